From an optimization exercise on the open Yosys and OpenROAD flow, aimed at small area; shortcuts taken in it are not production practice.
Where RTL was checked, it was by simulation tests only, not by an equivalence proof against the original.
Order is by start time. A run may have started before the one above it ended, and the first run may already hold edits.
Some runs may be left out. An edit can pass the tests and still lose a function that they never use.
Function not checked in run 4: the RTL went through the layout flow alone.

$ cat flow/run.sh
#!/bin/bash
# synth_recipe.tcl (not shown) runs the flow's synth.tcl, then flattens the netlist and writes it again
# the make line also repeats each setting of config.mk as NAME=value (left out here)
make -C /OpenROAD-flow-scripts/flow DESIGN_CONFIG=/design/flow/config.mk WORK_HOME=/design/flow/orfs CLKGATE_MAP_FILE= SYNTH_SCRIPT=/design/flow/synth_recipe.tcl finish
$ cat flow/config.mk
export PLATFORM = sky130hd
export DESIGN_NAME = top_module
export DESIGN_NICKNAME = top_module
export VERILOG_FILES = /design/flow/design.v
export SDC_FILE = /design/flow/constraint.sdc
export NUM_CORES = 4
export LEC_CHECK = 0
export CAP_MARGIN = 20
export CORE_MARGIN = 2
export CORE_UTILIZATION = 40
export SLEW_MARGIN = 20
$ cat flow/constraint.sdc
create_clock -name core_clock -period 10.0 [get_ports {clk}]
set_input_delay 2.0000 -clock core_clock [delete_from_list [all_inputs] [get_ports {clk}]]
set_output_delay 2.0000 -clock core_clock [all_outputs]
set_load 0.01 [all_outputs]
$ cat flow/design.v
`timescale 1ns / 1ps
module clk_divider(
	input clk_in,
	input rst,
	output reg divided_clk,
	output tick
    );
parameter toggle_value = 1000000;
reg [24:0] cnt;
assign tick = (cnt==toggle_value) & ~divided_clk;
always@(posedge clk_in)
begin
	if (rst==0) begin
		cnt <= 0;
		divided_clk <= 0;
	end
	else begin
		if (cnt==toggle_value) begin
			cnt <= 0;
			divided_clk <= ~divided_clk;
		end
		else begin
			cnt <= cnt +1;
			divided_clk <= divided_clk;		
		end
	end
end
endmodule
`timescale 1ns / 1ps
module debouncer(
	input 		clk,
	input 		tick,  
	input 		rst,
	input 		noisy_in,  
	output reg 	clean_out  
    );
reg noisy_in_reg;
reg clean_out_tmp1;  
reg clean_out_tmp2;  
always@(posedge clk)
begin
	if (rst==1'b0) begin
		noisy_in_reg <= 0;
		clean_out_tmp1 <= 0;
		clean_out_tmp2 <= 0;
		clean_out <= 0;
	end
	else if (tick) begin
		noisy_in_reg <= noisy_in; 
		clean_out_tmp1 <= noisy_in_reg;
		clean_out_tmp2 <= clean_out_tmp1;
		clean_out <= ~clean_out_tmp2 & clean_out_tmp1;  
	end
end
endmodule
`timescale 1ns / 1ps
module ssd(clk,reset,a,b,c,d,e,f,g,p,
		a_out,b_out,c_out,d_out,e_out,f_out,g_out,p_out,
		an
          );
input clk, reset; 
input [7:0] a,b,c,d,e,f,g,p;
output reg a_out,b_out,c_out,d_out,e_out,f_out,g_out,p_out;
output reg [7:0] an;
reg [3:0] state; 
reg [19:0] counter; 
parameter scan_limit = 20'h186A0;
always @ (posedge clk) begin  
	if(reset==0) begin	 
		state <= 0;  
		counter <= 0;
	end 
	else begin  
		if(counter == scan_limit) begin	  
			if (state == 4'b1000) 
				state <= 1;
			else
				state <= state + 1;
			counter <= 0;
		end
		else
			counter <= counter + 1;  
	end
end
always@(posedge clk)
begin
	if(reset==0) 
	begin
		an[7:0] <= 8'b11111111;
		a_out <= 1;
		b_out  <= 1;
		c_out  <= 1;
		d_out  <= 1;
		e_out  <= 1;
		f_out  <= 1;
		g_out  <= 1;
		p_out  <= 1;
	end
	else if(state == 4'b0001) 
	begin
		an[7:0] <= 8'b11111110;
		a_out  <= a[0];
		b_out  <= b[0];
		c_out  <= c[0];
		d_out  <= d[0];
		e_out  <= e[0];
		f_out  <= f[0];
		g_out  <= g[0];
		p_out  <= p[0];
	end
	else if(state == 4'b0010) 
	begin
		an[7:0] <= 8'b11111101;
		a_out  <= a[1];
		b_out  <= b[1];
		c_out  <= c[1];
		d_out  <= d[1];
		e_out  <= e[1];
		f_out  <= f[1];
		g_out  <= g[1];
		p_out  <= p[1];
	end
	else if(state == 4'b0011) 
	begin
		an[7:0] <= 8'b11111011;
		a_out  <= a[2];
		b_out  <= b[2];
		c_out  <= c[2];
		d_out  <= d[2];
		e_out  <= e[2];
		f_out  <= f[2];
		g_out  <= g[2];
		p_out  <= p[2];
	end
	else if(state == 4'b0100)	
	begin
		an[7:0] <= 8'b11110111;
		a_out  <= a[3];
		b_out  <= b[3];
		c_out  <= c[3];
		d_out  <= d[3];
		e_out  <= e[3];
		f_out  <= f[3];
		g_out  <= g[3];
		p_out  <= p[3];
	end
	else if(state == 4'b0101)	
	begin
		an[7:0] <= 8'b11101111;
		a_out  <= a[4];
		b_out  <= b[4];
		c_out  <= c[4];
		d_out  <= d[4];
		e_out  <= e[4];
		f_out  <= f[4];
		g_out  <= g[4];
		p_out  <= p[4];
	end
	else if(state == 4'b0110)	
	begin
		an[7:0] <= 8'b11011111;
		a_out  <= a[5];
		b_out  <= b[5];
		c_out  <= c[5];
		d_out  <= d[5];
		e_out  <= e[5];
		f_out  <= f[5];
		g_out  <= g[5];
		p_out  <= p[5];
	end
	else if(state == 4'b0111)	
	begin
		an[7:0] <= 8'b10111111;
		a_out  <= a[6];
		b_out  <= b[6];
		c_out  <= c[6];
		d_out  <= d[6];
		e_out  <= e[6];
		f_out  <= f[6];
		g_out  <= g[6];
		p_out  <= p[6];
	end
	else if(state == 4'b1000)	
	begin
		an[7:0] <= 8'b01111111;
		a_out  <= a[7];
		b_out  <= b[7];
		c_out  <= c[7];
		d_out  <= d[7];
		e_out  <= e[7];
		f_out  <= f[7];
		g_out  <= g[7];
		p_out  <= p[7];
	end
	else  
	begin
		an[7:0] <= 8'b11111111;
		a_out  <= 1;
		b_out  <= 1;
		c_out  <= 1;
		d_out  <= 1;
		e_out  <= 1;
		f_out  <= 1;
		g_out  <= 1;
		p_out  <= 1;
	end
end
endmodule
`timescale 1ns / 1ps
module elevator(
input clk, tick, rst,
floor_0_p,
floor_1_p,
floor_2_p,
floor_3_p,
floor_4_p,
direction_1,
direction_2,
direction_3,
floor_0_d,
floor_1_d,
floor_2_d,
floor_3_d,
floor_4_d,
output reg led_inside_0,
led_inside_1,
led_inside_2,
led_inside_3,
led_inside_4,
led_outside_0,
led_outside_1,
led_outside_2,
led_outside_3,
led_outside_4,
led_busy,
output reg [7:0] a,b,c,d,e,f,g,p
);
parameter IDLE = 2'b00;
parameter UP = 2'b01;
parameter DOWN = 2'b10;
parameter limit = 8'b11111010;  
reg [7:0] timer;
reg [2:0] current_floor_info;
reg [1:0] STATE;
reg [1:0] NEXT_STATE;
reg [4:0] queue;
reg [2:0] wanted_floor_info;  
reg [7:0] timer_n;
reg [2:0] current_floor_info_n;
reg [1:0] NEXT_STATE_n;
reg [4:0] queue_n;
reg [2:0] wanted_floor_info_n;
reg led_busy_n;
reg led_inside_0_n, led_inside_1_n, led_inside_2_n, led_inside_3_n, led_inside_4_n;
reg led_outside_0_n, led_outside_1_n, led_outside_2_n, led_outside_3_n, led_outside_4_n;
always @(posedge clk)
begin
    if(rst==0) begin
        STATE<=IDLE;
    end
    else if(tick) begin
        STATE<=NEXT_STATE;
    end
end
always @(posedge clk)
begin
    if(rst==0) begin
        timer <= 0;
        current_floor_info <= 0;
        NEXT_STATE <= IDLE;
        queue <= 5'b00000;
        wanted_floor_info <= 3'b111;
        led_busy <= 0;
        {led_inside_0, led_inside_1, led_inside_2, led_inside_3, led_inside_4} <= 5'b0;
        {led_outside_0, led_outside_1, led_outside_2, led_outside_3, led_outside_4} <= 5'b0;
    end
    else if(tick) begin
        timer <= timer_n;
        current_floor_info <= current_floor_info_n;
        NEXT_STATE <= NEXT_STATE_n;
        queue <= queue_n;
        wanted_floor_info <= wanted_floor_info_n;
        led_busy <= led_busy_n;
        {led_inside_0, led_inside_1, led_inside_2, led_inside_3, led_inside_4} <=
            {led_inside_0_n, led_inside_1_n, led_inside_2_n, led_inside_3_n, led_inside_4_n};
        {led_outside_0, led_outside_1, led_outside_2, led_outside_3, led_outside_4} <=
            {led_outside_0_n, led_outside_1_n, led_outside_2_n, led_outside_3_n, led_outside_4_n};
    end
end
always @*
begin
    timer_n = timer;
    current_floor_info_n = current_floor_info;
    NEXT_STATE_n = NEXT_STATE;
    queue_n = queue;
    wanted_floor_info_n = wanted_floor_info;
    led_busy_n = led_busy;
    led_inside_0_n = led_inside_0; led_inside_1_n = led_inside_1; led_inside_2_n = led_inside_2;
    led_inside_3_n = led_inside_3; led_inside_4_n = led_inside_4;
    led_outside_0_n = led_outside_0; led_outside_1_n = led_outside_1; led_outside_2_n = led_outside_2;
    led_outside_3_n = led_outside_3; led_outside_4_n = led_outside_4;
    if(rst==0) begin
        timer_n=0;
        current_floor_info_n = 0;
    end
    else begin
        if(timer_n == limit) begin
            timer_n = 0;
            case(STATE)
                IDLE:
                begin
                end
                UP:
                begin
                    if(led_busy_n)
                    begin
                        if(current_floor_info_n == wanted_floor_info_n)
                        begin
                            NEXT_STATE_n = IDLE;
                            led_busy_n = 0;    
                            wanted_floor_info_n = 7;
                        end
                        else
                        begin
                            led_busy_n = 0;
                            queue_n[current_floor_info_n] = 0;
                        end
                    end
                    else 
                    begin
                        current_floor_info_n = current_floor_info_n + 1;
                        if(wanted_floor_info_n == current_floor_info_n)
                        begin
                            led_busy_n = 1;
                            if(current_floor_info_n == 1) begin
                                 led_outside_1_n = 0;
                                 led_inside_1_n = 0;
                            end
                            else if(current_floor_info_n == 2) begin
                                led_outside_2_n = 0;
                                led_inside_2_n = 0;
                            end
                            else if(current_floor_info_n == 3) begin
                                   led_outside_3_n = 0;
                                   led_inside_3_n = 0;
                            end
                            else if(current_floor_info_n == 0) begin
                                   led_outside_0_n = 0;
                                   led_inside_0_n = 0;
                            end    
                            else if(current_floor_info_n == 4) begin
                                   led_outside_4_n = 0;
                                   led_inside_4_n = 0;
                            end                                                  
                            else begin
                            end 
                        end
                        else
                        begin
                            if(queue_n[current_floor_info_n] == 1)
                            begin
                                led_busy_n = 1;
                                if(current_floor_info_n == 1) begin
                                     led_outside_1_n = 0;
                                     led_inside_1_n = 0;
                                end
                                else if(current_floor_info_n == 2) begin
                                    led_outside_2_n = 0;
                                    led_inside_2_n = 0;
                                end
                                else if(current_floor_info_n == 3) begin
                                       led_outside_3_n = 0;
                                       led_inside_3_n = 0;
                                end
                                else begin
                                end 
                            end
                            else
                            begin
                            end
                        end
                    end
                end
                DOWN:
                begin
                    if(led_busy_n)
                    begin
                        if(current_floor_info_n == wanted_floor_info_n)
                        begin
                            NEXT_STATE_n = IDLE;
                            led_busy_n = 0;    
                            wanted_floor_info_n = 7;                   
                        end
                        else
                        begin
                            led_busy_n = 0;
                            queue_n[current_floor_info_n] = 0;
                        end
                    end
                    else 
                    begin
                        current_floor_info_n = current_floor_info_n - 1;
                        if(wanted_floor_info_n == current_floor_info_n)
                        begin
                            led_busy_n = 1;
                            if(current_floor_info_n == 1) begin
                                 led_outside_1_n = 0;
                                 led_inside_1_n = 0;
                            end
                            else if(current_floor_info_n == 2) begin
                                led_outside_2_n = 0;
                                led_inside_2_n = 0;
                            end
                            else if(current_floor_info_n == 3) begin
                                   led_outside_3_n = 0;
                                   led_inside_3_n = 0;
                            end
                            else if(current_floor_info_n == 0) begin
                                   led_outside_0_n = 0;
                                   led_inside_0_n = 0;
                            end    
                            else if(current_floor_info_n == 4) begin
                                   led_outside_4_n = 0;
                                   led_inside_4_n = 0;
                            end                                                  
                            else begin
                            end 
                        end
                        else
                        begin
                            if(queue_n[current_floor_info_n] == 1)
                            begin
                                led_busy_n = 1;
                                if(current_floor_info_n == 1) begin
                                     led_outside_1_n = 0;
                                     led_inside_1_n = 0;
                                end
                                else if(current_floor_info_n == 2) begin
                                    led_outside_2_n = 0;
                                    led_inside_2_n = 0;
                                end
                                else if(current_floor_info_n == 3) begin
                                       led_outside_3_n = 0;
                                       led_inside_3_n = 0;
                                end
                                else begin
                                end 
                            end
                            else
                            begin
                            end
                        end
                    end
                end
                default:
                begin
                end
            endcase
        end
        else begin
             timer_n = timer_n + 1;
        end
    end
if (floor_0_p == 1) begin
    if(current_floor_info_n!=0)
    begin
        if(wanted_floor_info_n ==7)
        begin
            timer_n = 0;
            wanted_floor_info_n = 0;
            NEXT_STATE_n = DOWN;
            led_outside_0_n = 1;
        end
        else
        begin
        end
    end
    else
    begin
    end
end
else begin
end
if (floor_1_p == 1) begin
    if(wanted_floor_info_n == 7)
    begin
        if(current_floor_info_n!=1)
        begin
            timer_n = 0;
            wanted_floor_info_n = 1;
            led_outside_1_n = 1;
            if(current_floor_info_n>1)
            begin
                NEXT_STATE_n = DOWN;            
            end
            else
            begin
                NEXT_STATE_n = UP;
            end
        end
        else
        begin
        end
    end
    else 
    begin
        if(direction_1 == 1)
        begin
            if(wanted_floor_info_n>1 & current_floor_info_n<1)
            begin
                queue_n[1] = 1;
                led_outside_1_n = 1;
            end
            else
            begin
            end
       end
       else
       begin
            if(wanted_floor_info_n<1 & current_floor_info_n>1)
               begin
                   queue_n[1] = 1;
                   led_outside_1_n = 1;
               end
               else
               begin
               end           
       end
    end
end
else begin
end
    if (floor_2_p == 1) begin
        if(wanted_floor_info_n == 7)
        begin
            if(current_floor_info_n!=2)
                begin
                    timer_n = 0;
                    wanted_floor_info_n = 2;
                    led_outside_2_n = 1;
                    if(current_floor_info_n>2)
                    begin
                        NEXT_STATE_n = DOWN;            
                    end
                    else
                    begin
                        NEXT_STATE_n = UP;
                    end
                end
                else
                begin
                end           
        end
        else 
        begin
            if(direction_2 == 1)
            begin
                if(wanted_floor_info_n>2 & current_floor_info_n<2)
                begin
                    queue_n[2] = 1;
                    led_outside_2_n = 1;
                end
                else
                begin
                end
           end
           else
           begin
                if(wanted_floor_info_n<2 & current_floor_info_n>2)
                   begin
                       queue_n[2] = 1;
                       led_outside_2_n = 1;
                   end
                   else
                   begin
                   end           
           end
        end
    end
    else begin
    end
if (floor_3_p == 1) begin
    if(wanted_floor_info_n == 7)
    begin
        if(current_floor_info_n!=3)
            begin
                timer_n = 0;
                wanted_floor_info_n = 3;
                led_outside_3_n = 1;
                if(current_floor_info_n>3)
                begin
                    NEXT_STATE_n = DOWN;            
                end
                else
                begin
                    NEXT_STATE_n = UP;
                end
            end
            else
            begin
            end          
    end
    else 
    begin
        if(direction_3 == 1)
        begin
            if(wanted_floor_info_n>3 & current_floor_info_n<3)
            begin
                queue_n[3] = 1;
                led_outside_3_n = 1;
            end
            else
            begin
            end
       end
       else
       begin
            if(wanted_floor_info_n<3 & current_floor_info_n>3)
               begin
                   queue_n[3] = 1;
                   led_outside_3_n = 1;
               end
               else
               begin
               end           
       end
    end
end
else begin
end   
if (floor_4_p == 1) begin
    if(current_floor_info_n!=4)
    begin
        if(wanted_floor_info_n ==7)
        begin
            timer_n = 0;
            wanted_floor_info_n = 4;
            NEXT_STATE_n = UP;
            led_outside_4_n = 1;
        end
        else
        begin
        end
    end
    else
    begin
    end
end
else begin
end
if(floor_0_d == 1) 
begin
    if(current_floor_info_n!=0)
    begin
        if(wanted_floor_info_n == 7)  
        begin
            timer_n = 0;
            wanted_floor_info_n = 0;
            led_inside_0_n = 1;
            NEXT_STATE_n = DOWN;
        end
        else
        begin
        end
    end 
    else
    begin
    end
end
else
begin
end 
if(floor_1_d == 1)
begin
    if(wanted_floor_info_n == 7)
    begin
        if(current_floor_info_n!=1)
        begin
            timer_n = 0;
            led_inside_1_n = 1;
            wanted_floor_info_n = 1;
            if(current_floor_info_n<1)
            begin
                NEXT_STATE_n = UP;
            end
            else
            begin
                NEXT_STATE_n = DOWN;
            end
        end
        else
        begin
        end
    end
    else
    begin
        if(wanted_floor_info_n>current_floor_info_n)
        begin
            if(wanted_floor_info_n>1 & current_floor_info_n<1)
            begin
                queue_n[1] = 1;
                led_inside_1_n = 1;
            end
            else
            begin
            end
       end
       else
       begin
            if(wanted_floor_info_n<1 & current_floor_info_n>1)
            begin
               queue_n[1] = 1;
               led_inside_1_n = 1;
           end
           else
           begin
           end           
       end
    end     
end
else
begin
end
if(floor_2_d == 1)
begin
    if(wanted_floor_info_n == 7)
    begin
        if(current_floor_info_n!=2)
        begin
            timer_n = 0;
            wanted_floor_info_n = 2;
            led_inside_2_n = 1;
            if(current_floor_info_n<2)
            begin
                NEXT_STATE_n = UP;
            end
            else
            begin
                NEXT_STATE_n = DOWN;
            end
        end
        else
        begin
        end
    end
    else
    begin
        if(wanted_floor_info_n>current_floor_info_n)
        begin
            if(wanted_floor_info_n>2 & current_floor_info_n<2)
            begin
                queue_n[2] = 1;
                led_inside_2_n = 1;
            end
            else
            begin
            end
       end
       else
       begin
            if(wanted_floor_info_n<2 & current_floor_info_n>2)
            begin
               queue_n[2] = 1;
               led_inside_2_n = 1;
           end
           else
           begin
           end           
       end
    end     
end
else
begin
end 
if(floor_3_d == 1)
begin
    if(wanted_floor_info_n == 7)
    begin
        if(current_floor_info_n!=3)
        begin
            timer_n = 0;
            wanted_floor_info_n = 3;
            led_inside_3_n = 1;
            if(current_floor_info_n<3)
            begin
                NEXT_STATE_n = UP;
            end
            else
            begin
                NEXT_STATE_n = DOWN;
            end
        end
        else
        begin
        end
    end
    else
    begin
        if(wanted_floor_info_n>current_floor_info_n)
        begin
            if(wanted_floor_info_n>3 & current_floor_info_n<3)
            begin
                queue_n[3] = 1;
                led_inside_3_n = 1;
            end
            else
            begin
            end
       end
       else
       begin
            if(wanted_floor_info_n<3 & current_floor_info_n>3)
            begin
               queue_n[3] = 1;
               led_inside_3_n = 1;
           end
           else
           begin
           end           
       end
    end     
end
else
begin
end     
if(floor_4_d == 1) 
begin
   if(current_floor_info_n!=4)
   begin 
        if(wanted_floor_info_n == 7)  
        begin
            timer_n = 0;
            wanted_floor_info_n = 4;
            led_inside_4_n = 1;
            NEXT_STATE_n = UP;
        end
        else
        begin
        end
    end
    else
    begin
    end
end 
else
begin
end 
end
always @(posedge clk)
    if(rst==0) begin
        a <= 8'd1; b <= 8'd1; c <= 8'd1; d <= 8'd1;
        e <= 8'd1; f <= 8'd1; g <= 8'd1; p <= 8'd1;
    end
    else if(tick)
    case(STATE)
        IDLE:
            if(current_floor_info == 0) begin
                 a <= 8'b11110110;
                 b <= 8'b11001110;
                 c <= 8'b11001110;
                 d <= 8'b11101010;
                 e <= 8'b11100010;
                 f <= 8'b11110010;
                 g <= 8'b11100111;
                 p <= 8'b11111111;
            end
            else if(current_floor_info == 1) begin
                 a <= 8'b11110111;
                 b <= 8'b11001110;
                 c <= 8'b11001110;
                 d <= 8'b11101011;
                 e <= 8'b11100011;
                 f <= 8'b11110011;
                 g <= 8'b11100111;
                 p <= 8'b11111111;
            end 
            else if(current_floor_info == 2) begin
                 a <= 8'b11110110;
                 b <= 8'b11001110;
                 c <= 8'b11001111;
                 d <= 8'b11101010;
                 e <= 8'b11100010;
                 f <= 8'b11110011;
                 g <= 8'b11100110;
                 p <= 8'b11111111;
            end       
            else if(current_floor_info == 3) begin
                 a <= 8'b11110110;
                 b <= 8'b11001110;
                 c <= 8'b11001110;
                 d <= 8'b11101010;
                 e <= 8'b11100011;
                 f <= 8'b11110011;
                 g <= 8'b11100110;
                 p <= 8'b11111111;
            end  
            else if(current_floor_info == 4) begin
                 a <= 8'b11110111;
                 b <= 8'b11001110;
                 c <= 8'b11001110;
                 d <= 8'b11101011;
                 e <= 8'b11100011;
                 f <= 8'b11110010;
                 g <= 8'b11100110;
                 p <= 8'b11111111;
            end     
            else begin
                ;
            end
        UP:
            if(current_floor_info == 0) begin
                 a <= 8'b11100110;
                 b <= 8'b11001110;
                 c <= 8'b11011110;
                 d <= 8'b11011010;
                 e <= 8'b11010010;
                 f <= 8'b11000010;
                 g <= 8'b11100111;
                 p <= 8'b11111111;
            end
            else if(current_floor_info == 1) begin
                 a <= 8'b11100111;
                 b <= 8'b11001110;
                 c <= 8'b11011110;
                 d <= 8'b11011011;
                 e <= 8'b11010011;
                 f <= 8'b11000011;
                 g <= 8'b11100111;
                 p <= 8'b11111111;
            end 
            else if(current_floor_info == 2) begin
                 a <= 8'b11100110;
                 b <= 8'b11001110;
                 c <= 8'b11011111;
                 d <= 8'b11011010;
                 e <= 8'b11010010;
                 f <= 8'b11000011;
                 g <= 8'b11100110;
                 p <= 8'b11111111;
            end       
            else if(current_floor_info == 3) begin
                 a <= 8'b11100110;
                 b <= 8'b11001110;
                 c <= 8'b11011110;
                 d <= 8'b11011010;
                 e <= 8'b11010011;
                 f <= 8'b11000011;
                 g <= 8'b11100110;
                 p <= 8'b11111111;
            end  
            else if(current_floor_info == 4) begin
                 a <= 8'b11100111;
                 b <= 8'b11001110;
                 c <= 8'b11011110;
                 d <= 8'b11011011;
                 e <= 8'b11010011;
                 f <= 8'b11000010;
                 g <= 8'b11100110;
                 p <= 8'b11111111;
            end     
            else begin
                ;
            end            
        DOWN:
            if(current_floor_info == 0) begin
                 a <= 8'b11110110;
                 b <= 8'b11011110;
                 c <= 8'b11001110;
                 d <= 8'b11001010;
                 e <= 8'b11000010;
                 f <= 8'b11110010;
                 g <= 8'b11000111;
                 p <= 8'b11111111;
            end
            else if(current_floor_info == 1) begin
                 a <= 8'b11110111;
                 b <= 8'b11011110;
                 c <= 8'b11001110;
                 d <= 8'b11001011;
                 e <= 8'b11000011;
                 f <= 8'b11110011;
                 g <= 8'b11000111;
                 p <= 8'b11111111;
            end 
            else if(current_floor_info == 2) begin
                 a <= 8'b11110110;
                 b <= 8'b11011110;
                 c <= 8'b11001111;
                 d <= 8'b11001010;
                 e <= 8'b11000010;
                 f <= 8'b11110011;
                 g <= 8'b11000110;
                 p <= 8'b11111111;
            end       
            else if(current_floor_info == 3) begin
                 a <= 8'b11110110;
                 b <= 8'b11011110;
                 c <= 8'b11001110;
                 d <= 8'b11001010;
                 e <= 8'b11000011;
                 f <= 8'b11110011;
                 g <= 8'b11000110;
                 p <= 8'b11111111;
            end  
            else if(current_floor_info == 4) begin
                 a <= 8'b11110111;
                 b <= 8'b11011110;
                 c <= 8'b11001110;
                 d <= 8'b11001011;
                 e <= 8'b11000011;
                 f <= 8'b11110010;
                 g <= 8'b11000110;
                 p <= 8'b11111111;
            end     
            else begin
                ;
            end
        default:
            ;
    endcase 
endmodule
`timescale 1ns / 1ps
module top_module(
    input clk,
    rst,
    floor_0_p,
    floor_1_p,
    floor_2_p,
    floor_3_p,
    floor_4_p,
    direction_1,
    direction_2,
    direction_3,
    floor_0_d,
    floor_1_d,
    floor_2_d,
    floor_3_d,
    floor_4_d,
    output led_inside_0,
    led_inside_1,
    led_inside_2,
    led_inside_3,
    led_inside_4,
    led_outside_0,
    led_outside_1,
    led_outside_2,
    led_outside_3,
    led_outside_4,
    led_busy,
    a_out,b_out,c_out,d_out,e_out,f_out,g_out,p_out,
    output [7:0] an
);
    wire [7:0] a,b,c,d,e,f,g,p;
    wire clk50hz, tick;
    wire floor_0_p_clean, floor_1_p_clean, floor_2_p_clean, floor_3_p_clean, floor_4_p_clean;
    clk_divider #(.toggle_value(1)) divider(.clk_in(clk), .rst(rst), .divided_clk(clk50hz), .tick(tick));
    debouncer pb0(.clk(clk), .tick(tick), .rst(rst), .noisy_in(floor_0_p), .clean_out(floor_0_p_clean));
    debouncer pb1(.clk(clk), .tick(tick), .rst(rst), .noisy_in(floor_1_p), .clean_out(floor_1_p_clean));
    debouncer pb2(.clk(clk), .tick(tick), .rst(rst), .noisy_in(floor_2_p), .clean_out(floor_2_p_clean));
    debouncer pb3(.clk(clk), .tick(tick), .rst(rst), .noisy_in(floor_3_p), .clean_out(floor_3_p_clean));
    debouncer pb4(.clk(clk), .tick(tick), .rst(rst), .noisy_in(floor_4_p), .clean_out(floor_4_p_clean));
    ssd #(.scan_limit(20'd24)) seven_segment_display(clk,rst,a,b,c,d,e,f,g,p,
		a_out,b_out,c_out,d_out,e_out,f_out,g_out,p_out,
		an);
	elevator elev(
	clk,tick,rst,
	floor_0_p_clean,floor_1_p_clean,floor_2_p_clean,floor_3_p_clean,floor_4_p_clean,
	direction_1,direction_2,direction_3,
	floor_0_d,floor_1_d,floor_2_d,floor_3_d,floor_4_d,
	led_inside_0,led_inside_1,led_inside_2,led_inside_3,led_inside_4,
	led_outside_0,led_outside_1,led_outside_2,led_outside_3,led_outside_4, led_busy,
	a,b,c,d,e,f,g,p);
endmodule
==> run summary, run 1 <==
- CTS Buf Count: 17
- Primary FF master, synth: dfxtp_1
- Clk buf depth: 2
- Fillcell total: between 1,500 and 2,000
- Core area: between 15,000 and 20,000 sq um
- Hold Buf Count CTS: 0
- Status: complete, no violations
- Vias in the first global route: approximately 6,500
- Initial Utilization: 0.406
- Synthesis warning total: 4
- Worst slew margin: 0.240
- Layout Cells excl Fill: between 1,000 and 1,500
- Resized cells post-CTS: 0
- IO Port Bufs: between 40 and 50
- Final setup fails: 0
- WL/cell: between 15 and 20 um
- Drt drc: 0
- Required @ worst endpoint: 10.36 ns
- Boundary pin count: 42
- Final worst path period need: 7.29 ns
- Mapped cell area: a little under 8000 sq um
- Slew Viols, Final: 0
- N_diodes: 0
- Clock Tree Root: clkbuf_16
- Maxcap violations: 0
- Fmax achieved: about 0.14 GHz
- TritonCTS Sinks: around 140
- Crit path capture type: register
- Antenna violation net count after detailed routing: 0
- Total negative slack: 0 ns
- Clock Latency Late Sink: ~0.43 ns
- Largest net degree at the start of global routing: 53
- CTS tree: done
- Mapped Nets: around 1,000
- Critical Path AT: 7.64 ns
- Sequential fraction of the synthesis area: 0.349
- Syn_area_per_cell: between 7 and 8 sq um
- Post-DP HPWL: ~15,000 um
- Async SR Flop Fraction: 0
- Final hold vios: 0
- Post-layout nets: about 1,100
- Biggest regs: divider.cnt x25, seven_segment_display.counter x20
- Die X-Extent: ~140 um
- Site Rows: 51
- Number of post-CTS setup repair buffers: 0
- Routability cong.: between 0.9 and 1
- Full die area: approximately 21,000 sq um
- Netlist cell types: 89
- CTS clk-pin slew, worst paths: 0.06 ns
- Share of cells above drive strength 1: 0.0745
- Routed vias/inst: about 5.6
- Post-synth EDFFs: 0
- CTS H-tree depth: 4
- Tcrit/Tclk final: 0.729
- Congestion Overflow GR: 0
- Syn Inst Count: 1,000
- Largest fanout on the critical path: 52
- Setup crit start kind: input port
- Post-synthesis register bit count: around 140
- Setup Skew: 0.0135 ns
- Worst min path class: register to register
- Iter 0 DRT Violations: about 690
- Largest Register: divider.cnt
- Via count: about 7,300
- Gr usage total: 0.199
- Initial antenna violation count: 0
- Global-route wire length before repair: roughly 33,000 um
- RSZ-0062 raised after global routing: false
- Largest register FFs: 25
- Tightest Pin Transition: ~1.1 ns
- Die Height: approximately 140 um
- Dpl cells: roughly 1,300
- Area grow syn2layout: 14.6%
- First-pass DRT Iterations: 8
- WL final: roughly 20,000 um
- CP Class: input port to register
path summary, 6_finish.rpt:
| kind | from | slack, ns | cells past startpoint | to |
|---|---|---|---|---|
| hold reg to reg | pb2.clean_out_tmp2 | 0.45 | 2 | pb2.clean_out_tmp2 |
| setup reg to reg | elev.current_floor_info[0] | 3.36 | 21 | elev.led_inside_2 |
| hold / removal | pb2.clean_out_tmp2 | 0.45 | 2 | pb2.clean_out_tmp2 |
| setup / recovery | rst | 2.71 | 20 | elev.led_inside_2 |
cells in the mapped netlist (4+ instances only):
| library cell | n | area, sq um |
|---|---|---|
| or3_1 | 16 | 100 |
| xor2_1 | 28 | 245 |
| dfxtp_1 | 137 | 2740 |
| o21a_1 | 4 | 30.0 |
| buf_2 | 7 | 35.0 |
| o22ai_1 | 7 | 43.8 |
| nor4_1 | 12 | 75.1 |
| o32ai_1 | 4 | 35.0 |
| nand2_1 | 137 | 514 |
| a22oi_1 | 7 | 52.6 |
| o31ai_1 | 8 | 60.1 |
| nor3_1 | 17 | 85.1 |
| mux2i_1 | 7 | 70.1 |
| o21ai_0 | 56 | 280 |
| nand4_1 | 20 | 125 |
| or2_2 | 6 | 37.5 |
| nor2_1 | 122 | 458 |
| clkbuf_1 | 28 | 105 |
| nand3b_1 | 7 | 52.6 |
| buf_4 | 6 | 45.0 |
| a2111oi_0 | 4 | 35.0 |
| xnor2_1 | 14 | 123 |
| o2111ai_1 | 5 | 43.8 |
| buf_6 | 5 | 56.3 |
| a21oi_1 | 79 | 395 |
| and3_1 | 11 | 68.8 |
| nor2b_1 | 6 | 37.5 |
| a211oi_1 | 5 | 37.5 |
| ha_1 | 33 | 413 |
| and2_1 | 11 | 68.8 |
| nand3_1 | 42 | 210 |
| inv_1 | 36 | 135 |
| a31oi_1 | 8 | 50.1 |
| o211ai_1 | 9 | 67.6 |
| nor3b_1 | 5 | 37.5 |
stage by stage:
| stage | setup WS (ns) | hold WS (ns) | util | area, sq um |
|---|---|---|---|---|
| 2_1_floorplan | 4.22 | 0.418 | - | 7850 |
| 3_3_place_gp | 2.40 | 0.438 | 0.435 | 8410 |
| 3_5_place_dp | 2.35 | 0.443 | 0.435 | 8410 |
| 4_1_cts | 2.78 | 0.452 | 0.465 | 8990 |
| 5_1_grt | 2.37 | 0.470 | 0.465 | 8990 |
| 6_report | 2.71 | 0.450 | 0.465 | 8990 |
critical path, cell delays in order:
cell	delay, ns
clkdlybuf4s50_1	0.39
buf_4	0.28
inv_2	0.17
buf_4	0.48
a211oi_1	0.10
buf_4	0.22
inv_1	0.41
nand2_1	0.20
a311oi_1	0.78
nor3_4	0.15
and4_4	0.25
o41ai_4	0.49
inv_2	0.11
ha_1	0.31
a21oi_1	0.13
a31oi_1	0.07
or3b_2	0.45
o311ai_1	0.41
a211oi_1	0.09
nor2_1	0.11
layout make-up:
type,instances,area [sq um],share of cell area
multi-input combinational,775,4710,0.524
inverter,39,146,0.0163
clock inverter,15,160,0.0178
tap,265,332,0.0369
sequential,137,2740,0.305
clock buffer,17,425,0.0473
timing repair buffer,50,478,0.0532
layer usage:
layer,up-vias,wire (um),share of wire,global-route usage
met5,-,0,0,0
met3,42,1330,0.065,0.0460
met4,0,414,0.020,0.0645
met1,3386,9680,0.47,0.273
met2,234,9140,0.44,0.310
li1,3639,-,-,-
kinds of logic after synthesis:
kind of cell    synth area share
fa+ha+maj                 0.0539
simple gates               0.266
xor+xnor                  0.0469
mux                       0.0161
buf+inv                   0.0513
compound gates             0.217
flops                      0.349
cell usage in the layout, fill, tap and decap left out, types with 5 or more instances in the layout:
master           netlist  layout
nand4_1               20      20
xor2_1                28      28
a22oi_1                7       7
or2_2                  6       6
nor4_1                12      12
nand2_1              137     137
nand3_1               42      42
nor3_1                17      16
and3_1                11      11
clkbuf_16              0      17
o22ai_1                7       7
nand3b_1               7       7
and2_1                11      11
o31ai_1                8       8
ha_1                  33      33
nor3b_1                5       5
nor2_1               122     122
clkdlybuf4s50_1        0      41
o211ai_1               9       9
inv_1                 36      35
buf_4                  6       9
o21ai_0               56      55
mux2i_1                7       7
o2111ai_1              5       5
a211oi_1               5       5
a21oi_1               79      79
dfxtp_1              137     137
xnor2_1               14      14
or3_1                 16      16
a31oi_1                8       8
nor2b_1                6       6
Power of run 1 is not shown: the default activity estimate is doubtful for this run.
==> run 2, diff against run 1 <==
==> flow/design.v (replaced) <==
`timescale 1ns / 1ps
module clk_divider(
	input clk_in,
	input rst,
	output tick
    );
reg q0, q1;
assign tick = q0 & ~q1;
always @(posedge clk_in)
begin
	if (rst == 1'b0) begin
		q0 <= 1'b0;
		q1 <= 1'b0;
	end
	else begin
		q0 <= ~q1;
		q1 <= q0;
	end
end
endmodule
`timescale 1ns / 1ps
module debouncer(
	input 		clk,
	input 		tick,
	input 		rst,
	input 		noisy_in,
	output reg 	clean_out
    );
reg s0, s1, s2;
always @(posedge clk)
begin
	if (rst == 1'b0) begin
		s0 <= 0;
		s1 <= 0;
		s2 <= 0;
		clean_out <= 0;
	end
	else if (tick) begin
		s0 <= noisy_in;
		s1 <= s0;
		s2 <= s1;
		clean_out <= ~s2 & s1;
	end
end
endmodule
`timescale 1ns / 1ps
module ssd(
	input clk, reset,
	input [1:0] sd,    
	input [2:0] fd,    
	output a_out, b_out, c_out, d_out, e_out, f_out, g_out, p_out,
	output [7:0] an
);
reg [4:0] counter;
reg blank;
reg [2:0] idx;
reg [1:0] xs;    
reg [2:0] xf;
always @(posedge clk) begin
	if (reset == 1'b0) begin
		counter <= 5'd31;
		blank <= 1'b1;
		idx <= 3'd7;
	end
	else if (counter == 5'd24) begin
		counter <= 5'd0;
		blank <= 1'b0;
		idx <= idx + 3'd1;
	end
	else
		counter <= counter + 5'd1;
end
always @(posedge clk) begin
	xs <= sd;
	xf <= fd;
end
assign an = blank ? 8'hFF : ~(8'd1 << idx);
reg [6:0] seg;  
wire up = xs[0], dn = xs[1];
always @* begin
	seg = 7'b1111111;
	if (!blank)
		case (idx)
			3'd0: case (xf)
				3'd0: seg = 7'b0000001;
				3'd1: seg = 7'b1001111;
				3'd2: seg = 7'b0010010;
				3'd3: seg = 7'b0000110;
				default: seg = 7'b1001100;
			endcase
			3'd2: seg = 7'b1110001;
			3'd3: seg = 7'b0111000;
			3'd4: seg = {~up, dn, up, up, up, ~up, 1'b0};
			3'd5: seg = {1'b1, 1'b0, 1'b0, ~up & ~dn, ~up & ~dn, ~up, ~dn};
			default: seg = 7'b1111111;
		endcase
end
assign {a_out, b_out, c_out, d_out, e_out, f_out, g_out} = seg;
assign p_out = 1'b1;
endmodule
`timescale 1ns / 1ps
module elevator(
	input clk, tick, rst,
	input floor_0_p, floor_1_p, floor_2_p, floor_3_p, floor_4_p,
	input direction_1, direction_2, direction_3,
	input floor_0_d, floor_1_d, floor_2_d, floor_3_d, floor_4_d,
	output reg [4:0] led_inside,
	output reg [4:0] led_outside,
	output reg led_busy,
	output reg [1:0] sd,
	output reg [2:0] fd
);
reg [7:0] timer;
reg [2:0] F;
reg [2:0] W;
reg dir;
reg [1:0] S;
reg [3:1] Q;
reg [7:0] Tn;
reg [2:0] Fn, Wn;
reg dirn, Bn;
reg [3:1] Qn;
reg [4:0] LIn, LOn;
reg stop;
wire [4:0] fp = {floor_4_p, floor_3_p, floor_2_p, floor_1_p, floor_0_p};
wire [4:0] fdn = {floor_4_d, floor_3_d, floor_2_d, floor_1_d, floor_0_d};
wire [3:1] dirs = {direction_3, direction_2, direction_1};
integer k;
always @* begin
	Tn = timer; Fn = F; Wn = W; dirn = dir; Bn = led_busy; Qn = Q;
	LIn = led_inside; LOn = led_outside;
	stop = 1'b0;
	if (timer == 8'd250) begin
		Tn = 8'd0;
		if (W != 3'd7) begin
			if (led_busy) begin
				Bn = 1'b0;
				if (F == W)
					Wn = 3'd7;
				else
					Qn[F] = 1'b0;
			end
			else begin
				Fn = dir ? F + 3'd1 : F - 3'd1;
				if (W == Fn)
					stop = 1'b1;
				else if (Fn >= 3'd1 && Fn <= 3'd3 && Q[Fn])
					stop = 1'b1;
				if (stop) begin
					Bn = 1'b1;
					LOn[Fn] = 1'b0;
					LIn[Fn] = 1'b0;
				end
			end
		end
	end
	else
		Tn = timer + 8'd1;
	for (k = 0; k < 5; k = k + 1)
		if (fp[k]) begin
			if (Wn == 3'd7) begin
				if (Fn != k) begin
					Tn = 8'd0; Wn = k; LOn[k] = 1'b1;
					dirn = (Fn < k);
				end
			end
			else if (k >= 1 && k <= 3) begin
				if (dirs[k] ? (Wn > k && Fn < k) : (Wn < k && Fn > k)) begin
					Qn[k] = 1'b1; LOn[k] = 1'b1;
				end
			end
		end
	for (k = 0; k < 5; k = k + 1)
		if (fdn[k]) begin
			if (Wn == 3'd7) begin
				if (Fn != k) begin
					Tn = 8'd0; Wn = k; LIn[k] = 1'b1;
					dirn = (Fn < k);
				end
			end
			else if (k >= 1 && k <= 3) begin
				if ((Wn > Fn) ? (Wn > k && Fn < k) : (Wn < k && Fn > k)) begin
					Qn[k] = 1'b1; LIn[k] = 1'b1;
				end
			end
		end
end
always @(posedge clk) begin
	if (rst == 1'b0) begin
		timer <= 8'd0;
		F <= 3'd0;
		W <= 3'd7;
		dir <= 1'b0;
		S <= 2'b00;
		Q <= 3'b000;
		led_busy <= 1'b0;
		led_inside <= 5'b0;
		led_outside <= 5'b0;
	end
	else if (tick) begin
		timer <= Tn;
		F <= Fn;
		W <= Wn;
		dir <= dirn;
		S <= (W == 3'd7) ? 2'b00 : (dir ? 2'b01 : 2'b10);
		Q <= Qn;
		led_busy <= Bn;
		led_inside <= LIn;
		led_outside <= LOn;
	end
end
always @(posedge clk)
	if (tick) begin
		sd <= S;
		fd <= F;
	end
endmodule
`timescale 1ns / 1ps
module top_module(
    input clk,
    rst,
    floor_0_p,
    floor_1_p,
    floor_2_p,
    floor_3_p,
    floor_4_p,
    direction_1,
    direction_2,
    direction_3,
    floor_0_d,
    floor_1_d,
    floor_2_d,
    floor_3_d,
    floor_4_d,
    output led_inside_0,
    led_inside_1,
    led_inside_2,
    led_inside_3,
    led_inside_4,
    led_outside_0,
    led_outside_1,
    led_outside_2,
    led_outside_3,
    led_outside_4,
    led_busy,
    a_out,b_out,c_out,d_out,e_out,f_out,g_out,p_out,
    output [7:0] an
);
    wire tick;
    wire p0, p1, p2, p3, p4;
    wire [4:0] li, lo;
    wire [1:0] sd;
    wire [2:0] fd;
    clk_divider divider(.clk_in(clk), .rst(rst), .tick(tick));
    debouncer pb0(.clk(clk), .tick(tick), .rst(rst), .noisy_in(floor_0_p), .clean_out(p0));
    debouncer pb1(.clk(clk), .tick(tick), .rst(rst), .noisy_in(floor_1_p), .clean_out(p1));
    debouncer pb2(.clk(clk), .tick(tick), .rst(rst), .noisy_in(floor_2_p), .clean_out(p2));
    debouncer pb3(.clk(clk), .tick(tick), .rst(rst), .noisy_in(floor_3_p), .clean_out(p3));
    debouncer pb4(.clk(clk), .tick(tick), .rst(rst), .noisy_in(floor_4_p), .clean_out(p4));
    elevator elev(
        .clk(clk), .tick(tick), .rst(rst),
        .floor_0_p(p0), .floor_1_p(p1), .floor_2_p(p2), .floor_3_p(p3), .floor_4_p(p4),
        .direction_1(direction_1), .direction_2(direction_2), .direction_3(direction_3),
        .floor_0_d(floor_0_d), .floor_1_d(floor_1_d), .floor_2_d(floor_2_d),
        .floor_3_d(floor_3_d), .floor_4_d(floor_4_d),
        .led_inside(li), .led_outside(lo), .led_busy(led_busy),
        .sd(sd), .fd(fd));
    assign {led_inside_4, led_inside_3, led_inside_2, led_inside_1, led_inside_0} = li;
    assign {led_outside_4, led_outside_3, led_outside_2, led_outside_1, led_outside_0} = lo;
    ssd seven_segment_display(.clk(clk), .reset(rst), .sd(sd), .fd(fd),
        .a_out(a_out), .b_out(b_out), .c_out(c_out), .d_out(d_out), .e_out(e_out),
        .f_out(f_out), .g_out(g_out), .p_out(p_out), .an(an));
endmodule
==> run summary, run 2 <==
- Status: complete, no violations
- Worst min path class: register to register
- Final setup fails: 0 (unchanged)
- Fmax achieved: 0.188 GHz (+37%)
- Gr usage total: 0.223 (+0.0235)
- Boundary pin count: 42 (unchanged)
- CP Class: register to register
- Area grow syn2layout: 15.1%
- Largest fanout on the critical path: 20 (-62%)
- Core area: 12,500 sq um (-35%)
- Routability cong.: 0.993 (+6.1%)
- Worst slew margin: 0.362 (+0.122)
- Required @ worst endpoint: 10.26 ns (-0.10 ns)
- Hold EP: seven_segment_display.xf[1]
- Mapped cell area: 5080 sq um (-35%)
- Post-layout nets: 704 (-34%)
- Netlist cell types: 83 (-6.7%)
- Maxcap violations: 0 (unchanged)
- Post-synth EDFFs: 5 (+5)
- Vias in the first global route: 4,368 (-32%)
- Number of post-CTS setup repair buffers: 0 (unchanged)
- Hold Crit Depth: 0 (-2)
- Final worst path period need: 5.33 ns (-1.96 ns)
- WL/cell: 17.7 um (+12%)
- Cell with the most instances after synthesis: nand2_1
- Hold slack: 0.344 ns (-0.106 ns)
- Global-route wire length before repair: 23,400 um (-29%)
- RR Endpoint: elev.led_inside[3]
- Slew Viols, Final: 0 (unchanged)
- CTS Buf Count: 9 (-8)
- WL final: 14,700 um (-28%)
- Routed vias/inst: 5.75 (+2.3%)
- Largest net degree at the start of global routing: 59 (+11%)
- Fillcell total: 1,282 (-34%)
- Drt drc: 0 (unchanged)
- Resized cells post-CTS: 0 (unchanged)
- CTS tree: done
- RSZ-0062 raised after global routing: false
- Synth top area share: 0.264 (-0.0853)
- Mapped Nets: 682 (-35%)
- Critical Path AT: 5.59 ns (-2.05 ns)
- Antenna violation net count after detailed routing: 0 (unchanged)
- N_diodes: 0 (unchanged)
- Post-synthesis register bit count: 72 (-47%)
- Synth top area cells: dfxtp_1 26%, ha_1 8.4%, nand2_1 7.4%
- Final hold vios: 0 (unchanged)
- Primary FF master, synth: dfxtp_1
- Clk buf depth: 2 (unchanged)
- Initial Utilization: 0.406 (about the same)
- Tightest Pin Transition: 0.943 ns (-0.192 ns)
- Async SR Flop Fraction: 0 (unchanged)
- Most instantiated cells after synthesis: 100 x nand2_1, 67 x dfxtp_1, 34 x ha_1
- Die X-Extent: 117 um (-19%)
- Clock Latency Late Sink: 0.33 ns (-0.10 ns)
- Initial antenna violation count: 0 (unchanged)
- Site Rows: 41 (-20%)
- Setup crit start kind: register
- Congestion Overflow GR: 0 (unchanged)
- Share of cells above drive strength 1: 0.0653 (-0.00929)
- Total negative slack: 0 ns (unchanged)
- Synthesis warning total: 4 (unchanged)
- Most frequent cells in the layout: 100 x nand2_1, 67 x dfxtp_1, 39 x clkdlybuf4s50_1, 34 x ha_1, 33 x inv_1
- Syn Inst Count: 632 (-37%)
- Full die area: 13,600 sq um (-34%)
- Hold Buf Count CTS: 0 (unchanged)
- Post-DP HPWL: 11,000 um (-25%)
- Die Height: 117 um (-19%)
- Iter 0 DRT Violations: 352 (-49%)
- Largest Register: elev.timer
- CTS clk-pin slew, worst paths: 0.06 ns (about the same)
- Worst r2r src: elev.F[0]
- Sequential fraction of the synthesis area: 0.294 (-0.0557)
- Via count: 4,780 (-35%)
- Area leader, netlist: dfxtp_1
- Setup Skew: 0.00699 ns (-0.00653 ns)
- Hold_sp: elev.fd[1]
- R2R setup slack: 4.67 ns (+1.31 ns)
- IO Port Bufs: 40 (-2.4%)
- Commonest non-fill, non-tap cell in the layout: nand2_1
- Reg2reg path depth: 14 (-33%)
- CTS H-tree depth: 3 (-1)
- First-pass DRT Iterations: 6 (-2)
- Crit path capture type: register
- Syn_area_per_cell: 8.03 sq um (+2.3%)
- Clock Tree Root: clkbuf_16
- Largest register FFs: 8 (-68%)
- Tcrit/Tclk final: 0.533 (-0.196)
- TritonCTS Sinks: 72 (-47%)
## run 2: cell count changes in the layout (fill, tap and decap cells not counted), sizes merged, moves of 15 or more
| cell | previous run | this run |
|---|---|---|
| nand2 | 137 | 100 |
| a21boi | 1 | 27 |
| xor2 | 28 | 4 |
| nand3 | 42 | 26 |
| o21ai | 59 | 34 |
| dfxtp | 137 | 67 |
| a21oi | 80 | 18 |
| nor2 | 123 | 28 |
| nand4 | 20 | 5 |
## run 2: cells by family (layout without fill, tap and decap cells)
group,count (synthesis),after routing,share of synthesized area
AND/OR/NAND/NOR,258,258,0.266
AO/OA/AOI/OAI,174,174,0.250
flip-flops,72,72,0.294
buffers and inverters,69,96,0.0572
adder cells (fa/ha/maj),35,35,0.0878
XOR/XNOR,15,15,0.0286
multiplexers,8,8,0.0163
other,1,1,0.000739
## run 2: worst max path at each step
| stage | startpoint | end | slack [ns] | depth (start not counted) |
|---|---|---|---|---|
| CTS | elev.F[0] | elev.led_inside[2] | 4.73 | 15 |
| global route | elev.F[0] | elev.led_inside[2] | 4.32 | 15 |
| global placement | floor_0_d | elev.led_inside[3] | 4.70 | 13 |
| finish | elev.F[0] | elev.led_inside[3] | 4.67 | 14 |
| floorplan | floor_0_d | elev.led_inside[3] | 5.56 | 12 |
| detailed placement | floor_0_d | elev.led_inside[2] | 4.63 | 13 |
## run 2: cell type report
type | count | area [sq um] | share of cell area
multi-input cells | 491 | 3290 | 0.564
flip-flops and latches | 72 | 1490 | 0.255
repair buffers | 46 | 440 | 0.0754
clock buffers | 10 | 229 | 0.0392
well taps | 172 | 215 | 0.0368
inverters | 34 | 128 | 0.0218
clock inverters | 6 | 43.8 | 0.00750
## run 2: worst max-delay path, stage by stage (launching register included)
cell	delay (ns)
dfxtp_1	0.76
fa_1	0.67
or3_1	0.42
mux2i_1	0.50
o32a_1	0.36
nand3_1	0.29
or4_4	0.63
nand2_1	0.14
ha_1	0.24
a31oi_1	0.30
and2_1	0.18
nand4_1	0.13
o41ai_1	0.36
o21ai_0	0.12
a21oi_1	0.14
## run 2: metrics by stage
step / setup WS, ns / utilization / std cells / area, sq um
4_1_cts: 4.73 / 0.467 / 831 / 5840
5_1_grt: 4.32 / 0.467 / 831 / 5840
3_5_place_dp: 4.63 / 0.445 / 815 / 5570
3_3_place_gp: 4.70 / 0.445 / 815 / 5570
2_1_floorplan: 5.56 / - / 632 / 5080
6_report: 4.67 / 0.467 / 831 / 5840
## run 2: metal layers
| metal | vias up | GRT usage | share of wire |
|---|---|---|---|
| met5 | - | 0 | 0 |
| met4 | 0 | 0.0839 | 0.032 |
| li1 | 2340 | - | - |
| met1 | 2212 | 0.299 | 0.44 |
| met3 | 37 | 0.0394 | 0.073 |
| met2 | 191 | 0.358 | 0.45 |
Power of run 2 is not shown: the default activity estimate is doubtful for this run.
==> run 3, diff against run 2 <==
--- a/flow/design.v
+++ b/flow/design.v
@@ -51,6 +51,7 @@
 	output a_out, b_out, c_out, d_out, e_out, f_out, g_out, p_out,
 	output [7:0] an
 );
+parameter SCAN = 5'd24;
 reg [4:0] counter;
 reg blank;
 reg [2:0] idx;
@@ -62,7 +63,7 @@
 		blank <= 1'b1;
 		idx <= 3'd7;
 	end
-	else if (counter == 5'd24) begin
+	else if (counter == SCAN) begin
 		counter <= 5'd0;
 		blank <= 1'b0;
 		idx <= idx + 3'd1;
@@ -110,81 +111,49 @@
 	output reg [1:0] sd,
 	output reg [2:0] fd
 );
+parameter LIMIT = 8'd250;
 reg [7:0] timer;
 reg [2:0] F;
 reg [2:0] W;
 reg dir;
 reg [1:0] S;
 reg [3:1] Q;
-reg [7:0] Tn;
-reg [2:0] Fn, Wn;
-reg dirn, Bn;
-reg [3:1] Qn;
-reg [4:0] LIn, LOn;
-reg stop;
 wire [4:0] fp = {floor_4_p, floor_3_p, floor_2_p, floor_1_p, floor_0_p};
-wire [4:0] fdn = {floor_4_d, floor_3_d, floor_2_d, floor_1_d, floor_0_d};
+wire [4:0] fc = {floor_4_d, floor_3_d, floor_2_d, floor_1_d, floor_0_d};
 wire [3:1] dirs = {direction_3, direction_2, direction_1};
+wire expire = (timer == LIMIT);
+wire moving = (W != 3'd7);
+wire arrive_done = expire & moving & led_busy & (F == W);    
+wire leave_stop  = expire & moving & led_busy & (F != W);    
+wire step        = expire & moving & ~led_busy;              
+wire [2:0] F1 = step ? (dir ? F + 3'd1 : F - 3'd1) : F;
+wire [2:0] W1 = arrive_done ? 3'd7 : W;
+wire [4:0] F1hot = 5'b1 << F1;
+wire stop = step & ((F1 == W) | (|(F1hot[3:1] & Q)));
+wire idle = (W1 == 3'd7);
+wire [4:0] pv = fp & ~F1hot;
+wire [4:0] cv = fc & ~F1hot;
+wire anyp = |pv;
+wire anyc = |cv;
+wire [4:0] pfirst = pv & ~{pv[3:0], 1'b0} & ~{pv[2:0], 2'b0} & ~{pv[1:0], 3'b0} & ~{pv[0], 4'b0};
+wire [4:0] cfirst = cv & ~{cv[3:0], 1'b0} & ~{cv[2:0], 2'b0} & ~{cv[1:0], 3'b0} & ~{cv[0], 4'b0};
+wire [4:0] thot = anyp ? pfirst : cfirst;
+wire [2:0] tgt = thot[1] ? 3'd1 : thot[2] ? 3'd2 : thot[3] ? 3'd3 : thot[4] ? 3'd4 : 3'd0;
+wire newt = idle & (anyp | anyc);
+wire [2:0] W2 = newt ? tgt : W1;
+reg [3:1] qp, qc;
 integer k;
 always @* begin
-	Tn = timer; Fn = F; Wn = W; dirn = dir; Bn = led_busy; Qn = Q;
-	LIn = led_inside; LOn = led_outside;
-	stop = 1'b0;
-	if (timer == 8'd250) begin
-		Tn = 8'd0;
-		if (W != 3'd7) begin
-			if (led_busy) begin
-				Bn = 1'b0;
-				if (F == W)
-					Wn = 3'd7;
-				else
-					Qn[F] = 1'b0;
-			end
-			else begin
-				Fn = dir ? F + 3'd1 : F - 3'd1;
-				if (W == Fn)
-					stop = 1'b1;
-				else if (Fn >= 3'd1 && Fn <= 3'd3 && Q[Fn])
-					stop = 1'b1;
-				if (stop) begin
-					Bn = 1'b1;
-					LOn[Fn] = 1'b0;
-					LIn[Fn] = 1'b0;
-				end
-			end
-		end
-	end
-	else
-		Tn = timer + 8'd1;
-	for (k = 0; k < 5; k = k + 1)
-		if (fp[k]) begin
-			if (Wn == 3'd7) begin
-				if (Fn != k) begin
-					Tn = 8'd0; Wn = k; LOn[k] = 1'b1;
-					dirn = (Fn < k);
-				end
-			end
-			else if (k >= 1 && k <= 3) begin
-				if (dirs[k] ? (Wn > k && Fn < k) : (Wn < k && Fn > k)) begin
-					Qn[k] = 1'b1; LOn[k] = 1'b1;
-				end
-			end
-		end
-	for (k = 0; k < 5; k = k + 1)
-		if (fdn[k]) begin
-			if (Wn == 3'd7) begin
-				if (Fn != k) begin
-					Tn = 8'd0; Wn = k; LIn[k] = 1'b1;
-					dirn = (Fn < k);
-				end
-			end
-			else if (k >= 1 && k <= 3) begin
-				if ((Wn > Fn) ? (Wn > k && Fn < k) : (Wn < k && Fn > k)) begin
-					Qn[k] = 1'b1; LIn[k] = 1'b1;
-				end
-			end
-		end
-end
+	for (k = 1; k <= 3; k = k + 1) begin
+		qc[k] = (W2 != 3'd7) & ((F1 < k && W2 > k) || (F1 > k && W2 < k));
+		qp[k] = (W2 != 3'd7) & (dirs[k] ? (F1 < k && W2 > k) : (F1 > k && W2 < k));
+	end
+end
+wire [3:1] setqp = fp[3:1] & qp;
+wire [3:1] setqc = fc[3:1] & qc;
+wire [4:0] clr = stop ? F1hot : 5'b0;
+wire [4:0] setlo = (newt & anyp ? pfirst : 5'b0) | {1'b0, setqp, 1'b0};
+wire [4:0] setli = (newt & ~anyp ? cfirst : 5'b0) | {1'b0, setqc, 1'b0};
 always @(posedge clk) begin
 	if (rst == 1'b0) begin
 		timer <= 8'd0;
@@ -198,15 +167,15 @@
 		led_outside <= 5'b0;
 	end
 	else if (tick) begin
-		timer <= Tn;
-		F <= Fn;
-		W <= Wn;
-		dir <= dirn;
-		S <= (W == 3'd7) ? 2'b00 : (dir ? 2'b01 : 2'b10);
-		Q <= Qn;
-		led_busy <= Bn;
-		led_inside <= LIn;
-		led_outside <= LOn;
+		timer <= (expire | newt) ? 8'd0 : timer + 8'd1;
+		F <= F1;
+		W <= W2;
+		if (newt) dir <= (F1 < tgt);
+		S <= moving ? (dir ? 2'b01 : 2'b10) : 2'b00;
+		Q <= (Q & ~(leave_stop ? F1hot[3:1] : 3'b0)) | setqp | setqc;
+		led_busy <= stop | (led_busy & ~(expire & moving));
+		led_inside <= (led_inside & ~clr) | setli;
+		led_outside <= (led_outside & ~clr) | setlo;
 	end
 end
 always @(posedge clk)
==> run summary, run 3 <==
- Iter 0 DRT Violations: 295 (-16%)
- Post-DP HPWL: 7770 um (-29%)
- Crit path capture type: output port
- Netlist cell types: 81 (-2.4%)
- Initial Utilization: 0.411 (+0.00556)
- RSZ-0062 raised after global routing: false
- Routability cong.: 0.931 (-6.3%)
- Most instantiated cells after synthesis: 77 x nand2_1, 67 x dfxtp_1, 46 x a21oi_1
- Commonest non-fill, non-tap cell in the layout: nand2_1
- R2R setup slack: 5.46 ns (+0.79 ns)
- Number of post-CTS setup repair buffers: 0 (unchanged)
- Clock Tree Root: clkbuf_8
- Hold_sp: elev.fd[2]
- Vias in the first global route: 3,567 (-18%)
- Area grow syn2layout: 14.9%
- WL final: 11,100 um (-25%)
- Core area: 10,300 sq um (-18%)
- Maxcap violations: 0 (unchanged)
- Worst path slowest cell: clkdlybuf4s50_1
- Antenna violation net count after detailed routing: 0 (unchanged)
- Cell with the most instances after synthesis: nand2_1
- Required @ worst endpoint: 8.00 ns (-2.26 ns)
- Die Height: 107 um (-8.3%)
- Site Rows: 37 (-9.8%)
- CP Class: register to output port
- Most frequent cells in the layout: 77 x nand2_1, 67 x dfxtp_1, 46 x a21oi_1, 44 x nor2_1, 40 x clkdlybuf4s50_1
- Status: complete, no violations
- Clock Latency Late Sink: 0.36 ns (+0.03 ns)
- Share of cells above drive strength 1: 0.0768 (+0.0115)
- Post-layout util: 0.472 (+0.00572)
- Boundary pin count: 42 (unchanged)
- Worst slew margin: 0.385 (+0.0223)
- Synth top area cells: dfxtp_1 32%, nand2_1 6.8%, a21oi_1 5.4%
- Setup Skew: 0.0108 ns (+0.00383 ns)
- Syn_area_per_cell: 8.18 sq um (+1.8%)
- TritonCTS Sinks: 72 (unchanged)
- Tcrit/Tclk final: 0.466 (-0.0673)
- Adder-cell share of the synthesized area: 0.0371 (-0.0506)
- CTS clk-pin slew, worst paths: 0.08 ns (+0.02 ns)
- Sequential fraction of the synthesis area: 0.351 (+0.0576)
- Gr usage total: 0.198 (-0.0241)
- Routed vias/inst: 5.61 (-2.5%)
- IO Port Bufs: 40 (unchanged)
- Final hold vios: 0 (unchanged)
- Slew Viols, Final: 0 (unchanged)
- Congestion Overflow GR: 0 (unchanged)
- Mapped Nets: 546 (-20%)
- Die X-Extent: 107 um (-8.3%)
- Initial antenna violation count: 0 (unchanged)
- Layout Cells excl Fill: 683 (-18%)
- Post-layout nets: 569 (-19%)
- Crit path largest cell delay: 0.55 ns (-0.21 ns)
- First-pass DRT Iterations: 7 (+1)
- XOR/XNOR Fraction of Synth Area: 0.0481 (+0.0195)
- Total negative slack: 0 ns (unchanged)
- Mapped cell area: 4240 sq um (-16%)
- Worst min path class: register to register
- Critical Path AT: 2.66 ns (-2.93 ns)
- Critical Path Source: seven_segment_display.idx[2]
- Post-synth EDFFs: 5 (unchanged)
- Fmax achieved: 0.215 GHz (+14%)
- Tightest Pin Transition: 0.919 ns (-0.0244 ns)
- N_diodes: 0 (unchanged)
- Synth Area in Simple Gates: 0.246 (-0.0198)
- Synth top area share: 0.316 (+0.0518)
- Final setup fails: 0 (unchanged)
- Drt drc: 0 (unchanged)
- Largest net degree at the start of global routing: 45 (-24%)
- Setup crit start kind: register
- Synthesis warning total: 4 (unchanged)
- Worst r2r src: elev.F[0]
- Full die area: 11,500 sq um (-16%)
- Post-synthesis register bit count: 72 (unchanged)
- Fillcell total: 1,044 (-19%)
- Dpl cells: 667 (-18%)
- Hold Buf Count CTS: 0 (unchanged)
- Area leader, netlist: dfxtp_1
- Async SR Flop Fraction: 0 (unchanged)
- Hold slack: 0.344 ns (-0.000181 ns)
- Syn Inst Count: 519 (-18%)
- CTS Buf Count: 9 (unchanged)
- WL/cell: 16.2 um (-8.5%)
- Combinational family with the most area after synthesis: simple AND/OR/NAND/NOR gates
- Largest register FFs: 8 (unchanged)
- CP cell instances: inv_1 > ha_1 > nor4b_1 > nor2_1 > o21ai_0 > o21bai_1 > clkdlybuf4s50_1
- Via count: 3,829 (-20%)
- Global-route wire length before repair: 18,000 um (-23%)
- Clk buf depth: 2 (unchanged)
- Complex-gate fraction of the synthesized area: 0.240 (-0.00942)
- Final worst path period need: 4.66 ns (-0.673 ns)
- CTS tree: done
- Resized cells post-CTS: 0 (unchanged)
- Largest Register: elev.timer
- Largest fanout on the critical path: 12 (-40%)
- Mux cell area share after synthesis: 0.0224 (+0.00614)
- CTS H-tree depth: 3 (unchanged)
- Primary FF master, synth: dfxtp_1
[run 3: stage by stage]
step                      setup WS (ns)  area (sq um)
after floorplan                    6.08          4240
after CTS                          5.34          4880
after detailed placement           5.40          4690
final                              5.34          4880
after global placement             5.41          4690
after global routing               5.13          4880
[run 3: per-layer routing]
| layer | vias to the layer above | track usage | share of wire |
|---|---|---|---|
| li1 | 1905 | - | - |
| met1 | 1787 | 0.260 | 0.46 |
| met2 | 120 | 0.331 | 0.47 |
| met3 | 17 | 0.0298 | 0.050 |
| met4 | 0 | 0.0733 | 0.019 |
| met5 | - | 0 | 0 |
[run 3: worst max-delay path: cells and delay by family, from the launching register on]
kind	cells	cell delay, ns
AND/OR/NAND/NOR	2	0.53
flip-flops	1	0.54
AO/OA/AOI/OAI	2	0.26
buffers and inverters	2	0.70
adder cells (fa/ha/maj)	1	0.27
[run 3: cell type report]
type                            count  area [sq um]  area share
Tap cell                          136           170      0.0349
Timing Repair Buffer               43           423      0.0867
Clock buffer                       11           153      0.0313
Clock inverter                      5          36.3     0.00744
Inverter                           21          78.8      0.0162
Multi-Input combinational cell    395          2520       0.518
Sequential cell                    72          1490       0.306
[run 3: worst paths after layout]
path,endpoint,cells after the start
worst min register to register,seven_segment_display.xf[2],0
worst max-delay path,e_out,7
worst max register to register,elev.led_inside[1],13
worst min-delay path,seven_segment_display.xf[2],0
[run 3: kinds of logic after synthesis]
kind of cell / Yosys count
adder cells (fa/ha/maj): 12
flip-flops: 72
XOR/XNOR: 20
multiplexers: 7
other: 1
AND/OR/NAND/NOR: 205
AO/OA/AOI/OAI: 150
buffers and inverters: 52
Power of run 3 is not shown: the default activity estimate is doubtful for this run.
==> run 4, diff against run 3 <==
==> flow/design.v (replaced) <==
`timescale 1ns / 1ps
module clk_divider(
	input clk_in,
	input rst,
	output tick
    );
reg q0, q1;
assign tick = q0 & ~q1;
always @(posedge clk_in)
begin
	if (rst == 1'b0) begin
		q0 <= 1'b0;
		q1 <= 1'b0;
	end
	else begin
		q0 <= ~q1;
		q1 <= q0;
	end
end
endmodule
`timescale 1ns / 1ps
module debouncer(
	input 		clk,
	input 		load,
	input 		hold,
	input 		noisy_in,
	output reg 	clean_out
    );
reg s0, s1, s2;
always @(posedge clk)
begin
	s0 <= (load & noisy_in) | (hold & s0);
	s1 <= (load & s0) | (hold & s1);
	s2 <= (load & s1) | (hold & s2);
	clean_out <= (load & s1 & ~s2) | (hold & clean_out);
end
endmodule
`timescale 1ns / 1ps
module ssd(
	input clk, reset,
	input [1:0] sd,    
	input [2:0] fd,    
	output a_out, b_out, c_out, d_out, e_out, f_out, g_out, p_out,
	output [7:0] an
);
reg [4:0] counter;
parameter SCAN = 24;    
reg [4:0] bcount;       
wire wrap = (SCAN == 24) ? (~counter[4] & counter[3] & ~counter[2] & counter[0]) : (bcount == SCAN);
reg blank;
reg [2:0] idx;
reg [1:0] xs;    
reg [2:0] xf;
always @(posedge clk) begin
	if (reset == 1'b0) begin
		counter <= 5'b11001;
		bcount <= 5'd31;
		blank <= 1'b1;
		idx <= 3'd7;
	end
	else begin
		counter <= {counter[3:0], counter[4] ^ counter[2] ^ wrap};
		bcount <= wrap ? 5'd0 : bcount + 5'd1;
		if (wrap) begin
			blank <= 1'b0;
			idx <= idx + 3'd1;
		end
	end
end
always @(posedge clk) begin
	xs <= sd;
	xf <= fd;
end
wire [7:0] dsel;    
assign dsel[0] = ~idx[2] & ~idx[1] & ~idx[0];
assign dsel[1] = ~idx[2] & ~idx[1] &  idx[0];
assign dsel[2] = ~idx[2] &  idx[1] & ~idx[0];
assign dsel[3] = ~idx[2] &  idx[1] &  idx[0];
assign dsel[4] =  idx[2] & ~idx[1] & ~idx[0];
assign dsel[5] =  idx[2] & ~idx[1] &  idx[0];
assign dsel[6] =  idx[2] &  idx[1] & ~idx[0];
assign dsel[7] =  idx[2] &  idx[1] &  idx[0];
assign an = ~(dsel & {8{~blank}});
reg [6:0] seg;  
wire up = xs[0], dn = xs[1];
always @* begin
	seg = 7'b1111111;
	if (!blank)
		case (idx)
			3'd0: case (xf)
				3'd0: seg = 7'b0000001;
				3'd1: seg = 7'b1001111;
				3'd2: seg = 7'b0010010;
				3'd3: seg = 7'b0000110;
				default: seg = 7'b1001100;
			endcase
			3'd2: seg = 7'b1110001;
			3'd3: seg = 7'b0111000;
			3'd4: seg = {~up, dn, up, up, up, ~up, 1'b0};
			3'd5: seg = {1'b1, 1'b0, 1'b0, ~up & ~dn, ~up & ~dn, ~up, ~dn};
			default: seg = 7'b1111111;
		endcase
end
assign {a_out, b_out, c_out, d_out, e_out, f_out, g_out} = seg;
assign p_out = 1'b1;
endmodule
`timescale 1ns / 1ps
module elevator(
	input clk, tick, rst, load, hold,
	input floor_0_p, floor_1_p, floor_2_p, floor_3_p, floor_4_p,
	input direction_1, direction_2, direction_3,
	input floor_0_d, floor_1_d, floor_2_d, floor_3_d, floor_4_d,
	output [4:0] led_inside,
	output [4:0] led_outside,
	output reg led_busy,
	output reg [1:0] sd,
	output reg [2:0] fd
);
reg [7:0] timer;
wire [7:0] timer_step = {timer[6:0], ~(timer[7] ^ timer[6] ^ timer[5] ^ timer[0])};
reg [2:0] F;
reg [2:0] W;
reg dir;
reg pt;              
reg [1:0] S;
reg [3:1] LI, LO;    
wire [4:0] fp = {floor_4_p, floor_3_p, floor_2_p, floor_1_p, floor_0_p};
wire [4:0] fc = {floor_4_d, floor_3_d, floor_2_d, floor_1_d, floor_0_d};
wire [3:1] dirs = {direction_3, direction_2, direction_1};
parameter LIMIT = 250;    
function [7:0] lfsr_after;
	input integer n;
	integer i;
	begin
		lfsr_after = 8'd0;
		for (i = 0; i < n; i = i + 1)
			lfsr_after = {lfsr_after[6:0], ~(lfsr_after[7] ^ lfsr_after[6] ^ lfsr_after[5] ^ lfsr_after[0])};
	end
endfunction
localparam [7:0] TEXP = lfsr_after(LIMIT);
wire expire = (LIMIT == 250) ? (~timer[7] & timer[6] & ~timer[5] & ~timer[4] & ~timer[2] & ~timer[1] & ~timer[0])
                             : (timer == TEXP);
wire moving = (W != 3'd7);
wire at_target = (F == W);
wire arrive_done = expire & moving & led_busy & at_target;    
wire step        = expire & moving & ~led_busy;               
wire [2:0] F1 = step ? (dir ? F + 3'd1 : F - 3'd1) : F;
wire [2:0] W1 = arrive_done ? 3'd7 : W;
wire [4:0] F1hot = 5'b1 << F1;
wire [4:0] lit = {1'b0, LO | LI, 1'b0};
wire stop = step & ((F1 == W) | (|(F1hot & lit)));
wire idle = (W == 3'd7) | arrive_done;
wire [4:0] Fhot = 5'b1 << F;
wire [4:0] pv = fp & ~Fhot;
wire [4:0] cv = fc & ~Fhot;
wire anyp = |pv;
wire anyc = |cv;
wire [4:0] pfirst = pv & ~{pv[3:0], 1'b0} & ~{pv[2:0], 2'b0} & ~{pv[1:0], 3'b0} & ~{pv[0], 4'b0};
wire [4:0] cfirst = cv & ~{cv[3:0], 1'b0} & ~{cv[2:0], 2'b0} & ~{cv[1:0], 3'b0} & ~{cv[0], 4'b0};
wire [4:0] thot = anyp ? pfirst : cfirst;
wire [2:0] tgt = {thot[4], thot[3] | thot[2], thot[3] | thot[1]};
wire newt = idle & (anyp | anyc);
wire [2:0] W2 = newt ? tgt : W1;
wire up = newt ? (tgt > F) : dir;
wire [2:0] Fq = newt ? F : F1;
reg [3:1] qp, qc;
integer k;
always @* begin
	for (k = 1; k <= 3; k = k + 1) begin
		qc[k] = ~idle | newt ? (up ? (Fq < k && W2 > k) : (Fq > k && W2 < k)) : 1'b0;
		qp[k] = ~idle | newt ? (up == dirs[k]) & (up ? (Fq < k && W2 > k) : (Fq > k && W2 < k)) : 1'b0;
	end
end
wire [3:1] clr = stop ? F1hot[3:1] : 3'b0;
wire [3:1] setlo = (newt & anyp ? pfirst[3:1] : 3'b0) | (fp[3:1] & qp);
wire [3:1] setli = (newt & ~anyp ? cfirst[3:1] : 3'b0) | (fc[3:1] & qc);
wire [7:0] timer_n = (expire | newt) ? 8'd0 : timer_step;
wire [1:0] S_n = moving ? (dir ? 2'b01 : 2'b10) : 2'b00;
wire B_n = stop | (led_busy & ~(expire & moving));
always @(posedge clk) begin
	timer <= ({8{load}} & timer_n) | ({8{hold}} & timer);
	F <= ({3{load}} & F1) | ({3{hold}} & F);
	W <= {3{~rst}} | ({3{load}} & W2) | ({3{hold}} & W);
	dir <= (load & (newt ? up : dir)) | (hold & dir);
	pt <= (load & (newt ? anyp : pt)) | (hold & pt);
	S <= ({2{load}} & S_n) | ({2{hold}} & S);
	led_busy <= (load & B_n) | (hold & led_busy);
	LI <= ({3{load}} & ((LI & ~clr) | setli)) | ({3{hold}} & LI);
	LO <= ({3{load}} & ((LO & ~clr) | setlo)) | ({3{hold}} & LO);
end
wire t0 = (W == 3'd0) & (F != 3'd0);
wire t4 = (W == 3'd4) & (F != 3'd4);
assign led_outside = {t4 & pt, LO, t0 & pt};
assign led_inside = {t4 & ~pt, LI, t0 & ~pt};
always @(posedge clk)
	if (tick) begin
		sd <= S;
		fd <= F;
	end
endmodule
`timescale 1ns / 1ps
module top_module(
    input clk,
    rst,
    floor_0_p,
    floor_1_p,
    floor_2_p,
    floor_3_p,
    floor_4_p,
    direction_1,
    direction_2,
    direction_3,
    floor_0_d,
    floor_1_d,
    floor_2_d,
    floor_3_d,
    floor_4_d,
    output led_inside_0,
    led_inside_1,
    led_inside_2,
    led_inside_3,
    led_inside_4,
    led_outside_0,
    led_outside_1,
    led_outside_2,
    led_outside_3,
    led_outside_4,
    led_busy,
    a_out,b_out,c_out,d_out,e_out,f_out,g_out,p_out,
    output [7:0] an
);
    wire tick;
    wire load = rst & tick;
    wire hold = rst & ~tick;
    wire p0, p1, p2, p3, p4;
    wire [4:0] li, lo;
    wire [1:0] sd;
    wire [2:0] fd;
    clk_divider divider(.clk_in(clk), .rst(rst), .tick(tick));
    debouncer pb0(.clk(clk), .load(load), .hold(hold), .noisy_in(floor_0_p), .clean_out(p0));
    debouncer pb1(.clk(clk), .load(load), .hold(hold), .noisy_in(floor_1_p), .clean_out(p1));
    debouncer pb2(.clk(clk), .load(load), .hold(hold), .noisy_in(floor_2_p), .clean_out(p2));
    debouncer pb3(.clk(clk), .load(load), .hold(hold), .noisy_in(floor_3_p), .clean_out(p3));
    debouncer pb4(.clk(clk), .load(load), .hold(hold), .noisy_in(floor_4_p), .clean_out(p4));
    elevator elev(
        .clk(clk), .tick(tick), .rst(rst), .load(load), .hold(hold),
        .floor_0_p(p0), .floor_1_p(p1), .floor_2_p(p2), .floor_3_p(p3), .floor_4_p(p4),
        .direction_1(direction_1), .direction_2(direction_2), .direction_3(direction_3),
        .floor_0_d(floor_0_d), .floor_1_d(floor_1_d), .floor_2_d(floor_2_d),
        .floor_3_d(floor_3_d), .floor_4_d(floor_4_d),
        .led_inside(li), .led_outside(lo), .led_busy(led_busy),
        .sd(sd), .fd(fd));
    assign {led_inside_4, led_inside_3, led_inside_2, led_inside_1, led_inside_0} = li;
    assign {led_outside_4, led_outside_3, led_outside_2, led_outside_1, led_outside_0} = lo;
    ssd seven_segment_display(.clk(clk), .reset(rst), .sd(sd), .fd(fd),
        .a_out(a_out), .b_out(b_out), .c_out(c_out), .d_out(d_out), .e_out(e_out),
        .f_out(f_out), .g_out(g_out), .p_out(p_out), .an(an));
endmodule
==> flow/flow/run.sh (new file) <==
#!/bin/bash
# Standard layout, with the port buffers made from the smallest buffer cell.
set -euo pipefail
export BUFFER_PORTS_ARGS="-buffer_cell sky130_fd_sc_hd__buf_1"
export RECOVER_POWER=100
bash standard.sh > standard.log 2>&1
==> flow/standard.sh (new file) <==
#!/bin/bash
# synth_recipe.tcl (not shown) runs the flow's synth.tcl, then flattens the netlist and writes it again
# the make line also repeats each setting of config.mk as NAME=value (left out here)
make -C /OpenROAD-flow-scripts/flow DESIGN_CONFIG=/design/flow/config.mk WORK_HOME=/design/flow/orfs CLKGATE_MAP_FILE= SYNTH_SCRIPT=/design/flow/synth_recipe.tcl "${@:-finish}"
--- a/flow/config.mk
+++ b/flow/config.mk
@@ -5,7 +5,9 @@
 export SDC_FILE = /design/flow/constraint.sdc
 export NUM_CORES = 4
 export LEC_CHECK = 0
+export ABC_AREA = 1
 export CAP_MARGIN = 20
 export CORE_MARGIN = 2
-export CORE_UTILIZATION = 40
+export CORE_UTILIZATION = 60
+export CTS_BUF_LIST = sky130_fd_sc_hd__clkbuf_4
 export SLEW_MARGIN = 20
removed: flow/run.sh
==> run summary, run 4 <==
- Complex-gate fraction of the synthesized area: 0.113 (-0.127)
- Syn_area_per_cell: 7.22 sq um (-12%)
- Largest fanout on the critical path: 22 (+10)
- Gr usage total: 0.284 (+0.0852)
- First-pass DRT Iterations: 5 (-2)
- XOR/XNOR Fraction of Synth Area: 0.0202 (-0.0279)
- Commonest non-fill, non-tap cell in the layout: nand2_1
- Post-synth EDFFs: 5 (unchanged)
- Area grow syn2layout: 10.7%
- Crit path largest cell delay: 0.84 ns (+0.29 ns)
- Worst slew margin: 0.239 (-0.146)
- CP top delay family: buffers and inverters
- TritonCTS Sinks: 66 (-8.3%)
- Setup crit start kind: input port
- Antenna violation net count after detailed routing: 0 (unchanged)
- Levels on crit path: 6 (-1)
- Number of post-CTS setup repair buffers: 0 (unchanged)
- Area leader, netlist: dfxtp_1
- Fmax achieved: 0.225 GHz (+4.9%)
- Resized cells post-CTS: 0 (unchanged)
- Netlist cell types: 38 (-53%)
- Post-layout nets: 555 (-2.5%)
- CTS tree: done
- Syn Inst Count: 481 (-7.3%)
- Die X-Extent: 80.1 um (-25%)
- Full die area: 6410 sq um (-44%)
- Synth Area in Simple Gates: 0.343 (+0.0968)
- Worst min path class: register to register
- Synth top area cells: dfxtp_1 35%, nand2_1 15%, nand3_1 5.8%
- Routed vias/inst: 5.42 (-3.3%)
- Critical Path AT: 4.73 ns (+2.07 ns)
- Largest register FFs: 8 (unchanged)
- Core area: 5540 sq um (-46%)
- Mux cell area share after synthesis: 0 (-0.0224)
- Share of cells above drive strength 1: 0.0830 (+0.00624)
- Clock Tree Root: clkbuf_4
- Total negative slack: 0 ns (unchanged)
- Slew Viols, Final: 0 (unchanged)
- Cell with the most instances after synthesis: nand2_1
- Required @ worst endpoint: 10.29 ns (+2.29 ns)
- Status: complete, no violations
- Post-layout util: 0.694 (+0.221)
- Mapped Nets: 511 (-6.4%)
- Site Rows: 27 (-27%)
- Final worst path period need: 4.44 ns (-0.219 ns)
- Reg2reg path depth: 19 (+6)
- Boundary pin count: 42 (unchanged)
- Final hold vios: 0 (unchanged)
- CTS H-tree depth: 3 (unchanged)
- Die Height: 80.1 um (-25%)
- Routability cong.: 0.919 (-1.3%)
- Clock Latency Late Sink: 0.41 ns (+0.05 ns)
- Congestion Overflow GR: 0 (unchanged)
- WL/cell: 13.6 um (-16%)
- Hold Buf Count CTS: 0 (unchanged)
- Largest Register: elev.timer
- Biggest regs: elev.timer x8, seven_segment_display.counter x5
- Pre-CTS setup slack: 5.81 ns (+0.408 ns)
- Setup ws final: 5.56 ns (+0.219 ns)
- Largest net degree at the start of global routing: 25 (-44%)
- Most instantiated cells after synthesis: 141 x nand2_1, 61 x dfxtp_1, 50 x inv_1
- Most frequent cells in the layout: 143 x nand2_1, 61 x dfxtp_1, 51 x inv_1, 41 x nand3_1, 41 x nor2_1
- Synth top area share: 0.352 (+0.0355)
- IO Port Bufs: 40 (unchanged)
- Global-route wire length before repair: 14,000 um (-22%)
- CP Class: input port to register
- Async SR Flop Fraction: 0 (unchanged)
- Crit path capture type: register
- Initial antenna violation count: 0 (unchanged)
- Drt drc: 0 (unchanged)
- Adder-cell share of the synthesized area: 0.0562 (+0.0190)
- Clk buf depth: 2 (unchanged)
- Hold Crit Depth: 0 (unchanged)
- CTS Buf Count: 9 (unchanged)
- Post-synthesis register bit count: 66 (-8.3%)
- CP dominant cell by count: clkbuf_1
- Number of buffer and inverter stages on the critical path: 4 (+2)
- CTS clk-pin slew, worst paths: 0.12 ns (+0.04 ns)
- Tcrit/Tclk final: 0.444 (-0.0219)
- Maxcap violations: 0 (unchanged)
- Final setup fails: 0 (unchanged)
- Combinational family with the most area after synthesis: simple AND/OR/NAND/NOR gates
- Initial Utilization: 0.627 (+0.216)
- Tightest Pin Transition: 1.14 ns (+0.223 ns)
- Synthesis warning total: 4 (unchanged)
- Setup Skew: 0.0208 ns (+0.00998 ns)
- Vias in the first global route: 3,091 (-13%)
- N_diodes: 0 (unchanged)
- Sequential fraction of the synthesis area: 0.395 (+0.0434)
- Primary FF master, synth: dfxtp_1
- Worst path slowest cell: clkbuf_1
- Post-DP HPWL: 6020 um (-23%)
- RSZ-0062 raised after global routing: false
- CP cell instances: clkbuf_1 > inv_1 > nor2_1 > clkbuf_1 > clkinv_1 > o32ai_1
- Mapped cell area: 3470 sq um (-18%)
- WL final: 8210 um (-26%)
- Iter 0 DRT Violations: 207 (-30%)
- Via count: 3,263 (-15%)
run 4: cell count changes in the layout (fill, tap and decap cells not counted), sizes merged, moves of 6 or more:
cell and delta:
a21oi -32, nand2 +75, and2 -6, nor4 -7
clkdlybuf4s50 -40, inv +32, nand2b -10, dfxtp -6
xor2 -7, buf +37, a31oi -10, or3 -6
o211ai -7, nand3 +31
run 4: metrics by stage:
step	instance area (sq um)	hold slack [ns]	cells
after floorplan	3470	0.323	481
after detailed placement	3690	0.333	586
after global placement	3690	0.327	586
after CTS	3880	0.344	602
after global routing	3840	0.355	602
final	3840	0.357	602
run 4: final cells by class:
class                   instances  area, sq um
clock buffers                  10         75.1
clock inverters                 6          113
fillers                       486         1700
inverters                      56          210
multi-input cells             350         1820
flip-flops and latches         66         1370
well taps                      72         90.1
repair buffers                 42          161
run 4: metal layers:
metal  part of all wire  vias up  track usage  wire length (um)
li1                   -     1665            -                 -
met1               0.47     1459        0.387              3870
met2               0.44      118        0.440              3650
met3              0.063       21       0.0506               516
met4              0.021        0        0.125               171
met5                  0        -            0                 0
run 4: worst reg2reg max path, stage by stage, from the launching register on:
cell and delay, ns:
dfxtp_1 0.44, nor2_1 0.22, nand2_1 0.17, nand2_1 0.13
nand2_1 0.09, nor2_1 0.14, nand2_1 0.07, a21oi_1 0.30
ha_1 0.34, a21oi_1 0.16, o21ai_0 0.09, nand2_1 0.07
nand3_1 0.12, nand2_1 0.29, nand3_1 0.12, o21ai_0 0.22
nand3_1 0.10, nand2_1 0.07, nand2_1 0.04, nand2_1 0.08
run 4: worst paths after layout:
| path | startpoint | end | slack [ns] |
|---|---|---|---|
| worst max-delay path | rst | elev.timer[6] | 5.56 |
| worst min-delay path | elev.sd[0] | seven_segment_display.xs[0] | 0.36 |
| worst max register to register | elev.F[0] | elev.LI[1] | 6.68 |
| worst min register to register | elev.sd[0] | seven_segment_display.xs[0] | 0.36 |
run 4: kinds of logic (layout without fill, tap and decap cells):
logic type	Yosys count	count (layout)
adders and majority gates	15	15
other	1	1
and+or+nand+nor	263	263
DFF	66	66
buffers and inverters	65	114
xor gates and xnor gates	8	8
AOI/OAI and AO/OA	63	63
Power of run 4 is not shown: the default activity estimate is doubtful for this run.
==> run 5, diff against run 4 <==
--- a/flow/design.v
+++ b/flow/design.v
@@ -81,26 +81,15 @@
 assign dsel[6] =  idx[2] &  idx[1] & ~idx[0];
 assign dsel[7] =  idx[2] &  idx[1] &  idx[0];
 assign an = ~(dsel & {8{~blank}});
-reg [6:0] seg;  
 wire up = xs[0], dn = xs[1];
-always @* begin
-	seg = 7'b1111111;
-	if (!blank)
-		case (idx)
-			3'd0: case (xf)
-				3'd0: seg = 7'b0000001;
-				3'd1: seg = 7'b1001111;
-				3'd2: seg = 7'b0010010;
-				3'd3: seg = 7'b0000110;
-				default: seg = 7'b1001100;
-			endcase
-			3'd2: seg = 7'b1110001;
-			3'd3: seg = 7'b0111000;
-			3'd4: seg = {~up, dn, up, up, up, ~up, 1'b0};
-			3'd5: seg = {1'b1, 1'b0, 1'b0, ~up & ~dn, ~up & ~dn, ~up, ~dn};
-			default: seg = 7'b1111111;
-		endcase
-end
+wire [6:0] seg_f = (xf == 3'd0) ? 7'b0000001 :
+                   (xf == 3'd1) ? 7'b1001111 :
+                   (xf == 3'd2) ? 7'b0010010 :
+                   (xf == 3'd3) ? 7'b0000110 : 7'b1001100;
+wire [6:0] seg_4 = {~up, dn, up, up, up, ~up, 1'b0};
+wire [6:0] seg_5 = {1'b1, 1'b0, 1'b0, ~up & ~dn, ~up & ~dn, ~up, ~dn};
+wire [6:0] seg = ~(({7{dsel[0]}} & ~seg_f) | ({7{dsel[2]}} & 7'b0001110) | ({7{dsel[3]}} & 7'b1000111) |
+                   ({7{dsel[4]}} & ~seg_4) | ({7{dsel[5]}} & ~seg_5)) | {7{blank}};
 assign {a_out, b_out, c_out, d_out, e_out, f_out, g_out} = seg;
 assign p_out = 1'b1;
 endmodule
==> flow/flow/run.sh (replaced) <==
#!/bin/bash
# The standard layout (bash standard.sh), with two changes that only save
# cell area: the port buffers are the smallest buffer cell, and the clock
# tree gets no dummy load cells at its leaves.
set -euo pipefail
export BUFFER_PORTS_ARGS="-buffer_cell sky130_fd_sc_hd__buf_1"
export CTS_ARGS="-sink_clustering_enable -repair_clock_nets -dont_use_dummy_load -buf_list sky130_fd_sc_hd__clkbuf_4"
bash standard.sh > standard.log 2>&1
==> run summary, run 5 <==
- Setup crit start kind: register
- CP top delay family: compound AO/OA/AOI/OAI gates
- Pre-CTS setup slack: 5.80 ns (-0.00937 ns)
- Largest register FFs: 8 (unchanged)
- Die Height: 79.6 um (-0.66%)
- Worst slew margin: 0.496 (+0.257)
- Post-layout nets: 548 (-1.3%)
- CP cell instances: inv_1 > nand2_1 > a211oi_1 > a21oi_1 > o21a_1 > buf_1
- Netlist cell types: 41 (+7.9%)
- Setup ws final: 6.05 ns (+0.483 ns)
- Full die area: 6330 sq um (-1.3%)
- Biggest regs: elev.timer x8, seven_segment_display.counter x5
- TritonCTS Sinks: 66 (unchanged)
- Post-layout util: 0.671 (-0.0228)
- Largest Register: elev.timer
- Largest net degree at the start of global routing: 24 (-4.0%)
- Required @ worst endpoint: 8.00 ns (-2.29 ns)
- Hold Buf Count CTS: 0 (unchanged)
- Core area: 5510 sq um (-0.61%)
- Boundary pin count: 42 (unchanged)
- CP Class: register to output port
- Final setup fails: 0 (unchanged)
- Die X-Extent: 79.6 um (-0.66%)
- Area grow syn2layout: 7.85%
- Worst path slowest cell: dfxtp_1
- WL/cell: 13.5 um (-1.2%)
- IO Port Bufs: 40 (unchanged)
- Status: complete, no violations
- RSZ-0062 raised after global routing: false
- Mapped cell area: 3430 sq um (-1.4%)
- Sequential fraction of the synthesis area: 0.400 (+0.00548)
- First-pass DRT Iterations: 5 (unchanged)
- Syn Inst Count: 485 (+0.83%)
- Synthesis warning total: 4 (unchanged)
- Crit path largest cell delay: 0.38 ns (-0.46 ns)
- Number of post-CTS setup repair buffers: 0 (unchanged)
- CTS tree: done
- N_diodes: 0 (unchanged)
- Congestion Overflow GR: 0 (unchanged)
- Share of cells above drive strength 1: 0.0838 (+0.000791)
- Routability cong.: 0.922 (+0.28%)
- Worst min path class: register to register
- Async SR Flop Fraction: 0 (unchanged)
- Most instantiated cells after synthesis: 132 x nand2_1, 63 x inv_1, 61 x dfxtp_1
- Clk buf depth: 2 (unchanged)
- Tightest Pin Transition: 0.756 ns (-0.386 ns)
- Gr usage total: 0.269 (-0.0143)
- Most frequent cells in the layout: 132 x nand2_1, 63 x inv_1, 61 x dfxtp_1, 43 x nor2_1, 40 x buf_1
- CTS H-tree depth: 3 (unchanged)
- CTS clk-pin slew, worst paths: 0.11 ns (about the same)
- Commonest non-fill, non-tap cell in the layout: nand2_1
- Post-synthesis register bit count: 66 (unchanged)
- Area leader, netlist: dfxtp_1
- Iter 0 DRT Violations: 271 (+31%)
- Post-DP HPWL: 5940 um (-1.3%)
- Cell with the most instances after synthesis: nand2_1
- Post-synth EDFFs: 5 (unchanged)
- Site Rows: 27 (unchanged)
- Resized cells post-CTS: 0 (unchanged)
- Fmax achieved: 0.253 GHz (+12%)
- Routed vias/inst: 5.38 (-0.68%)
- Largest fanout on the critical path: 8 (-64%)
- Total negative slack: 0 ns (unchanged)
- Synth top area share: 0.356 (+0.00488)
- Mapped Nets: 506 (-0.98%)
- Global-route wire length before repair: 13,200 um (-5.4%)
- Maxcap violations: 0 (unchanged)
- Final worst path period need: 3.95 ns (-0.483 ns)
- CTS Buf Count: 9 (unchanged)
- Tcrit/Tclk final: 0.395 (-0.0483)
- Slew Viols, Final: 0 (unchanged)
- Critical Path AT: 1.95 ns (-2.78 ns)
- Number of buffer and inverter stages on the critical path: 2 (-2)
- Syn_area_per_cell: 7.06 sq um (-2.2%)
- Synth top area cells: dfxtp_1 36%, nand2_1 14%, inv_1 6.9%
- Clock Tree Root: clkbuf_4
- Vias in the first global route: 2,960 (-4.2%)
- Initial Utilization: 0.622 (-0.00479)
- Setup Skew: 0.0296 ns (+0.00880 ns)
- Initial antenna violation count: 0 (unchanged)
- Drt drc: 0 (unchanged)
- WL final: 8040 um (-2.0%)
- Clock Latency Late Sink: 0.40 ns (about the same)
- Antenna violation net count after detailed routing: 0 (unchanged)
- Primary FF master, synth: dfxtp_1
- Crit path capture type: output port
- Final hold vios: 0 (unchanged)
- Via count: 3,214 (-1.5%)
==> run 5: cell types whose count changed after synthesis, moves of 6 or more <==
cell | before | now
inv_1 | 50 | 63
nand2_1 | 141 | 132
nand3_1 | 40 | 34
ha_1 | 14 | 5
==> run 5: path summary, 6_finish.rpt <==
path | start | endpoint | slack (ns) | depth (start not counted)
worst max-delay path | seven_segment_display.idx[0] | a_out | 6.05 | 6
worst min-delay path | elev.fd[1] | seven_segment_display.xf[1] | 0.35 | 0
worst max register to register | elev.F[1] | elev.LO[1] | 6.93 | 21
worst min register to register | elev.fd[1] | seven_segment_display.xf[1] | 0.35 | 0
==> run 5: cells by family (layout without fill, tap and decap cells) <==
logic type / Yosys count / after routing / synth area share
AOI/OAI and AO/OA: 69 / 69 / 0.123
xor gates and xnor gates: 8 / 8 / 0.0205
adders and majority gates: 6 / 6 / 0.0241
buffers and inverters: 80 / 120 / 0.0913
DFF: 66 / 66 / 0.400
other: 1 / 1 / 0.00109
and+or+nand+nor: 255 / 255 / 0.339
==> run 5: worst reg2reg max path, delay by kind of cell, from the launching register on <==
kind | cells | cell delay (ns)
AND/OR/NAND/NOR | 15 | 1.65
flip-flops | 1 | 0.42
AO/OA/AOI/OAI | 3 | 0.39
adder cells (fa/ha/maj) | 1 | 0.32
buffers and inverters | 2 | 0.24
==> run 5: per-layer routing <==
layer / wire length [um] / part of all wire / up-vias / GRT usage
met5: 0 / 0 / - / 0
met2: 3560 / 0.44 / 114 / 0.424
li1: - / - / 1653 / -
met3: 516 / 0.064 / 12 / 0.0611
met4: 118 / 0.015 / 0 / 0.0931
met1: 3840 / 0.48 / 1435 / 0.364
==> run 5: final cells by class <==
cell class / instances / area (sq um)
clock buffers: 9 / 67.6
fillers: 508 / 1810
inverters: 69 / 259
multi-input cells: 339 / 1740
flip-flops and latches: 66 / 1370
well taps: 72 / 90.1
repair buffers: 42 / 165
==> run 5: through the flow <==
step           std cells  hold WS [ns]  cell area, sq um
2_1_floorplan        485         0.323              3430
3_3_place_gp         588         0.326              3630
3_5_place_dp         588         0.327              3630
4_1_cts              597         0.347              3690
5_1_grt              597         0.360              3690
6_report             597         0.347              3690
Power of run 5 is not shown: the default activity estimate is doubtful for this run.
==> run 6, diff against run 5 <==
==> flow/flow/run.sh (replaced) <==
#!/bin/bash
# The standard layout (bash standard.sh) with three changes that only save
# cell area:
#  - synthesis is the standard flow's own (synth_recipe.tcl, unchanged), except that
#    ABC maps the logic with an area-oriented script (flow/area.abc)
#    instead of ORFS's, which buffers and upsizes for a 10 ps clock;
#  - the port buffers are the smallest buffer cell;
#  - the clock tree gets no dummy load cells at its leaves.
set -euo pipefail
here=$(pwd)
export AREA_ABC_SCRIPT="$here/flow/area.abc"
# synth_recipe.tcl with an abc wrapper after its first line (the synth wrapper)
{
  head -n 1 synth_recipe.tcl
  cat <<'TCL'
proc abc {args} {
  set i [lsearch -exact $args -script]
  if {$i >= 0 && [regexp {abc_(area|speed)\.script$} [lindex $args [expr {$i + 1}]]]} {
    set args [lreplace $args $i [expr {$i + 1}] -script $::env(AREA_ABC_SCRIPT)]
    puts "area ABC script: $::env(AREA_ABC_SCRIPT)"
  }
  yosys abc {*}$args
}
TCL
  tail -n +2 synth_recipe.tcl
} > area_synth.tcl
export BUFFER_PORTS_ARGS="-buffer_cell sky130_fd_sc_hd__buf_1"
export CTS_ARGS="-sink_clustering_enable -repair_clock_nets -dont_use_dummy_load -buf_list sky130_fd_sc_hd__clkbuf_4"
bash standard.sh SYNTH_SCRIPT="$here/area_synth.tcl" finish > standard.log 2>&1
==> flow/flow/area.abc (new file) <==
strash
dch
map -a
topo
dnsize
==> run summary, run 6 <==
- Most frequent cells in the layout: 75 x clkinv_1, 69 x nand2_1, 61 x dfxtp_1, 40 x buf_1, 39 x nor2_1
- WL final: 7090 um (-12%)
- CTS tree: done
- Synth top area cells: dfxtp_1 40%, clkinv_1 9.3%, nand2_1 8.5%
- Critical Path AT: 5.28 ns (+3.33 ns)
- Clock Tree Root: clkbuf_4
- FF/Latch Area: 1370 sq um (unchanged)
- Global-route wire length before repair: 11,500 um (-13%)
- Final worst path period need: 5.06 ns (+1.11 ns)
- Syn_area_per_cell: 7.56 sq um (+7.1%)
- Via count: 2,944 (-8.4%)
- Required @ worst endpoint: 10.21 ns (+2.21 ns)
- Largest fanout on the critical path: 10 (+2)
- Resized cells post-CTS: 0 (unchanged)
- Post-synth EDFFs: 5 (unchanged)
- Multi-input gate area: 1370 sq um (-21%)
- CTS clk-pin slew, worst paths: 0.10 ns (about the same)
- Tcrit/Tclk final: 0.506 (+0.111)
- Vias in the first global route: 2,544 (-14%)
- Mapped Nets: 422 (-17%)
- Async SR Flop Fraction: 0 (unchanged)
- Worst r2r src: elev.F[0]
- Area grow syn2layout: 9.94%
- Hold_sp: elev.fd[0]
- Initial Utilization: 0.634 (+0.0116)
- Slew Viols, Final: 0 (unchanged)
- Synth top area share: 0.403 (+0.0462)
- Gr usage total: 0.272 (+0.00290)
- Status: complete, no violations
- Routed vias/inst: 5.69 (+5.8%)
- Critical Path Source: elev.F[0]
- Full die area: 5640 sq um (-11%)
- Antenna violation net count after detailed routing: 0 (unchanged)
- Crit path capture type: register
- CTS H-tree depth: 3 (unchanged)
- RSZ-0062 raised after global routing: false
- Clk buf depth: 2 (unchanged)
- Post-layout nets: 473 (-14%)
- Post-layout util: 0.697 (+0.0257)
- CP Class: register to register
- Worst min path class: register to register
- Commonest non-fill, non-tap cell in the layout: clkinv_1
- Biggest regs: elev.timer x8, seven_segment_display.counter x5
- Fmax achieved: 0.198 GHz (-22%)
- Routability cong.: 0.917 (-0.52%)
- Number of post-CTS setup repair buffers: 0 (unchanged)
- Tightest Pin Transition: 1.08 ns (+0.324 ns)
- Die Height: 75.1 um (-5.6%)
- Initial antenna violation count: 0 (unchanged)
- Maxcap violations: 0 (unchanged)
- Largest Register: elev.timer
- Primary FF master, synth: dfxtp_1
- Largest register FFs: 8 (unchanged)
- Worst slew margin: 0.273 (-0.223)
- Final setup fails: 0 (unchanged)
- Die X-Extent: 75.1 um (-5.6%)
- CTS Buf Count: 9 (unchanged)
- Cell with the most instances after synthesis: clkinv_1
- TritonCTS Sinks: 66 (unchanged)
- Site Rows: 25 (-7.4%)
- Mapped cell area: 3030 sq um (-11%)
- IO Port Bufs: 40 (unchanged)
- Share of cells above drive strength 1: 0.0244 (-0.0594)
- First-pass DRT Iterations: 5 (unchanged)
- Iter 0 DRT Violations: 249 (-8.1%)
- WL/cell: 13.7 um (+1.8%)
- Netlist cell types: 30 (-27%)
- N_diodes: 0 (unchanged)
- Post-DP HPWL: 5340 um (-10%)
- Most instantiated cells after synthesis: 75 x clkinv_1, 69 x nand2_1, 61 x dfxtp_1
- Setup Skew: 0.0256 ns (-0.00403 ns)
- Area leader, netlist: dfxtp_1
- Congestion Overflow GR: 0 (unchanged)
- Fillcell total: 437 (-14%)
- Largest net degree at the start of global routing: 30 (+25%)
- Post-synthesis register bit count: 66 (unchanged)
- Core area: 4790 sq um (-13%)
- Hold Buf Count CTS: 0 (unchanged)
- Setup crit start kind: register
- Sequential fraction of the synthesis area: 0.452 (+0.0519)
- Drt drc: 0 (unchanged)
- Total negative slack: 0 ns (unchanged)
- Synthesis warning total: 4 (unchanged)
- Clock Latency Late Sink: 0.39 ns (about the same)
- Syn Inst Count: 401 (-17%)
- Final hold vios: 0 (unchanged)
- Boundary pin count: 42 (unchanged)
[run 6: cell count changes in the layout (fill, tap and decap cells not counted), sizes merged, moves of 5 or more]
cell and delta:
nor3 +10, o21ai +8, or2 -5, o22ai +11, clkinv +74, nand3 -26
nor2 -9, nand2 -77, inv -68
[run 6: cells by family (layout without fill, tap and decap cells)]
family                     count (synthesis)  count (layout)  share of synthesized area
DFF                                       66              66                      0.452
and+or+nand+nor                          144             144                      0.198
AOI/OAI and AO/OA                        100             100                      0.203
xor gates and xnor gates                   8               8                     0.0231
adders and majority gates                  6               6                     0.0272
other                                      1               1                    0.00124
buffers and inverters                     76             125                     0.0953
[run 6: worst paths after layout]
| check | end | slack [ns] | depth (start not counted) |
|---|---|---|---|
| max | elev.LO[1] | 4.94 | 17 |
| min | seven_segment_display.xf[0] | 0.33 | 0 |
| max reg2reg | elev.LO[1] | 4.94 | 17 |
| min reg2reg | seven_segment_display.xf[0] | 0.33 | 0 |
[run 6: metrics by stage]
step	instance area [sq um]	hold slack, ns	std cells	setup slack (ns)
global route	3330	0.318	517	4.57
detailed placement	3270	0.329	508	4.69
floorplan	3030	0.323	401	5.38
CTS	3330	0.317	517	5.06
finish	3330	0.333	517	4.94
global placement	3270	0.325	508	4.91
[run 6: layout make-up]
type,instances,area share
multi-input combinational,259,0.412
sequential,66,0.411
inverter,75,0.0844
timing repair buffer,41,0.0473
tap,67,0.0251
clock buffer,9,0.0203
[run 6: worst max-delay path, stage by stage (launching register included)]
cell and delay, ns:
dfxtp_1 0.57, clkinv_1 0.29, nor3_1 0.37, nor2_1 0.09
a21oi_1 0.25, nand2_1 0.14, a21oi_1 0.19, clkinv_1 0.20
o311ai_0 0.61, ha_1 0.36, nand3b_1 0.10, a32oi_1 0.06
o21ai_0 0.84, clkinv_1 0.27, a21oi_1 0.18, a21oi_1 0.07
a41oi_1 0.17, o22ai_1 0.09
[run 6: per-layer routing]
| layer | track usage | vias to the layer above | routed length [um] | part of all wire |
|---|---|---|---|---|
| met5 | 0 | - | 0 | 0 |
| met4 | 0.121 | 0 | 161 | 0.023 |
| met3 | 0.0643 | 17 | 466 | 0.066 |
| met2 | 0.429 | 99 | 3240 | 0.46 |
| met1 | 0.357 | 1358 | 3220 | 0.45 |
| li1 | - | 1470 | - | - |
Power of run 6 is not shown: the default activity estimate is doubtful for this run.
==> run 7, diff against run 6 <==
--- a/flow/design.v
+++ b/flow/design.v
@@ -2,10 +2,12 @@
 module clk_divider(
 	input clk_in,
 	input rst,
-	output tick
+	output tick,
+	output after_tick    
     );
 reg q0, q1;
 assign tick = q0 & ~q1;
+assign after_tick = q0 & q1;
 always @(posedge clk_in)
 begin
 	if (rst == 1'b0) begin
@@ -39,7 +41,7 @@
 module ssd(
 	input clk, reset,
 	input [1:0] sd,    
-	input [2:0] fd,    
+	input [2:0] xf,    
 	output a_out, b_out, c_out, d_out, e_out, f_out, g_out, p_out,
 	output [7:0] an
 );
@@ -50,7 +52,6 @@
 reg blank;
 reg [2:0] idx;
 reg [1:0] xs;    
-reg [2:0] xf;
 always @(posedge clk) begin
 	if (reset == 1'b0) begin
 		counter <= 5'b11001;
@@ -69,7 +70,6 @@
 end
 always @(posedge clk) begin
 	xs <= sd;
-	xf <= fd;
 end
 wire [7:0] dsel;    
 assign dsel[0] = ~idx[2] & ~idx[1] & ~idx[0];
@@ -95,7 +95,7 @@
 endmodule
 `timescale 1ns / 1ps
 module elevator(
-	input clk, tick, rst, load, hold,
+	input clk, tick, after_tick, rst, load, hold,
 	input floor_0_p, floor_1_p, floor_2_p, floor_3_p, floor_4_p,
 	input direction_1, direction_2, direction_3,
 	input floor_0_d, floor_1_d, floor_2_d, floor_3_d, floor_4_d,
@@ -103,14 +103,15 @@
 	output [4:0] led_outside,
 	output reg led_busy,
 	output reg [1:0] sd,
-	output reg [2:0] fd
+	output [2:0] dfloor
 );
 reg [7:0] timer;
 wire [7:0] timer_step = {timer[6:0], ~(timer[7] ^ timer[6] ^ timer[5] ^ timer[0])};
 reg [2:0] F;
 reg [2:0] W;
 reg dir;
-reg pt;              
+reg pt;
+reg stepped;              
 reg [1:0] S;
 reg [3:1] LI, LO;    
 wire [4:0] fp = {floor_4_p, floor_3_p, floor_2_p, floor_1_p, floor_0_p};
@@ -150,16 +151,17 @@
 wire [2:0] tgt = {thot[4], thot[3] | thot[2], thot[3] | thot[1]};
 wire newt = idle & (anyp | anyc);
 wire [2:0] W2 = newt ? tgt : W1;
-wire up = newt ? (tgt > F) : dir;
-wire [2:0] Fq = newt ? F : F1;
-reg [3:1] qp, qc;
+wire up = tgt > F;
+reg [3:1] bup, bdn;
 integer k;
 always @* begin
 	for (k = 1; k <= 3; k = k + 1) begin
-		qc[k] = ~idle | newt ? (up ? (Fq < k && W2 > k) : (Fq > k && W2 < k)) : 1'b0;
-		qp[k] = ~idle | newt ? (up == dirs[k]) & (up ? (Fq < k && W2 > k) : (Fq > k && W2 < k)) : 1'b0;
-	end
-end
+		bup[k] = (W2 != 3'd7) && F1 < k && W2 > k;
+		bdn[k] = F1 > k && W2 < k;
+	end
+end
+wire [3:1] qc = bup | bdn;
+wire [3:1] qp = (dirs & bup) | (~dirs & bdn);
 wire [3:1] clr = stop ? F1hot[3:1] : 3'b0;
 wire [3:1] setlo = (newt & anyp ? pfirst[3:1] : 3'b0) | (fp[3:1] & qp);
 wire [3:1] setli = (newt & ~anyp ? cfirst[3:1] : 3'b0) | (fc[3:1] & qc);
@@ -172,6 +174,7 @@
 	W <= {3{~rst}} | ({3{load}} & W2) | ({3{hold}} & W);
 	dir <= (load & (newt ? up : dir)) | (hold & dir);
 	pt <= (load & (newt ? anyp : pt)) | (hold & pt);
+	stepped <= (load & ((expire | newt) ? step : stepped)) | (hold & stepped);
 	S <= ({2{load}} & S_n) | ({2{hold}} & S);
 	led_busy <= (load & B_n) | (hold & led_busy);
 	LI <= ({3{load}} & ((LI & ~clr) | setli)) | ({3{hold}} & LI);
@@ -182,10 +185,10 @@
 assign led_outside = {t4 & pt, LO, t0 & pt};
 assign led_inside = {t4 & ~pt, LI, t0 & ~pt};
 always @(posedge clk)
-	if (tick) begin
+	if (tick)
 		sd <= S;
-		fd <= F;
-	end
+wire moved = stepped & ~|timer[7:1] & (~timer[0] | after_tick);    
+assign dfloor = moved ? (dir ? F - 3'd1 : F + 3'd1) : F;
 endmodule
 `timescale 1ns / 1ps
 module top_module(
@@ -224,24 +227,25 @@
     wire p0, p1, p2, p3, p4;
     wire [4:0] li, lo;
     wire [1:0] sd;
-    wire [2:0] fd;
-    clk_divider divider(.clk_in(clk), .rst(rst), .tick(tick));
+    wire [2:0] dfloor;
+    wire after_tick;
+    clk_divider divider(.clk_in(clk), .rst(rst), .tick(tick), .after_tick(after_tick));
     debouncer pb0(.clk(clk), .load(load), .hold(hold), .noisy_in(floor_0_p), .clean_out(p0));
     debouncer pb1(.clk(clk), .load(load), .hold(hold), .noisy_in(floor_1_p), .clean_out(p1));
     debouncer pb2(.clk(clk), .load(load), .hold(hold), .noisy_in(floor_2_p), .clean_out(p2));
     debouncer pb3(.clk(clk), .load(load), .hold(hold), .noisy_in(floor_3_p), .clean_out(p3));
     debouncer pb4(.clk(clk), .load(load), .hold(hold), .noisy_in(floor_4_p), .clean_out(p4));
     elevator elev(
-        .clk(clk), .tick(tick), .rst(rst), .load(load), .hold(hold),
+        .clk(clk), .tick(tick), .after_tick(after_tick), .rst(rst), .load(load), .hold(hold),
         .floor_0_p(p0), .floor_1_p(p1), .floor_2_p(p2), .floor_3_p(p3), .floor_4_p(p4),
         .direction_1(direction_1), .direction_2(direction_2), .direction_3(direction_3),
         .floor_0_d(floor_0_d), .floor_1_d(floor_1_d), .floor_2_d(floor_2_d),
         .floor_3_d(floor_3_d), .floor_4_d(floor_4_d),
         .led_inside(li), .led_outside(lo), .led_busy(led_busy),
-        .sd(sd), .fd(fd));
+        .sd(sd), .dfloor(dfloor));
     assign {led_inside_4, led_inside_3, led_inside_2, led_inside_1, led_inside_0} = li;
     assign {led_outside_4, led_outside_3, led_outside_2, led_outside_1, led_outside_0} = lo;
-    ssd seven_segment_display(.clk(clk), .reset(rst), .sd(sd), .fd(fd),
+    ssd seven_segment_display(.clk(clk), .reset(rst), .sd(sd), .xf(dfloor),
         .a_out(a_out), .b_out(b_out), .c_out(c_out), .d_out(d_out), .e_out(e_out),
         .f_out(f_out), .g_out(g_out), .p_out(p_out), .an(an));
 endmodule
==> flow/flow/area.abc (replaced) <==
strash
&get -n
&st
&dch -f
&nf -a -R 1000
&put
strash
&get -n
&st
&dch -f
&nf -a -R 1000
&put
strash
&get -n
&st
&dch -f
&nf -a -R 1000
&put
strash
&get -n
&st
&dch -f
&nf -a -R 1000
&put
topo
dnsize
==> run summary, run 7 <==
- Gr usage total: 0.264 (-0.00863)
- Most instantiated cells after synthesis: 72 x nand2_1, 59 x dfxtp_1, 30 x o21ai_0
- Maxcap violations: 0 (unchanged)
- Fmax achieved: 0.213 GHz (+8.0%)
- Synth top area share: 0.406 (+0.00321)
- Most frequent cells in the layout: 72 x nand2_1, 59 x dfxtp_1, 40 x buf_1, 30 x o21ai_0, 28 x nor2_1
- Largest net degree at the start of global routing: 31 (+3.3%)
- TritonCTS Sinks: 61 (-7.6%)
- Total negative slack: 0 ns (unchanged)
- Cell with the most instances after synthesis: nand2_1
- Post-synth EDFFs: 2 (-3)
- Die X-Extent: 73.6 um (-1.9%)
- Synthesis warning total: 4 (unchanged)
- Hold Buf Count CTS: 0 (unchanged)
- Status: complete, no violations
- Post-synthesis register bit count: 61 (-7.6%)
- Clk buf depth: 2 (unchanged)
- Area leader, netlist: dfxtp_1
- Initial Utilization: 0.620 (-0.0135)
- Number of buffer and inverter stages on the critical path: 3 (unchanged)
- CP top delay family: compound AO/OA/AOI/OAI gates
- CP cell instances: clkinv_1 > ha_1 > xor2_1 > nor2_1 > a21oi_1 > clkinv_1 > a211oi_1 > a211oi_1 > buf_1
- First-pass DRT Iterations: 4 (-1)
- Biggest regs: elev.timer x8, seven_segment_display.counter x5
- Required @ worst endpoint: 8.00 ns (-2.21 ns)
- Drt drc: 0 (unchanged)
- Initial antenna violation count: 0 (unchanged)
- Resized cells post-CTS: 0 (unchanged)
- Slew Viols, Final: 0 (unchanged)
- Critical Path AT: 2.69 ns (-2.59 ns)
- CTS H-tree depth: 3 (unchanged)
- Post-DP HPWL: 5000 um (-6.4%)
- Iter 0 DRT Violations: 215 (-14%)
- Vias in the first global route: 2,263 (-11%)
- Worst slew margin: 0.466 (+0.193)
- Final setup fails: 0 (unchanged)
- Mapped cell area: 2910 sq um (-4.0%)
- Synth top area cells: dfxtp_1 41%, nand2_1 9.3%, o21ai_0 5.2%
- Primary FF master, synth: dfxtp_1
- Sequential fraction of the synthesis area: 0.426 (-0.0257)
- Commonest non-fill, non-tap cell in the layout: nand2_1
- CTS clk-pin slew, worst paths: 0.09 ns (about the same)
- Largest fanout on the critical path: 7 (-3)
- WL/cell: 14.5 um (+5.6%)
- Clock Tree Root: clkbuf_4
- Setup Skew: 0.0211 ns (-0.00449 ns)
- Worst min path class: register to register
- Post-layout nets: 432 (-8.7%)
- WL final: 6630 um (-6.4%)
- Core area: 4690 sq um (-2.0%)
- Largest register FFs: 8 (unchanged)
- Share of cells above drive strength 1: 0.0272 (+0.00278)
- Crit path capture type: output port
- CTS Buf Count: 9 (unchanged)
- Boundary pin count: 42 (unchanged)
- Syn_area_per_cell: 8.20 sq um (+8.4%)
- Final worst path period need: 4.69 ns (-0.377 ns)
- Routability cong.: 0.973 (+6.2%)
- Global-route wire length before repair: 10,800 um (-5.9%)
- Mapped Nets: 381 (-9.7%)
- Clock Latency Late Sink: 0.40 ns (about the same)
- Site Rows: 25 (unchanged)
- Netlist cell types: 42 (+40%)
- Via count: 2,691 (-8.6%)
- IO Port Bufs: 40 (unchanged)
- Final hold vios: 0 (unchanged)
- Number of post-CTS setup repair buffers: 0 (unchanged)
- RSZ-0062 raised after global routing: false
- Largest Register: elev.timer
- Async SR Flop Fraction: 0 (unchanged)
- Area grow syn2layout: 9.93% (about the same)
- CP Class: register to output port
- Full die area: 5420 sq um (-3.8%)
- Crit path largest cell delay: 0.54 ns (-0.30 ns)
- Antenna violation net count after detailed routing: 0 (unchanged)
- N_diodes: 0 (unchanged)
- Setup crit start kind: register
- CTS tree: done
- Congestion Overflow GR: 0 (unchanged)
- Tightest Pin Transition: 0.799 ns (-0.280 ns)
- Worst path slowest cell: dfxtp_1
- Die Height: 73.6 um (-1.9%)
- Routed vias/inst: 5.88 (+3.2%)
- Syn Inst Count: 355 (-11%)
- Tcrit/Tclk final: 0.469 (-0.0377)
==> run 7: changes by cell type in the layout (fill, tap and decap cells not counted), moves of 6 or more <==
cell,delta
nor2_1,-11
o32ai_1,-7
nor2b_1,+7
xnor2_1,+7
nand2b_1,+6
a22o_1,+17
ha_1,+6
o22ai_1,-16
clkinv_1,-62
==> run 7: cell type report <==
| cell class | instances | area [sq um] |
|---|---|---|
| sequential | 61 | 1240 |
| multi-input combinational | 280 | 1620 |
| clock buffer | 9 | 67.6 |
| fill | 408 | 1490 |
| tap | 54 | 67.6 |
| timing repair buffer | 41 | 158 |
| inverter | 13 | 48.8 |
==> run 7: routing by layer <==
metal	track usage	part of all wire
met3	0.0521	0.058
met2	0.369	0.43
met5	0	0
met4	0.129	0.023
met1	0.385	0.49
==> run 7: final timing paths <==
check	to	from	depth (start not counted)	slack [ns]
max	d_out	elev.F[0]	9	5.31
min reg2reg	seven_segment_display.xs[0]	elev.sd[0]	0	0.35
max reg2reg	elev.LI[1]	elev.timer[5]	13	6.09
min	seven_segment_display.xs[0]	elev.sd[0]	0	0.35
==> run 7: logic make-up (layout without fill, tap and decap cells) <==
logic type                 after synthesis  in the layout  synth area share
AOI/OAI and AO/OA                      100            100             0.229
muxes                                    1              1           0.00344
adders and majority gates               11             11            0.0473
and+or+nand+nor                        156            156             0.240
buffers and inverters                   14             63            0.0193
xor gates and xnor gates                11             11            0.0331
other                                    1              1           0.00129
DFF                                     61             61             0.426
==> run 7: through the flow <==
step	setup WS, ns	instances	instance area (sq um)	hold slack (ns)	utilization
after floorplan	6.12	355	2910	0.323	-
after global placement	5.75	449	3130	0.325	0.667
after detailed placement	5.72	449	3130	0.334	0.667
after CTS	5.28	458	3200	0.355	0.682
after global routing	4.98	458	3200	0.369	0.682
final	5.31	458	3200	0.351	0.682
Power of run 7 is not shown: the default activity estimate is doubtful for this run.
==> run 8, diff against run 7 <==
--- a/flow/flow/run.sh
+++ b/flow/flow/run.sh
@@ -26,4 +26,4 @@
 } > area_synth.tcl
 export BUFFER_PORTS_ARGS="-buffer_cell sky130_fd_sc_hd__buf_1"
 export CTS_ARGS="-sink_clustering_enable -repair_clock_nets -dont_use_dummy_load -buf_list sky130_fd_sc_hd__clkbuf_4"
-bash standard.sh SYNTH_SCRIPT="$here/area_synth.tcl" finish > standard.log 2>&1
+bash standard.sh SYNTH_SCRIPT="$here/area_synth.tcl" ADDER_MAP_FILE= finish > standard.log 2>&1
==> run summary, run 8 <==
- IO Port Bufs: 40 (unchanged)
- Multi-input gate area: 1510 sq um (-6.7%)
- Pre-CTS setup slack: 5.55 ns (-0.172 ns)
- Boundary pin count: 42 (unchanged)
- Post-synth EDFFs: 2 (unchanged)
- Largest net degree at the start of global routing: 30 (-3.2%)
- Async SR Flop Fraction: 0 (unchanged)
- Critical Path AT: 2.75 ns (+0.06 ns)
- Adder-cell share of the synthesized area: 0.00357 (-0.0437)
- Synth top area share: 0.421 (+0.0152)
- N_diodes: 0 (unchanged)
- Synth Area in Simple Gates: 0.252 (+0.0112)
- Final setup fails: 0 (unchanged)
- Status: complete, no violations
- Post-DP HPWL: 4930 um (-1.2%)
- Die X-Extent: 72.4 um (-1.7%)
- Total negative slack: 0 ns (unchanged)
- Area grow syn2layout: 10.3%
- Levels on crit path: 10 (+1)
- Maxcap violations: 0 (unchanged)
- Mux cell area share after synthesis: 0.00401 (+0.000575)
- Congestion Overflow GR: 0 (unchanged)
- WL final: 6790 um (+2.4%)
- Core area: 4410 sq um (-5.9%)
- Synth top area cells: dfxtp_1 42%, nand2_1 11%, a22o_1 5.6%
- Slew Viols, Final: 0 (unchanged)
- Post-synthesis register bit count: 61 (unchanged)
- Die Height: 72.4 um (-1.7%)
- TritonCTS Sinks: 61 (unchanged)
- Gr usage total: 0.279 (+0.0152)
- Clock Latency Late Sink: 0.40 ns (about the same)
- Commonest non-fill, non-tap cell in the layout: nand2_1
- RR Endpoint: elev.LI[2]
- Cell with the most instances after synthesis: nand2_1
- Final worst path period need: 4.75 ns (+0.0661 ns)
- Dpl cells: 446 (-0.67%)
- CP cell instances: nand2b_1 > or2_0 > nand2_1 > nor2_1 > a211oi_1 > a21oi_1 > o21ai_0 > a221oi_1 > or2_0 > buf_1
- Routed vias/inst: 5.96 (+1.4%)
- Critical Path Source: elev.F[2]
- Hold slack: 0.351 ns (+0.000630 ns)
- Number of buffer and inverter stages on the critical path: 1 (-2)
- Setup ws final: 5.25 ns (-0.0661 ns)
- CP top delay family: simple AND/OR/NAND/NOR gates
- Setup Skew: 0.0280 ns (+0.00692 ns)
- Most frequent cells in the layout: 83 x nand2_1, 59 x dfxtp_1, 40 x buf_1, 31 x nor2_1, 31 x o21ai_0
- Setup crit start kind: register
- WL/cell: 14.9 um (+3.0%)
- Largest register FFs: 8 (unchanged)
- Crit path capture type: output port
- Fillcell total: 383 (-6.1%)
- Tcrit/Tclk final: 0.475 (+0.00661)
- CTS Buf Count: 9 (unchanged)
- Worst min path class: register to register
- CP dominant cell by count: or2_0
- End of the critical path: f_out
- RSZ-0062 raised after global routing: false
- Final hold vios: 0 (unchanged)
- Resized cells post-CTS: 0 (unchanged)
- Biggest regs: elev.timer x8, seven_segment_display.counter x5
- Mapped cell area: 2810 sq um (-3.6%)
- Initial antenna violation count: 0 (unchanged)
- Most instantiated cells after synthesis: 83 x nand2_1, 59 x dfxtp_1, 31 x nor2_1, 31 x o21ai_0, 18 x a22o_1
- Antenna violation net count after detailed routing: 0 (unchanged)
- CTS tree: done
- Synthesis warning total: 4 (unchanged)
- Hold Buf Count CTS: 0 (unchanged)
- Reg2reg path depth: 14 (+1)
- Clk buf depth: 2 (unchanged)
- Required @ worst endpoint: 8.00 ns (about the same)
- Netlist cell types: 39 (-7.1%)
- Via count: 2,710 (+0.71%)
- Clock Tree Root: clkbuf_4
- Syn_area_per_cell: 7.95 sq um (-3.1%)
- First-pass DRT Iterations: 7 (+3)
- Site Rows: 24 (-4.0%)
- Combinational family with the most area after synthesis: simple AND/OR/NAND/NOR gates
- Vias in the first global route: 2,304 (+1.8%)
- Largest fanout on the critical path: 11 (+4)
- Worst r2r src: elev.timer[4]
- XOR/XNOR Fraction of Synth Area: 0.0468 (+0.0137)
- Initial Utilization: 0.635 (+0.0152)
- Syn Inst Count: 353 (-0.56%)
- Area leader, netlist: dfxtp_1
- Complex-gate fraction of the synthesized area: 0.230 (+0.00143)
- Routability cong.: 0.932 (-4.3%)
- Post-layout nets: 420 (-2.8%)
- R2R setup slack: 5.70 ns (-0.39 ns)
- Worst path slowest cell: dfxtp_1
- FF/Latch Area: 1240 sq um (unchanged)
- Drt drc: 0 (unchanged)
- Share of cells above drive strength 1: 0.0273 (+0.0000676)
- Largest Register: elev.timer
- Layout Cells excl Fill: 455 (-0.66%)
- Full die area: 5240 sq um (-3.4%)
- CTS clk-pin slew, worst paths: 0.10 ns (about the same)
- Global-route wire length before repair: 11,300 um (+4.9%)
- CP Class: register to output port
- Crit path largest cell delay: 0.51 ns (-0.03 ns)
- Primary FF master, synth: dfxtp_1
- Worst slew margin: 0.421 (-0.0443)
- Tightest Pin Transition: 0.868 ns (+0.0685 ns)
- Number of post-CTS setup repair buffers: 0 (unchanged)
- Iter 0 DRT Violations: 369 (+72%)
- CTS H-tree depth: 3 (unchanged)
- Fmax achieved: 0.210 GHz (-1.4%)
- Mapped Nets: 368 (-3.4%)
- Sequential fraction of the synthesis area: 0.442 (+0.0160)
-- run 8: cell count changes after synthesis, sizes merged, moves of 4 or more --
cell	before	now
a211oi	6	1
nand3	15	10
a31oi	2	6
ha	11	0
nand2	72	83
-- run 8: stage by stage --
step                 util  instance area (sq um)
floorplan               -                   2810
global placement    0.686                   3030
detailed placement  0.686                   3030
CTS                 0.701                   3100
global route        0.701                   3100
finish              0.701                   3100
-- run 8: layer usage --
metal	global-route usage	wire length [um]
met1	0.410	3160
met4	0.0823	84
met5	0	0
met3	0.0556	599
met2	0.416	2940
-- run 8: how the worst min path moves through the flow --
stage,start,endpoint,cells past startpoint
2_1_floorplan,elev.sd[0],seven_segment_display.xs[0],0
3_3_place_gp,elev.sd[1],seven_segment_display.xs[1],0
3_5_place_dp,elev.sd[1],seven_segment_display.xs[1],0
4_1_cts,elev.sd[1],seven_segment_display.xs[1],0
5_1_grt,elev.sd[1],seven_segment_display.xs[1],0
6_report,elev.sd[1],seven_segment_display.xs[1],0
-- run 8: area by class of cell --
type,count,share of cell area
clock buffers,9,0.0218
inverters,13,0.0158
multi-input cells,278,0.487
flip-flops and latches,61,0.401
well taps,52,0.0210
repair buffers,42,0.0534
-- run 8: kinds of logic (layout without fill, tap and decap cells) --
group,after synthesis,in the layout
simple gates,162,162
fa+ha+maj,1,1
compound gates,98,98
mux,1,1
buf+inv,14,64
xor+xnor,15,15
other cells,1,1
flops,61,61
Power of run 8 is not shown: the default activity estimate is doubtful for this run.
==> run 9, diff against run 8 <==
--- a/flow/flow/run.sh
+++ b/flow/flow/run.sh
@@ -1,9 +1,11 @@
 #!/bin/bash
-# The standard layout (bash standard.sh) with three changes that only save
-# cell area:
-#  - synthesis is the standard flow's own (synth_recipe.tcl, unchanged), except that
-#    ABC maps the logic with an area-oriented script (flow/area.abc)
-#    instead of ORFS's, which buffers and upsizes for a 10 ps clock;
+# The standard layout (bash standard.sh) with changes that only save cell
+# area:
+#  - synthesis is the standard flow's own (synth_recipe.tcl, unchanged), except that ABC
+#    maps the logic with an area-oriented script (flow/area.abc) instead of
+#    ORFS's, which buffers and upsizes for a 10 ps clock, and that no half
+#    or full adder cells are extracted before ABC (ADDER_MAP_FILE empty), so
+#    ABC maps that logic too;
 #  - the port buffers are the smallest buffer cell;
 #  - the clock tree gets no dummy load cells at its leaves.
 set -euo pipefail
==> run summary, run 9 <==
- Gr usage total: 0.279 (unchanged)
- Sequential fraction of the synthesis area: 0.442 (unchanged)
- Site Rows: 24 (unchanged)
- Largest Register: elev.timer
- Final worst path period need: 4.75 ns (unchanged)
- Vias in the first global route: 2,304 (unchanged)
- Synthesis warning total: 4 (unchanged)
- Status: complete, no violations
- Full die area: 5240 sq um (unchanged)
- TritonCTS Sinks: 61 (unchanged)
- Area leader, netlist: dfxtp_1
- Maxcap violations: 0 (unchanged)
- Critical Path AT: 2.75 ns (about the same)
- Largest fanout on the critical path: 11 (unchanged)
- Antenna violation net count after detailed routing: 0 (unchanged)
- Crit path largest cell delay: 0.51 ns (about the same)
- Most frequent cells in the layout: 83 x nand2_1, 59 x dfxtp_1, 40 x buf_1, 31 x nor2_1, 31 x o21ai_0
- Number of post-CTS setup repair buffers: 0 (unchanged)
- Most instantiated cells after synthesis: 83 x nand2_1, 59 x dfxtp_1, 31 x nor2_1, 31 x o21ai_0, 18 x a22o_1
- Setup Skew: 0.0280 ns (unchanged)
- CP dominant cell by count: or2_0
- Iter 0 DRT Violations: 369 (unchanged)
- Initial Utilization: 0.635 (unchanged)
- Post-layout nets: 420 (unchanged)
- Syn Inst Count: 353 (unchanged)
- Drt drc: 0 (unchanged)
- Final hold vios: 0 (unchanged)
- Multi-input gate area: 1510 sq um (unchanged)
- Tightest Pin Transition: 0.868 ns (unchanged)
- Post-DP HPWL: 4930 um (unchanged)
- Share of cells above drive strength 1: 0.0273 (unchanged)
- Clock Tree Root: clkbuf_4
- Synth top area share: 0.421 (unchanged)
- Initial antenna violation count: 0 (unchanged)
- CTS Buf Count: 9 (unchanged)
- CP cell instances: nand2b_1 > or2_0 > nand2_1 > nor2_1 > a211oi_1 > a21oi_1 > o21ai_0 > a221oi_1 > or2_0 > buf_1
- Required @ worst endpoint: 8.00 ns (about the same)
- Die X-Extent: 72.4 um (unchanged)
- Congestion Overflow GR: 0 (unchanged)
- CP Class: register to output port
- CTS clk-pin slew, worst paths: 0.10 ns (about the same)
- Tcrit/Tclk final: 0.475 (unchanged)
- Commonest non-fill, non-tap cell in the layout: nand2_1
- Final setup fails: 0 (unchanged)
- Crit path capture type: output port
- Biggest regs: elev.timer x8, seven_segment_display.counter x5
- Boundary pin count: 42 (unchanged)
- CTS tree: done
- First-pass DRT Iterations: 7 (unchanged)
- RSZ-0062 raised after global routing: false
- Total negative slack: 0 ns (unchanged)
- Die Height: 72.4 um (unchanged)
- Resized cells post-CTS: 0 (unchanged)
- N_diodes: 0 (unchanged)
- Syn_area_per_cell: 7.95 sq um (unchanged)
- Core area: 4410 sq um (unchanged)
- Largest net degree at the start of global routing: 30 (unchanged)
- Async SR Flop Fraction: 0 (unchanged)
- Via count: 2,710 (unchanged)
- Fmax achieved: 0.210 GHz (unchanged)
- Routability cong.: 0.932 (unchanged)
- Clock Latency Late Sink: 0.40 ns (about the same)
- Worst path slowest cell: dfxtp_1
- FF/Latch Area: 1240 sq um (unchanged)
- Slew Viols, Final: 0 (unchanged)
- WL final: 6790 um (unchanged)
- CTS H-tree depth: 3 (unchanged)
- Post-synth EDFFs: 2 (unchanged)
- Primary FF master, synth: dfxtp_1
- Worst slew margin: 0.421 (unchanged)
- Clk buf depth: 2 (unchanged)
- WL/cell: 14.9 um (unchanged)
- Synth top area cells: dfxtp_1 42%, nand2_1 11%, a22o_1 5.6%
- Netlist cell types: 39 (unchanged)
- Cell with the most instances after synthesis: nand2_1
- Area grow syn2layout: 10.3% (unchanged)
- Hold Buf Count CTS: 0 (unchanged)
- Worst min path class: register to register
- Mapped Nets: 368 (unchanged)
- Setup crit start kind: register
- Fillcell total: 383 (unchanged)
- Routed vias/inst: 5.96 (unchanged)
- IO Port Bufs: 40 (unchanged)
- Global-route wire length before repair: 11,300 um (unchanged)
- Mapped cell area: 2810 sq um (unchanged)
- Largest register FFs: 8 (unchanged)
- Post-synthesis register bit count: 61 (unchanged)
## run 9: layer usage
metal / up-vias / track usage / part of all wire
li1: 1367 / - / -
met1: 1211 / 0.410 / 0.47
met2: 123 / 0.416 / 0.43
met3: 9 / 0.0556 / 0.088
met4: 0 / 0.0823 / 0.012
met5: - / 0 / 0
## run 9: per-stage QoR
step / hold slack (ns) / cells / area (sq um) / utilization / setup WS [ns]
finish: 0.351 / 455 / 3100 / 0.701 / 5.25
global route: 0.370 / 455 / 3100 / 0.701 / 4.90
CTS: 0.354 / 455 / 3100 / 0.701 / 5.28
detailed placement: 0.329 / 446 / 3030 / 0.686 / 5.55
global placement: 0.325 / 446 / 3030 / 0.686 / 5.61
floorplan: 0.323 / 353 / 2810 / - / 5.63
## run 9: layout make-up
class / count / area share
Multi-Input combinational cell: 278 / 0.487
Timing Repair Buffer: 42 / 0.0534
Sequential cell: 61 / 0.401
Clock buffer: 9 / 0.0218
Inverter: 13 / 0.0158
Tap cell: 52 / 0.0210
## run 9: cells by family (layout without fill, tap and decap cells)
group | Yosys count | in the layout | synth area share
adders and majority gates | 1 | 1 | 0.00357
and+or+nand+nor | 162 | 162 | 0.252
AOI/OAI and AO/OA | 98 | 98 | 0.230
muxes | 1 | 1 | 0.00401
DFF | 61 | 61 | 0.442
xor gates and xnor gates | 15 | 15 | 0.0468
buffers and inverters | 14 | 64 | 0.0201
other | 1 | 1 | 0.00134
## run 9: path summary, 6_finish.rpt
check | from | end | slack, ns | depth (start not counted)
setup / recovery | elev.F[2] | f_out | 5.25 | 10
hold / removal | elev.sd[1] | seven_segment_display.xs[1] | 0.35 | 0
hold reg to reg | elev.sd[1] | seven_segment_display.xs[1] | 0.35 | 0
setup reg to reg | elev.timer[4] | elev.LI[2] | 5.70 | 14
## run 9: worst max-delay path, delay by kind of cell, from the launching register on
family / cells / cell delay, ns
flops: 1 / 0.51
compound gates: 4 / 0.85
simple gates: 5 / 0.87
buf+inv: 1 / 0.15
Power of run 9 is not shown: the default activity estimate is doubtful for this run.
==> run 10, diff against run 9 <==
--- a/flow/flow/run.sh
+++ b/flow/flow/run.sh
@@ -27,5 +27,5 @@
   tail -n +2 synth_recipe.tcl
 } > area_synth.tcl
 export BUFFER_PORTS_ARGS="-buffer_cell sky130_fd_sc_hd__buf_1"
-export CTS_ARGS="-sink_clustering_enable -repair_clock_nets -dont_use_dummy_load -buf_list sky130_fd_sc_hd__clkbuf_4"
+export CTS_ARGS="-sink_clustering_enable -repair_clock_nets -dont_use_dummy_load -sink_clustering_size 20 -sink_clustering_max_diameter 200 -buf_list sky130_fd_sc_hd__clkbuf_8"
 bash standard.sh SYNTH_SCRIPT="$here/area_synth.tcl" ADDER_MAP_FILE= finish > standard.log 2>&1
==> run summary, run 10 <==
- Status: complete, no violations
- Resized cells post-CTS: 0 (unchanged)
- Routed vias/inst: 5.97 (+0.26%)
- CP top delay family: simple AND/OR/NAND/NOR gates
- Critical Path AT: 2.71 ns (-0.04 ns)
- Setup Skew: 0.0197 ns (-0.00830 ns)
- Sequential fraction of the synthesis area: 0.442 (unchanged)
- Setup crit start kind: register
- Complex-gate fraction of the synthesized area: 0.230 (unchanged)
- Post-layout nets: 420 (unchanged)
- Most frequent cells in the layout: 83 x nand2_1, 59 x dfxtp_1, 40 x buf_1, 31 x nor2_1, 31 x o21ai_0
- Post-synth EDFFs: 2 (unchanged)
- Maxcap violations: 0 (unchanged)
- Synth top area cells: dfxtp_1 42%, nand2_1 11%, a22o_1 5.6%
- Largest Register: elev.timer
- Adder-cell share of the synthesized area: 0.00357 (unchanged)
- CTS clk-pin slew, worst paths: 0.06 ns (-0.04 ns)
- Syn_area_per_cell: 7.95 sq um (unchanged)
- Mux cell area share after synthesis: 0.00401 (unchanged)
- Synth Area in Simple Gates: 0.252 (unchanged)
- Clock Tree Root: clkbuf_8
- Mapped cell area: 2810 sq um (unchanged)
- CTS tree: done
- XOR/XNOR Fraction of Synth Area: 0.0468 (unchanged)
- Met1 Use GR: 0.411 (+0.000880)
- Share of cells above drive strength 1: 0.0273 (unchanged)
- Cell with the most instances after synthesis: nand2_1
- Mapped Nets: 368 (unchanged)
- Netlist cell types: 39 (unchanged)
- CP cell instances: nand2b_1 > or2_0 > nand2_1 > nor2_1 > a211oi_1 > a21oi_1 > o21ai_0 > a221oi_1 > or2_0 > buf_1
- Final worst path period need: 4.71 ns (-0.0390 ns)
- Post-DP HPWL: 4930 um (unchanged)
- Routability cong.: 0.932 (unchanged)
- Slew Viols, Final: 0 (unchanged)
- Post-synthesis register bit count: 61 (unchanged)
- Clk buf depth: 2 (unchanged)
- Area grow syn2layout: 12.4%
- Commonest non-fill, non-tap cell in the layout: nand2_1
- Iter 0 DRT Violations: 341 (-7.6%)
- WL/cell: 15.0 um (+0.55%)
- Via count: 2,717 (+0.26%)
- Crit path capture type: output port
- Core area: 4410 sq um (unchanged)
- CP Class: register to output port
- Syn Inst Count: 353 (unchanged)
- Tcrit/Tclk final: 0.471 (-0.00390)
- CP dominant cell by count: or2_0
- WL final: 6820 um (+0.55%)
- Number of post-CTS setup repair buffers: 0 (unchanged)
- Biggest regs: elev.timer x8, seven_segment_display.counter x5
- Worst path slowest cell: dfxtp_1
- Die X-Extent: 72.4 um (unchanged)
- CTS Buf Count: 9 (unchanged)
- CTS H-tree depth: 3 (unchanged)
- Crit path largest cell delay: 0.50 ns (about the same)
- Total negative slack: 0 ns (unchanged)
- Worst slew margin: 0.427 (+0.00579)
- Met3 Use GR: 0.0722 (+0.0167)
- Initial antenna violation count: 0 (unchanged)
- Clock Latency Late Sink: 0.34 ns (-0.06 ns)
- Die Height: 72.4 um (unchanged)
- Area leader, netlist: dfxtp_1
- IO Port Bufs: 40 (unchanged)
- Congestion Overflow GR: 0 (unchanged)
- Global-route wire length before repair: 11,500 um (+1.5%)
- Largest fanout on the critical path: 11 (unchanged)
- Site Rows: 24 (unchanged)
- N_diodes: 0 (unchanged)
- Tightest Pin Transition: 0.859 ns (-0.00869 ns)
- Async SR Flop Fraction: 0 (unchanged)
- Synth top area share: 0.421 (unchanged)
- Final setup fails: 0 (unchanged)
- Initial Utilization: 0.635 (unchanged)
- Drt drc: 0 (unchanged)
- Antenna violation net count after detailed routing: 0 (unchanged)
- Boundary pin count: 42 (unchanged)
- Met2 usage: 0.428 (+0.0122)
- Number of buffer and inverter stages on the critical path: 1 (unchanged)
- Worst min path class: register to register
- Full die area: 5240 sq um (unchanged)
- Required @ worst endpoint: 8.00 ns (about the same)
- Largest net degree at the start of global routing: 30 (unchanged)
- TritonCTS Sinks: 61 (unchanged)
- Hold Buf Count CTS: 0 (unchanged)
- Fmax achieved: 0.212 GHz (+0.83%)
- Fillcell total: 378 (-1.3%)
- Primary FF master, synth: dfxtp_1
- Largest register FFs: 8 (unchanged)
- Final hold vios: 0 (unchanged)
- First-pass DRT Iterations: 7 (unchanged)
- Gr usage total: 0.285 (+0.00584)
- RSZ-0062 raised after global routing: false
- Vias in the first global route: 2,319 (+0.65%)
- Combinational family with the most area after synthesis: simple AND/OR/NAND/NOR gates
- Most instantiated cells after synthesis: 83 x nand2_1, 59 x dfxtp_1, 31 x nor2_1, 31 x o21ai_0, 18 x a22o_1
- Synthesis warning total: 4 (unchanged)
- Busiest grt layer: met2
## run 10: metrics by stage
stage	utilization	std cells	setup slack, ns	instance area (sq um)	hold slack, ns
floorplan	-	353	5.63	2810	0.323
global placement	0.686	446	5.61	3030	0.325
detailed placement	0.686	446	5.55	3030	0.329
CTS	0.714	455	5.31	3150	0.345
global route	0.714	455	4.93	3150	0.360
finish	0.714	455	5.29	3150	0.352
## run 10: cell families (layout without fill, tap and decap cells)
family,Yosys count,count (layout)
other,1,1
XOR/XNOR,15,15
AO/OA/AOI/OAI,98,98
adder cells (fa/ha/maj),1,1
flip-flops,61,61
buffers and inverters,14,64
multiplexers,1,1
AND/OR/NAND/NOR,162,162
## run 10: routing by layer
layer  share of wire  vias to the layer above
li1                -                     1362
met1            0.45                     1221
met2            0.45                      130
met3           0.091                        4
met4          0.0069                        0
met5               0                        -
## run 10: layout make-up
type	instances	area, sq um	share of cell area
multi-input combinational	278	1510	0.478
sequential	61	1240	0.394
timing repair buffer	42	165	0.0524
clock buffer	9	124	0.0393
tap	52	65.1	0.0206
inverter	13	48.8	0.0155
## run 10: worst paths after layout
kind                                               endpoint  slack, ns           from  cells past startpoint
worst max-delay path                                  f_out       5.29      elev.F[2]                     10
worst max register to register                   elev.LI[2]       5.70  elev.timer[4]                     14
worst min-delay path            seven_segment_display.xs[1]       0.35     elev.sd[1]                      0
worst min register to register  seven_segment_display.xs[1]       0.35     elev.sd[1]                      0
Power of run 10 is not shown: the default activity estimate is doubtful for this run.
==> run 11, diff against run 10 <==
--- a/flow/flow/run.sh
+++ b/flow/flow/run.sh
@@ -27,5 +27,5 @@
   tail -n +2 synth_recipe.tcl
 } > area_synth.tcl
 export BUFFER_PORTS_ARGS="-buffer_cell sky130_fd_sc_hd__buf_1"
-export CTS_ARGS="-sink_clustering_enable -repair_clock_nets -dont_use_dummy_load -sink_clustering_size 20 -sink_clustering_max_diameter 200 -buf_list sky130_fd_sc_hd__clkbuf_8"
+export CTS_ARGS="-sink_clustering_enable -repair_clock_nets -dont_use_dummy_load -sink_clustering_size 12 -sink_clustering_max_diameter 60 -buf_list sky130_fd_sc_hd__clkbuf_4"
 bash standard.sh SYNTH_SCRIPT="$here/area_synth.tcl" ADDER_MAP_FILE= finish > standard.log 2>&1
==> run summary, run 11 <==
- Status: complete, no violations
- Setup Skew: 0.0280 ns (+0.00830 ns)
- Most instantiated cells after synthesis: 83 x nand2_1, 59 x dfxtp_1, 31 x nor2_1, 31 x o21ai_0, 18 x a22o_1
- Final setup fails: 0 (unchanged)
- Worst slew margin: 0.421 (-0.00579)
- CP Class: register to output port
- Final hold vios: 0 (unchanged)
- Final worst path period need: 4.75 ns (+0.0390 ns)
- TritonCTS Sinks: 61 (unchanged)
- Area grow syn2layout: 10.3%
- Clock Tree Root: clkbuf_4
- Post-synthesis register bit count: 61 (unchanged)
- Vias in the first global route: 2,304 (-0.65%)
- Mapped cell area: 2810 sq um (unchanged)
- Crit path capture type: output port
- Full die area: 5240 sq um (unchanged)
- Finished Cell Area: 3100 sq um (-1.8%)
- Biggest regs: elev.timer x8, seven_segment_display.counter x5
- Clock Latency Late Sink: 0.40 ns (+0.06 ns)
- Routed vias/inst: 5.96 (-0.26%)
- Async SR Flop Fraction: 0 (unchanged)
- Gr usage total: 0.279 (-0.00584)
- Iter 0 DRT Violations: 369 (+8.2%)
- Largest fanout on the critical path: 11 (unchanged)
- Required @ worst endpoint: 8.00 ns (about the same)
- Congestion Overflow GR: 0 (unchanged)
- CTS tree: done
- Critical Path AT: 2.75 ns (+0.04 ns)
- Initial antenna violation count: 0 (unchanged)
- Primary FF master, synth: dfxtp_1
- Worst path slowest cell: dfxtp_1
- Sequential fraction of the synthesis area: 0.442 (unchanged)
- Crit path largest cell delay: 0.51 ns (about the same)
- Clk buf depth: 2 (unchanged)
- Syn Inst Count: 353 (unchanged)
- Tightest Pin Transition: 0.868 ns (+0.00869 ns)
- Post-DP HPWL: 4930 um (unchanged)
- Die Height: 72.4 um (unchanged)
- Tcrit/Tclk final: 0.475 (+0.00390)
- CTS Buf Count: 9 (unchanged)
- Setup crit start kind: register
- CTS clk-pin slew, worst paths: 0.10 ns (+0.04 ns)
- Worst min path class: register to register
- Largest register FFs: 8 (unchanged)
- Antenna violation net count after detailed routing: 0 (unchanged)
- Number of post-CTS setup repair buffers: 0 (unchanged)
- Post-layout nets: 420 (unchanged)
- Die X-Extent: 72.4 um (unchanged)
- Cell with the most instances after synthesis: nand2_1
- Via count: 2,710 (-0.26%)
- N_diodes: 0 (unchanged)
- Site Rows: 24 (unchanged)
- Maxcap violations: 0 (unchanged)
- Share of cells above drive strength 1: 0.0273 (unchanged)
- Setup ws final: 5.25 ns (-0.0390 ns)
- Post-synth EDFFs: 2 (unchanged)
- Drt drc: 0 (unchanged)
- Fmax achieved: 0.210 GHz (-0.82%)
- Global-route wire length before repair: 11,300 um (-1.4%)
- Pre-CTS setup slack: 5.55 ns (unchanged)
- Routability cong.: 0.932 (unchanged)
- CP cell instances: nand2b_1 > or2_0 > nand2_1 > nor2_1 > a211oi_1 > a21oi_1 > o21ai_0 > a221oi_1 > or2_0 > buf_1
- WL/cell: 14.9 um (-0.54%)
- WL final: 6790 um (-0.54%)
- CTS H-tree depth: 3 (unchanged)
- Core area: 4410 sq um (unchanged)
- Syn_area_per_cell: 7.95 sq um (unchanged)
- Synth top area cells: dfxtp_1 42%, nand2_1 11%, a22o_1 5.6%
- Netlist cell types: 39 (unchanged)
- Largest net degree at the start of global routing: 30 (unchanged)
- Initial Utilization: 0.635 (unchanged)
- Largest Register: elev.timer
- Slew Viols, Final: 0 (unchanged)
- Commonest non-fill, non-tap cell in the layout: nand2_1
- Synth top area share: 0.421 (unchanged)
- Hold Buf Count CTS: 0 (unchanged)
- Boundary pin count: 42 (unchanged)
- Mapped Nets: 368 (unchanged)
- Total negative slack: 0 ns (unchanged)
- CP dominant cell by count: or2_0
- IO Port Bufs: 40 (unchanged)
- Post-layout util: 0.701 (-0.0128)
- Area post-placement: 3030 sq um (unchanged)
- Area leader, netlist: dfxtp_1
- RSZ-0062 raised after global routing: false
- Synthesis warning total: 4 (unchanged)
- Resized cells post-CTS: 0 (unchanged)
- Most frequent cells in the layout: 83 x nand2_1, 59 x dfxtp_1, 40 x buf_1, 31 x nor2_1, 31 x o21ai_0
- First-pass DRT Iterations: 7 (unchanged)
==> run 11: layout make-up <==
class	instances	area (sq um)
clock buffer	9	67.6
tap	52	65.1
multi-input combinational	278	1510
timing repair buffer	42	165
sequential	61	1240
fill	383	1320
inverter	13	48.8
==> run 11: worst paths after layout <==
check / slack (ns) / endpoint / from / cells after the start
max: 5.25 / f_out / elev.F[2] / 10
min: 0.35 / seven_segment_display.xs[1] / elev.sd[1] / 0
max reg2reg: 5.70 / elev.LI[2] / elev.timer[4] / 14
min reg2reg: 0.35 / seven_segment_display.xs[1] / elev.sd[1] / 0
==> run 11: per-layer routing <==
metal | track usage | wire length, um | part of all wire
met5 | 0 | 0 | 0
met4 | 0.0823 | 84 | 0.012
met3 | 0.0556 | 599 | 0.088
met2 | 0.416 | 2940 | 0.43
met1 | 0.410 | 3160 | 0.47
==> run 11: per-stage QoR <==
stage | hold WS (ns) | instances
after floorplan | 0.323 | 353
after global placement | 0.325 | 446
after detailed placement | 0.329 | 446
after CTS | 0.354 | 455
after global routing | 0.370 | 455
final | 0.351 | 455
==> run 11: cell families (layout without fill, tap and decap cells) <==
| logic type | Yosys count | count (layout) | synth area share |
|---|---|---|---|
| flops | 61 | 61 | 0.442 |
| other cells | 1 | 1 | 0.00134 |
| mux | 1 | 1 | 0.00401 |
| fa+ha+maj | 1 | 1 | 0.00357 |
| compound gates | 98 | 98 | 0.230 |
| simple gates | 162 | 162 | 0.252 |
| buf+inv | 14 | 64 | 0.0201 |
| xor+xnor | 15 | 15 | 0.0468 |
==> run 11: worst max-delay path: cells and delay by family, from the launching register on <==
family                 cells  cell delay [ns]
AO/OA/AOI/OAI              4             0.85
AND/OR/NAND/NOR            5             0.87
flip-flops                 1             0.51
buffers and inverters      1             0.15
Power of run 11 is not shown: the default activity estimate is doubtful for this run.
==> run 12, diff against run 11 <==
--- a/flow/flow/run.sh
+++ b/flow/flow/run.sh
@@ -27,5 +27,5 @@
   tail -n +2 synth_recipe.tcl
 } > area_synth.tcl
 export BUFFER_PORTS_ARGS="-buffer_cell sky130_fd_sc_hd__buf_1"
-export CTS_ARGS="-sink_clustering_enable -repair_clock_nets -dont_use_dummy_load -sink_clustering_size 12 -sink_clustering_max_diameter 60 -buf_list sky130_fd_sc_hd__clkbuf_4"
+export CTS_ARGS="-sink_clustering_enable -repair_clock_nets -dont_use_dummy_load -buf_list {sky130_fd_sc_hd__clkbuf_2 sky130_fd_sc_hd__clkbuf_4}"
 bash standard.sh SYNTH_SCRIPT="$here/area_synth.tcl" ADDER_MAP_FILE= finish > standard.log 2>&1
==> run summary, run 12 <==
- IO Port Bufs: 40 (unchanged)
- Biggest regs: elev.timer x8, seven_segment_display.counter x5
- Async SR Flop Fraction: 0 (unchanged)
- Required @ worst endpoint: 8.00 ns (about the same)
- Most instantiated cells after synthesis: 83 x nand2_1, 59 x dfxtp_1, 31 x nor2_1, 31 x o21ai_0, 18 x a22o_1
- Cell with the most instances after synthesis: nand2_1
- Crit path capture type: output port
- Synthesis warning total: 4 (unchanged)
- Maxcap violations: 0 (unchanged)
- CP cell instances: nand2b_1 > or2_0 > nand2_1 > nor2_1 > a211oi_1 > a21oi_1 > o21ai_0 > a221oi_1 > or2_0 > buf_1
- Hold Crit Depth: 0 (unchanged)
- Clk buf depth: 2 (unchanged)
- Syn_area_per_cell: 7.95 sq um (unchanged)
- Vias in the first global route: 2,304 (unchanged)
- RSZ-0062 raised after global routing: false
- Largest fanout on the critical path: 11 (unchanged)
- Routability cong.: 0.932 (unchanged)
- Share of cells above drive strength 1: 0.0273 (unchanged)
- Mapped Nets: 368 (unchanged)
- CP dominant cell by count: or2_0
- Slew Viols, Final: 0 (unchanged)
- Setup crit start kind: register
- Post-synth EDFFs: 2 (unchanged)
- Total negative slack: 0 ns (unchanged)
- Setup Skew: 0.0280 ns (unchanged)
- First-pass DRT Iterations: 7 (unchanged)
- Tightest Pin Transition: 0.868 ns (unchanged)
- Via count: 2,710 (unchanged)
- Final setup fails: 0 (unchanged)
- Largest Register: elev.timer
- Post-layout nets: 420 (unchanged)
- Tcrit/Tclk final: 0.475 (unchanged)
- Worst slew margin: 0.421 (unchanged)
- CTS H-tree depth: 3 (unchanged)
- Global-route wire length before repair: 11,300 um (unchanged)
- Mapped cell area: 2810 sq um (unchanged)
- Largest net degree at the start of global routing: 30 (unchanged)
- Critical Path AT: 2.75 ns (about the same)
- Routed vias/inst: 5.96 (unchanged)
- Synth top area cells: dfxtp_1 42%, nand2_1 11%, a22o_1 5.6%
- TritonCTS Sinks: 61 (unchanged)
- Final worst path period need: 4.75 ns (unchanged)
- CTS clk-pin slew, worst paths: 0.10 ns (about the same)
- Status: complete, no violations
- Clock Latency Late Sink: 0.40 ns (about the same)
- Worst path slowest cell: dfxtp_1
- N_diodes: 0 (unchanged)
- Post-DP HPWL: 4930 um (unchanged)
- Post-synthesis register bit count: 61 (unchanged)
- Die Height: 72.4 um (unchanged)
- Fillcell total: 383 (unchanged)
- Full die area: 5240 sq um (unchanged)
- Sequential fraction of the synthesis area: 0.442 (unchanged)
- CTS tree: done
- WL/cell: 14.9 um (unchanged)
- Largest register FFs: 8 (unchanged)
- Core area: 4410 sq um (unchanged)
- Fmax achieved: 0.210 GHz (unchanged)
- Die X-Extent: 72.4 um (unchanged)
- Syn Inst Count: 353 (unchanged)
- CTS Buf Count: 9 (unchanged)
- Resized cells post-CTS: 0 (unchanged)
- Congestion Overflow GR: 0 (unchanged)
- Reg2reg path depth: 14 (unchanged)
- Antenna violation net count after detailed routing: 0 (unchanged)
- Hold Buf Count CTS: 0 (unchanged)
- Synth top area share: 0.421 (unchanged)
- Number of post-CTS setup repair buffers: 0 (unchanged)
- Gr usage total: 0.279 (unchanged)
- Site Rows: 24 (unchanged)
- Initial Utilization: 0.635 (unchanged)
- Commonest non-fill, non-tap cell in the layout: nand2_1
- Most frequent cells in the layout: 83 x nand2_1, 59 x dfxtp_1, 40 x buf_1, 31 x nor2_1, 31 x o21ai_0
- Iter 0 DRT Violations: 369 (unchanged)
- Area grow syn2layout: 10.3% (unchanged)
- Final hold vios: 0 (unchanged)
- WL final: 6790 um (unchanged)
- Drt drc: 0 (unchanged)
- Boundary pin count: 42 (unchanged)
- Crit path largest cell delay: 0.51 ns (about the same)
- Primary FF master, synth: dfxtp_1
- Initial antenna violation count: 0 (unchanged)
- Clock Tree Root: clkbuf_4
- Worst min path class: register to register
- CP Class: register to output port
- Netlist cell types: 39 (unchanged)
- Area leader, netlist: dfxtp_1
run 12: kinds of logic (layout without fill, tap and decap cells):
kind of cell / Yosys count / after routing / share of synthesized area
buffers and inverters: 14 / 64 / 0.0201
AOI/OAI and AO/OA: 98 / 98 / 0.230
DFF: 61 / 61 / 0.442
adders and majority gates: 1 / 1 / 0.00357
other: 1 / 1 / 0.00134
xor gates and xnor gates: 15 / 15 / 0.0468
and+or+nand+nor: 162 / 162 / 0.252
muxes: 1 / 1 / 0.00401
run 12: final timing paths:
kind	from	to	slack, ns
worst max-delay path	elev.F[2]	f_out	5.25
worst min-delay path	elev.sd[1]	seven_segment_display.xs[1]	0.35
worst max register to register	elev.timer[4]	elev.LI[2]	5.70
worst min register to register	elev.sd[1]	seven_segment_display.xs[1]	0.35
run 12: worst max-delay path, delay by kind of cell (launching register included):
| family | cells | cell delay (ns) |
|---|---|---|
| AO/OA/AOI/OAI | 4 | 0.85 |
| buffers and inverters | 1 | 0.15 |
| flip-flops | 1 | 0.51 |
| AND/OR/NAND/NOR | 5 | 0.87 |
run 12: final cells by class:
type	count	area, sq um	share of cell area
repair buffers	42	165	0.0534
well taps	52	65.1	0.0210
flip-flops and latches	61	1240	0.401
clock buffers	9	67.6	0.0218
inverters	13	48.8	0.0158
multi-input cells	278	1510	0.487
run 12: metal layers:
layer  global-route usage  wire [um]  up-vias
li1                     -          -     1367
met1                0.410       3160     1211
met2                0.416       2940      123
met3               0.0556        599        9
met4               0.0823         84        0
met5                    0          0        -
run 12: through the flow:
step | std cells | setup WS, ns | cell area (sq um) | utilization | hold WS (ns)
3_5_place_dp | 446 | 5.55 | 3030 | 0.686 | 0.329
2_1_floorplan | 353 | 5.63 | 2810 | - | 0.323
3_3_place_gp | 446 | 5.61 | 3030 | 0.686 | 0.325
5_1_grt | 455 | 4.90 | 3100 | 0.701 | 0.370
6_report | 455 | 5.25 | 3100 | 0.701 | 0.351
4_1_cts | 455 | 5.28 | 3100 | 0.701 | 0.354
Power of run 12 is not shown: the default activity estimate is doubtful for this run.
==> run 13, diff against run 12 <==
--- a/flow/flow/run.sh
+++ b/flow/flow/run.sh
@@ -2,7 +2,8 @@
 # The standard layout (bash standard.sh) with changes that only save cell
 # area:
 #  - synthesis is the standard flow's own (synth_recipe.tcl, unchanged), except that ABC
-#    maps the logic with an area-oriented script (flow/area.abc) instead of
+#    maps the logic with an area-oriented script (flow/area.abc: AIG
+#    resynthesis with &deepsyn, then area mapping with &nf) instead of
 #    ORFS's, which buffers and upsizes for a 10 ps clock, and that no half
 #    or full adder cells are extracted before ABC (ADDER_MAP_FILE empty), so
 #    ABC maps that logic too;
@@ -27,5 +28,5 @@
   tail -n +2 synth_recipe.tcl
 } > area_synth.tcl
 export BUFFER_PORTS_ARGS="-buffer_cell sky130_fd_sc_hd__buf_1"
-export CTS_ARGS="-sink_clustering_enable -repair_clock_nets -dont_use_dummy_load -buf_list {sky130_fd_sc_hd__clkbuf_2 sky130_fd_sc_hd__clkbuf_4}"
+export CTS_ARGS="-sink_clustering_enable -repair_clock_nets -dont_use_dummy_load -buf_list sky130_fd_sc_hd__clkbuf_4"
 bash standard.sh SYNTH_SCRIPT="$here/area_synth.tcl" ADDER_MAP_FILE= finish > standard.log 2>&1
==> flow/flow/area.abc (replaced) <==
strash
&get -n
&deepsyn -J 200 -T 900
&put
strash
&get -n
&st
&dch -f
&nf -a -R 1000
&put
topo
dnsize
==> run summary, run 13 <==
- Status: complete, no violations
- Largest net degree at the start of global routing: 30 (unchanged)
- Crit path capture type: output port
- Tcrit/Tclk final: 0.492 (+0.0165)
- Global-route wire length before repair: 10,600 um (-6.5%)
- CTS H-tree depth: 3 (unchanged)
- Post-synthesis register bit count: 61 (unchanged)
- Post-DP HPWL: 4650 um (-5.8%)
- Mapped cell area: 2780 sq um (-1.1%)
- First-pass DRT Iterations: 4 (-3)
- Largest register FFs: 8 (unchanged)
- Critical Path AT: 2.92 ns (+0.17 ns)
- Clock Latency Late Sink: 0.40 ns (about the same)
- R2R setup slack: 6.03 ns (+0.33 ns)
- CP Class: register to output port
- Cell with the most instances after synthesis: nand2_1
- Worst slew margin: 0.468 (+0.0470)
- Final setup fails: 0 (unchanged)
- IO Port Bufs: 40 (unchanged)
- Tightest Pin Transition: 0.793 ns (-0.0752 ns)
- Die Height: 72.0 um (-0.50%)
- Iter 0 DRT Violations: 255 (-31%)
- Worst min path class: register to register
- Sequential fraction of the synthesis area: 0.447 (+0.00479)
- Post-synth EDFFs: 2 (unchanged)
- Routability cong.: 0.884 (-5.1%)
- WL final: 6480 um (-4.6%)
- Post-layout nets: 404 (-3.8%)
- Congestion Overflow GR: 0 (unchanged)
- Most instantiated cells after synthesis: 67 x nand2_1, 59 x dfxtp_1, 31 x nor2_1
- Syn_area_per_cell: 8.26 sq um (+3.9%)
- WL/cell: 14.7 um (-1.1%)
- Antenna violation net count after detailed routing: 0 (unchanged)
- Core area: 4410 sq um (unchanged)
- Initial Utilization: 0.629 (-0.00680)
- Async SR Flop Fraction: 0 (unchanged)
- Largest fanout on the critical path: 6 (-5)
- TritonCTS Sinks: 61 (unchanged)
- Synth top area cells: dfxtp_1 43%, nand2_1 9.1%, a22o_1 5.7%
- Primary FF master, synth: dfxtp_1
- Clk buf depth: 2 (unchanged)
- Number of post-CTS setup repair buffers: 0 (unchanged)
- CTS clk-pin slew, worst paths: 0.10 ns (about the same)
- Vias in the first global route: 2,277 (-1.2%)
- Slew Viols, Final: 0 (unchanged)
- Fmax achieved: 0.203 GHz (-3.4%)
- Mapped Nets: 351 (-4.6%)
- Largest Register: elev.timer
- CTS Buf Count: 9 (unchanged)
- Site Rows: 24 (unchanged)
- Setup crit start kind: register
- Synth top area share: 0.426 (+0.00456)
- CTS tree: done
- Clock Tree Root: clkbuf_4
- Commonest non-fill, non-tap cell in the layout: nand2_1
- Boundary pin count: 42 (unchanged)
- Netlist cell types: 44 (+13%)
- Hold Buf Count CTS: 0 (unchanged)
- Biggest regs: elev.timer x8, seven_segment_display.counter x5
- Area leader, netlist: dfxtp_1
- Initial antenna violation count: 0 (unchanged)
- Full die area: 5190 sq um (-1.0%)
- Share of cells above drive strength 1: 0.0336 (+0.00630)
- Gr usage total: 0.266 (-0.0132)
- Maxcap violations: 0 (unchanged)
- RSZ-0062 raised after global routing: false
- Area grow syn2layout: 10.8%
- Drt drc: 0 (unchanged)
- Die X-Extent: 72.0 um (-0.50%)
- N_diodes: 0 (unchanged)
- Most frequent cells in the layout: 67 x nand2_1, 59 x dfxtp_1, 40 x buf_1, 30 x nor2_1, 20 x o21ai_0
- Setup Skew: 0.0224 ns (-0.00565 ns)
- Total negative slack: 0 ns (unchanged)
- Resized cells post-CTS: 0 (unchanged)
- Final hold vios: 0 (unchanged)
- Syn Inst Count: 336 (-4.8%)
- Via count: 2,587 (-4.5%)
- Final worst path period need: 4.92 ns (+0.165 ns)
- Routed vias/inst: 5.89 (-1.1%)
- Fillcell total: 376 (-1.8%)
- Required @ worst endpoint: 8.00 ns (about the same)
- Synthesis warning total: 4 (unchanged)
## run 13: cell types whose count changed in the layout (fill, tap and decap cells not counted), sizes merged, moves of 3 or more
cell     delta
or2         -3
a22oi       +3
o21ai      -11
nand2      -16
a222oi      -4
nand3       +6
a21oi       -4
o2111ai     +4
clkinv      -3
## run 13: cell families after synthesis
family / Yosys count / synth area share
xor+xnor: 15 / 0.0473
mux: 1 / 0.00406
other cells: 1 / 0.00135
simple gates: 156 / 0.253
flops: 61 / 0.447
buf+inv: 11 / 0.0162
compound gates: 91 / 0.231
## run 13: cell type report
cell class,count,area [sq um],share of cell area
multi-input cells,264,1490,0.485
flip-flops and latches,61,1240,0.404
well taps,52,65.1,0.0212
repair buffers,43,173,0.0561
inverters,10,37.5,0.0122
clock buffers,9,67.6,0.0220
## run 13: metrics by stage
step / worst slack [ns] / hold slack [ns] / cells / cell area, sq um / util
2_1_floorplan: 5.91 / 0.323 / 336 / 2780 / -
3_3_place_gp: 5.68 / 0.324 / 430 / 3010 / 0.681
3_5_place_dp: 5.49 / 0.327 / 430 / 3010 / 0.681
4_1_cts: 5.05 / 0.349 / 439 / 3080 / 0.697
5_1_grt: 4.79 / 0.353 / 439 / 3080 / 0.697
6_report: 5.08 / 0.348 / 439 / 3080 / 0.697
## run 13: path summary, 6_finish.rpt
| path | cells after the start | to | start |
|---|---|---|---|
| max | 10 | e_out | elev.timer[4] |
| min | 0 | seven_segment_display.xs[0] | elev.sd[0] |
| max reg2reg | 15 | elev.LO[3] | elev.F[0] |
| min reg2reg | 0 | seven_segment_display.xs[0] | elev.sd[0] |
## run 13: per-layer routing
| metal | vias up | track usage | part of all wire |
|---|---|---|---|
| li1 | 1320 | - | - |
| met3 | 12 | 0.0694 | 0.075 |
| met4 | 0 | 0.130 | 0.015 |
| met1 | 1164 | 0.366 | 0.48 |
| met2 | 91 | 0.388 | 0.43 |
| met5 | - | 0 | 0 |
## run 13: critical path, cell delays in order, from the launching register on
cell	delay (ns)
dfxtp_1	0.34
nor3_1	0.23
nand2_1	0.10
a211oi_1	0.64
nor2b_1	0.25
nor3_1	0.06
a21oi_1	0.21
xnor2_1	0.14
nor2_1	0.08
a221oi_1	0.26
buf_1	0.19
Power of run 13 is not shown: the default activity estimate is doubtful for this run.
==> run 14, diff against run 13 <==
--- a/flow/design.v
+++ b/flow/design.v
@@ -1,24 +1,13 @@
 `timescale 1ns / 1ps
 module clk_divider(
-	input clk_in,
-	input rst,
+	input [1:0] idx,        
+	input [1:0] count,      
 	output tick,
-	output after_tick    
+	output after_tick       
     );
-reg q0, q1;
-assign tick = q0 & ~q1;
-assign after_tick = q0 & q1;
-always @(posedge clk_in)
-begin
-	if (rst == 1'b0) begin
-		q0 <= 1'b0;
-		q1 <= 1'b0;
-	end
-	else begin
-		q0 <= ~q1;
-		q1 <= q0;
-	end
-end
+wire [1:0] s = idx + count;    
+assign tick = s[1] & s[0];
+assign after_tick = ~s[1] & ~s[0];
 endmodule
 `timescale 1ns / 1ps
 module debouncer(
@@ -43,25 +32,23 @@
 	input [1:0] sd,    
 	input [2:0] xf,    
 	output a_out, b_out, c_out, d_out, e_out, f_out, g_out, p_out,
-	output [7:0] an
+	output [7:0] an,
+	output [1:0] idx_low, count_low    
 );
+parameter SCAN = 24;    
 reg [4:0] counter;
-parameter SCAN = 24;    
-reg [4:0] bcount;       
-wire wrap = (SCAN == 24) ? (~counter[4] & counter[3] & ~counter[2] & counter[0]) : (bcount == SCAN);
+wire wrap = (SCAN == 24) ? (counter[4] & counter[3] & ~counter[0]) : (counter == SCAN);
 reg blank;
 reg [2:0] idx;
 reg [1:0] xs;    
 always @(posedge clk) begin
 	if (reset == 1'b0) begin
-		counter <= 5'b11001;
-		bcount <= 5'd31;
+		counter <= 5'd31;
 		blank <= 1'b1;
 		idx <= 3'd7;
 	end
 	else begin
-		counter <= {counter[3:0], counter[4] ^ counter[2] ^ wrap};
-		bcount <= wrap ? 5'd0 : bcount + 5'd1;
+		counter <= wrap ? 5'd0 : counter + 5'd1;
 		if (wrap) begin
 			blank <= 1'b0;
 			idx <= idx + 3'd1;
@@ -71,6 +58,8 @@
 always @(posedge clk) begin
 	xs <= sd;
 end
+assign idx_low = idx[1:0];
+assign count_low = counter[1:0];
 wire [7:0] dsel;    
 assign dsel[0] = ~idx[2] & ~idx[1] & ~idx[0];
 assign dsel[1] = ~idx[2] & ~idx[1] &  idx[0];
@@ -80,16 +69,14 @@
 assign dsel[5] =  idx[2] & ~idx[1] &  idx[0];
 assign dsel[6] =  idx[2] &  idx[1] & ~idx[0];
 assign dsel[7] =  idx[2] &  idx[1] &  idx[0];
-assign an = ~(dsel & {8{~blank}});
+assign an = ~(dsel & {~blank, 7'h7f});
 wire up = xs[0], dn = xs[1];
-wire [6:0] seg_f = (xf == 3'd0) ? 7'b0000001 :
-                   (xf == 3'd1) ? 7'b1001111 :
-                   (xf == 3'd2) ? 7'b0010010 :
-                   (xf == 3'd3) ? 7'b0000110 : 7'b1001100;
+wire [6:0] seg_f = {xf[2] | (~xf[1] & xf[0]), 1'b0, xf[1] & ~xf[0], xf[2] | (~xf[1] & xf[0]),
+                    xf[2] | xf[0], xf[1] | xf[0], ~xf[2] & ~xf[1]};
 wire [6:0] seg_4 = {~up, dn, up, up, up, ~up, 1'b0};
 wire [6:0] seg_5 = {1'b1, 1'b0, 1'b0, ~up & ~dn, ~up & ~dn, ~up, ~dn};
 wire [6:0] seg = ~(({7{dsel[0]}} & ~seg_f) | ({7{dsel[2]}} & 7'b0001110) | ({7{dsel[3]}} & 7'b1000111) |
-                   ({7{dsel[4]}} & ~seg_4) | ({7{dsel[5]}} & ~seg_5)) | {7{blank}};
+                   ({7{dsel[4]}} & ~seg_4) | ({7{dsel[5]}} & ~seg_5));
 assign {a_out, b_out, c_out, d_out, e_out, f_out, g_out} = seg;
 assign p_out = 1'b1;
 endmodule
@@ -110,8 +97,8 @@
 reg [2:0] F;
 reg [2:0] W;
 reg dir;
-reg pt;
-reg stepped;              
+reg pt;              
+reg stepped;
 reg [1:0] S;
 reg [3:1] LI, LO;    
 wire [4:0] fp = {floor_4_p, floor_3_p, floor_2_p, floor_1_p, floor_0_p};
@@ -130,17 +117,29 @@
 localparam [7:0] TEXP = lfsr_after(LIMIT);
 wire expire = (LIMIT == 250) ? (~timer[7] & timer[6] & ~timer[5] & ~timer[4] & ~timer[2] & ~timer[1] & ~timer[0])
                              : (timer == TEXP);
-wire moving = (W != 3'd7);
+function [4:0] hot;    
+	input [2:0] f;
+	hot = {f[2], f[1] & f[0], f[1] & ~f[0], ~f[1] & f[0], ~f[2] & ~f[1] & ~f[0]};
+endfunction
+function [2:0] inc;    
+	input [2:0] f;
+	inc = {f[1] & f[0], f[1] ^ f[0], ~f[0]};
+endfunction
+function [2:0] dec;    
+	input [2:0] f;
+	dec = {1'b0, f[2] | (f[1] & f[0]), ~f[0] & (f[2] | f[1])};
+endfunction
+wire moving = ~(W[2] & W[1]);    
 wire at_target = (F == W);
 wire arrive_done = expire & moving & led_busy & at_target;    
 wire step        = expire & moving & ~led_busy;               
-wire [2:0] F1 = step ? (dir ? F + 3'd1 : F - 3'd1) : F;
+wire [2:0] F1 = step ? (dir ? inc(F) : dec(F)) : F;
 wire [2:0] W1 = arrive_done ? 3'd7 : W;
-wire [4:0] F1hot = 5'b1 << F1;
+wire [4:0] F1hot = hot(F1);
 wire [4:0] lit = {1'b0, LO | LI, 1'b0};
 wire stop = step & ((F1 == W) | (|(F1hot & lit)));
-wire idle = (W == 3'd7) | arrive_done;
-wire [4:0] Fhot = 5'b1 << F;
+wire idle = ~moving | arrive_done;
+wire [4:0] Fhot = hot(F);
 wire [4:0] pv = fp & ~Fhot;
 wire [4:0] cv = fc & ~Fhot;
 wire anyp = |pv;
@@ -151,15 +150,13 @@
 wire [2:0] tgt = {thot[4], thot[3] | thot[2], thot[3] | thot[1]};
 wire newt = idle & (anyp | anyc);
 wire [2:0] W2 = newt ? tgt : W1;
-wire up = tgt > F;
-reg [3:1] bup, bdn;
-integer k;
-always @* begin
-	for (k = 1; k <= 3; k = k + 1) begin
-		bup[k] = (W2 != 3'd7) && F1 < k && W2 > k;
-		bdn[k] = F1 > k && W2 < k;
-	end
-end
+wire up = |(thot & {~F[2], ~F[2] & ~(F[1] & F[0]), ~F[2] & ~F[1], Fhot[0], 1'b0});
+wire [3:1] below = {~F1[2] & ~(F1[1] & F1[0]), ~F1[2] & ~F1[1], ~F1[2] & ~F1[1] & ~F1[0]};    
+wire [3:1] above = {F1[2], F1[2] | (F1[1] & F1[0]), F1[2] | F1[1]};                          
+wire [3:1] tabove = {W2[2] & ~W2[1], (W2[2] & ~W2[1]) | (~W2[2] & W2[1] & W2[0]), W2[2] ^ W2[1]};    
+wire [3:1] tbelow = {~W2[2] & ~(W2[1] & W2[0]), ~W2[2] & ~W2[1], ~W2[2] & ~W2[1] & ~W2[0]};    
+wire [3:1] bup = below & tabove;
+wire [3:1] bdn = above & tbelow;
 wire [3:1] qc = bup | bdn;
 wire [3:1] qp = (dirs & bup) | (~dirs & bdn);
 wire [3:1] clr = stop ? F1hot[3:1] : 3'b0;
@@ -180,15 +177,15 @@
 	LI <= ({3{load}} & ((LI & ~clr) | setli)) | ({3{hold}} & LI);
 	LO <= ({3{load}} & ((LO & ~clr) | setlo)) | ({3{hold}} & LO);
 end
-wire t0 = (W == 3'd0) & (F != 3'd0);
-wire t4 = (W == 3'd4) & (F != 3'd4);
+wire t0 = ~W[2] & ~W[1] & ~W[0] & ~Fhot[0];
+wire t4 = W[2] & ~W[1] & ~F[2];
 assign led_outside = {t4 & pt, LO, t0 & pt};
 assign led_inside = {t4 & ~pt, LI, t0 & ~pt};
 always @(posedge clk)
 	if (tick)
 		sd <= S;
 wire moved = stepped & ~|timer[7:1] & (~timer[0] | after_tick);    
-assign dfloor = moved ? (dir ? F - 3'd1 : F + 3'd1) : F;
+assign dfloor = moved ? (dir ? dec(F) : inc(F)) : F;
 endmodule
 `timescale 1ns / 1ps
 module top_module(
@@ -229,7 +226,8 @@
     wire [1:0] sd;
     wire [2:0] dfloor;
     wire after_tick;
-    clk_divider divider(.clk_in(clk), .rst(rst), .tick(tick), .after_tick(after_tick));
+    wire [1:0] idx_low, count_low;
+    clk_divider divider(.idx(idx_low), .count(count_low), .tick(tick), .after_tick(after_tick));
     debouncer pb0(.clk(clk), .load(load), .hold(hold), .noisy_in(floor_0_p), .clean_out(p0));
     debouncer pb1(.clk(clk), .load(load), .hold(hold), .noisy_in(floor_1_p), .clean_out(p1));
     debouncer pb2(.clk(clk), .load(load), .hold(hold), .noisy_in(floor_2_p), .clean_out(p2));
@@ -247,5 +245,6 @@
     assign {led_outside_4, led_outside_3, led_outside_2, led_outside_1, led_outside_0} = lo;
     ssd seven_segment_display(.clk(clk), .reset(rst), .sd(sd), .xf(dfloor),
         .a_out(a_out), .b_out(b_out), .c_out(c_out), .d_out(d_out), .e_out(e_out),
-        .f_out(f_out), .g_out(g_out), .p_out(p_out), .an(an));
-endmodule
+        .f_out(f_out), .g_out(g_out), .p_out(p_out), .an(an),
+        .idx_low(idx_low), .count_low(count_low));
+endmodule
==> run summary, run 14 <==
- CTS Buf Count: 9 (unchanged)
- Gr usage total: 0.286 (+0.0199)
- Final worst path period need: 4.78 ns (-0.134 ns)
- Initial antenna violation count: 0 (unchanged)
- Area post-placement: 2950 sq um (-1.9%)
- Routability cong.: 0.947 (+7.2%)
- Largest net degree at the start of global routing: 30 (unchanged)
- Most instantiated cells after synthesis: 77 x nand2_1, 57 x dfxtp_1, 24 x o21ai_0
- Worst r2r src: elev.F[0]
- Tightest Pin Transition: 0.637 ns (-0.156 ns)
- RSZ-0062 raised after global routing: false
- Hold_sp: elev.sd[1]
- TritonCTS Sinks: 59 (-3.3%)
- Critical Path AT: 2.78 ns (-0.14 ns)
- Async SR Flop Fraction: 0 (unchanged)
- Largest Register: elev.timer
- Setup Skew: 0.0145 ns (-0.00785 ns)
- Global-route wire length before repair: 11,500 um (+8.4%)
- Share of cells above drive strength 1: 0.0367 (+0.00315)
- Primary FF master, synth: dfxtp_1
- First-pass DRT Iterations: 5 (+1)
- Required @ worst endpoint: 8.00 ns (about the same)
- CTS H-tree depth: 3 (unchanged)
- Hold Buf Count CTS: 0 (unchanged)
- Crit path capture type: output port
- Post-synth EDFFs: 2 (unchanged)
- Fmax achieved: 0.209 GHz (+2.8%)
- Commonest non-fill, non-tap cell in the layout: nand2_1
- Setup crit start kind: register
- Syn Inst Count: 330 (-1.8%)
- Most frequent cells in the layout: 77 x nand2_1, 57 x dfxtp_1, 40 x buf_1, 24 x o21ai_0, 20 x nor2_1
- Multi-input gate area: 1500 sq um (+0.59%)
- Biggest regs: elev.timer x8, seven_segment_display.counter x5
- Via count: 2,735 (+5.7%)
- R2R setup slack: 6.51 ns (+0.48 ns)
- Routed vias/inst: 6.32 (+7.2%)
- WL/cell: 15.2 um (+3.1%)
- CTS tree: done
- Drt drc: 0 (unchanged)
- Synth top area share: 0.421 (-0.00494)
- Mapped cell area: 2710 sq um (-2.3%)
- RR Endpoint: elev.LI[1]
- Area grow syn2layout: 11.3%
- Syn_area_per_cell: 8.22 sq um (-0.48%)
- Status: complete, no violations
- Number of post-CTS setup repair buffers: 0 (unchanged)
- CTS clk-pin slew, worst paths: 0.08 ns (-0.02 ns)
- Final setup fails: 0 (unchanged)
- Sequential fraction of the synthesis area: 0.443 (-0.00445)
- Maxcap violations: 0 (unchanged)
- Largest fanout on the critical path: 5 (-1)
- Post-synthesis register bit count: 59 (-3.3%)
- Hold slack: 0.353 ns (+0.00457 ns)
- Total negative slack: 0 ns (unchanged)
- Congestion Overflow GR: 0 (unchanged)
- CP Class: register to output port
- Worst min path class: register to register
- Slew Viols, Final: 0 (unchanged)
- Post-layout nets: 398 (-1.5%)
- Resized cells post-CTS: 0 (unchanged)
- Worst slew margin: 0.563 (+0.0949)
- Site Rows: 24 (unchanged)
- Tcrit/Tclk final: 0.478 (-0.0134)
- Clock Latency Late Sink: 0.39 ns (about the same)
- Reg2reg path depth: 14 (-1)
- Initial Utilization: 0.623 (-0.00570)
- Boundary pin count: 42 (unchanged)
- Largest register FFs: 8 (unchanged)
- Synth top area cells: dfxtp_1 42%, nand2_1 11%, a22o_1 5.8%
- N_diodes: 0 (unchanged)
- Iter 0 DRT Violations: 294 (+15%)
- Finished Cell Area: 3020 sq um (-1.9%)
- FF/Latch Area: 1200 sq um (-3.2%)
- Area leader, netlist: dfxtp_1
- Mapped Nets: 345 (-1.7%)
- Full die area: 5080 sq um (-2.1%)
- Hold EP: seven_segment_display.xs[1]
- Clk buf depth: 2 (unchanged)
- Post-DP HPWL: 4700 um (+1.2%)
- Final hold vios: 0 (unchanged)
- IO Port Bufs: 40 (unchanged)
- Cell with the most instances after synthesis: nand2_1
- Die Height: 71.2 um (-1.1%)
- Synthesis warning total: 3 (-1)
- Die X-Extent: 71.2 um (-1.1%)
- Vias in the first global route: 2,471 (+8.5%)
- Antenna violation net count after detailed routing: 0 (unchanged)
- Netlist cell types: 47 (+6.8%)
- Clock Tree Root: clkbuf_4
- WL final: 6580 um (+1.7%)
- Hold Crit Depth: 0 (unchanged)
- Core area: 4350 sq um (-1.4%)
- Fillcell total: 402 (+6.9%)
==> run 14: kinds of logic (layout without fill, tap and decap cells) <==
group | count (synthesis) | count (layout) | share of synthesized area
flops | 59 | 59 | 0.443
other cells | 1 | 1 | 0.00138
simple gates | 156 | 156 | 0.262
xor+xnor | 9 | 9 | 0.0291
compound gates | 99 | 99 | 0.250
buf+inv | 4 | 55 | 0.00692
mux | 2 | 2 | 0.00784
==> run 14: how the worst max path moves through the flow <==
stage                                           from       end  slack (ns)  cells after the start
finish                                 elev.timer[5]     e_out        5.22                     10
CTS                 seven_segment_display.counter[0]     e_out        5.21                      9
floorplan                                        rst  elev.dir        5.75                      5
global placement    seven_segment_display.counter[0]     e_out        5.70                      9
detailed placement  seven_segment_display.counter[0]     e_out        5.63                      9
global route                           elev.timer[5]     e_out        4.94                     10
==> run 14: layer usage <==
layer	global-route usage	wire length (um)
met3	0.0520	525
met4	0.115	114
met5	0	0
met2	0.423	2870
met1	0.414	3070
==> run 14: area by class of cell <==
| cell class | instances | share of cell area |
|---|---|---|
| multi-input combinational | 267 | 0.497 |
| sequential | 59 | 0.398 |
| timing repair buffer | 43 | 0.0572 |
| clock buffer | 9 | 0.0224 |
| inverter | 3 | 0.00373 |
| tap | 52 | 0.0216 |
==> run 14: through the flow <==
step            util  setup WS (ns)  std cells
2_1_floorplan      -           5.75        330
3_3_place_gp   0.678           5.70        424
3_5_place_dp   0.678           5.63        424
4_1_cts        0.693           5.21        433
5_1_grt        0.693           4.94        433
6_report       0.693           5.22        433
==> run 14: critical path: stages (launching register included) <==
cell and delay [ns]:
dfxtp_1 0.37, or2_0 0.17, nor4_1 0.08, nand4_1 0.20
or2_0 0.21, nor3_1 0.06, or4_1 0.50, nor4_1 0.44
o21a_1 0.19, nor3_1 0.04, buf_1 0.14
Power of run 14 is not shown: the default activity estimate is doubtful for this run.
==> run 15, diff against run 14 <==
--- a/flow/config.mk
+++ b/flow/config.mk
@@ -6,8 +6,8 @@
 export NUM_CORES = 4
 export LEC_CHECK = 0
 export ABC_AREA = 1
-export CAP_MARGIN = 20
+export CAP_MARGIN = 0
 export CORE_MARGIN = 2
 export CORE_UTILIZATION = 60
 export CTS_BUF_LIST = sky130_fd_sc_hd__clkbuf_4
-export SLEW_MARGIN = 20
+export SLEW_MARGIN = 0
==> run summary, run 15 <==
- Antenna violation net count after detailed routing: 0 (unchanged)
- CP cell instances: or2_0 > nor4_1 > nand4_1 > or2_0 > nor3_1 > or4_1 > nor4_1 > o21a_1 > nor3_1 > buf_1
- Initial antenna violation count: 0 (unchanged)
- Share of cells above drive strength 1: 0.0367 (unchanged)
- Crit path capture type: output port
- Primary FF master, synth: dfxtp_1
- Hold slack: 0.353 ns (unchanged)
- First-pass DRT Iterations: 5 (unchanged)
- Tightest Pin Transition: 0.637 ns (unchanged)
- Site Rows: 24 (unchanged)
- Maxcap violations: 0 (unchanged)
- Largest Register: elev.timer
- Largest net degree at the start of global routing: 30 (unchanged)
- Pre-CTS setup slack: 5.63 ns (unchanged)
- Boundary pin count: 42 (unchanged)
- Hold Crit Depth: 0 (unchanged)
- Routed vias/inst: 6.32 (unchanged)
- Mapped cell area: 2710 sq um (unchanged)
- WL final: 6580 um (unchanged)
- Critical Path AT: 2.78 ns (about the same)
- Synthesis warning total: 3 (unchanged)
- Initial Utilization: 0.623 (unchanged)
- Hold_sp: elev.sd[1]
- Vias in the first global route: 2,471 (unchanged)
- R2R setup slack: 6.51 ns (about the same)
- Post-synth EDFFs: 2 (unchanged)
- Syn Inst Count: 330 (unchanged)
- Final setup fails: 0 (unchanged)
- Wire length on met3: 525 um (unchanged)
- Status: complete, no violations
- Largest fanout on the critical path: 5 (unchanged)
- Final hold vios: 0 (unchanged)
- Synth top area cells: dfxtp_1 42%, nand2_1 11%, a22o_1 5.8%
- Finished Cell Area: 3020 sq um (unchanged)
- Setup ws final: 5.22 ns (unchanged)
- Worst path slowest cell: or4_1
- CTS Buf Count: 9 (unchanged)
- Sequential fraction of the synthesis area: 0.443 (unchanged)
- Congestion Overflow GR: 0 (unchanged)
- Number of buffer and inverter stages on the critical path: 1 (unchanged)
- Tcrit/Tclk final: 0.478 (unchanged)
- Biggest regs: elev.timer x8, seven_segment_display.counter x5
- RR Endpoint: elev.LI[1]
- Die Height: 71.2 um (unchanged)
- TritonCTS Sinks: 59 (unchanged)
- Fmax achieved: 0.209 GHz (unchanged)
- Top Layer Used: met4
- Reg2reg path depth: 14 (unchanged)
- Post-layout nets: 398 (unchanged)
- Gr usage total: 0.286 (unchanged)
- Mapped Nets: 345 (unchanged)
- Synth top area share: 0.421 (unchanged)
- Wl on met1: 3070 um (unchanged)
- Hold Buf Count CTS: 0 (unchanged)
- Clock Latency Late Sink: 0.39 ns (about the same)
- Most instantiated cells after synthesis: 77 x nand2_1, 57 x dfxtp_1, 24 x o21ai_0
- Slew Viols, Final: 0 (unchanged)
- Worst min path class: register to register
- Clk buf depth: 2 (unchanged)
- Core area: 4350 sq um (unchanged)
- Hold EP: seven_segment_display.xs[1]
- Via count: 2,735 (unchanged)
- Total negative slack: 0 ns (unchanged)
- Global-route wire length before repair: 11,500 um (unchanged)
- Post-DP HPWL: 4700 um (unchanged)
- Post-synthesis register bit count: 59 (unchanged)
- Final worst path period need: 4.78 ns (unchanged)
- Netlist cell types: 47 (unchanged)
- Most frequent cells in the layout: 77 x nand2_1, 57 x dfxtp_1, 40 x buf_1, 24 x o21ai_0, 20 x nor2_1
- Area leader, netlist: dfxtp_1
- Area grow syn2layout: 11.3% (unchanged)
- CP top delay family: simple AND/OR/NAND/NOR gates
- IO Port Bufs: 40 (unchanged)
- Resized cells post-CTS: 0 (unchanged)
- Die X-Extent: 71.2 um (unchanged)
- Clock Tree Root: clkbuf_4
- Worst slew margin: 0.563 (unchanged)
- Area post-placement: 2950 sq um (unchanged)
- Met2 routed WL: 2870 um (unchanged)
- Required @ worst endpoint: 8.00 ns (about the same)
- Largest register FFs: 8 (unchanged)
- CTS tree: done
- N_diodes: 0 (unchanged)
- CTS H-tree depth: 3 (unchanged)
- Setup Skew: 0.0145 ns (unchanged)
- Setup crit start kind: register
- WL/cell: 15.2 um (unchanged)
- Crit path largest cell delay: 0.50 ns (about the same)
- Commonest non-fill, non-tap cell in the layout: nand2_1
- Fillcell total: 402 (unchanged)
- RSZ-0062 raised after global routing: false
- Full die area: 5080 sq um (unchanged)
- Async SR Flop Fraction: 0 (unchanged)
- Cell with the most instances after synthesis: nand2_1
- CP Class: register to output port
- Routability cong.: 0.947 (unchanged)
- CTS clk-pin slew, worst paths: 0.08 ns (about the same)
- Number of post-CTS setup repair buffers: 0 (unchanged)
- Drt drc: 0 (unchanged)
- Syn_area_per_cell: 8.22 sq um (unchanged)
- Iter 0 DRT Violations: 294 (unchanged)
- Worst r2r src: elev.F[0]
==> run 15: cell counts after synthesis <==
No cell type changed its count.
==> run 15: worst max-delay path by stage <==
stage / startpoint / end / cells after the start
3_5_place_dp: seven_segment_display.counter[0] / e_out / 9
6_report: elev.timer[5] / e_out / 10
5_1_grt: elev.timer[5] / e_out / 10
3_3_place_gp: seven_segment_display.counter[0] / e_out / 9
2_1_floorplan: rst / elev.dir / 5
4_1_cts: seven_segment_display.counter[0] / e_out / 9
==> run 15: cell families after synthesis <==
logic type                synth area share
AOI/OAI and AO/OA                    0.250
and+or+nand+nor                      0.262
buffers and inverters              0.00692
DFF                                  0.443
other                              0.00138
xor gates and xnor gates            0.0291
muxes                              0.00784
==> run 15: cell type report <==
cell class                      count  area (sq um)  share of cell area
Clock buffer                        9          67.6              0.0224
Inverter                            3          11.3             0.00373
Multi-Input combinational cell    267          1500               0.497
Sequential cell                    59          1200               0.398
Tap cell                           52          65.1              0.0216
Timing Repair Buffer               43           173              0.0572
==> run 15: stage by stage <==
stage / instances / util
5_1_grt: 433 / 0.693
6_report: 433 / 0.693
3_5_place_dp: 424 / 0.678
4_1_cts: 433 / 0.693
2_1_floorplan: 330 / -
3_3_place_gp: 424 / 0.678
==> run 15: metal layers <==
| layer | vias up | track usage |
|---|---|---|
| met3 | 13 | 0.0520 |
| met4 | 0 | 0.115 |
| li1 | 1328 | - |
| met2 | 137 | 0.423 |
| met1 | 1257 | 0.414 |
| met5 | - | 0 |
Power of run 15 is not shown: the default activity estimate is doubtful for this run.
==> run 16, diff against run 15 <==
==> flow/flow/area.abc (replaced) <==
strash
&get -n
&deepsyn -J 200 -T 900 -t
&put
strash
&get -n
&st
&dch -f
&nf -a -R 1000
&put
topo
dnsize
--- a/flow/config.mk
+++ b/flow/config.mk
@@ -6,8 +6,8 @@
 export NUM_CORES = 4
 export LEC_CHECK = 0
 export ABC_AREA = 1
-export CAP_MARGIN = 0
+export CAP_MARGIN = 20
 export CORE_MARGIN = 2
 export CORE_UTILIZATION = 60
 export CTS_BUF_LIST = sky130_fd_sc_hd__clkbuf_4
-export SLEW_MARGIN = 0
+export SLEW_MARGIN = 20
==> run summary, run 16 <==
- Pre-CTS setup slack: 5.71 ns (+0.0749 ns)
- Boundary pin count: 42 (unchanged)
- Final hold vios: 0 (unchanged)
- Largest register FFs: 8 (unchanged)
- Tcrit/Tclk final: 0.475 (-0.00314)
- Initial Utilization: 0.622 (-0.00144)
- Congestion Overflow GR: 0 (unchanged)
- TritonCTS Sinks: 59 (unchanged)
- Die Height: 71.2 um (-0.11%)
- Required @ worst endpoint: 8.00 ns (about the same)
- Most frequent cells in the layout: 75 x nand2_1, 57 x dfxtp_1, 40 x buf_1, 30 x o21ai_0, 23 x nor2_1
- Final setup fails: 0 (unchanged)
- Worst min path class: register to register
- Hold slack: 0.348 ns (-0.00514 ns)
- Slew Viols, Final: 0 (unchanged)
- Post-DP HPWL: 4670 um (-0.62%)
- Final worst path period need: 4.75 ns (-0.0314 ns)
- Multi-input gate area: 1480 sq um (-1.3%)
- Synth top area cells: dfxtp_1 42%, nand2_1 10%, a22o_1 5.8%
- CTS H-tree depth: 3 (unchanged)
- Routability cong.: 0.880 (-7.1%)
- Number of post-CTS setup repair buffers: 0 (unchanged)
- Syn_area_per_cell: 8.23 sq um (about the same)
- Fmax achieved: 0.210 GHz (+0.66%)
- Biggest regs: elev.timer x8, seven_segment_display.counter x5
- Largest Register: elev.timer
- Commonest non-fill, non-tap cell in the layout: nand2_1
- Clock Latency Late Sink: 0.39 ns (about the same)
- Worst slew margin: 0.416 (-0.147)
- Full die area: 5060 sq um (-0.22%)
- Netlist cell types: 48 (+2.1%)
- Post-synth EDFFs: 2 (unchanged)
- CP Class: register to output port
- Clk buf depth: 2 (unchanged)
- WL final: 6440 um (-2.2%)
- Global-route wire length before repair: 10,900 um (-5.4%)
- Synthesis warning total: 3 (unchanged)
- Via count: 2,660 (-2.7%)
- Mapped Nets: 344 (-0.29%)
- Hold Crit Depth: 0 (unchanged)
- Area grow syn2layout: 10.8%
- CTS tree: done
- Hold Buf Count CTS: 0 (unchanged)
- Maxcap violations: 0 (unchanged)
- Routed vias/inst: 6.17 (-2.3%)
- Vias in the first global route: 2,335 (-5.5%)
- Reg2reg path depth: 14 (unchanged)
- Setup ws final: 5.25 ns (+0.0314 ns)
- N_diodes: 0 (unchanged)
- Antenna violation net count after detailed routing: 0 (unchanged)
- Sequential fraction of the synthesis area: 0.444 (+0.00102)
- Core area: 4350 sq um (unchanged)
- Most instantiated cells after synthesis: 75 x nand2_1, 57 x dfxtp_1, 30 x o21ai_0
- Resized cells post-CTS: 0 (unchanged)
- Largest net degree at the start of global routing: 32 (+6.7%)
- Area leader, netlist: dfxtp_1
- Site Rows: 24 (unchanged)
- RSZ-0062 raised after global routing: false
- Mapped cell area: 2710 sq um (-0.23%)
- Async SR Flop Fraction: 0 (unchanged)
- CTS clk-pin slew, worst paths: 0.08 ns (about the same)
- Tightest Pin Transition: 0.867 ns (+0.230 ns)
- Status: complete, no violations
- Fillcell total: 382 (-5.0%)
- Crit path capture type: output port
- Critical Path AT: 2.75 ns (-0.03 ns)
- CTS Buf Count: 9 (unchanged)
- Synth top area share: 0.422 (+0.000972)
- Clock Tree Root: clkbuf_4
- Setup crit start kind: register
- Cell with the most instances after synthesis: nand2_1
- Initial antenna violation count: 0 (unchanged)
- First-pass DRT Iterations: 8 (+3)
- Drt drc: 0 (unchanged)
- Share of cells above drive strength 1: 0.0317 (-0.00508)
- Post-layout nets: 396 (-0.50%)
- FF/Latch Area: 1200 sq um (unchanged)
- Gr usage total: 0.272 (-0.0139)
- Total negative slack: 0 ns (unchanged)
- IO Port Bufs: 40 (unchanged)
- Post-synthesis register bit count: 59 (unchanged)
- Die X-Extent: 71.2 um (-0.11%)
- Syn Inst Count: 329 (-0.30%)
- R2R setup slack: 6.06 ns (-0.45 ns)
- WL/cell: 14.9 um (-1.7%)
- Largest fanout on the critical path: 5 (unchanged)
- Setup Skew: 0.0155 ns (+0.00101 ns)
- Iter 0 DRT Violations: 337 (+15%)
- Primary FF master, synth: dfxtp_1
-- run 16: worst max-delay path: stages (launching register included) --
cell and delay (ns):
dfxtp_1 0.34, or3_1 0.37, nor3_1 0.18, nand4_1 0.28
or3b_1 0.47, o211a_1 0.24, a21oi_1 0.17, nand2b_1 0.07
o21ai_0 0.08, buf_1 0.17
-- run 16: cells by family after synthesis --
logic type	count (synthesis)	share of synthesized area
XOR/XNOR	11	0.0356
other	1	0.00139
AND/OR/NAND/NOR	145	0.245
flip-flops	59	0.444
AO/OA/AOI/OAI	107	0.264
buffers and inverters	6	0.00971
-- run 16: stage by stage --
stage | std cells | instance area, sq um | utilization
after floorplan | 329 | 2710 | -
after global placement | 422 | 2930 | 0.673
after detailed placement | 422 | 2930 | 0.673
after CTS | 431 | 3000 | 0.689
after global routing | 431 | 3000 | 0.689
final | 431 | 3000 | 0.689
-- run 16: final cells by class --
| class | instances | share of cell area |
|---|---|---|
| flip-flops and latches | 59 | 0.400 |
| inverters | 5 | 0.00626 |
| repair buffers | 42 | 0.0551 |
| clock buffers | 9 | 0.0225 |
| multi-input cells | 264 | 0.494 |
| well taps | 52 | 0.0217 |
-- run 16: path summary, 6_finish.rpt --
kind,startpoint,to
hold reg to reg,elev.sd[1],seven_segment_display.xs[1]
hold / removal,elev.sd[1],seven_segment_display.xs[1]
setup reg to reg,elev.timer[7],elev.LO[2]
setup / recovery,elev.timer[7],e_out
-- run 16: layer usage --
| layer | share of wire | up-vias | global-route usage |
|---|---|---|---|
| met4 | 0.018 | 0 | 0.132 |
| met1 | 0.45 | 1195 | 0.368 |
| met3 | 0.090 | 12 | 0.0484 |
| met5 | 0 | - | 0 |
| li1 | - | 1311 | - |
| met2 | 0.44 | 142 | 0.419 |
Power of run 16 is not shown: the default activity estimate is doubtful for this run.

==> separate check: timing with driven ports <==
In the flow no input, the clock included, has a driving cell. The finished layouts below were timed again as built, in two steps.
Step 1, drivers: a clkbuf_16 drives clk and a buf_2 each remaining input, both assumed.
Step 2 also shifts input and output timing later by t, the mid clock arrival at the registers, as if the neighbouring blocks saw the same clock.
a / b / c = ideal / step 1 / step 2; a / b = the first two.
| run | t, ns | slack for setup (ns) | latest minus earliest clock arrival (ns) | worst register clock-pin slew, ns |
|---|---|---|---|---|
| run 1 | 0.464 | 2.715 / 2.732 / 2.268 | 0.013 / 0.014 | 0.08 / 0.08 |
| run 2 | 0.367 | 4.671 / 4.671 / 4.589 | 0.007 / 0.007 | 0.06 / 0.06 |
| run 3 | 0.389 | 5.345 / 5.313 / 5.349 | 0.011 / 0.011 | 0.08 / 0.08 |
| run 4 | 0.432 | 5.564 / 5.573 / 5.140 | 0.021 / 0.021 | 0.12 / 0.12 |
| run 5 | 0.413 | 6.047 / 6.019 / 5.727 | 0.030 / 0.029 | 0.11 / 0.11 |
| run 6 | 0.404 | 4.938 / 4.938 / 4.541 | 0.025 / 0.025 | 0.10 / 0.10 |
| run 7 | 0.411 | 5.315 / 5.289 / 5.701 | 0.021 / 0.021 | 0.10 / 0.10 |
| run 8 | 0.415 | 5.249 / 5.223 / 5.473 | 0.028 / 0.028 | 0.10 / 0.10 |
| run 9 | 0.415 | 5.249 / 5.223 / 5.473 | 0.028 / 0.028 | 0.10 / 0.10 |
| run 10 | 0.356 | 5.288 / 5.259 / 5.466 | 0.020 / 0.020 | 0.07 / 0.07 |
| run 11 | 0.415 | 5.249 / 5.223 / 5.473 | 0.028 / 0.028 | 0.10 / 0.10 |
| run 12 | 0.415 | 5.249 / 5.223 / 5.473 | 0.028 / 0.028 | 0.10 / 0.10 |
| run 13 | 0.411 | 5.084 / 5.059 / 5.470 | 0.023 / 0.023 | 0.10 / 0.10 |
| run 14 | 0.411 | 5.217 / 5.192 / 5.603 | 0.015 / 0.015 | 0.09 / 0.09 |
| run 15 | 0.411 | 5.217 / 5.192 / 5.603 | 0.015 / 0.015 | 0.09 / 0.09 |
| run 16 | 0.409 | 5.249 / 5.224 / 5.634 | 0.016 / 0.015 | 0.10 / 0.10 |
After both steps every run listed still meets setup and hold. For run 1, which loses most, drivers alone change the setup slack by +0.017 ns; drivers and shift together by -0.447 ns.
